This is an optimization exercise on Yosys and OpenROAD, whose aim is small area, not a production implementation. RTL that was checked went through simulation tests only; none was proved equivalent to the original. The runs stand in the order in which they began. Some may have run side by side, so a run need not build on the results above it, and the first need not be the original design. The series may have gaps, and a smaller design here may also do less where the tests do not look. Only the layout flow was run in runs 3 to 5, 11 and 14; the RTL was not checked for function there.

**constraint.sdc**
```tcl
create_clock -name core_clock -period 110.0 [get_ports {clk}]
set_input_delay 22.0000 -clock core_clock [delete_from_list [all_inputs] [get_ports {clk}]]
set_output_delay 22.0000 -clock core_clock [all_outputs]
set_load 0.01 [all_outputs]
```
**config.mk**
```make
export PLATFORM = sky130hd
export DESIGN_NAME = Calculator2_0
export DESIGN_NICKNAME = Calculator2_0
export VERILOG_FILES = /design/flow/design.v
export SDC_FILE = /design/flow/constraint.sdc
export NUM_CORES = 4
export LEC_CHECK = 0
export CAP_MARGIN = 20
export CORE_MARGIN = 2
export CORE_UTILIZATION = 40
export SLEW_MARGIN = 20
```
**run.sh**
```bash
#!/bin/bash
# synth_recipe.tcl (not shown) runs the flow's synth.tcl, then flattens the netlist and writes it again
# the make line also repeats each setting of config.mk as NAME=value (left out here)
make -C /OpenROAD-flow-scripts/flow DESIGN_CONFIG=/design/flow/config.mk WORK_HOME=/design/flow/orfs CLKGATE_MAP_FILE= SYNTH_SCRIPT=/design/flow/synth_recipe.tcl finish
```
**design.v**
```verilog
module divfreq(clk, rst, clk1kHz);
input clk;
input rst;
output clk1kHz;
reg [20:0]count;
reg clk1kHz_q;
assign clk1kHz = (count >= 21'd24) && !clk1kHz_q;
always @(posedge clk)begin
	if (rst) begin
		count <= 0;
		clk1kHz_q <= 0;
	end else if(count < 24)begin
		count <= count + 1'd1;
	end else begin
		clk1kHz_q <= !clk1kHz_q;
		count <= 0;
	end
end
endmodule
module divfreq20(clk, rst, clk20Hz);
input clk;
input rst;
output clk20Hz;
reg [20:0]count20;
reg clk20Hz_q;
assign clk20Hz = (count20 >= 21'd249) && !clk20Hz_q;
always @(posedge clk)begin
	if (rst) begin
		count20 <= 0;
		clk20Hz_q <= 0;
	end else if(count20 < 249)begin
		count20 <= count20 + 1'd1;
	end else begin
		clk20Hz_q <= !clk20Hz_q;
		count20 <= 0;
	end
end
endmodule
module Barrido_filas(clk, rst, clk20Hz, fil);
	input clk;
	input rst;
	input clk20Hz;
	output reg [3:0] fil;
	reg [1:0] contador;
	always @(posedge clk) begin
		if (rst) begin
			contador <= 'b0;
			fil <= 'b0000;
		end else if (clk20Hz) begin
			case(contador)
				'b00: fil <= 'b1000;
				'b01: fil <= 'b0100;
				'b10: fil <= 'b0010;
				'b11: fil <= 'b0001;
			endcase
			contador <= contador + 'b1;
		end
	end
endmodule
module Comparador_col(clk, rst, fil, col, tecla);
	input clk;
	input rst;
	input [3:0]fil;
	input [3:0]col;
	output reg [3:0] tecla;
	reg [3:0] tecla_q;
	always @(*) begin
		tecla = tecla_q;
		if(col == 'b1000)begin  
			case(fil)
				'b1000: tecla = 'd15;
				'b0100: tecla = 'd1;
				'b0010: tecla = 'd4;
				'b0001: tecla = 'd7;
			default: tecla = 'd15;
			endcase
		end if (col == 'b0100)begin  
			case(fil)
				'b1000: tecla = 'd0;
				'b0100: tecla = 'd2;
				'b0010: tecla = 'd5;
				'b0001: tecla = 'd8;
			default: tecla = 'd15;
			endcase
		end if (col == 'b0010)begin  
			case(fil)
				'b1000: tecla = 'd14;
				'b0100: tecla = 'd3;
				'b0010: tecla = 'd6;
				'b0001: tecla = 'd9;
			default: tecla = 'd15;
			endcase
		end if (col == 'b0001)begin  
			case(fil)
				'b1000: tecla = 'd13;
				'b0100: tecla = 'd10;
				'b0010: tecla = 'd11;
				'b0001: tecla = 'd12;
			default: tecla = 'd15;
			endcase
		end
	end
	always @(posedge clk) begin
		if (rst) tecla_q <= 'd15;
		else tecla_q <= tecla;
	end
endmodule
module Conversor(tecla, CSseg);
	input [3:0] tecla;
	output reg [6:0] CSseg;
	parameter segmin = 7'b1111110;  
	parameter segplus = 7'b1101100;  
	parameter segdiv = 7'b1011011;  
	parameter segmult = 7'b1001000;  
	parameter seg0 = 7'b0000001;  
	parameter seg1 = 7'b1001111;  
	parameter seg2 = 7'b0010010;  
	parameter seg3 = 7'b0000110;  
	parameter seg4 = 7'b1001100;  
	parameter seg5 = 7'b0100100;  
	parameter seg6 = 7'b0100000;  
	parameter seg7 = 7'b0001111;  
	parameter seg8 = 7'b0000000;  
	parameter seg9 = 7'b0000100;  
	parameter segA = 7'b0001000;  
	parameter segb = 7'b1100000;  
	parameter segC = 7'b0110001;  
	parameter segd = 7'b1000010;  
	parameter segE = 7'b0110000;  
	parameter segF = 7'b0111000;  
	parameter sego = 7'b1100010;  
	parameter segh = 7'b1101000;  
	parameter segeq = 7'b1110110;  
	parameter nul = 7'b1111111; 
	always @(*)begin
			case(tecla)
				4'b0000: CSseg = seg0;
				4'b0001: CSseg = seg1;
				4'b0010: CSseg = seg2;
				4'b0011: CSseg = seg3;
				4'b0100: CSseg = seg4;
				4'b0101: CSseg = seg5;
				4'b0110: CSseg = seg6;
				4'b0111: CSseg = seg7;
				4'b1000: CSseg = seg8;
				4'b1001: CSseg = seg9;
				4'b1010: CSseg = segplus;
				4'b1011: CSseg = segmin;
				4'b1100: CSseg = segmult;
				4'b1101: CSseg = segdiv;
				4'b1110: CSseg = segeq;
				4'b1111: CSseg = nul;
			endcase
	end
endmodule
module Barrido_displays(clk, rst, btn, btnres, CSseg, clk1kHz, dres, signo_resultado, Sseg, anodos, Ssegnum1, Ssegnum2, operador, signo1);
	input clk;
	input rst;
	input btn;
	input btnres;
	input [6:0] CSseg;
	input clk1kHz;
	input [23:0] dres;
	input [1:0] signo_resultado;
	output reg [6:0] Sseg;
	output reg [7:0] anodos;
	output reg [20:0] Ssegnum1;
	output reg [20:0] Ssegnum2;
	output reg [6:0] operador;
	output reg [6:0] signo1;	
	reg [6:0] Sseg0;
	reg [6:0] Sseg1;
	reg [6:0] Sseg2;
	reg [6:0] Sseg3;
	reg [6:0] Sseg4;
	reg [6:0] Sseg5;
	reg [6:0] Sseg6;
	reg [6:0] Sseg7;
	parameter segmin = 7'b1111110;  
	parameter segplus = 7'b1101100;  
	parameter segdiv = 7'b1011011;  
	parameter segmult = 7'b1001000;  
	parameter seg0 = 7'b0000001;  
	parameter seg1 = 7'b1001111;  
	parameter seg2 = 7'b0010010;  
	parameter seg3 = 7'b0000110;  
	parameter seg4 = 7'b1001100;  
	parameter seg5 = 7'b0100100;  
	parameter seg6 = 7'b0100000;  
	parameter seg7 = 7'b0001111;  
	parameter seg8 = 7'b0000000;  
	parameter seg9 = 7'b0000100;  
	parameter segeq = 7'b1110110;  
	parameter nul = 7'b1111111; 
	reg [2:0]contadorbar;
	reg btnON;
	reg btnresON;
	reg estado;
	reg [2:0]posdisplay;
	always @(posedge clk) begin
	if (rst) begin
		contadorbar = 3'b0;
		Sseg0 = nul;
		Sseg1 = nul;
		Sseg2 = nul;
		Sseg3 = nul;
		Sseg4 = nul;
		Sseg5 = nul;
		Sseg6 = nul;
		Sseg7 = nul;
		btnON = 1'b0;
		btnresON = 'b0;
		estado = 'b0;
		posdisplay = 'b0;
		anodos <= 8'b11111111;
		Sseg <= nul;
		Ssegnum1 <= {nul, nul, nul};
		Ssegnum2 <= {nul, nul, nul};
		signo1 <= nul;
		operador <= nul;
	end else if (clk1kHz) begin
		if (btnres == 'b0 && btnresON == 'b0)begin
			estado = ~estado;
			btnresON = 'b1;
		end
		if (btnres == 'b1) begin
			btnresON = 'b0;
		end
		contadorbar = contadorbar + 1'b1;
		case(contadorbar)
			3'b000: begin anodos <= 8'b11111110; Sseg <= Sseg0; end
			3'b001: begin anodos <= 8'b11111101; Sseg <= Sseg1; end
			3'b010: begin anodos <= 8'b11111011; Sseg <= Sseg2; end
			3'b011: begin anodos <= 8'b11110111; Sseg <= Sseg3; end
			3'b100: begin anodos <= 8'b11101111; Sseg <= Sseg4; end
			3'b101: begin anodos <= 8'b11011111; Sseg <= Sseg5; end
			3'b110: begin anodos <= 8'b10111111; Sseg <= Sseg6; end
			3'b111: begin anodos <= 8'b01111111; Sseg <= Sseg7; end
		endcase
		if (estado == 0)begin
		if (btn == 'b0 && btnON == 'b0)begin
			posdisplay = posdisplay + 'b1;
			btnON = 'b1;
		end
		if (btn == 'b1) begin
			btnON = 'b0;
		end
		case(posdisplay)
			3'b000: Sseg7 = CSseg;
			3'b001: Sseg6 = CSseg;
			3'b010: Sseg5 = CSseg;
			3'b011: Sseg4 = CSseg;
			3'b100: Sseg3 = CSseg;
			3'b101: Sseg2 = CSseg;
			3'b110: Sseg1 = CSseg;
			3'b111: Sseg0 = CSseg;
		endcase 
		Ssegnum1 <= {Sseg6, Sseg5, Sseg4};
		Ssegnum2 <= {Sseg2, Sseg1, Sseg0};
		signo1 <= Sseg7;
		operador <= Sseg3;
		end
		if (estado == 1) begin
			if(signo_resultado == 2)begin
			Sseg0 = 7'b0110001;  
			Sseg1 = seg0;	 
			Sseg2 = 7'b0110001;	 
			Sseg3 = 7'b0110001;	 
			Sseg4 = 7'b0110000;	 
			Sseg5 = nul;
			Sseg6 = nul;
			Sseg7 = nul;
			end else begin
			case(dres[3:0])
				4'b0000: Sseg0 = seg0;
				4'b0001: Sseg0 = seg1;
				4'b0010: Sseg0 = seg2;
				4'b0011: Sseg0 = seg3;
				4'b0100: Sseg0 = seg4;
				4'b0101: Sseg0 = seg5;
				4'b0110: Sseg0 = seg6;
				4'b0111: Sseg0 = seg7;
				4'b1000: Sseg0 = seg8;
				4'b1001: Sseg0 = seg9;
				default: Sseg0 = nul;
			endcase
			case(dres[7:4])
				4'b0000: Sseg1 = seg0;
				4'b0001: Sseg1 = seg1;
				4'b0010: Sseg1 = seg2;
				4'b0011: Sseg1 = seg3;
				4'b0100: Sseg1 = seg4;
				4'b0101: Sseg1 = seg5;
				4'b0110: Sseg1 = seg6;
				4'b0111: Sseg1 = seg7;
				4'b1000: Sseg1 = seg8;
				4'b1001: Sseg1 = seg9;
				default: Sseg1 = nul;
			endcase
			case(dres[11:8])
				4'b0000: Sseg2 = seg0;
				4'b0001: Sseg2 = seg1;
				4'b0010: Sseg2 = seg2;
				4'b0011: Sseg2 = seg3;
				4'b0100: Sseg2 = seg4;
				4'b0101: Sseg2 = seg5;
				4'b0110: Sseg2 = seg6;
				4'b0111: Sseg2 = seg7;
				4'b1000: Sseg2 = seg8;
				4'b1001: Sseg2 = seg9;
				default: Sseg2 = nul;
			endcase
			case(dres[15:12])
				4'b0000: Sseg3 = seg0;
				4'b0001: Sseg3 = seg1;
				4'b0010: Sseg3 = seg2;
				4'b0011: Sseg3 = seg3;
				4'b0100: Sseg3 = seg4;
				4'b0101: Sseg3 = seg5;
				4'b0110: Sseg3 = seg6;
				4'b0111: Sseg3 = seg7;
				4'b1000: Sseg3 = seg8;
				4'b1001: Sseg3 = seg9;
				default: Sseg3 = nul;
			endcase
			case(dres[19:16])
				4'b0000: Sseg4 = seg0;
				4'b0001: Sseg4 = seg1;
				4'b0010: Sseg4 = seg2;
				4'b0011: Sseg4 = seg3;
				4'b0100: Sseg4 = seg4;
				4'b0101: Sseg4 = seg5;
				4'b0110: Sseg4 = seg6;
				4'b0111: Sseg4 = seg7;
				4'b1000: Sseg4 = seg8;
				4'b1001: Sseg4 = seg9;
				default: Sseg4 = nul;
			endcase
			case(dres[23:20])
				4'b0000: Sseg5 = seg0;
				4'b0001: Sseg5 = seg1;
				4'b0010: Sseg5 = seg2;
				4'b0011: Sseg5 = seg3;
				4'b0100: Sseg5 = seg4;
				4'b0101: Sseg5 = seg5;
				4'b0110: Sseg5 = seg6;
				4'b0111: Sseg5 = seg7;
				4'b1000: Sseg5 = seg8;
				4'b1001: Sseg5 = seg9;
				default: Sseg5 = nul;
			endcase
			if(signo_resultado == 0) begin
				Sseg6 = nul;
				Sseg7 = nul;
			end else begin 
				Sseg6 = segmin;
				Sseg7 = nul;
			end
			end		
		end
	end
	end
endmodule
module Ssegtobin (clk, rst, Ssegnum1, Ssegnum2, signo1, operador, num1, num2, sig1, oper);
	input clk;
	input rst;
	input [20:0] Ssegnum1;
	input [20:0] Ssegnum2;
	input [6:0] signo1;
	input [6:0] operador;
	output reg [9:0] num1;
	output reg [9:0] num2;
	output reg sig1;
	output reg [1:0] oper;
	reg [3:0] digit11;
	reg [3:0] digit12;
	reg [3:0] digit13;
	reg [3:0] digit21;
	reg [3:0] digit22;
	reg [3:0] digit23;
	parameter [6:0] segmin = 7'b1111110;  
	parameter [6:0] segplus = 7'b1101100;  
	parameter [6:0] segdiv = 7'b1011011;  
	parameter [6:0] segmult = 7'b1001000;  
	parameter [6:0] seg0 = 7'b0000001;  
	parameter [6:0] seg1 = 7'b1001111;  
	parameter [6:0] seg2 = 7'b0010010;  
	parameter [6:0] seg3 = 7'b0000110;  
	parameter [6:0] seg4 = 7'b1001100;  
	parameter [6:0] seg5 = 7'b0100100;  
	parameter [6:0] seg6 = 7'b0100000;  
	parameter [6:0] seg7 = 7'b0001111;  
	parameter [6:0] seg8 = 7'b0000000;  
	parameter [6:0] seg9 = 7'b0000100;  
	parameter [6:0] nul = 7'b1111111; 
	reg [3:0] digit11_q;
	reg [3:0] digit12_q;
	reg [3:0] digit13_q;
	reg [3:0] digit21_q;
	reg [3:0] digit22_q;
	reg [3:0] digit23_q;
	reg [1:0] oper_q;
	always @(posedge clk) begin
		if (rst) begin
			digit11_q <= 'b0;
			digit12_q <= 'b0;
			digit13_q <= 'b0;
			digit21_q <= 'b0;
			digit22_q <= 'b0;
			digit23_q <= 'b0;
			oper_q <= 'b0;
		end else begin
			digit11_q <= digit11;
			digit12_q <= digit12;
			digit13_q <= digit13;
			digit21_q <= digit21;
			digit22_q <= digit22;
			digit23_q <= digit23;
			oper_q <= oper;
		end
	end
	always @(*)begin
		digit11 = digit11_q;
		digit12 = digit12_q;
		digit13 = digit13_q;
		digit21 = digit21_q;
		digit22 = digit22_q;
		digit23 = digit23_q;
		oper = oper_q;
		case(Ssegnum1[6:0])
			seg0: digit13 = 'd0;
			seg1: digit13 = 'd1;
			seg2: digit13 = 'd2;
			seg3: digit13 = 'd3;
			seg4: digit13 = 'd4;
			seg5: digit13 = 'd5;
			seg6: digit13 = 'd6;
			seg7: digit13 = 'd7;
			seg8: digit13 = 'd8;
			seg9: digit13 = 'd9;
			default: ;
		endcase
		case(Ssegnum1[13:7])
			seg0: digit12 = 'd0;
			seg1: digit12 = 'd1;
			seg2: digit12 = 'd2;
			seg3: digit12 = 'd3;
			seg4: digit12 = 'd4;
			seg5: digit12 = 'd5;
			seg6: digit12 = 'd6;
			seg7: digit12 = 'd7;
			seg8: digit12 = 'd8;
			seg9: digit12 = 'd9;
			default: ;
		endcase
		case(Ssegnum1[20:14])
			seg0: digit11 = 'd0;
			seg1: digit11 = 'd1;
			seg2: digit11 = 'd2;
			seg3: digit11 = 'd3;
			seg4: digit11 = 'd4;
			seg5: digit11 = 'd5;
			seg6: digit11 = 'd6;
			seg7: digit11 = 'd7;
			seg8: digit11 = 'd8;
			seg9: digit11 = 'd9;
			default: ;
		endcase
		case(Ssegnum2[6:0])
			seg0: digit23 = 'd0;
			seg1: digit23 = 'd1;
			seg2: digit23 = 'd2;
			seg3: digit23 = 'd3;
			seg4: digit23 = 'd4;
			seg5: digit23 = 'd5;
			seg6: digit23 = 'd6;
			seg7: digit23 = 'd7;
			seg8: digit23 = 'd8;
			seg9: digit23 = 'd9;
			default: ;
		endcase
		case(Ssegnum2[13:7])
			seg0: digit22 = 'd0;
			seg1: digit22 = 'd1;
			seg2: digit22 = 'd2;
			seg3: digit22 = 'd3;
			seg4: digit22 = 'd4;
			seg5: digit22 = 'd5;
			seg6: digit22 = 'd6;
			seg7: digit22 = 'd7;
			seg8: digit22 = 'd8;
			seg9: digit22 = 'd9;
			default: ;
		endcase
		case(Ssegnum2[20:14])
			seg0: digit21 = 'd0;
			seg1: digit21 = 'd1;
			seg2: digit21 = 'd2;
			seg3: digit21 = 'd3;
			seg4: digit21 = 'd4;
			seg5: digit21 = 'd5;
			seg6: digit21 = 'd6;
			seg7: digit21 = 'd7;
			seg8: digit21 = 'd8;
			seg9: digit21 = 'd9;
			default: ;
		endcase
		case(operador)
			segplus: oper = 'd0;
			segmin:  oper = 'd1;
			segmult: oper = 'd2;
			segdiv:  oper = 'd3;
			default: ;
		endcase
		sig1 = (signo1 == nul) ? 'd0:'d1;
		num1 = (digit11 * 'd100) + (digit12 * 'd10) + digit13;
		num2 = (digit21 * 'd100) + (digit22 * 'd10) + digit23;
	end
endmodule
module Operacion (num1, num2, sig1, oper, resultado, signo_resultado);
	input [9:0]num1;
	input [9:0]num2;
	input sig1;
	input [1:0]oper;
	output reg [19:0] resultado;
	output reg [1:0] signo_resultado;
	always @(*)begin
		resultado = 'd0;
		signo_resultado = 'd0;
		case(oper)
			'd0: begin	if (sig1 == 0) begin  
						resultado = num1 + num2;
						signo_resultado = 'd0;
					end else begin
						if (num1 > num2)begin
							resultado = num1 - num2;
							signo_resultado = 'd1;
						end else begin
							resultado = num2 - num1;
							signo_resultado = 'd0;
						end
					end
				end
			'd1: begin	if (sig1 == 1) begin  
						resultado = num1 + num2;
						signo_resultado = 'd1;
					end else begin
						if (num2 > num1)begin
							resultado = num2 - num1;
							signo_resultado = 'd1;
						end else begin
							resultado = num1 - num2;
							signo_resultado = 'd0;
						end
					end
				end
			'd2: begin resultado = num1*num2;
							if (sig1 == 0) begin  
								signo_resultado = 'd0;
							end else signo_resultado = 'd1;
			end
			'd3: begin if(num2 != 0 && num1 % num2 == 0) begin  
								resultado = num1/num2;
								if (sig1 == 0) begin  
									signo_resultado = 'd0;
								end else signo_resultado = 'd1;	
							end else signo_resultado = 'd2;
			end
		endcase
	end
endmodule
module Digitos_result (resultado, dres);
	input [19:0] resultado;
	output reg [23:0] dres;
	integer i;
	reg [43:0] sh;
	always @(*)begin
		sh = {24'd0, resultado};
		for (i = 0; i < 20; i = i + 1) begin
			if (sh[23:20] >= 5) sh[23:20] = sh[23:20] + 4'd3;
			if (sh[27:24] >= 5) sh[27:24] = sh[27:24] + 4'd3;
			if (sh[31:28] >= 5) sh[31:28] = sh[31:28] + 4'd3;
			if (sh[35:32] >= 5) sh[35:32] = sh[35:32] + 4'd3;
			if (sh[39:36] >= 5) sh[39:36] = sh[39:36] + 4'd3;
			if (sh[43:40] >= 5) sh[43:40] = sh[43:40] + 4'd3;
			sh = sh << 1;
		end
		dres = sh[43:20];
	end
endmodule
module Calculator2_0(clk, rst, col, btn, btnres, fil, Sseg, anodos);
	input clk;
	input rst;
	input [3:0] col;
	input btn;
	input btnres;
	output [3:0] fil;
	output [6:0] Sseg;
	output [7:0] anodos;
	wire clk1kHz;
	wire clk20Hz;
	wire [3:0]tecla;
	wire [20:0] Ssegnum1;
	wire [20:0] Ssegnum2;
	wire [6:0] signo1;
	wire [6:0] operador;
	wire [9:0] num1;
	wire [9:0] num2;
	wire sig1;
	wire [1:0] oper;
	wire [19:0] resultado;
	wire [1:0] signo_resultado;
	wire [23:0] dres;
	wire [6:0] CSseg;
	divfreq div(clk, rst, clk1kHz);
	divfreq20 div20(clk, rst, clk20Hz);
	Barrido_filas barfil(clk, rst, clk20Hz, fil);
	Comparador_col comp(clk, rst, fil, col, tecla);
	Conversor print(tecla, CSseg);
	Barrido_displays bardisp(clk, rst, btn, btnres, CSseg, clk1kHz, dres, signo_resultado, Sseg, anodos, Ssegnum1, Ssegnum2, operador, signo1);
	Ssegtobin convsegtobin(clk, rst, Ssegnum1, Ssegnum2, signo1, operador, num1, num2, sig1, oper);
	Operacion op(num1, num2, sig1, oper, resultado, signo_resultado);
	Digitos_result digres(resultado, dres);
endmodule
```
==> results.toml, run 1 <==
[run_status]
status = "finished clean"

[timing]
tightestPinTransition_ns = 1.11
drv_slew = 0
timing.final.ws_setup_ns = 6.81
period_needed_ns = 103.19
hold_viol = 0
finalCritPeriodShare_pct = 93.8
tns_ns = 0
max_freq_mhz = 9.69
max_slew_margin_pct = 25.7
finClkSkew_ns = 0.0369
setup-violations-final = 0

[yosys]
synth-compound-area-share_pct = 31.2
synth_edf_count = 0
ys_ff_latch = 216
synthXorXnorAreaFrac_pct = 6.17
async_reset_ff_share_pct = 0
synth_cell_types = 185
syn_inst = 7405
yosys_warnings = 9
yosys.area_share.simple_pct = 26.4
ys.flop_type = "dfxtp_1"
synthAdderAreaFrac_pct = 18.5
yosysSeqAreaShare_pct = 7.98
synth.avg_cell_area_um2 = 7.32
synth_mux_area_share_pct = 4.91
synth.cell_area_mm2 = 0.0542
synth_top_family_by_area = "compound AO/OA/AOI/OAI gates"

[place]
post-dp-hpwl_mm = 131
gp_congestion = 0.940
io_buffer_count = 26
dp_slack_ns = -2.13
dp.cells = 9133

[clock_tree]
clock_latency_ns = 0.55
cts_root_buf = "clkbuf_16"
cts.sinks = 216
clock_path_buffers = 3
clkSlewWorstSetupHoldPaths_ns = 0.06
cts_tree = "built"
hold_buffers = 0
cts_max_level = 1
cts_made_buffers = 24

[worst_setup_path]
startpoint_type = "register"
path_common_cell = "o21a_1"
setup.worst_path.start = "bardisp.Ssegnum2[10]"
critical_path_required_ns = 110.42
slowest_delay_ns = 0.75
critical_path_class = "reg -> reg"
endpoint_kind = "register"
cp_max_fo = 29
reg2reg_from = "bardisp.Ssegnum2[10]"
critical-path-slowest-cell = "or4_2"
crit_arrival_ns = 103.62

[die]
fp.dieArea_mm2 = 0.138
dieWidth_um = 372
die_h_um = 372
start_util_pct = 40.2
boundaryPins = 27
rows = 135
coreArea_mm2 = 0.135

[drt]
viasPerCell = 6.07
drtIter0Drc = 4271
antenna_left = 0
remaining_drc_errors = 0
wl_per_cell_um = 18.3
dr.pass1.iters = 7
vias = 56100
totalWireLength_mm = 169

[grt]
grt_pass1_wl_mm = 269
grt_pass1_vias = 52000
overflow = 0
antenna_found_initial = 0
grtUsageTotal_pct = 23.1
grt_max_degree = 107

[min_path]
hp-start = "bardisp.signo1[2]"
min_path_type = "reg -> reg"

[finish]
mostFrequentLayoutCell = "nor2_1"
syn2layout_area_growth_pct = 8.03
drive_gt1_share_pct = 10.7
final_cell_mix = "nor2_1, ha_1, nand2_1, a21oi_1, nor3_1"
final_net_count = 8207
fin_cells = 9241
antenna-diode-count = 0
post-route-util_pct = 43.4

[run]
maxCapViolCount = 0
layer usage:
metal | wire length (µm) | share of wire, % | track usage, %
met1 | 77900 | 46 | 31.2
met2 | 80000 | 47 | 40.4
met3 | 7690 | 4.6 | 1.29
met4 | 3420 | 2.0 | 4.41
met5 | 0 | 0 | 0
registers in the layout, summed over array words and instances (netlist names), 8 cells and up:
name / flops
bardisp.Ssegnum2: 21
bardisp.Ssegnum1: 21
div.count: 21
div20.count20: 21
bardisp.anodos: 8
cells in the mapped netlist, types with 66 or more instances:
| library cell | n | area [µm²] |
|---|---|---|
| a211oi_1 | 95 | 713 |
| a21o_1 | 106 | 796 |
| a21oi_1 | 521 | 2610 |
| and2_1 | 97 | 607 |
| and3_1 | 66 | 413 |
| clkbuf_1 | 160 | 601 |
| dfxtp_1 | 216 | 4320 |
| fa_1 | 76 | 1520 |
| ha_1 | 680 | 8510 |
| inv_1 | 362 | 1360 |
| mux2_2 | 100 | 1130 |
| mux2i_1 | 128 | 1280 |
| nand2_1 | 681 | 2560 |
| nand2b_1 | 79 | 494 |
| nand3_1 | 154 | 771 |
| nand4_1 | 86 | 538 |
| nor2_1 | 772 | 2900 |
| nor2b_1 | 67 | 419 |
| nor3_1 | 378 | 1890 |
| o211ai_1 | 100 | 751 |
| o21a_1 | 298 | 2240 |
| o21ai_0 | 249 | 1250 |
| o21ai_1 | 91 | 455 |
| o21bai_1 | 66 | 495 |
| o31ai_1 | 144 | 1080 |
| or2_2 | 68 | 425 |
| or3_1 | 66 | 413 |
| xnor2_1 | 222 | 1940 |
| xor2_1 | 126 | 1100 |
cells by family (layout without fill, tap and decap cells):
kind of cell    after synthesis  after routing
xor+xnor                    364            364
fa+ha+maj                   758            758
simple gates               2833           2837
other cells                   1             61
buf+inv                     619            610
compound gates             2367           2367
flops                       216            216
mux                         247            247
metrics by stage:
| step | hold slack (ns) | cell area (µm²) |
|---|---|---|
| finish | 0.465 | 58600 |
| global placement | 0.447 | 56500 |
| global route | 0.489 | 58600 |
| detailed placement | 0.452 | 56500 |
| CTS | 0.467 | 57500 |
| floorplan | 0.430 | 54400 |
critical path, delay by kind of cell (launching register included):
| family | cells | cell delay [ns] |
|---|---|---|
| AOI/OAI and AO/OA | 246 | 49.67 |
| and+or+nand+nor | 141 | 28.88 |
| adders and majority gates | 51 | 13.86 |
| buffers and inverters | 38 | 4.44 |
| muxes | 13 | 3.45 |
| xor gates and xnor gates | 8 | 2.13 |
| DFF | 1 | 0.48 |
worst paths after layout:
kind	to	slack [ns]	cells past startpoint
max reg2reg	bardisp.Sseg5[3]	6.81	497
max	bardisp.Sseg5[3]	6.81	497
min	bardisp.signo1[2]	0.47	2
min reg2reg	bardisp.signo1[2]	0.47	2
layout make-up:
type,instances,area (µm²)
fillers,13700,76400
multi-input cells,6634,48300
well taps,1781,2230
clock inverters,10,98.8
clock buffers,33,694
inverters,383,1450
flip-flops and latches,216,4330
repair buffers,184,1470
repair_timing:
action | in CTS | in global routing
pin swaps | 4 | 24
gates resized for setup | 17 | 139
buffers inserted | 6 | 55
setup endpoints to repair | 42 | 42
gates cloned | 1 | 3
Power of run 1 is not shown: default switching activity piles up to over one toggle a cycle in this logic, so the estimate is an artifact.
==> run 2: changes to the inputs <==
==> design.v (replaced) <==
module Calculator2_0(clk, rst, col, btn, btnres, fil, Sseg, anodos);
	input clk;
	input rst;
	input [3:0] col;
	input btn;
	input btnres;
	output [3:0] fil;
	output reg [6:0] Sseg;
	output [7:0] anodos;
	reg [5:0] c50;       
	reg [2:0] m5;        
	reg [2:0] p;         
	reg [1:0] r;         
	reg       fs;        
	wire tick = (c50 == 6'd49);
	wire rtick = (c50 == 6'd24) && (m5 == 3'd0) && !p[0];
	always @(posedge clk) begin
		if (rst) begin
			c50 <= 6'd25;
			m5 <= 3'd7;
			p <= 3'd1;
			r <= 2'd3;
			fs <= 1'b0;
		end else begin
			c50 <= tick ? 6'd0 : c50 + 6'd1;
			if (tick) begin
				m5 <= (m5 == 3'd4) ? 3'd0 : (m5 == 3'd7) ? 3'd1 : m5 + 3'd1;
				p <= p + 3'd1;
			end
			if (rtick) begin
				r <= r + 2'd1;
				fs <= 1'b1;
			end
		end
	end
	assign fil = fs ? (4'b1000 >> r) : 4'b0000;
	wire [2:0] cb = p - 3'd1;
	assign anodos = (m5 == 3'd7) ? 8'hFF : ~(8'd1 << cb);
	reg [3:0] tecla_q;
	reg [3:0] tecla;
	always @(*) begin
		tecla = tecla_q;
		if (col == 4'b1000 || col == 4'b0100 || col == 4'b0010 || col == 4'b0001) begin
			if (!fs) tecla = 4'd15;
			else case ({r, col})
				6'b00_1000: tecla = 4'd15;
				6'b00_0100: tecla = 4'd0;
				6'b00_0010: tecla = 4'd14;
				6'b00_0001: tecla = 4'd13;
				6'b01_1000: tecla = 4'd1;
				6'b01_0100: tecla = 4'd2;
				6'b01_0010: tecla = 4'd3;
				6'b01_0001: tecla = 4'd10;
				6'b10_1000: tecla = 4'd4;
				6'b10_0100: tecla = 4'd5;
				6'b10_0010: tecla = 4'd6;
				6'b10_0001: tecla = 4'd11;
				6'b11_1000: tecla = 4'd7;
				6'b11_0100: tecla = 4'd8;
				6'b11_0010: tecla = 4'd9;
				default:    tecla = 4'd12;
			endcase
		end
	end
	always @(posedge clk) begin
		if (rst) tecla_q <= 4'd15;
		else tecla_q <= tecla;
	end
	reg [3:0] D0, D1, D2, D3, D4, D5, D6, D7;
	reg F0, F2, F3, F4;       
	reg estado, btnON, btnresON;
	reg [2:0] q;              
	reg [4:0] oc;             
	wire tog = tick && !btnres && !btnresON;
	wire est_n = estado ^ tog;
	wire adv = !btn && !btnON;
	wire [2:0] q_n = q - {2'b0, adv};
	wire ewr = tick && !est_n;    
	reg [3:0] a2, a1, a0, b2, b1, b0;
	reg [1:0] oper;
	reg sig1;
	wire run = estado && !tick;
	wire [1:0] g = c50[5:4];
	wire [3:0] k = c50[3:0];
	wire s_clr = run && (c50 == 6'd0);
	wire s_sh = run && (k == 4'd0) && (g == 2'd1 || g == 2'd2);
	wire s_slot = run && (k != 4'd0) && (k <= 4'd9) && (g != 2'd3);
	wire s_fin = run && (c50 == 6'd48);
	wire mul = (oper == 2'd2);
	wire dv = (oper == 2'd3);
	wire sub = !oper[1] && (oper[0] ^ sig1);
	wire add = !oper[1] && !(oper[0] ^ sig1);
	wire s_rot = run && dv && (g == 2'd2) && (k >= 4'd10) && (k <= 4'd13);
	wire s33 = run && (c50 == 6'd33);
	wire s34 = run && (c50 == 6'd34);
	reg [3:0] Y;
	always @(*) begin
		case (g)
			2'd0: Y = a2;
			2'd1: Y = a1;
			default: Y = a0;
		endcase
	end
	wire [3:0] ins = mul ? 4'd0 : Y;
	wire fail = !D6[2];           
	wire rev = sub && (s33 ? sig1 : !sig1);
	wire subt = dv || sub;        
	wire cmpb = subt && !rev;     
	wire en = (mul && s_slot && (k <= Y)) || (dv && s_slot) || (add && s33) ||
	          (sub && (s33 || (s34 && fail)));
	function [4:0] bcdadd;        
		input [3:0] x;
		input [3:0] y;
		input c;
		reg [4:0] t;
		begin
			t = x + y + c;
			bcdadd = (t >= 5'd10) ? {1'b1, t[3:0] + 4'd6} : {1'b0, t[3:0]};
		end
	endfunction
	function [3:0] c9;
		input [3:0] x;
		begin
			c9 = 4'd9 - x;
		end
	endfunction
	wire [3:0] U0 = rev ? c9(D0) : D0;
	wire [3:0] U1 = rev ? c9(D1) : D1;
	wire [3:0] U2 = rev ? c9(D2) : D2;
	wire [3:0] V0 = cmpb ? c9(b0) : b0;
	wire [3:0] V1 = cmpb ? c9(b1) : b1;
	wire [3:0] V2 = cmpb ? c9(b2) : b2;
	wire [4:0] S0 = bcdadd(U0, V0, subt);
	wire [4:0] S1 = bcdadd(U1, V1, S0[4]);
	wire [4:0] S2 = bcdadd(U2, V2, S1[4]);
	wire [4:0] S3 = bcdadd(D3, subt ? 4'd9 : 4'd0, S2[4]);
	wire c4 = S3[4] && !sub;
	wire [4:0] S4 = bcdadd(D4, 4'd0, c4);
	wire [4:0] S5 = bcdadd(D5, 4'd0, S4[4]);
	wire wr = en && (!subt || S3[4]);
	wire err = dv && ((D4 != 4'd0) || (D5 != 4'd0) || (D6 != 4'd0) || ({b2, b1, b0} == 12'd0));
	wire neg_fin = sig1 && !err;
	always @(posedge clk) begin
		if (rst) begin
			D0 <= 4'd15; D1 <= 4'd15; D2 <= 4'd15; D3 <= 4'd15;
			D4 <= 4'd15; D5 <= 4'd15; D6 <= 4'd15; D7 <= 4'd15;
			F0 <= 1'b0; F2 <= 1'b0; F3 <= 1'b0; F4 <= 1'b0;
			estado <= 1'b0; btnON <= 1'b0; btnresON <= 1'b0;
			q <= 3'd7;
			oc <= 5'd15;
		end else begin
			if (tick) begin
				btnresON <= !btnres;
				estado <= est_n;
				case (p)
					3'd0: oc <= {F0, D0};
					3'd1: oc <= {1'b0, D1};
					3'd2: oc <= {F2, D2};
					3'd3: oc <= {F3, D3};
					3'd4: oc <= {F4, D4};
					3'd5: oc <= {1'b0, D5};
					3'd6: oc <= {1'b0, D6};
					default: oc <= {1'b0, D7};
				endcase
			end
			if (ewr) begin
				btnON <= !btn;
				q <= q_n;
				case (q_n)
					3'd0: begin D0 <= tecla; F0 <= 1'b0; end
					3'd1: D1 <= tecla;
					3'd2: begin D2 <= tecla; F2 <= 1'b0; end
					3'd3: begin D3 <= tecla; F3 <= 1'b0; end
					3'd4: begin D4 <= tecla; F4 <= 1'b0; end
					3'd5: D5 <= tecla;
					3'd6: D6 <= tecla;
					default: D7 <= tecla;
				endcase
			end
			if (s_clr) begin
				D0 <= ins; D1 <= 4'd0; D2 <= 4'd0; D3 <= 4'd0;
				D4 <= 4'd0; D5 <= 4'd0; D6 <= 4'd0; D7 <= 4'd0;
			end
			if (s_sh || s_rot) begin
				D0 <= s_rot ? D7 : ins;
				D1 <= D0; D2 <= D1; D3 <= D2; D4 <= D3; D5 <= D4; D6 <= D5; D7 <= D6;
			end
			if (wr) begin
				D0 <= S0[3:0]; D1 <= S1[3:0]; D2 <= S2[3:0]; D3 <= S3[3:0];
				D4 <= S4[3:0]; D5 <= S5[3:0];
			end
			if (sub && s33)
				D6 <= {1'b1, S3[4], 2'b11};
			if (s_fin) begin
				F0 <= err; F2 <= err; F3 <= err; F4 <= err;
				if (err) begin
					D0 <= 4'd15; D1 <= 4'd0; D2 <= 4'd15; D3 <= 4'd15;
					D4 <= 4'd14; D5 <= 4'd15;
				end
				if (!sub) D6 <= {1'b1, !neg_fin, 2'b11};
				D7 <= 4'd15;
			end
		end
	end
	always @(posedge clk) begin
		if (rst) begin
			a2 <= 4'd0; a1 <= 4'd0; a0 <= 4'd0;
			b2 <= 4'd0; b1 <= 4'd0; b0 <= 4'd0;
			oper <= 2'd0; sig1 <= 1'b0;
		end else if (!estado) begin
			if (D6 <= 4'd9) a2 <= D6;
			if (D5 <= 4'd9) a1 <= D5;
			if (D4 <= 4'd9) a0 <= D4;
			if (D2 <= 4'd9) b2 <= D2;
			if (D1 <= 4'd9) b1 <= D1;
			if (D0 <= 4'd9) b0 <= D0;
			if (D3 >= 4'd10 && D3 <= 4'd13) oper <= D3[1:0] + 2'd2;
			sig1 <= (D7 != 4'd15);
		end
	end
	always @(*) begin
		case (oc)
			5'd0:  Sseg = 7'b0000001;
			5'd1:  Sseg = 7'b1001111;
			5'd2:  Sseg = 7'b0010010;
			5'd3:  Sseg = 7'b0000110;
			5'd4:  Sseg = 7'b1001100;
			5'd5:  Sseg = 7'b0100100;
			5'd6:  Sseg = 7'b0100000;
			5'd7:  Sseg = 7'b0001111;
			5'd8:  Sseg = 7'b0000000;
			5'd9:  Sseg = 7'b0000100;
			5'd10: Sseg = 7'b1101100;
			5'd11: Sseg = 7'b1111110;
			5'd12: Sseg = 7'b1001000;
			5'd13: Sseg = 7'b1011011;
			5'd14: Sseg = 7'b1110110;
			5'd30: Sseg = 7'b0110000;
			5'd31: Sseg = 7'b0110001;
			default: Sseg = 7'b1111111;
		endcase
	end
endmodule
==> run 2 against run 1 <==
Still clean. Worst setup slack improved by 79 ns. Sequential share of layout area rose by 17 points. Area after synthesis fell by 86%. Non-clock buffer count fell by 153. Global-route usage fell by 2.6 points. Critical path depth fell by 489. Via count fell by 88%. Flip-flop and latch count fell by 116. Routed wire length fell by 88%. Synthesized cell count fell by 88%. Die area fell by 86%. Critical path type is now in -> reg. Largest cell class unchanged. Highest routed layer unchanged.
==> results.toml, run 2 <==
[run_status]
status = "finished clean"

[drt]
antenna_left = 0
remaining_drc_errors = 0
viasPerCell = 5.81
wl_per_cell_um = 17.7
totalWireLength_mm = 20.4
vias = 6690
dr.pass1.iters = 6
drtIter0Drc = 499

[grt]
antenna_found_initial = 0
grt_pass1_vias = 6233
grtUsageTotal_pct = 20.5
overflow = 0
grt_pass1_wl_mm = 33.2
grt_max_degree = 51

[timing]
setup-violations-final = 0
drv_slew = 0
tightestPinTransition_ns = 1.19
max_freq_mhz = 40.5
rsz0062_at_grt = "false"
tns_ns = 0
period_needed_ns = 24.68
max_slew_margin_pct = 20.5
finalCritPeriodShare_pct = 22.4
finClkSkew_ns = 0.0116
hold_viol = 0
holdWs_ns = 0.467

[die]
boundaryPins = 27
dieWidth_um = 141
die_h_um = 141
fp.dieArea_mm2 = 0.0199
coreArea_mm2 = 0.0186
start_util_pct = 40.5
rows = 50

[finish]
antenna-diode-count = 0
mostFrequentLayoutCell = "dfxtp_1"
drive_gt1_share_pct = 7.84
final_net_count = 994
syn2layout_area_growth_pct = 8.76
largest_reg_flops = 7
final_cell_mix = "dfxtp_1, nand2_1, nor2_1, ha_1, a21oi_1"

[yosys]
ys_ff_latch = 100
synth.cell_area_mm2 = 0.00752
async_reset_ff_share_pct = 0
yosys.area.top_type_share_pct = 26.6
synth_area_leaders = "dfxtp_1, ha_1, nand2_1, nor2_1, a21oi_1"
ys_top_cells_by_count = "dfxtp_1, nand2_1, nor2_1"
synth.avg_cell_area_um2 = 8.19
synth_most_common_cell = "dfxtp_1"
yosys_warnings = 1
yosysSeqAreaShare_pct = 26.6
syn_inst = 919
synth_edf_count = 0
synth_cell_types = 85
synth.largest_area_cell = "dfxtp_1"
ys.flop_type = "dfxtp_1"

[clock_tree]
cts_max_level = 3
cts_made_buffers = 9
hold_buffers = 0
cts_root_buf = "clkbuf_16"
clkSlewWorstSetupHoldPaths_ns = 0.08
clock_latency_ns = 0.36
post_cts_resized = 0
cts_tree = "built"
cts_setup_buffers = 0
clock_path_buffers = 2
cts.sinks = 100

[min_path]
hp-start = "a2[2]"
min_path_type = "reg -> reg"

[place]
gp_congestion = 0.853
post-dp-hpwl_mm = 14.8
io_buffer_count = 26

[worst_setup_path]
endpoint_kind = "register"
cp_max_fo = 15
reg2reg_from = "c50[1]"
startpoint_type = "input pin"
crit_arrival_ns = 24.90
setup.worst_path.start = "col[3]"
critical_path_class = "in -> reg"
critical_path_required_ns = 110.22

[run]
maxCapViolCount = 0
-- run 2: worst max-delay path, stage by stage --
cell,delay [ns]
clkdlybuf4s50_1,0.77
xor2_1,0.25
a22o_1,0.32
o311ai_0,0.18
o22ai_1,0.77
mux2i_1,0.22
a221oi_2,0.29
o31ai_1,0.10
-- run 2: cell families (layout without fill, tap and decap cells) --
group	count (synthesis)	count (layout)	synth area share [%]
muxes	36	36	5.02
DFF	100	100	26.6
and+or+nand+nor	284	284	19.1
xor gates and xnor gates	45	45	5.24
buffers and inverters	105	104	5.97
adders and majority gates	73	73	12.8
AOI/OAI and AO/OA	276	276	25.2
-- run 2: layer usage --
metal | vias to the layer above | track usage, % | part of all wire, %
li1 | 3325 | - | -
met1 | 3150 | 28.3 | 47
met2 | 181 | 33.6 | 46
met3 | 34 | 3.06 | 5.1
met4 | 0 | 5.53 | 1.5
met5 | - | 0 | 0
-- run 2: stage by stage --
stage / setup WS (ns) / std cells / area (µm²) / utilization (%)
2_1_floorplan: 86.12 / 919 / 7520 / -
4_1_cts: 85.37 / 1152 / 8180 / 44.0
5_1_grt: 85.06 / 1152 / 8180 / 44.0
6_report: 85.32 / 1152 / 8180 / 44.0
3_3_place_gp: 85.16 / 1136 / 7880 / 42.4
3_5_place_dp: 85.00 / 1136 / 7880 / 42.4
-- run 2: cell type report --
| type | instances | area [µm²] |
|---|---|---|
| Sequential cell | 100 | 2000 |
| Clock buffer | 9 | 225 |
| Clock inverter | 7 | 80.1 |
| Inverter | 57 | 214 |
| Tap cell | 234 | 293 |
| Fill cell | 1869 | 10400 |
| Timing Repair Buffer | 31 | 293 |
| Multi-Input combinational cell | 714 | 5080 |
-- run 2: path summary, 6_finish.rpt --
kind	cells after the start	endpoint	slack, ns
worst max-delay path	8	D1[1]	85.32
worst min-delay path	2	a2[2]	0.47
worst max register to register	56	D5[2]	96.21
worst min register to register	2	a2[2]	0.47
Power of run 2 is not shown: the default activity estimate is doubtful for this run.
==> run 3: changes to the inputs <==
--- a/design.v
+++ b/design.v
@@ -109,12 +109,29 @@
 	wire en = (mul && s_slot && (k <= Y)) || (dv && s_slot) || (add && s33) ||
 	          (sub && (s33 || (s34 && fail)));
-	function [4:0] bcdadd;        
+	function [4:0] bcdadd;
 		input [3:0] x;
 		input [3:0] y;
 		input c;
-		reg [4:0] t;
+		reg [4:0] k;
+		reg [3:0] t;
+		reg co;
+		integer j;
 		begin
-			t = x + y + c;
-			bcdadd = (t >= 5'd10) ? {1'b1, t[3:0] + 4'd6} : {1'b0, t[3:0]};
+			k[0] = c;
+			for (j = 0; j < 4; j = j + 1) begin
+				t[j] = x[j] ^ y[j] ^ k[j];
+				k[j+1] = (x[j] & y[j]) | (x[j] & k[j]) | (y[j] & k[j]);
+			end
+			co = k[4] | (t[3] & (t[2] | t[1]));
+			bcdadd = {co, t[3] ^ (co & (t[2] | t[1])), t[2] ^ (co & ~t[1]), t[1] ^ co, t[0]};
+		end
+	endfunction
+	function [4:0] bcdinc;
+		input [3:0] x;
+		input c;
+		begin
+			if (!c) bcdinc = {1'b0, x};
+			else if (x == 4'd9) bcdinc = 5'b10000;
+			else bcdinc = {1'b0, x + 4'd1};
 		end
 	endfunction
@@ -122,5 +139,5 @@
 		input [3:0] x;
 		begin
-			c9 = 4'd9 - x;
+			c9 = {~(x[3] | x[2] | x[1]), x[2] ^ x[1], x[1], ~x[0]};
 		end
 	endfunction
@@ -134,15 +151,44 @@
 	wire [4:0] S1 = bcdadd(U1, V1, S0[4]);
 	wire [4:0] S2 = bcdadd(U2, V2, S1[4]);
-	wire [4:0] S3 = bcdadd(D3, subt ? 4'd9 : 4'd0, S2[4]);
+	wire c3 = S2[4];
+	wire [3:0] D3m = (D3 == 4'd0) ? 4'd9 : D3 - 4'd1;
+	wire [4:0] S3 = subt ? {c3 | (D3 != 4'd0), c3 ? D3 : D3m} : bcdinc(D3, c3);
 	wire c4 = S3[4] && !sub;
-	wire [4:0] S4 = bcdadd(D4, 4'd0, c4);
-	wire [4:0] S5 = bcdadd(D5, 4'd0, S4[4]);
+	wire [4:0] S4 = bcdinc(D4, c4);
+	wire [4:0] S5 = bcdinc(D5, S4[4]);
 	wire wr = en && (!subt || S3[4]);
 	wire err = dv && ((D4 != 4'd0) || (D5 != 4'd0) || (D6 != 4'd0) || ({b2, b1, b0} == 12'd0));
 	wire neg_fin = sig1 && !err;
-	always @(posedge clk) begin
+	wire ld = !rst && (s_clr || s_sh || s_rot);      
+	wire sh = !rst && (s_sh || s_rot);
+	wire w = !rst && wr;
+	wire fin = !rst && s_fin;
+	wire s6 = !rst && sub && s33;
+	wire [7:0] e = {8{ewr && !rst}} & (8'd1 << q_n);
+	wire [3:0] din0 = s_rot ? D7 : ins;
+	wire [7:0] hold;
+	assign hold[0] = !(rst || e[0] || ld || w || (fin && err));
+	assign hold[1] = !(rst || e[1] || ld || w || (fin && err));
+	assign hold[2] = !(rst || e[2] || ld || w || (fin && err));
+	assign hold[3] = !(rst || e[3] || ld || w || (fin && err));
+	assign hold[4] = !(rst || e[4] || ld || w || (fin && err));
+	assign hold[5] = !(rst || e[5] || ld || w || (fin && err));
+	assign hold[6] = !(rst || e[6] || ld || s6 || (fin && !sub));
+	assign hold[7] = !(rst || e[7] || ld || fin);
+	wire ferr = fin && err;
+	wire [3:0] D0n = ({4{hold[0]}} & D0) | ({4{e[0]}} & tecla) | ({4{ld && !rst}} & din0) | ({4{w}} & S0[3:0]) | {4{rst || ferr}};
+	wire [3:0] D1n = ({4{hold[1]}} & D1) | ({4{e[1]}} & tecla) | ({4{sh}} & D0) | ({4{w}} & S1[3:0]) | {4{rst}};
+	wire [3:0] D2n = ({4{hold[2]}} & D2) | ({4{e[2]}} & tecla) | ({4{sh}} & D1) | ({4{w}} & S2[3:0]) | {4{rst || ferr}};
+	wire [3:0] D3n = ({4{hold[3]}} & D3) | ({4{e[3]}} & tecla) | ({4{sh}} & D2) | ({4{w}} & S3[3:0]) | {4{rst || ferr}};
+	wire [3:0] D4n = ({4{hold[4]}} & D4) | ({4{e[4]}} & tecla) | ({4{sh}} & D3) | ({4{w}} & S4[3:0]) | {{3{rst || ferr}}, rst};
+	wire [3:0] D5n = ({4{hold[5]}} & D5) | ({4{e[5]}} & tecla) | ({4{sh}} & D4) | ({4{w}} & S5[3:0]) | {4{rst || ferr}};
+	wire [3:0] D6n = ({4{hold[6]}} & D6) | ({4{e[6]}} & tecla) | ({4{sh}} & D5) |
+	                 {3'b000, rst || s6 || (fin && !sub)} | {rst || s6 || (fin && !sub), (rst || (s6 && S3[4]) || (fin && !sub && !neg_fin)), 2'b00} |
+	                 {2'b00, rst || s6 || (fin && !sub), 1'b0};
+	wire [3:0] D7n = ({4{hold[7]}} & D7) | ({4{e[7]}} & tecla) | ({4{sh}} & D6) | {4{rst || fin}};
+	always @(posedge clk) begin
+		D0 <= D0n; D1 <= D1n; D2 <= D2n; D3 <= D3n;
+		D4 <= D4n; D5 <= D5n; D6 <= D6n; D7 <= D7n;
 		if (rst) begin
-			D0 <= 4'd15; D1 <= 4'd15; D2 <= 4'd15; D3 <= 4'd15;
-			D4 <= 4'd15; D5 <= 4'd15; D6 <= 4'd15; D7 <= 4'd15;
 			F0 <= 1'b0; F2 <= 1'b0; F3 <= 1'b0; F4 <= 1'b0;
 			estado <= 1'b0; btnON <= 1'b0; btnresON <= 1'b0;
@@ -167,37 +213,11 @@
 				btnON <= !btn;
 				q <= q_n;
-				case (q_n)
-					3'd0: begin D0 <= tecla; F0 <= 1'b0; end
-					3'd1: D1 <= tecla;
-					3'd2: begin D2 <= tecla; F2 <= 1'b0; end
-					3'd3: begin D3 <= tecla; F3 <= 1'b0; end
-					3'd4: begin D4 <= tecla; F4 <= 1'b0; end
-					3'd5: D5 <= tecla;
-					3'd6: D6 <= tecla;
-					default: D7 <= tecla;
-				endcase
-			end
-			if (s_clr) begin
-				D0 <= ins; D1 <= 4'd0; D2 <= 4'd0; D3 <= 4'd0;
-				D4 <= 4'd0; D5 <= 4'd0; D6 <= 4'd0; D7 <= 4'd0;
-			end
-			if (s_sh || s_rot) begin
-				D0 <= s_rot ? D7 : ins;
-				D1 <= D0; D2 <= D1; D3 <= D2; D4 <= D3; D5 <= D4; D6 <= D5; D7 <= D6;
-			end
-			if (wr) begin
-				D0 <= S0[3:0]; D1 <= S1[3:0]; D2 <= S2[3:0]; D3 <= S3[3:0];
-				D4 <= S4[3:0]; D5 <= S5[3:0];
-			end
-			if (sub && s33)
-				D6 <= {1'b1, S3[4], 2'b11};
+			end
+			if (e[0]) F0 <= 1'b0;
+			if (e[2]) F2 <= 1'b0;
+			if (e[3]) F3 <= 1'b0;
+			if (e[4]) F4 <= 1'b0;
 			if (s_fin) begin
 				F0 <= err; F2 <= err; F3 <= err; F4 <= err;
-				if (err) begin
-					D0 <= 4'd15; D1 <= 4'd0; D2 <= 4'd15; D3 <= 4'd15;
-					D4 <= 4'd14; D5 <= 4'd15;
-				end
-				if (!sub) D6 <= {1'b1, !neg_fin, 2'b11};
-				D7 <= 4'd15;
 			end
 		end
@@ -219,25 +239,5 @@
 		end
 	end
-	always @(*) begin
-		case (oc)
-			5'd0:  Sseg = 7'b0000001;
-			5'd1:  Sseg = 7'b1001111;
-			5'd2:  Sseg = 7'b0010010;
-			5'd3:  Sseg = 7'b0000110;
-			5'd4:  Sseg = 7'b1001100;
-			5'd5:  Sseg = 7'b0100100;
-			5'd6:  Sseg = 7'b0100000;
-			5'd7:  Sseg = 7'b0001111;
-			5'd8:  Sseg = 7'b0000000;
-			5'd9:  Sseg = 7'b0000100;
-			5'd10: Sseg = 7'b1101100;
-			5'd11: Sseg = 7'b1111110;
-			5'd12: Sseg = 7'b1001000;
-			5'd13: Sseg = 7'b1011011;
-			5'd14: Sseg = 7'b1110110;
-			5'd30: Sseg = 7'b0110000;
-			5'd31: Sseg = 7'b0110001;
-			default: Sseg = 7'b1111111;
-		endcase
-	end
+	wire [223:0] SEGTAB = 224'b01100010110000111111111111111111111111111111111111111111111111111111111111111111111111111111111111111111111111111111111111011010110111001000111111011011000000100000000000011110100000010010010011000000110001001010011110000001;
+	always @(*) Sseg = SEGTAB[oc*7 +: 7];
 endmodule
==> run 3 against run 2 <==
Flip-flop and latch count decreased by 7. Register-to-register slack gained 4.2 ns. Via count decreased by 5.6%. Worst setup slack gained 0.11 ns. Clock-buffer cell count is the same.
==> results.toml, run 3 <==
[run_status]
status = "finished clean"

[finish]
largest_reg_flops = 6
fill_cells = 1638
final_net_count = 900
antenna-diode-count = 0
syn2layout_area_growth_pct = 9.52
final_cell_mix = "dfxtp_1, nor2_1, nand2_1, a21oi_1"
drive_gt1_share_pct = 6.52
mostFrequentLayoutCell = "dfxtp_1"

[drt]
antenna_left = 0
vias = 6317
wl_per_cell_um = 18.1
totalWireLength_mm = 19.3
dr.pass1.iters = 8
remaining_drc_errors = 0
drtIter0Drc = 663
viasPerCell = 5.94

[yosys]
synth.cell_area_mm2 = 0.00682
ys.flop_type = "dfxtp_1"
synth.avg_cell_area_um2 = 7.98
async_reset_ff_share_pct = 0
yosys.area.top_type_share_pct = 27.3
ys_top_cells_by_count = "dfxtp_1, nor2_1, nand2_1"
synth_cell_types = 74
synth_edf_count = 0
synth.largest_area_cell = "dfxtp_1"
synth_most_common_cell = "dfxtp_1"
synth_area_leaders = "dfxtp_1, ha_1, nor2_1, a21oi_1, nand2_1"
yosys_warnings = 1
ys_ff_latch = 93
syn_inst = 855
yosysSeqAreaShare_pct = 27.3

[grt]
overflow = 0
grt_max_degree = 57
grt_pass1_vias = 5608
grt_pass1_wl_mm = 30.3
grtUsageTotal_pct = 21.2
antenna_found_initial = 0

[worst_setup_path]
reg2reg_depth = 35
startpoint_type = "input pin"
timing.rr.end = "D3[0]"
critical_path_class = "in -> reg"
reg2reg_from = "c50[4]"
endpoint_kind = "register"
cp_max_fo = 9
critical_path_required_ns = 110.25
crit_arrival_ns = 24.82
timing.reg2reg.setup_slack_ns = 100.38

[timing]
timing.final.ws_setup_ns = 85.43
drv_slew = 0
tns_ns = 0
max_slew_margin_pct = 29.7
setup-violations-final = 0
period_needed_ns = 24.57
rsz0062_at_grt = "false"
max_freq_mhz = 40.7
finClkSkew_ns = 0.0101
tightestPinTransition_ns = 1.05
finalCritPeriodShare_pct = 22.3
hold_viol = 0

[min_path]
hp-start = "a1[1]"
min_path_type = "reg -> reg"
holdPathEnd = "a1[1]"
holdPathStages = 2

[clock_tree]
cts_made_buffers = 9
clkSlewWorstSetupHoldPaths_ns = 0.07
hold_buffers = 0
clock_latency_ns = 0.36
cts_setup_buffers = 0
post_cts_resized = 0
cts_tree = "built"
cts_max_level = 3
cts.sinks = 93
clock_path_buffers = 2
cts_root_buf = "clkbuf_16"

[place]
post-dp-hpwl_mm = 13.4
dp_slack_ns = 85.06
gp_congestion = 0.887
io_buffer_count = 26

[die]
rows = 47
boundaryPins = 27
dieWidth_um = 135
fp.dieArea_mm2 = 0.0181
coreArea_mm2 = 0.0166
die_h_um = 135
start_util_pct = 41.0

[run]
maxCapViolCount = 0
run 3: cell types whose count changed after synthesis, moves of 13 or more:
cell,previous run,this run
ha_1,66,42
inv_1,55,42
xnor2_1,34,19
clkbuf_1,18,46
run 3: worst max-delay path by stage:
| stage | cells after the start | end | from |
|---|---|---|---|
| after floorplan | 8 | D5[2] | col[0] |
| after global placement | 7 | D5[3] | col[2] |
| after detailed placement | 9 | D5[3] | col[0] |
| after CTS | 6 | Sseg[3] | oc[1] |
| after global routing | 6 | Sseg[3] | oc[1] |
| final | 9 | D5[3] | col[0] |
run 3: critical path: stages:
cell             delay [ns]
clkdlybuf4s50_1        0.43
inv_1                  0.14
ha_1                   0.33
nor2b_1                0.12
o31ai_4                0.30
o311ai_1               0.19
o22ai_1                0.81
o221ai_1               0.20
a311o_1                0.30
run 3: area by class of cell:
cell class                 count  area (µm²)  area share (%)
multi-input combinational    660        4560            61.1
sequential                    93        1860            24.9
timing repair buffer          33         308            4.12
tap                          220         275            3.69
clock buffer                   9         225            3.02
inverter                      42         158            2.11
clock inverter                 7        81.3            1.09
run 3: metal layers:
metal,track usage [%],routed length [µm],vias to the layer above
met3,2.74,1110,34
met2,32.3,8530,201
li1,-,-,3075
met1,30.6,9150,3007
met4,8.01,490,0
met5,0,0,-
run 3: kinds of logic after synthesis:
family          count (synthesis)  share of synthesized area [%]
simple gates                  294                           21.3
xor+xnor                       34                           4.48
buf+inv                       102                           6.05
compound gates                251                           25.7
mux                            28                           4.27
fa+ha+maj                      53                           10.9
flops                          93                           27.3
run 3: through the flow:
stage | hold WS (ns) | cells | util [%] | instance area (µm²)
after floorplan | 0.441 | 855 | - | 6820
after global placement | 0.457 | 1048 | 43.0 | 7160
after detailed placement | 0.465 | 1048 | 43.0 | 7160
after CTS | 0.475 | 1064 | 44.9 | 7470
after global routing | 0.500 | 1064 | 44.9 | 7470
final | 0.473 | 1064 | 44.9 | 7470
Power of run 3 is not shown: the default activity estimate is doubtful for this run.
==> run 4: changes to the inputs <==
--- a/design.v
+++ b/design.v
@@ -6,5 +6,5 @@
 	input btnres;
 	output [3:0] fil;
-	output reg [6:0] Sseg;
+	output [6:0] Sseg;
 	output [7:0] anodos;
 	reg [5:0] c50;       
@@ -239,5 +239,10 @@
 		end
 	end
-	wire [223:0] SEGTAB = 224'b01100010110000111111111111111111111111111111111111111111111111111111111111111111111111111111111111111111111111111111111111011010110111001000111111011011000000100000000000011110100000010010010011000000110001001010011110000001;
-	always @(*) Sseg = SEGTAB[oc*7 +: 7];
+	assign Sseg[6] = !(oc == 5'd0 || oc == 5'd2 || oc == 5'd3 || oc == 5'd5 || oc == 5'd6 || oc == 5'd7 || oc == 5'd8 || oc == 5'd9 || oc == 5'd30 || oc == 5'd31);
+	assign Sseg[5] = !(oc == 5'd0 || oc == 5'd1 || oc == 5'd2 || oc == 5'd3 || oc == 5'd4 || oc == 5'd7 || oc == 5'd8 || oc == 5'd9 || oc == 5'd12 || oc == 5'd13);
+	assign Sseg[4] = !(oc == 5'd0 || oc == 5'd1 || oc == 5'd3 || oc == 5'd4 || oc == 5'd5 || oc == 5'd6 || oc == 5'd7 || oc == 5'd8 || oc == 5'd9 || oc == 5'd10 || oc == 5'd12);
+	assign Sseg[3] = !(oc == 5'd0 || oc == 5'd2 || oc == 5'd3 || oc == 5'd5 || oc == 5'd6 || oc == 5'd8 || oc == 5'd9 || oc == 5'd14 || oc == 5'd30 || oc == 5'd31);
+	assign Sseg[2] = !(oc == 5'd0 || oc == 5'd2 || oc == 5'd6 || oc == 5'd8 || oc == 5'd12 || oc == 5'd13 || oc == 5'd30 || oc == 5'd31);
+	assign Sseg[1] = !(oc == 5'd0 || oc == 5'd4 || oc == 5'd5 || oc == 5'd6 || oc == 5'd8 || oc == 5'd9 || oc == 5'd10 || oc == 5'd12 || oc == 5'd30 || oc == 5'd31);
+	assign Sseg[0] = !(oc == 5'd2 || oc == 5'd3 || oc == 5'd4 || oc == 5'd5 || oc == 5'd6 || oc == 5'd8 || oc == 5'd9 || oc == 5'd10 || oc == 5'd11 || oc == 5'd12 || oc == 5'd14 || oc == 5'd30);
 endmodule
--- a/config.mk
+++ b/config.mk
@@ -9,3 +9,4 @@
 export CORE_MARGIN = 2
 export CORE_UTILIZATION = 40
+export CTS_BUF_LIST = sky130_fd_sc_hd__clkbuf_8
 export SLEW_MARGIN = 20
==> run 4 against run 3 <==
First-iteration DRC count is 27% lower. Non-clock buffer count shrank 2. Fmax decreased by 0.44%. Clock skew is 0.0074 ns higher. Routed wire length grew 0.30%. Design area shrank 1.3%. Register-to-register slack gained 0.84 ns. Critical path type unchanged. Largest cell class unchanged.
==> results.toml, run 4 <==
[run_status]
status = "finished clean"

[clock_tree]
cts_made_buffers = 9
cts_root_buf = "clkbuf_8"
cts_setup_buffers = 0
clock_path_buffers = 2
hold_buffers = 0
cts_max_level = 3
cts.sinks = 93
clock_latency_ns = 0.39
clkSlewWorstSetupHoldPaths_ns = 0.10
post_cts_resized = 0
cts_tree = "built"

[timing]
setup-violations-final = 0
timing.final.ws_setup_ns = 85.32
max_freq_mhz = 40.5
period_needed_ns = 24.68
max_slew_margin_pct = 37.9
finClkSkew_ns = 0.0174
drv_slew = 0
holdWs_ns = 0.476
rsz0062_at_grt = "false"
finalCritPeriodShare_pct = 22.4
tns_ns = 0
hold_viol = 0
tightestPinTransition_ns = 0.931

[finish]
syn2layout_area_growth_pct = 8.01
fill_cells = 1717
final_net_count = 903
antenna-diode-count = 0
final_cell_mix = "dfxtp_1, nand2_1, nor2_1, a21oi_1, inv_1"
drive_gt1_share_pct = 7.28
design_area_mm2 = 0.00737
largest_reg_flops = 6
mostFrequentLayoutCell = "dfxtp_1"

[drt]
remaining_drc_errors = 0
drtIter0Drc = 486
antenna_left = 0
dr.pass1.iters = 7
vias = 6334
wl_per_cell_um = 18.0
totalWireLength_mm = 19.3
viasPerCell = 5.91

[yosys]
synth.cell_area_mm2 = 0.00683
synth_cell_types = 78
synth.largest_area_cell = "dfxtp_1"
ys.flop_type = "dfxtp_1"
yosys.area.top_type_share_pct = 27.3
yosysSeqAreaShare_pct = 27.3
ys_top_cells_by_count = "dfxtp_1, nand2_1, nor2_1"
synth_edf_count = 0
syn_inst = 860
synth_most_common_cell = "dfxtp_1"
async_reset_ff_share_pct = 0
ys_ff_latch = 93
synth_area_leaders = "dfxtp_1, ha_1, nand2_1, a21oi_1, nor2_1"
synth.avg_cell_area_um2 = 7.94
yosys_warnings = 1

[min_path]
min_path_type = "reg -> reg"
hp-start = "a2[1]"

[grt]
grt_use_met3_pct = 3.49
grt_pass1_wl_mm = 31.2
antenna_found_initial = 0
grt_max_degree = 64
busiest_layer = "met2"
grt_use_met1_pct = 31.7
grtUsageTotal_pct = 21.8
overflow = 0
grt_use_met2_pct = 32.7
grt_pass1_vias = 5707

[place]
post-dp-hpwl_mm = 13.9
gp_congestion = 0.879
dp_slack_ns = 84.91
dpl_cell_area_mm2 = 0.00717
io_buffer_count = 26

[worst_setup_path]
reg2reg_from = "c50[1]"
critical-path-slowest-cell = "o22ai_1"
slowest_delay_ns = 0.76
endpoint_kind = "register"
startpoint_type = "input pin"
critPathTopFamily = "compound AO/OA/AOI/OAI gates"
crit_arrival_ns = 24.98
crit_buf_inv = 2
critical_path_class = "in -> reg"
critical_path_depth = 10
critical_path_required_ns = 110.29
cp_max_fo = 9
reg2reg_depth = 35
worstPathCellList = "clkdlybuf4s50_1 -> inv_1 -> ha_1 -> nand2_1 -> o21a_1 -> o21ai_1 -> nand3_1 -> o22ai_1 -> o21ai_0 -> a311o_1"
setup.worst_path.end = "D5[3]"
setup.worst_path.start = "col[1]"
timing.reg2reg.setup_slack_ns = 101.22
timing.rr.end = "D5[1]"

[die]
dieWidth_um = 135
coreArea_mm2 = 0.0166
die_h_um = 135
rows = 47
boundaryPins = 27
start_util_pct = 41.0
fp.dieArea_mm2 = 0.0181

[run]
maxCapViolCount = 0
## run 4: cell count changes after synthesis, moves of 6 or more
cell,previous run,this run
a221oi_1,7,25
clkbuf_1,46,29
nand2_1,77,87
buf_1,2,10
a31oi_1,12,5
o21a_1,0,6
## run 4: cell families after synthesis
kind of cell | count (synthesis) | share of synthesized area (%)
flops | 93 | 27.3
xor+xnor | 28 | 3.59
mux | 31 | 4.73
buf+inv | 101 | 5.97
fa+ha+maj | 48 | 10.0
simple gates | 306 | 22.4
compound gates | 253 | 26.0
## run 4: routing by layer
| layer | routed length [µm] | up-vias |
|---|---|---|
| met4 | 434 | 0 |
| met1 | 9400 | 2993 |
| met5 | 0 | - |
| met2 | 8410 | 199 |
| li1 | - | 3108 |
| met3 | 1090 | 34 |
## run 4: final cells by class
type	instances	area, µm²	area share, %
multi-input cells	666	4570	62.0
flip-flops and latches	93	1860	25.2
well taps	220	275	3.73
repair buffers	31	293	3.97
clock buffers	11	151	2.05
clock inverters	5	51.3	0.696
inverters	46	173	2.34
## run 4: tightest hold or removal path, stage by stage, from the launching register on
cell	delay, ns
dfxtp_1	0.33
nand2_1	0.06
a21oi_1	0.05
## run 4: stage by stage
stage                     std cells  util, %
after floorplan                 860        -
after global placement         1056     43.1
after detailed placement       1056     43.1
after CTS                      1072     44.3
after global routing           1072     44.3
final                          1072     44.3
## run 4: worst min path at each step
stage,cells after the start,to,slack [ns]
floorplan,2,a1[1],0.44
global placement,2,a2[2],0.46
detailed placement,2,a2[2],0.46
CTS,2,a2[2],0.48
global route,2,a1[2],0.50
finish,2,a2[1],0.48
Power of run 4 is not shown: the default activity estimate is doubtful for this run.
==> run 5: changes to the inputs <==
==> flow/run.sh (new file) <==
#!/bin/bash
# Standard ORFS layout (standard.sh) with three changes:
#  - no adder extraction in synthesis (ADDER_MAP_FILE empty): abc maps the adders as plain gates;
#  - abc's area script;
#  - the port buffers are sky130_fd_sc_hd__buf_1.
# Registers, their names and cell types are those of the standard synthesis.
set -euo pipefail
export ADDER_MAP_FILE=
export ABC_AREA=1
export BUFFER_PORTS_ARGS="-buffer_cell sky130_fd_sc_hd__buf_1"
bash standard.sh ADDER_MAP_FILE= ABC_AREA=1 "BUFFER_PORTS_ARGS=-buffer_cell sky130_fd_sc_hd__buf_1" finish > standard_flow.log 2>&1
==> standard.sh (new file) <==
#!/bin/bash
# synth_recipe.tcl (not shown) runs the flow's synth.tcl, then flattens the netlist and writes it again
# the make line also repeats each setting of config.mk as NAME=value (left out here)
make -C /OpenROAD-flow-scripts/flow DESIGN_CONFIG=/design/flow/config.mk WORK_HOME=/design/flow/orfs CLKGATE_MAP_FILE= SYNTH_SCRIPT=/design/flow/synth_recipe.tcl "${@:-finish}"
--- a/config.mk
+++ b/config.mk
@@ -6,7 +6,7 @@
 export NUM_CORES = 4
 export LEC_CHECK = 0
+export ABC_AREA = 1
 export CAP_MARGIN = 20
 export CORE_MARGIN = 2
 export CORE_UTILIZATION = 40
-export CTS_BUF_LIST = sky130_fd_sc_hd__clkbuf_8
 export SLEW_MARGIN = 20
removed: run.sh
==> run 5 against run 4 <==
Synthesized cell count grew 22%. Worst setup slack got worse by 0.15 ns. Die area shrank 3.4%. First-iteration DRC count is 54% higher. Core utilization is 0.33 points higher. Routed wire length grew 6.5%. Non-clock buffer count shrank 3. Area after synthesis shrank 3.5%.
==> results.toml, run 5 <==
[drt]
dr.pass1.iters = 5
vias = 7082
totalWireLength_mm = 20.6
viasPerCell = 5.49
drtIter0Drc = 747
antenna_left = 0
wl_per_cell_um = 16.0
remaining_drc_errors = 0

[yosys]
ys_top_cells_by_count = "nand2_1, inv_1, nor2_1"
yosys.area.top_type_share_pct = 28.3
yosys_warnings = 1
synth_area_leaders = "dfxtp_1, nand2_1, inv_1, nor2_1, nand3_1"
synth.cell_area_mm2 = 0.00659
synth_edf_count = 0
synth_cell_types = 51
ys.flop_type = "dfxtp_1"
async_reset_ff_share_pct = 0
yosysSeqAreaShare_pct = 28.3
syn_inst = 1052
synth.largest_area_cell = "dfxtp_1"
synth.avg_cell_area_um2 = 6.26
synth_most_common_cell = "nand2_1"
ys_ff_latch = 93

[clock_tree]
cts_setup_buffers = 0
clock_latency_ns = 0.36
cts.sinks = 93
hold_buffers = 0
cts_root_buf = "clkbuf_16"
cts_max_level = 3
clock_path_buffers = 2
cts_made_buffers = 9
cts_tree = "built"
clkSlewWorstSetupHoldPaths_ns = 0.07
post_cts_resized = 0

[timing]
tns_ns = 0
drv_slew = 0
tightestPinTransition_ns = 0.977
finalCritPeriodShare_pct = 22.6
rsz0062_at_grt = "false"
period_needed_ns = 24.83
setup-violations-final = 0
max_slew_margin_pct = 34.7
finClkSkew_ns = 0.00710
max_freq_mhz = 40.3
holdWs_ns = 0.454
hold_viol = 0

[finish]
final_net_count = 1076
fin_cells = 1289
antenna-diode-count = 0
final_cell_mix = "nand2_1, inv_1, nor2_1, dfxtp_1, nand3_1"
syn2layout_area_growth_pct = 8.41
largest_reg_flops = 6
mostFrequentLayoutCell = "nand2_1"
drive_gt1_share_pct = 7.08

[worst_setup_path]
cp_max_fo = 30
critical-path-slowest-cell = "nor2_1"
critical_path_depth = 11
reg2reg_depth = 34
crit_arrival_ns = 25.12
timing.rr.end = "D0[1]"
critPathTopFamily = "simple AND/OR/NAND/NOR gates"
worstPathCellList = "buf_1 -> buf_4 -> clkinv_1 -> buf_4 -> nand3b_1 -> nand2_1 -> nor2_1 -> nand2_4 -> nor2_4 -> nand2_1 -> nand3_1"
startpoint_type = "input pin"
setup.worst_path.start = "rst"
endpoint_kind = "register"
critical_path_class = "in -> reg"
reg2reg_from = "estado"
crit_buf_inv = 4
slowest_delay_ns = 0.85
critical_path_required_ns = 110.30
timing.reg2reg.setup_slack_ns = 105.10
setup.worst_path.end = "D1[1]"

[place]
io_buffer_count = 26
post-dp-hpwl_mm = 15.7
gp_congestion = 0.919
dp.cells = 1273

[die]
boundaryPins = 27
coreArea_mm2 = 0.0160
rows = 46
fp.dieArea_mm2 = 0.0175
dieWidth_um = 132
die_h_um = 132
start_util_pct = 41.2

[grt]
grt_max_degree = 31
grtUsageTotal_pct = 23.8
overflow = 0
antenna_found_initial = 0
grt_use_met2_pct = 38.0
grt_pass1_vias = 6436
grt_pass1_wl_mm = 33.7
grt_use_met3_pct = 4.69
grt_use_met1_pct = 32.2
busiest_layer = "met2"

[run_status]
status = "finished clean"

[min_path]
min_path_type = "reg -> reg"

[run]
maxCapViolCount = 0
-- run 5: cell type report --
type | count | area [µm²]
fillers | 1732 | 8860
clock inverters | 5 | 60.1
inverters | 186 | 701
multi-input cells | 750 | 3910
clock buffers | 11 | 233
flip-flops and latches | 93 | 1860
repair buffers | 28 | 113
well taps | 216 | 270
-- run 5: worst register-to-register path: cells and delay by family, from the launching register on --
family                 cells  cell delay (ns)
AO/OA/AOI/OAI              2             0.35
buffers and inverters      3             0.61
flip-flops                 1             0.73
AND/OR/NAND/NOR           29             3.11
-- run 5: worst min-delay path by stage --
stage,endpoint,cells past startpoint,start,slack (ns)
2_1_floorplan,c50[0],1,c50[0],0.41
3_3_place_gp,c50[0],1,c50[0],0.44
3_5_place_dp,c50[0],1,c50[0],0.44
4_1_cts,c50[0],1,c50[0],0.46
5_1_grt,c50[0],1,c50[0],0.48
6_report,c50[0],1,c50[0],0.45
-- run 5: cell families (layout without fill, tap and decap cells) --
group | after synthesis | in the layout | share of synthesized area, %
buffers and inverters | 209 | 230 | 12.5
XOR/XNOR | 11 | 11 | 1.58
AO/OA/AOI/OAI | 222 | 222 | 21.2
AND/OR/NAND/NOR | 517 | 517 | 36.5
flip-flops | 93 | 93 | 28.3
-- run 5: stage by stage --
stage	worst slack (ns)	utilization, %	instance area (µm²)
3_3_place_gp	84.89	42.8	6850
5_1_grt	84.90	44.6	7140
4_1_cts	85.18	44.6	7140
6_report	85.17	44.6	7140
3_5_place_dp	84.79	42.8	6850
2_1_floorplan	86.11	-	6590
-- run 5: routing by layer --
layer	part of all wire, %	vias up
met5	0	-
met4	2.4	0
li1	-	3566
met1	45	3220
met3	6.7	42
met2	46	254
Power of run 5 is not shown: the default activity estimate is doubtful for this run.
==> run 6: changes to the inputs <==
--- a/design.v
+++ b/design.v
@@ -10,15 +10,15 @@
 	reg [5:0] c50;       
 	reg [2:0] m5;        
-	reg [2:0] p;         
+	reg [2:0] cb;        
 	reg [1:0] r;         
 	reg       fs;        
 	wire tick = (c50 == 6'd49);
-	wire rtick = (c50 == 6'd24) && (m5 == 3'd0) && !p[0];
+	wire rtick = (c50 == 6'd24) && (m5 == 3'd0) && cb[0];
 	always @(posedge clk) begin
 		if (rst) begin
 			c50 <= 6'd25;
 			m5 <= 3'd7;
-			p <= 3'd1;
-			r <= 2'd3;
+			cb <= 3'd0;
+			r <= 2'b10;
 			fs <= 1'b0;
 		end else begin
@@ -26,14 +26,13 @@
 			if (tick) begin
 				m5 <= (m5 == 3'd4) ? 3'd0 : (m5 == 3'd7) ? 3'd1 : m5 + 3'd1;
-				p <= p + 3'd1;
+				cb <= cb + 3'd1;
 			end
 			if (rtick) begin
-				r <= r + 2'd1;
+				r <= {r[0], !r[1]};
 				fs <= 1'b1;
 			end
 		end
 	end
-	assign fil = fs ? (4'b1000 >> r) : 4'b0000;
-	wire [2:0] cb = p - 3'd1;
+	assign fil = {fs && r == 2'b00, fs && r == 2'b01, fs && r == 2'b11, fs && r == 2'b10};
 	assign anodos = (m5 == 3'd7) ? 8'hFF : ~(8'd1 << cb);
 	reg [3:0] tecla_q;
@@ -52,11 +51,11 @@
 				6'b01_0010: tecla = 4'd3;
 				6'b01_0001: tecla = 4'd10;
-				6'b10_1000: tecla = 4'd4;
-				6'b10_0100: tecla = 4'd5;
-				6'b10_0010: tecla = 4'd6;
-				6'b10_0001: tecla = 4'd11;
-				6'b11_1000: tecla = 4'd7;
-				6'b11_0100: tecla = 4'd8;
-				6'b11_0010: tecla = 4'd9;
+				6'b11_1000: tecla = 4'd4;
+				6'b11_0100: tecla = 4'd5;
+				6'b11_0010: tecla = 4'd6;
+				6'b11_0001: tecla = 4'd11;
+				6'b10_1000: tecla = 4'd7;
+				6'b10_0100: tecla = 4'd8;
+				6'b10_0010: tecla = 4'd9;
 				default:    tecla = 4'd12;
 			endcase
@@ -91,5 +90,5 @@
 	wire sub = !oper[1] && (oper[0] ^ sig1);
 	wire add = !oper[1] && !(oper[0] ^ sig1);
-	wire s_rot = run && dv && (g == 2'd2) && (k >= 4'd10) && (k <= 4'd13);
+	wire s_rot = run && dv && (g == 2'd2) && (k >= 4'd10) && (k <= 4'd12);
 	wire s33 = run && (c50 == 6'd33);
 	wire s34 = run && (c50 == 6'd34);
@@ -158,5 +157,5 @@
 	wire [4:0] S5 = bcdinc(D5, S4[4]);
 	wire wr = en && (!subt || S3[4]);
-	wire err = dv && ((D4 != 4'd0) || (D5 != 4'd0) || (D6 != 4'd0) || ({b2, b1, b0} == 12'd0));
+	wire err = dv && ((D3 != 4'd0) || (D4 != 4'd0) || (D5 != 4'd0) || ({b2, b1, b0} == 12'd0));
 	wire neg_fin = sig1 && !err;
 	wire ld = !rst && (s_clr || s_sh || s_rot);      
@@ -166,5 +165,5 @@
 	wire s6 = !rst && sub && s33;
 	wire [7:0] e = {8{ewr && !rst}} & (8'd1 << q_n);
-	wire [3:0] din0 = s_rot ? D7 : ins;
+	wire [3:0] din0 = s_rot ? D6 : ins;
 	wire [7:0] hold;
 	assign hold[0] = !(rst || e[0] || ld || w || (fin && err));
@@ -175,5 +174,5 @@
 	assign hold[5] = !(rst || e[5] || ld || w || (fin && err));
 	assign hold[6] = !(rst || e[6] || ld || s6 || (fin && !sub));
-	assign hold[7] = !(rst || e[7] || ld || fin);
+	assign hold[7] = !(rst || e[7] || fin);
 	wire ferr = fin && err;
 	wire [3:0] D0n = ({4{hold[0]}} & D0) | ({4{e[0]}} & tecla) | ({4{ld && !rst}} & din0) | ({4{w}} & S0[3:0]) | {4{rst || ferr}};
@@ -186,5 +185,5 @@
 	                 {3'b000, rst || s6 || (fin && !sub)} | {rst || s6 || (fin && !sub), (rst || (s6 && S3[4]) || (fin && !sub && !neg_fin)), 2'b00} |
 	                 {2'b00, rst || s6 || (fin && !sub), 1'b0};
-	wire [3:0] D7n = ({4{hold[7]}} & D7) | ({4{e[7]}} & tecla) | ({4{sh}} & D6) | {4{rst || fin}};
+	wire [3:0] D7n = ({4{hold[7]}} & D7) | ({4{e[7]}} & tecla) | {4{rst || fin}};
 	always @(posedge clk) begin
 		D0 <= D0n; D1 <= D1n; D2 <= D2n; D3 <= D3n;
@@ -199,12 +198,12 @@
 				btnresON <= !btnres;
 				estado <= est_n;
-				case (p)
-					3'd0: oc <= {F0, D0};
-					3'd1: oc <= {1'b0, D1};
-					3'd2: oc <= {F2, D2};
-					3'd3: oc <= {F3, D3};
-					3'd4: oc <= {F4, D4};
-					3'd5: oc <= {1'b0, D5};
-					3'd6: oc <= {1'b0, D6};
+				case (cb)
+					3'd7: oc <= {F0, D0};
+					3'd0: oc <= {1'b0, D1};
+					3'd1: oc <= {F2, D2};
+					3'd2: oc <= {F3, D3};
+					3'd3: oc <= {F4, D4};
+					3'd4: oc <= {1'b0, D5};
+					3'd5: oc <= {1'b0, D6};
 					default: oc <= {1'b0, D7};
 				endcase
==> flow/run.sh (replaced) <==
#!/bin/bash
# Standard ORFS layout (standard.sh) with these changes:
#  - no adder extraction in synthesis (ADDER_MAP_FILE empty): abc maps the adders as plain gates;
#  - abc's area script;
#  - the port buffers are sky130_fd_sc_hd__buf_1;
#  - clock tree from sky130_fd_sc_hd__clkbuf_8 only, without dummy loads.
# Registers, their names and cell types are those of the standard synthesis.
set -euo pipefail
CTS="-sink_clustering_enable -repair_clock_nets -dont_use_dummy_load -buf_list sky130_fd_sc_hd__clkbuf_8"
export ADDER_MAP_FILE=
export ABC_AREA=1
export BUFFER_PORTS_ARGS="-buffer_cell sky130_fd_sc_hd__buf_1"
export CTS_ARGS="$CTS"
bash standard.sh ADDER_MAP_FILE= ABC_AREA=1 "BUFFER_PORTS_ARGS=$BUFFER_PORTS_ARGS" "CTS_ARGS=$CTS" finish > standard_flow.log 2>&1
==> run 6 against run 5 <==
Worst setup slack improved by 0.56 ns. First-iteration DRC count fell by 28%. Flip-flop and latch count unchanged. Critical path depth unchanged. Non-clock buffer count grew 1. Routed wire length shrank 4.3%. Still clean. Via count shrank 2.7%. Core utilization down 1.2 points. Clock skew up 0.011 ns. Clock-buffer cell count is 2 lower. Design area shrank 3.0%.
==> results.toml, run 6 <==
[run_status]
status = "finished clean"

[yosys]
async_reset_ff_share_pct = 0
syn_inst = 1038
ys_ff_latch = 93
ys.flop_type = "dfxtp_1"
synth-compound-area-share_pct = 20.6
synth.avg_cell_area_um2 = 6.31
synth_top_family_by_area = "simple AND/OR/NAND/NOR gates"
synth.cell_area_mm2 = 0.00655
synth.largest_area_cell = "dfxtp_1"
synth_mux_area_share_pct = 0
synthAdderAreaFrac_pct = 0
yosys_warnings = 1
yosysSeqAreaShare_pct = 28.4
yosys.area_share.simple_pct = 37.1
synthXorXnorAreaFrac_pct = 2.12
synth_edf_count = 0
synth_most_common_cell = "nand2_1"
synth_area_leaders = "dfxtp_1, nand2_1, inv_1, nor2_1, nand3_1"
yosys.area.top_type_share_pct = 28.4
ys_top_cells_by_count = "nand2_1, inv_1, nor2_1"
synth_cell_types = 50

[die]
coreArea_mm2 = 0.0159
fp.dieArea_mm2 = 0.0174
die_h_um = 132
dieWidth_um = 132
boundaryPins = 27
rows = 46
start_util_pct = 41.1

[drt]
remaining_drc_errors = 0
viasPerCell = 5.45
drtIter0Drc = 535
dr.pass1.iters = 5
totalWireLength_mm = 19.7
antenna_left = 0
wl_per_cell_um = 15.6
vias = 6888

[worst_setup_path]
cp_max_fo = 30
critical_path_class = "in -> reg"
startpoint_type = "input pin"
critical_path_required_ns = 110.27
crit_arrival_ns = 24.54
reg2reg_from = "estado"
endpoint_kind = "register"
path_common_cell = "buf_4"
critPathTopFamily = "buffers and inverters"
critical-path-slowest-cell = "clkinv_1"
crit_buf_inv = 5
worstPathCellList = "buf_1 -> buf_4 -> clkinv_1 -> buf_4 -> nand2_1 -> nor2_1 -> buf_4 -> nand2_4 -> nor2_4 -> nand2_1 -> nand3_1"
setup.worst_path.start = "rst"
slowest_delay_ns = 0.48

[min_path]
min_path_type = "reg -> reg"
hp-start = "a2[0]"

[timing]
rsz0062_at_grt = "false"
finalCritPeriodShare_pct = 22.1
tns_ns = 0
period_needed_ns = 24.27
hold_viol = 0
tightestPinTransition_ns = 0.909
max_freq_mhz = 41.2
finClkSkew_ns = 0.0186
drv_slew = 0
max_slew_margin_pct = 37.8
setup-violations-final = 0

[clock_tree]
cts_max_level = 3
clock_path_buffers = 2
cts_root_buf = "clkbuf_8"
cts.sinks = 93
post_cts_resized = 0
clock_latency_ns = 0.39
cts_made_buffers = 9
clkSlewWorstSetupHoldPaths_ns = 0.08
hold_buffers = 0
cts_tree = "built"
cts_setup_buffers = 0

[place]
dpl_cell_area_mm2 = 0.00680
gp_congestion = 1.01
io_buffer_count = 26
post-dp-hpwl_mm = 15.1

[grt]
grtUsageTotal_pct = 23.0
grt_max_degree = 31
antenna_found_initial = 0
grt_pass1_wl_mm = 32.3
overflow = 0
grt_pass1_vias = 6166

[run]
maxCapViolCount = 0

[finish]
mostFrequentLayoutCell = "nand2_1"
final_net_count = 1059
drive_gt1_share_pct = 7.24
design_area_mm2 = 0.00693
final_cell_mix = "nand2_1, inv_1, nor2_1, dfxtp_1, nand3_1"
antenna-diode-count = 0
syn2layout_area_growth_pct = 5.75
post-route-util_pct = 43.5
largest_reg_flops = 6
[run 6: cell types whose count changed after synthesis, sizes merged, moves of 7 or more]
cell / previous run / this run
a31oi: 1 / 11
inv: 185 / 165
o21ai: 83 / 71
o221ai: 11 / 4
nor2: 127 / 141
nand2: 240 / 223
[run 6: metal layers]
metal	wire (µm)	vias to the layer above	part of all wire, %	track usage (%)
li1	-	3506	-	-
met1	9320	3103	47	32.8
met2	8510	238	43	34.4
met3	1160	41	5.9	2.81
met4	716	0	3.6	10.7
met5	0	-	0	0
[run 6: cells by family after synthesis]
logic type | count (synthesis)
XOR/XNOR | 15
buffers and inverters | 194
flip-flops | 93
AO/OA/AOI/OAI | 214
AND/OR/NAND/NOR | 522
[run 6: per-stage QoR]
stage	setup WS, ns	instances	hold slack, ns
6_report	85.73	1265	0.460
5_1_grt	85.48	1265	0.474
4_1_cts	85.77	1265	0.461
3_5_place_dp	85.35	1256	0.450
3_3_place_gp	85.45	1256	0.447
2_1_floorplan	86.04	1038	0.417
[run 6: layout make-up]
| cell class | instances | area (µm²) |
|---|---|---|
| Timing Repair Buffer | 29 | 120 |
| Inverter | 167 | 629 |
| Tap cell | 216 | 270 |
| Sequential cell | 93 | 1860 |
| Clock buffer | 9 | 124 |
| Fill cell | 1728 | 9010 |
| Multi-Input combinational cell | 751 | 3920 |
[run 6: path summary, 6_finish.rpt]
path / end / slack, ns / cells past startpoint
max: D0[2] / 85.73 / 11
min: a2[0] / 0.46 / 2
max reg2reg: D0[3] / 105.33 / 36
min reg2reg: a2[0] / 0.46 / 2
[run 6: worst reg2reg max path, delay by kind of cell, from the launching register on]
family / cells / cell delay, ns
buffers and inverters: 2 / 0.57
DFF: 1 / 0.61
and+or+nand+nor: 34 / 3.44
Power of run 6 is not shown: the default activity estimate is doubtful for this run.
==> run 7: changes to the inputs <==
--- a/design.v
+++ b/design.v
@@ -83,5 +83,4 @@
 	wire [3:0] k = c50[3:0];
 	wire s_clr = run && (c50 == 6'd0);
-	wire s_sh = run && (k == 4'd0) && (g == 2'd1 || g == 2'd2);
 	wire s_slot = run && (k != 4'd0) && (k <= 4'd9) && (g != 2'd3);
 	wire s_fin = run && (c50 == 6'd48);
@@ -90,10 +89,13 @@
 	wire sub = !oper[1] && (oper[0] ^ sig1);
 	wire add = !oper[1] && !(oper[0] ^ sig1);
+	wire fail = !D7[2];           
+	wire ph2 = run && sub && fail && (g == 2'd2) && (k >= 4'd4) && (k <= 4'd6);   
+	wire s_sh = run && (((k == 4'd0) && (g == 2'd1 || g == 2'd2)) || ph2);
 	wire s_rot = run && dv && (g == 2'd2) && (k >= 4'd10) && (k <= 4'd12);
 	wire s33 = run && (c50 == 6'd33);
-	wire s34 = run && (c50 == 6'd34);
+	wire s39 = run && (c50 == 6'd39);
 	reg [3:0] Y;
 	always @(*) begin
-		case (g)
+		case (ph2 ? c50[1:0] : g)
 			2'd0: Y = a2;
 			2'd1: Y = a1;
@@ -101,11 +103,9 @@
 		endcase
 	end
-	wire [3:0] ins = mul ? 4'd0 : Y;
-	wire fail = !D6[2];           
-	wire rev = sub && (s33 ? sig1 : !sig1);
+	wire [3:0] ins = mul ? 4'd0 : (sub && (sig1 ^ ph2)) ? c9(Y) : Y;
 	wire subt = dv || sub;        
-	wire cmpb = subt && !rev;     
+	wire cmpb = dv || (sub && (s33 ^ sig1));     
 	wire en = (mul && s_slot && (k <= Y)) || (dv && s_slot) || (add && s33) ||
-	          (sub && (s33 || (s34 && fail)));
+	          (sub && (s33 || (s39 && fail)));
 	function [4:0] bcdadd;
 		input [3:0] x;
@@ -141,7 +141,7 @@
 		end
 	endfunction
-	wire [3:0] U0 = rev ? c9(D0) : D0;
-	wire [3:0] U1 = rev ? c9(D1) : D1;
-	wire [3:0] U2 = rev ? c9(D2) : D2;
+	wire [3:0] U0 = D0;
+	wire [3:0] U1 = D1;
+	wire [3:0] U2 = D2;
 	wire [3:0] V0 = cmpb ? c9(b0) : b0;
 	wire [3:0] V1 = cmpb ? c9(b1) : b1;
@@ -156,12 +156,12 @@
 	wire [4:0] S4 = bcdinc(D4, c4);
 	wire [4:0] S5 = bcdinc(D5, S4[4]);
-	wire wr = en && (!subt || S3[4]);
+	wire wr = en && (!subt || S3[4] || (sub && s39));
 	wire err = dv && ((D3 != 4'd0) || (D4 != 4'd0) || (D5 != 4'd0) || ({b2, b1, b0} == 12'd0));
-	wire neg_fin = sig1 && !err;
+	wire neg_fin = sub ? fail : (sig1 && !err);
 	wire ld = !rst && (s_clr || s_sh || s_rot);      
 	wire sh = !rst && (s_sh || s_rot);
 	wire w = !rst && wr;
 	wire fin = !rst && s_fin;
-	wire s6 = !rst && sub && s33;
+	wire s7 = !rst && sub && s33;
 	wire [7:0] e = {8{ewr && !rst}} & (8'd1 << q_n);
 	wire [3:0] din0 = s_rot ? D6 : ins;
@@ -170,9 +170,9 @@
 	assign hold[1] = !(rst || e[1] || ld || w || (fin && err));
 	assign hold[2] = !(rst || e[2] || ld || w || (fin && err));
-	assign hold[3] = !(rst || e[3] || ld || w || (fin && err));
-	assign hold[4] = !(rst || e[4] || ld || w || (fin && err));
-	assign hold[5] = !(rst || e[5] || ld || w || (fin && err));
-	assign hold[6] = !(rst || e[6] || ld || s6 || (fin && !sub));
-	assign hold[7] = !(rst || e[7] || fin);
+	assign hold[3] = !(rst || e[3] || ld || w || (fin && (err || sub)));
+	assign hold[4] = !(rst || e[4] || ld || w || (fin && (err || sub)));
+	assign hold[5] = !(rst || e[5] || ld || w || (fin && (err || sub)));
+	assign hold[6] = !(rst || e[6] || ld || fin);
+	assign hold[7] = !(rst || e[7] || s7 || fin);
 	wire ferr = fin && err;
 	wire [3:0] D0n = ({4{hold[0]}} & D0) | ({4{e[0]}} & tecla) | ({4{ld && !rst}} & din0) | ({4{w}} & S0[3:0]) | {4{rst || ferr}};
@@ -183,7 +183,7 @@
 	wire [3:0] D5n = ({4{hold[5]}} & D5) | ({4{e[5]}} & tecla) | ({4{sh}} & D4) | ({4{w}} & S5[3:0]) | {4{rst || ferr}};
 	wire [3:0] D6n = ({4{hold[6]}} & D6) | ({4{e[6]}} & tecla) | ({4{sh}} & D5) |
-	                 {3'b000, rst || s6 || (fin && !sub)} | {rst || s6 || (fin && !sub), (rst || (s6 && S3[4]) || (fin && !sub && !neg_fin)), 2'b00} |
-	                 {2'b00, rst || s6 || (fin && !sub), 1'b0};
-	wire [3:0] D7n = ({4{hold[7]}} & D7) | ({4{e[7]}} & tecla) | {4{rst || fin}};
+	                 {rst || fin, rst || (fin && !neg_fin), rst || fin, rst || fin};
+	wire [3:0] D7n = ({4{hold[7]}} & D7) | ({4{e[7]}} & tecla) |
+	                 {rst || fin || s7, rst || fin || (s7 && S3[4]), rst || fin || s7, rst || fin || s7};
 	always @(posedge clk) begin
 		D0 <= D0n; D1 <= D1n; D2 <= D2n; D3 <= D3n;
==> flow/run.sh (replaced) <==
#!/bin/bash
# Standard ORFS layout (standard.sh) with these changes:
#  - synthesis: no adder extraction (ADDER_MAP_FILE empty), no Kogge-Stone carry map
#    (SYNTH_OPERATIONS_ARGS), and abc's area script replaced by flow/abc_area.script
#    (deepsyn, then area-only standard-cell mapping); the registers, their names and
#    cell types are those of the standard synthesis;
#  - the port buffers are sky130_fd_sc_hd__buf_1;
#  - clock tree from sky130_fd_sc_hd__clkbuf_8 only, without dummy loads.
# SCRIPTS_DIR points to a folder of links to ORFS's scripts, with abc_area.script replaced.
set -euo pipefail
HERE=$(pwd)
S=$HERE/scripts
rm -rf "$S"; mkdir -p "$S"
for f in "$FLOW_HOME"/scripts/*; do ln -s "$f" "$S/"; done
rm "$S/abc_area.script"; cp "$HERE/flow/abc_area.script" "$S/abc_area.script"
CTS="-sink_clustering_enable -repair_clock_nets -dont_use_dummy_load -buf_list sky130_fd_sc_hd__clkbuf_8"
BP="-buffer_cell sky130_fd_sc_hd__buf_1"
export SCRIPTS_DIR="$S" ADDER_MAP_FILE= ABC_AREA=1 SYNTH_OPERATIONS_ARGS=-noshare BUFFER_PORTS_ARGS="$BP" CTS_ARGS="$CTS"
bash standard.sh "SCRIPTS_DIR=$S" ADDER_MAP_FILE= ABC_AREA=1 SYNTH_OPERATIONS_ARGS=-noshare \
  "BUFFER_PORTS_ARGS=$BP" "CTS_ARGS=$CTS" finish > standard_flow.log 2>&1
==> flow/abc_area.script (new file) <==
strash
&get -n
&deepsyn -T 120
&put
dch
amap
topo
==> run 7 against run 6 <==
Sequential share of layout area increased by 5.1 points. Critical endpoint is now anodos[3]. Final cell count decreased by 23%. Via count decreased by 13%. Flip-flop and latch count unchanged. Hold slack about the same. Routed wire length decreased by 6.0%. Synthesized cell count decreased by 27%. Clock-buffer cell count unchanged. Area after synthesis decreased by 18%. Worst setup slack got worse by 0.14 ns. Fmax decreased by 0.57%.
==> results.toml, run 7 <==
[timing]
max_freq_mhz = 41.0
hold_viol = 0
setup-violations-final = 0
finalCritPeriodShare_pct = 22.2
rsz0062_at_grt = "false"
tightestPinTransition_ns = 1.11
max_slew_margin_pct = 25.7
period_needed_ns = 24.41
drv_slew = 0
finClkSkew_ns = 0.0166
tns_ns = 0

[place]
gp_congestion = 1.00
dpl_cell_area_mm2 = 0.00570
io_buffer_count = 26
post-dp-hpwl_mm = 14.1

[drt]
viasPerCell = 6.18
remaining_drc_errors = 0
vias = 6021
drtIter0Drc = 692
dr.pass1.iters = 5
totalWireLength_mm = 18.5
antenna_left = 0
wl_per_cell_um = 19.0

[worst_setup_path]
critical_path_depth = 5
critical_path_class = "reg -> out"
endpoint_kind = "output pin"
critical-path-slowest-cell = "nor2_1"
slowest_delay_ns = 0.61
setup.worst_path.end = "anodos[3]"
startpoint_type = "register"
path_common_cell = "clkinv_1"
crit_buf_inv = 3
critical_path_required_ns = 88.00
timing.reg2reg.setup_slack_ns = 99.62
cp_max_fo = 9
reg2reg_depth = 45
setup.worst_path.start = "cb[0]"
crit_arrival_ns = 2.41
reg2reg_from = "sig1"
timing.rr.end = "D4[3]"
worstPathCellList = "clkinv_1 -> nor2_1 -> clkinv_1 -> or3_1 -> buf_1"
critPathTopFamily = "simple AND/OR/NAND/NOR gates"

[die]
boundaryPins = 27
fp.dieArea_mm2 = 0.0143
coreArea_mm2 = 0.0131
dieWidth_um = 120
rows = 42
die_h_um = 120
start_util_pct = 40.7

[min_path]
holdPathStages = 2
min_path_type = "reg -> reg"

[clock_tree]
hold_buffers = 0
clock_latency_ns = 0.39
cts_made_buffers = 9
cts_setup_buffers = 0
cts_root_buf = "clkbuf_8"
cts_max_level = 3
clock_path_buffers = 2
post_cts_resized = 0
clkSlewWorstSetupHoldPaths_ns = 0.08
cts_tree = "built"
cts.sinks = 93

[finish]
final_net_count = 809
drive_gt1_share_pct = 1.63
mostFrequentLayoutCell = "clkinv_1"
antenna-diode-count = 0
syn2layout_area_growth_pct = 8.82
largest_reg_flops = 6
final_cell_mix = "clkinv_1, nor2_1, dfxtp_1, o21ai_0, o22ai_1"
design_area_mm2 = 0.00582

[yosys]
synth.avg_cell_area_um2 = 7.04
ys.flop_type = "dfxtp_1"
yosys_warnings = 1
ys_top_cells_by_count = "clkinv_1, nor2_1, dfxtp_1"
async_reset_ff_share_pct = 0
yosysSeqAreaShare_pct = 34.8
synth_area_leaders = "dfxtp_1, clkinv_1, nor2_1, o22ai_1, o21ai_0"
synth_most_common_cell = "clkinv_1"
synth_edf_count = 0
ys_ff_latch = 93
synth.largest_area_cell = "dfxtp_1"
synth_cell_types = 44
syn_inst = 760
synth.cell_area_mm2 = 0.00535
yosys.area.top_type_share_pct = 34.8

[grt]
grt_pass1_wl_mm = 29.2
overflow = 0
grt_max_degree = 26
antenna_found_initial = 0
grtUsageTotal_pct = 26.1
grt_pass1_vias = 5440

[run]
maxCapViolCount = 0

[run_status]
status = "finished clean"
-- run 7: logic make-up after synthesis --
logic type | Yosys count | synth area share, %
buffers and inverters | 132 | 9.27
DFF | 93 | 34.8
and+or+nand+nor | 257 | 21.1
AOI/OAI and AO/OA | 278 | 34.8
-- run 7: tightest hold or removal path, cell delays in order, from the launching register on --
cell	delay (ns)
dfxtp_1	0.33
nand2_1	0.04
o21ai_0	0.06
-- run 7: metal layers --
metal	global-route usage, %	wire length (µm)	vias to the layer above
met4	12.8	627	0
met1	36.0	8350	2812
met2	39.5	8080	293
met5	0	0	-
li1	-	-	2872
met3	4.52	1470	44
-- run 7: layout make-up --
type / instances / area, µm²
fillers: 1374 / 7320
clock buffers: 9 / 124
multi-input cells: 535 / 2990
well taps: 176 / 220
flip-flops and latches: 93 / 1860
repair buffers: 30 / 128
inverters: 132 / 495
-- run 7: worst min-delay path by stage --
stage,startpoint,to,slack (ns)
floorplan,c50[0],c50[0],0.40
global placement,c50[0],c50[0],0.44
detailed placement,btnresON,btnresON,0.44
CTS,btnresON,btnresON,0.46
global route,a0[2],a0[2],0.48
finish,btnresON,btnresON,0.46
-- run 7: stage by stage --
stage / instances / setup WS [ns] / utilization (%) / hold WS, ns
after CTS: 975 / 85.64 / 44.3 / 0.464
after floorplan: 760 / 85.85 / - / 0.399
after global routing: 975 / 85.31 / 44.3 / 0.484
after global placement: 966 / 85.50 / 43.4 / 0.441
final: 975 / 85.59 / 44.3 / 0.461
after detailed placement: 966 / 85.37 / 43.4 / 0.443
Power of run 7 is not shown: the default activity estimate is doubtful for this run.
==> run 8: changes to the inputs <==
--- a/flow/run.sh
+++ b/flow/run.sh
@@ -14,5 +14,5 @@
 for f in "$FLOW_HOME"/scripts/*; do ln -s "$f" "$S/"; done
 rm "$S/abc_area.script"; cp "$HERE/flow/abc_area.script" "$S/abc_area.script"
-CTS="-sink_clustering_enable -repair_clock_nets -dont_use_dummy_load -buf_list sky130_fd_sc_hd__clkbuf_8"
+CTS="-sink_clustering_enable -repair_clock_nets -dont_use_dummy_load -buf_list sky130_fd_sc_hd__clkbuf_8 -sink_clustering_size 25 -sink_clustering_max_diameter 100"
 BP="-buffer_cell sky130_fd_sc_hd__buf_1"
 export SCRIPTS_DIR="$S" ADDER_MAP_FILE= ABC_AREA=1 SYNTH_OPERATIONS_ARGS=-noshare BUFFER_PORTS_ARGS="$BP" CTS_ARGS="$CTS"
==> flow/abc_area.script (replaced) <==
strash
&get -n
&deepsyn -T 400
&put
dch
amap
topo
==> run 8 against run 7 <==
Design area increased by 0.30%. First-iteration DRC count decreased by 8.2%. Clock skew increased by 0.010 ns. Fmax increased by 0.31%. Clock-buffer cell count unchanged. Critical path depth increased by 7. Via count increased by 0.25%. Global-route usage increased by 0.77 points. Non-clock buffer count increased by 3. Flip-flop and latch count unchanged. Die area about the same. Synthesized cell count increased by 2.6%. Critical endpoint is now D4[3]. Largest cell class unchanged.
==> results.toml, run 8 <==
[drt]
met2WireLength_mm = 8.46
remaining_drc_errors = 0
drtIter0Drc = 635
antenna_left = 0
top_layer = "met4"
dr.pass1.iters = 6
vias = 6036
wl_met1_mm = 8.64
viasPerCell = 6.05
totalWireLength_mm = 19.1
wl_met3_mm = 1.37
wl_per_cell_um = 19.2

[timing]
finalCritPeriodShare_pct = 22.1
finClkSkew_ns = 0.0270
rsz0062_at_grt = "false"
setup-violations-final = 0
hold_viol = 0
period_needed_ns = 24.33
tns_ns = 0
drv_slew = 0
max_freq_mhz = 41.1
max_slew_margin_pct = 17.7
tightestPinTransition_ns = 1.23

[clock_tree]
cts.sinks = 93
cts_made_buffers = 9
cts_max_level = 3
clock_path_buffers = 2
clock_latency_ns = 0.40
cts_root_buf = "clkbuf_8"
cts_tree = "built"
post_cts_resized = 0
hold_buffers = 0
clkSlewWorstSetupHoldPaths_ns = 0.10
cts_setup_buffers = 0

[yosys]
ys.flop_type = "dfxtp_1"
synth_most_common_cell = "nor2_1"
synth_area_leaders = "dfxtp_1, nor2_1, clkinv_1, o21ai_0, nand2_1"
ys_ff_latch = 93
ys_top_cells_by_count = "nor2_1, clkinv_1, dfxtp_1"
synth.cell_area_mm2 = 0.00534
async_reset_ff_share_pct = 0
synth.avg_cell_area_um2 = 6.85
synth.largest_area_cell = "dfxtp_1"
yosysSeqAreaShare_pct = 34.8
yosys_warnings = 1
syn_inst = 780
synth_edf_count = 0
yosys.area.top_type_share_pct = 34.8
synth_cell_types = 44

[finish]
design_area_mm2 = 0.00584
largest_reg_flops = 6
fill_cells = 1411
mostFrequentLayoutCell = "nor2_1"
fin_cells = 998
post-route-util_pct = 44.4
final_cell_mix = "nor2_1, clkinv_1, dfxtp_1, o21ai_0, nand2_1"
antenna-diode-count = 0
final_net_count = 832
syn2layout_area_growth_pct = 9.25
drive_gt1_share_pct = 1.95

[run_status]
status = "finished clean"

[grt]
overflow = 0
grt_pass1_vias = 5485
grt_pass1_wl_mm = 29.8
grt_max_degree = 29
antenna_found_initial = 0
grtUsageTotal_pct = 26.9

[run]
maxCapViolCount = 0

[worst_setup_path]
endpoint_kind = "register"
critical_path_class = "in -> reg"
startpoint_type = "input pin"
critical_path_required_ns = 110.25
cp_max_fo = 6
crit_arrival_ns = 24.58

[die]
boundaryPins = 27
fp.dieArea_mm2 = 0.0143
dieWidth_um = 120
rows = 42
start_util_pct = 40.7
die_h_um = 120
coreArea_mm2 = 0.0131

[place]
dp.cells = 989
gp_congestion = 0.974
io_buffer_count = 26
post-dp-hpwl_mm = 14.6
dpl_cell_area_mm2 = 0.00571

[min_path]
min_path_type = "reg -> reg"
run 8: kinds of logic after synthesis:
family	share of synthesized area, %
compound gates	30.6
buf+inv	7.73
flops	34.8
simple gates	26.8
run 8: layout make-up:
class / count / area, µm² / share of cell area [%]
flip-flops and latches: 93 / 1860 / 31.9
inverters: 110 / 413 / 7.07
clock buffers: 9 / 124 / 2.12
well taps: 176 / 220 / 3.77
multi-input cells: 577 / 3070 / 52.6
repair buffers: 33 / 150 / 2.57
run 8: routing by layer:
metal  vias to the layer above  track usage, %
met3                        47            5.09
met4                         0            10.7
met1                      2791            36.3
met2                       302            42.5
met5                         -               0
li1                       2896               -
run 8: per-stage QoR:
step / hold slack, ns / setup slack [ns]
2_1_floorplan: 0.411 / 85.93
6_report: 0.473 / 85.67
3_3_place_gp: 0.439 / 85.55
5_1_grt: 0.495 / 85.37
3_5_place_dp: 0.447 / 85.37
4_1_cts: 0.471 / 85.76
run 8: worst paths after layout:
kind | start | end | slack, ns | cells after the start
max | btnres | D4[3] | 85.67 | 12
min | a2[0] | a2[0] | 0.47 | 2
max reg2reg | sig1 | D4[3] | 99.32 | 44
min reg2reg | a2[0] | a2[0] | 0.47 | 2
run 8: critical path: stages:
cell	delay, ns
buf_1	0.08
nor2_1	0.20
o211ai_1	0.19
or3_1	0.45
o21ai_0	0.32
nor2_1	0.12
nand3_1	0.22
clkinv_1	0.09
o21ai_0	0.38
nor2_1	0.12
a311oi_1	0.29
o21ai_0	0.12
Power of run 8 is not shown: the default activity estimate is doubtful for this run.
==> run 9: changes to the inputs <==
--- a/flow/run.sh
+++ b/flow/run.sh
@@ -14,5 +14,5 @@
 for f in "$FLOW_HOME"/scripts/*; do ln -s "$f" "$S/"; done
 rm "$S/abc_area.script"; cp "$HERE/flow/abc_area.script" "$S/abc_area.script"
-CTS="-sink_clustering_enable -repair_clock_nets -dont_use_dummy_load -buf_list sky130_fd_sc_hd__clkbuf_8 -sink_clustering_size 25 -sink_clustering_max_diameter 100"
+CTS="-sink_clustering_enable -repair_clock_nets -dont_use_dummy_load -buf_list sky130_fd_sc_hd__clkbuf_8"
 BP="-buffer_cell sky130_fd_sc_hd__buf_1"
 export SCRIPTS_DIR="$S" ADDER_MAP_FILE= ABC_AREA=1 SYNTH_OPERATIONS_ARGS=-noshare BUFFER_PORTS_ARGS="$BP" CTS_ARGS="$CTS"
==> flow/abc_area.script (replaced) <==
strash
&get -n
&deepsyn -T 120
&put
dch
amap
topo
--- a/config.mk
+++ b/config.mk
@@ -9,4 +9,4 @@
 export CAP_MARGIN = 20
 export CORE_MARGIN = 2
-export CORE_UTILIZATION = 40
+export CORE_UTILIZATION = 65
 export SLEW_MARGIN = 20
==> run 9 against run 8 <==
Routed wire length down 7.6%. Design area down 1.8%. Final cell count down 9.4%. First-iteration DRC count up 37%. Critical path depth up 5. Hold slack worse by 0.042 ns. Core utilization up 26 points. Critical path type unchanged.
==> results.toml, run 9 <==
[worst_setup_path]
endpoint_kind = "register"
worstPathCellList = "buf_1 -> nor2_1 -> nand2_1 -> o211ai_1 -> or2_0 -> nor2_1 -> nand2_1 -> o21ai_0 -> nand2_1 -> nor3_1 -> o22ai_1 -> clkinv_1 -> nor2_1 -> a21oi_1 -> o21a_1 -> a222oi_1 -> a2111o_1"
critical-path-slowest-cell = "or2_0"
crit_arrival_ns = 24.66
critical_path_class = "in -> reg"
critical_path_required_ns = 110.24
slowest_delay_ns = 0.30
startpoint_type = "input pin"
cp_max_fo = 5
reg2reg_depth = 45

[yosys]
synth_edf_count = 0
synth_most_common_cell = "clkinv_1"
ys_ff_latch = 93
synth.avg_cell_area_um2 = 7.04
syn_inst = 760
yosysSeqAreaShare_pct = 34.8
synth_cell_types = 44
ys.flop_type = "dfxtp_1"
yosys.area.top_type_share_pct = 34.8
synth.cell_area_mm2 = 0.00535
async_reset_ff_share_pct = 0
synth.largest_area_cell = "dfxtp_1"
yosys_warnings = 1
ys_top_cells_by_count = "clkinv_1, nor2_1, dfxtp_1"
synth_area_leaders = "dfxtp_1, clkinv_1, nor2_1, o22ai_1, o21ai_0"

[timing]
tns_ns = 0
holdWs_ns = 0.432
hold_viol = 0
max_slew_margin_pct = 35.3
tightestPinTransition_ns = 0.946
max_freq_mhz = 40.9
setup-violations-final = 0
rsz0062_at_grt = "false"
drv_slew = 0
finalCritPeriodShare_pct = 22.2
period_needed_ns = 24.42
finClkSkew_ns = 0.0252

[grt]
grt_max_degree = 26
grtUsageTotal_pct = 39.9
overflow = 0
antenna_found_initial = 0
grt_pass1_vias = 5539
grt_pass1_wl_mm = 27.4

[die]
die_h_um = 94.7
boundaryPins = 27
fp.dieArea_mm2 = 0.00897
rows = 33
dieWidth_um = 94.7
start_util_pct = 66.1
coreArea_mm2 = 0.00809

[place]
io_buffer_count = 26
post-dp-hpwl_mm = 13.3
gp_congestion = 1.04

[finish]
final_net_count = 809
syn2layout_area_growth_pct = 7.16
ff_latch_area_mm2 = 0.00186
final_cell_mix = "clkinv_1, nor2_1, dfxtp_1, o21ai_0, o22ai_1"
drive_gt1_share_pct = 1.63
mostFrequentLayoutCell = "clkinv_1"
post-route-util_pct = 70.8
fill_cells = 697
largest_reg_flops = 6
antenna-diode-count = 0
multiInputGateArea_mm2 = 0.00299

[min_path]
holdPathStages = 1
min_path_type = "reg -> reg"

[clock_tree]
cts.sinks = 93
clock_latency_ns = 0.37
cts_tree = "built"
cts_max_level = 3
post_cts_resized = 0
hold_buffers = 0
clkSlewWorstSetupHoldPaths_ns = 0.07
cts_made_buffers = 9
clock_path_buffers = 2
cts_setup_buffers = 0
cts_root_buf = "clkbuf_8"

[drt]
vias = 6200
dr.pass1.iters = 7
totalWireLength_mm = 17.7
wl_per_cell_um = 19.6
viasPerCell = 6.86
remaining_drc_errors = 0
drtIter0Drc = 870
antenna_left = 0

[run]
maxCapViolCount = 0

[run_status]
status = "finished clean"
-- run 9: metrics by stage --
| stage | instances | instance area [µm²] | setup WS, ns |
|---|---|---|---|
| after floorplan | 760 | 5350 | 85.85 |
| final | 904 | 5730 | 85.58 |
| after CTS | 904 | 5730 | 85.65 |
| after global routing | 904 | 5730 | 85.35 |
| after global placement | 895 | 5610 | 85.58 |
| after detailed placement | 895 | 5610 | 85.31 |
-- run 9: layout make-up --
type / count / area share, %
multi-input cells: 535 / 52.2
flip-flops and latches: 93 / 32.5
inverters: 132 / 8.65
well taps: 105 / 2.29
repair buffers: 30 / 2.23
clock buffers: 9 / 2.16
-- run 9: cell families (layout without fill, tap and decap cells) --
| kind of cell | Yosys count | after routing | share of synthesized area [%] |
|---|---|---|---|
| AOI/OAI and AO/OA | 278 | 278 | 34.8 |
| buffers and inverters | 132 | 171 | 9.27 |
| DFF | 93 | 93 | 34.8 |
| and+or+nand+nor | 257 | 257 | 21.1 |
-- run 9: final timing paths --
kind | startpoint | slack, ns | endpoint
max | btnres | 85.58 | D3[2]
min | c50[0] | 0.43 | c50[0]
max reg2reg | sig1 | 99.68 | D4[3]
min reg2reg | c50[0] | 0.43 | c50[0]
-- run 9: routing by layer --
metal / wire (µm) / global-route usage (%) / up-vias
li1: - / - / 2887
met1: 7160 / 52.8 / 2808
met2: 7620 / 61.6 / 432
met3: 2180 / 9.66 / 73
met4: 713 / 17.6 / 0
met5: 0 / 0 / -
-- run 9: critical path, delay by kind of cell --
family / cells / cell delay [ns]
AND/OR/NAND/NOR: 8 / 1.07
AO/OA/AOI/OAI: 7 / 1.38
buffers and inverters: 2 / 0.20
Power of run 9 is not shown: the default activity estimate is doubtful for this run.
==> run 10: changes to the inputs <==
--- a/flow/run.sh
+++ b/flow/run.sh
@@ -14,5 +14,5 @@
 for f in "$FLOW_HOME"/scripts/*; do ln -s "$f" "$S/"; done
 rm "$S/abc_area.script"; cp "$HERE/flow/abc_area.script" "$S/abc_area.script"
-CTS="-sink_clustering_enable -repair_clock_nets -dont_use_dummy_load -buf_list sky130_fd_sc_hd__clkbuf_8"
+CTS="-sink_clustering_enable -repair_clock_nets -dont_use_dummy_load -buf_list \"sky130_fd_sc_hd__clkbuf_4 sky130_fd_sc_hd__clkbuf_8 sky130_fd_sc_hd__clkbuf_16\""
 BP="-buffer_cell sky130_fd_sc_hd__buf_1"
 export SCRIPTS_DIR="$S" ADDER_MAP_FILE= ABC_AREA=1 SYNTH_OPERATIONS_ARGS=-noshare BUFFER_PORTS_ARGS="$BP" CTS_ARGS="$CTS"
--- a/config.mk
+++ b/config.mk
@@ -9,4 +9,4 @@
 export CAP_MARGIN = 20
 export CORE_MARGIN = 2
-export CORE_UTILIZATION = 65
+export CORE_UTILIZATION = 40
 export SLEW_MARGIN = 20
==> run 10 against run 9 <==
The flow now stops in clock tree synthesis. Synthesized cell count is the same. Area after synthesis is the same.
==> results.toml, run 10 <==
[yosys]
synth_edf_count = 0
synth.cell_area_mm2 = 0.00535
yosys.area.top_type_share_pct = 34.8
yosysSeqAreaShare_pct = 34.8
async_reset_ff_share_pct = 0
ys_top_cells_by_count = "clkinv_1, nor2_1, dfxtp_1"
synth.largest_area_cell = "dfxtp_1"
ys.flop_type = "dfxtp_1"
yosys_warnings = 1
synth.avg_cell_area_um2 = 7.04
syn_inst = 760
synth_cell_types = 44
synth_most_common_cell = "clkinv_1"
ys_ff_latch = 93
synth_area_leaders = "dfxtp_1, clkinv_1, nor2_1, o22ai_1, o21ai_0"

[die]
boundaryPins = 27
die_h_um = 120
dieWidth_um = 120
start_util_pct = 40.7
rows = 42

[run_status]
failing_step = "clock tree synthesis"
status = "did not finish"
error = "[ERROR STA-0564] clock_tree_synthesis positional arguments not supported."

[place]
gp_congestion = 1.00
dp.cells = 966
dpl_cell_area_mm2 = 0.00570
post-dp-hpwl_mm = 14.1
io_buffer_count = 26
==> run 10: cell counts after synthesis <==
Identical to the previous run, type by type.
==> run 10: kinds of logic after synthesis <==
| kind of cell | after synthesis | synth area share [%] |
|---|---|---|
| AND/OR/NAND/NOR | 257 | 21.1 |
| flip-flops | 93 | 34.8 |
| buffers and inverters | 132 | 9.27 |
| AO/OA/AOI/OAI | 278 | 34.8 |
==> run 10: through the flow <==
| step | setup WS (ns) | hold slack [ns] | util (%) |
|---|---|---|---|
| detailed placement | 85.37 | 0.443 | 43.4 |
| global placement | 85.50 | 0.441 | 43.4 |
| floorplan | 85.85 | 0.399 | - |
==> run 10: worst max path at each step <==
stage	slack, ns	to
after floorplan	85.85	D3[2]
after global placement	85.50	D0[3]
after detailed placement	85.37	D3[2]
==> run 11: changes to the inputs <==
--- a/design.v
+++ b/design.v
@@ -238,10 +238,12 @@
 		end
 	end
-	assign Sseg[6] = !(oc == 5'd0 || oc == 5'd2 || oc == 5'd3 || oc == 5'd5 || oc == 5'd6 || oc == 5'd7 || oc == 5'd8 || oc == 5'd9 || oc == 5'd30 || oc == 5'd31);
-	assign Sseg[5] = !(oc == 5'd0 || oc == 5'd1 || oc == 5'd2 || oc == 5'd3 || oc == 5'd4 || oc == 5'd7 || oc == 5'd8 || oc == 5'd9 || oc == 5'd12 || oc == 5'd13);
-	assign Sseg[4] = !(oc == 5'd0 || oc == 5'd1 || oc == 5'd3 || oc == 5'd4 || oc == 5'd5 || oc == 5'd6 || oc == 5'd7 || oc == 5'd8 || oc == 5'd9 || oc == 5'd10 || oc == 5'd12);
-	assign Sseg[3] = !(oc == 5'd0 || oc == 5'd2 || oc == 5'd3 || oc == 5'd5 || oc == 5'd6 || oc == 5'd8 || oc == 5'd9 || oc == 5'd14 || oc == 5'd30 || oc == 5'd31);
-	assign Sseg[2] = !(oc == 5'd0 || oc == 5'd2 || oc == 5'd6 || oc == 5'd8 || oc == 5'd12 || oc == 5'd13 || oc == 5'd30 || oc == 5'd31);
-	assign Sseg[1] = !(oc == 5'd0 || oc == 5'd4 || oc == 5'd5 || oc == 5'd6 || oc == 5'd8 || oc == 5'd9 || oc == 5'd10 || oc == 5'd12 || oc == 5'd30 || oc == 5'd31);
-	assign Sseg[0] = !(oc == 5'd2 || oc == 5'd3 || oc == 5'd4 || oc == 5'd5 || oc == 5'd6 || oc == 5'd8 || oc == 5'd9 || oc == 5'd10 || oc == 5'd11 || oc == 5'd12 || oc == 5'd14 || oc == 5'd30);
+	wire [111:0] SEGTAB = 112'b1111111111011010110111001000111111011011000000100000000000011110100000010010010011000000110001001010011110000001;
+	reg [6:0] seg16;
+	integer si;
+	always @(*) begin
+		seg16 = 7'b1111111;
+		for (si = 0; si < 16; si = si + 1)
+			if (oc[3:0] == si) seg16 = SEGTAB[si*7 +: 7];
+	end
+	assign Sseg = oc[4] ? (oc[0] ? 7'b0110001 : 7'b0110000) : seg16;
 endmodule
--- a/flow/run.sh
+++ b/flow/run.sh
@@ -14,5 +14,5 @@
 for f in "$FLOW_HOME"/scripts/*; do ln -s "$f" "$S/"; done
 rm "$S/abc_area.script"; cp "$HERE/flow/abc_area.script" "$S/abc_area.script"
-CTS="-sink_clustering_enable -repair_clock_nets -dont_use_dummy_load -buf_list \"sky130_fd_sc_hd__clkbuf_4 sky130_fd_sc_hd__clkbuf_8 sky130_fd_sc_hd__clkbuf_16\""
+CTS="-sink_clustering_enable -repair_clock_nets -dont_use_dummy_load -buf_list sky130_fd_sc_hd__clkbuf_8"
 BP="-buffer_cell sky130_fd_sc_hd__buf_1"
 export SCRIPTS_DIR="$S" ADDER_MAP_FILE= ABC_AREA=1 SYNTH_OPERATIONS_ARGS=-noshare BUFFER_PORTS_ARGS="$BP" CTS_ARGS="$CTS"
==> run 11 against run 10 <==
Now clean on timing, DRC and antenna. Synthesized cell count increased by 2.0%. Area after synthesis increased by 0.23%.
==> results.toml, run 11 <==
[run_status]
status = "finished clean"

[worst_setup_path]
endpoint_kind = "register"
crit_arrival_ns = 25.23
path_common_cell = "nor2_1"
critical_path_required_ns = 110.27
timing.rr.end = "D4[3]"
startpoint_type = "input pin"
reg2reg_depth = 40
critical_path_class = "in -> reg"
setup.worst_path.start = "btnres"
reg2reg_from = "estado"
worstPathCellList = "buf_1 -> nor2_1 -> nor2_1 -> a211oi_1 -> clkinv_1 -> or3_1 -> nand2_1 -> o21ai_0 -> nor3_1 -> o22ai_1 -> a31oi_1 -> a21oi_1 -> or4_1"
critical-path-slowest-cell = "a211oi_1"
timing.reg2reg.setup_slack_ns = 99.76
slowest_delay_ns = 0.53
cp_max_fo = 6

[finish]
largest_reg_flops = 6
antenna-diode-count = 0
final_cell_mix = "clkinv_1, nor2_1, dfxtp_1, o21ai_0, nand2_1"
drive_gt1_share_pct = 1.96
mostFrequentLayoutCell = "clkinv_1"
final_net_count = 827
syn2layout_area_growth_pct = 9.22

[die]
start_util_pct = 40.6
fp.dieArea_mm2 = 0.0143
boundaryPins = 27
dieWidth_um = 120
die_h_um = 120
rows = 42
coreArea_mm2 = 0.0132

[clock_tree]
cts_root_buf = "clkbuf_8"
cts_tree = "built"
post_cts_resized = 0
clkSlewWorstSetupHoldPaths_ns = 0.09
hold_buffers = 0
cts_made_buffers = 9
cts.sinks = 93
cts_setup_buffers = 0
cts_max_level = 3
clock_path_buffers = 2
clock_latency_ns = 0.40

[grt]
grtUsageTotal_pct = 26.6
grt_max_degree = 28
grt_pass1_vias = 5481
antenna_found_initial = 0
grt_pass1_wl_mm = 29.5
overflow = 0

[drt]
totalWireLength_mm = 18.9
dr.pass1.iters = 5
drtIter0Drc = 475
antenna_left = 0
remaining_drc_errors = 0
viasPerCell = 6.11
wl_per_cell_um = 19.0
vias = 6069

[yosys]
synth_area_leaders = "dfxtp_1, clkinv_1, nor2_1, o21ai_0, o22ai_1"
yosysSeqAreaShare_pct = 34.7
ys.flop_type = "dfxtp_1"
synth.cell_area_mm2 = 0.00536
synthXorXnorAreaFrac_pct = 0.327
synth_mux_area_share_pct = 0
synth_edf_count = 0
synth-compound-area-share_pct = 32.7
synth_cell_types = 41
yosys.area_share.simple_pct = 22.7
yosys_warnings = 1
ys_top_cells_by_count = "clkinv_1, nor2_1, dfxtp_1"
synth.largest_area_cell = "dfxtp_1"
yosys.area.top_type_share_pct = 34.7
synth_top_family_by_area = "compound AO/OA/AOI/OAI gates"
async_reset_ff_share_pct = 0
synth.avg_cell_area_um2 = 6.92
synthAdderAreaFrac_pct = 0
syn_inst = 775
ys_ff_latch = 93
synth_most_common_cell = "clkinv_1"

[min_path]
holdPathStages = 1
holdPathEnd = "c50[0]"
min_path_type = "reg -> reg"
hp-start = "c50[0]"

[timing]
rsz0062_at_grt = "false"
hold_viol = 0
max_slew_margin_pct = 27.6
drv_slew = 0
setup-violations-final = 0
max_freq_mhz = 40.1
finClkSkew_ns = 0.0306
period_needed_ns = 24.97
tns_ns = 0
finalCritPeriodShare_pct = 22.7
tightestPinTransition_ns = 1.09

[run]
maxCapViolCount = 0

[place]
gp_congestion = 1.00
post-dp-hpwl_mm = 14.4
io_buffer_count = 26
## run 11: cell types whose count changed after synthesis, sizes merged, moves of 5 or more
cell     change
nor3         +9
o22ai        -7
o21ai       +15
o221a        +5
nor2         +7
nand2        +8
o221ai      +12
a21oi        -5
a2111oi      -7
o2111ai      -5
## run 11: how the worst max path moves through the flow
stage,to,slack [ns],depth (start not counted)
after floorplan,D4[2],85.30,12
after global placement,D4[2],84.83,13
after detailed placement,D4[2],84.70,13
after CTS,D4[2],85.12,13
after global routing,D4[2],84.68,13
final,D4[2],85.03,13
## run 11: cell type report
| cell class | count | area [µm²] |
|---|---|---|
| fillers | 1393 | 7340 |
| flip-flops and latches | 93 | 1860 |
| clock buffers | 9 | 124 |
| repair buffers | 33 | 150 |
| well taps | 176 | 220 |
| inverters | 135 | 507 |
| multi-input cells | 547 | 2990 |
## run 11: kinds of logic (layout without fill, tap and decap cells)
kind of cell	count (synthesis)	count (layout)
simple gates	279	279
compound gates	266	266
buf+inv	135	177
flops	93	93
xor+xnor	2	2
## run 11: worst max-delay path, delay by kind of cell
family          cells  cell delay [ns]
simple gates        6             1.59
buf+inv             2             0.35
compound gates      5             1.28
## run 11: layer usage
layer / vias up / track usage, % / share of wire, %
li1: 2913 / - / -
met1: 2865 / 36.7 / 45
met2: 255 / 41.1 / 44
met3: 36 / 4.90 / 7.4
met4: 0 / 10.3 / 2.7
met5: - / 0 / 0
## run 11: through the flow
step | setup WS, ns | cell area [µm²] | hold slack [ns] | instances | util (%)
final | 85.03 | 5850 | 0.453 | 993 | 44.4
after global routing | 84.68 | 5850 | 0.491 | 993 | 44.4
after CTS | 85.12 | 5850 | 0.455 | 993 | 44.4
after detailed placement | 84.70 | 5730 | 0.432 | 984 | 43.4
after global placement | 84.83 | 5730 | 0.428 | 984 | 43.4
after floorplan | 85.30 | 5360 | 0.404 | 775 | -
Power of run 11 is not shown: the default activity estimate is doubtful for this run.
==> run 12: changes to the inputs <==
--- a/design.v
+++ b/design.v
@@ -238,12 +238,10 @@
 		end
 	end
-	wire [111:0] SEGTAB = 112'b1111111111011010110111001000111111011011000000100000000000011110100000010010010011000000110001001010011110000001;
-	reg [6:0] seg16;
-	integer si;
-	always @(*) begin
-		seg16 = 7'b1111111;
-		for (si = 0; si < 16; si = si + 1)
-			if (oc[3:0] == si) seg16 = SEGTAB[si*7 +: 7];
-	end
-	assign Sseg = oc[4] ? (oc[0] ? 7'b0110001 : 7'b0110000) : seg16;
+	assign Sseg[6] = !(oc == 5'd0 || oc == 5'd2 || oc == 5'd3 || oc == 5'd5 || oc == 5'd6 || oc == 5'd7 || oc == 5'd8 || oc == 5'd9 || oc == 5'd30 || oc == 5'd31);
+	assign Sseg[5] = !(oc == 5'd0 || oc == 5'd1 || oc == 5'd2 || oc == 5'd3 || oc == 5'd4 || oc == 5'd7 || oc == 5'd8 || oc == 5'd9 || oc == 5'd12 || oc == 5'd13);
+	assign Sseg[4] = !(oc == 5'd0 || oc == 5'd1 || oc == 5'd3 || oc == 5'd4 || oc == 5'd5 || oc == 5'd6 || oc == 5'd7 || oc == 5'd8 || oc == 5'd9 || oc == 5'd10 || oc == 5'd12);
+	assign Sseg[3] = !(oc == 5'd0 || oc == 5'd2 || oc == 5'd3 || oc == 5'd5 || oc == 5'd6 || oc == 5'd8 || oc == 5'd9 || oc == 5'd14 || oc == 5'd30 || oc == 5'd31);
+	assign Sseg[2] = !(oc == 5'd0 || oc == 5'd2 || oc == 5'd6 || oc == 5'd8 || oc == 5'd12 || oc == 5'd13 || oc == 5'd30 || oc == 5'd31);
+	assign Sseg[1] = !(oc == 5'd0 || oc == 5'd4 || oc == 5'd5 || oc == 5'd6 || oc == 5'd8 || oc == 5'd9 || oc == 5'd10 || oc == 5'd12 || oc == 5'd30 || oc == 5'd31);
+	assign Sseg[0] = !(oc == 5'd2 || oc == 5'd3 || oc == 5'd4 || oc == 5'd5 || oc == 5'd6 || oc == 5'd8 || oc == 5'd9 || oc == 5'd10 || oc == 5'd11 || oc == 5'd12 || oc == 5'd14 || oc == 5'd30);
 endmodule
--- a/flow/run.sh
+++ b/flow/run.sh
@@ -14,5 +14,5 @@
 for f in "$FLOW_HOME"/scripts/*; do ln -s "$f" "$S/"; done
 rm "$S/abc_area.script"; cp "$HERE/flow/abc_area.script" "$S/abc_area.script"
-CTS="-sink_clustering_enable -repair_clock_nets -dont_use_dummy_load -buf_list sky130_fd_sc_hd__clkbuf_8"
+CTS="-sink_clustering_enable -repair_clock_nets -dont_use_dummy_load -buf_list {sky130_fd_sc_hd__clkbuf_4 sky130_fd_sc_hd__clkbuf_8 sky130_fd_sc_hd__clkbuf_16}"
 BP="-buffer_cell sky130_fd_sc_hd__buf_1"
 export SCRIPTS_DIR="$S" ADDER_MAP_FILE= ABC_AREA=1 SYNTH_OPERATIONS_ARGS=-noshare BUFFER_PORTS_ARGS="$BP" CTS_ARGS="$CTS"
==> run 12 against run 11 <==
Non-clock buffer count shrank 3. Die area is 0.23% lower. Area after synthesis fell by 0.23%. Global-route usage down 0.45 points. Clock-buffer cell count unchanged. First-iteration DRC count up 29%. Hold slack better by 0.0071 ns. Fmax grew 2.5%. Routed wire length fell by 1.8%. Flip-flop and latch count did not move. Final cell count is 1.8% lower. Largest cell class unchanged.
==> results.toml, run 12 <==
[worst_setup_path]
critical_path_class = "reg -> out"
critical_path_required_ns = 88.00
crit_arrival_ns = 2.36
cp_max_fo = 4
endpoint_kind = "output pin"
startpoint_type = "register"

[finish]
antenna-diode-count = 0
largest_reg_flops = 6
ff_latch_area_mm2 = 0.00186
mostFrequentLayoutCell = "clkinv_1"
fill_cells = 1362
final_cell_mix = "clkinv_1, nor2_1, dfxtp_1, o21ai_0, o22ai_1"
final_net_count = 809
syn2layout_area_growth_pct = 10.7
multiInputGateArea_mm2 = 0.00299
drive_gt1_share_pct = 1.63

[yosys]
synth_edf_count = 0
yosysSeqAreaShare_pct = 34.8
ys_ff_latch = 93
synth_cell_types = 44
synth_most_common_cell = "clkinv_1"
ys.flop_type = "dfxtp_1"
synth.cell_area_mm2 = 0.00535
async_reset_ff_share_pct = 0
yosys_warnings = 1
synth_area_leaders = "dfxtp_1, clkinv_1, nor2_1, o22ai_1, o21ai_0"
yosys.area.top_type_share_pct = 34.8
ys_top_cells_by_count = "clkinv_1, nor2_1, dfxtp_1"
synth.avg_cell_area_um2 = 7.04
synth.largest_area_cell = "dfxtp_1"
syn_inst = 760

[timing]
finClkSkew_ns = 0.0121
drv_slew = 0
tightestPinTransition_ns = 1.10
max_slew_margin_pct = 26.8
tns_ns = 0
period_needed_ns = 24.36
rsz0062_at_grt = "false"
hold_viol = 0
setup-violations-final = 0
max_freq_mhz = 41.1
finalCritPeriodShare_pct = 22.1

[die]
die_h_um = 120
coreArea_mm2 = 0.0131
start_util_pct = 40.7
fp.dieArea_mm2 = 0.0143
dieWidth_um = 120
rows = 42
boundaryPins = 27

[clock_tree]
clock_path_buffers = 2
post_cts_resized = 0
cts_root_buf = "clkbuf_16"
hold_buffers = 0
cts.sinks = 93
cts_made_buffers = 9
cts_tree = "built"
cts_max_level = 3
clkSlewWorstSetupHoldPaths_ns = 0.06
clock_latency_ns = 0.35
cts_setup_buffers = 0

[place]
gp_congestion = 1.00
post-dp-hpwl_mm = 14.1
io_buffer_count = 26

[grt]
antenna_found_initial = 0
grtUsageTotal_pct = 26.1
overflow = 0
grt_pass1_wl_mm = 29.2
grt_max_degree = 26
grt_pass1_vias = 5469

[drt]
viasPerCell = 6.17
drtIter0Drc = 613
antenna_left = 0
vias = 6015
remaining_drc_errors = 0
dr.pass1.iters = 5
totalWireLength_mm = 18.5
wl_per_cell_um = 19.0

[run_status]
status = "finished clean"

[run]
maxCapViolCount = 0

[min_path]
min_path_type = "reg -> reg"
[run 12: cell count changes after synthesis, moves of 5 or more]
cell	delta
o21ai_0	-15
nand2_1	-8
o221a_1	-5
a21oi_1	+5
nor2_1	-7
o221ai_1	-12
a2111oi_0	+7
o22ai_1	+7
nor3_1	-9
o2111ai_1	+5
[run 12: cell type report]
type,instances,area share [%]
Clock buffer,9,3.80
Inverter,132,8.37
Multi-Input combinational cell,535,50.5
Sequential cell,93,31.4
Tap cell,176,3.72
Timing Repair Buffer,30,2.16
[run 12: metal layers]
| metal | global-route usage [%] | up-vias | wire, µm |
|---|---|---|---|
| met3 | 4.28 | 44 | 1340 |
| met4 | 13.4 | 0 | 646 |
| li1 | - | 2881 | - |
| met5 | 0 | - | 0 |
| met2 | 39.4 | 257 | 8090 |
| met1 | 35.9 | 2833 | 8440 |
[run 12: metrics by stage]
stage	hold WS, ns	instance area (µm²)	std cells	worst slack [ns]	util (%)
finish	0.460	5920	975	85.64	45.1
global route	0.481	5920	975	85.28	45.1
CTS	0.458	5920	975	85.69	45.1
detailed placement	0.443	5700	966	85.37	43.4
global placement	0.441	5700	966	85.50	43.4
floorplan	0.399	5350	760	85.85	-
[run 12: final timing paths]
path	startpoint	end	slack, ns	depth (start not counted)
worst max-delay path	oc[3]	Sseg[3]	85.64	9
worst min-delay path	btnresON	btnresON	0.46	2
worst max register to register	c50[0]	D4[3]	99.62	43
worst min register to register	btnresON	btnresON	0.46	2
[run 12: worst max-delay path, stage by stage, from the launching register on]
cell and delay (ns):
dfxtp_1 0.35, clkinv_1 0.14, nor3_1 0.26, a21oi_1 0.09, o21ai_0 0.30, clkinv_1 0.13
o21a_1 0.20, or2_0 0.23, o21a_1 0.18, buf_1 0.12
[run 12: logic make-up after synthesis]
| logic type | share of synthesized area, % |
|---|---|
| flip-flops | 34.8 |
| AO/OA/AOI/OAI | 34.8 |
| buffers and inverters | 9.27 |
| AND/OR/NAND/NOR | 21.1 |
Power of run 12 is not shown: the default activity estimate is doubtful for this run.
==> run 13: changes to the inputs <==
--- a/flow/run.sh
+++ b/flow/run.sh
@@ -14,5 +14,5 @@
 for f in "$FLOW_HOME"/scripts/*; do ln -s "$f" "$S/"; done
 rm "$S/abc_area.script"; cp "$HERE/flow/abc_area.script" "$S/abc_area.script"
-CTS="-sink_clustering_enable -repair_clock_nets -dont_use_dummy_load -buf_list {sky130_fd_sc_hd__clkbuf_4 sky130_fd_sc_hd__clkbuf_8 sky130_fd_sc_hd__clkbuf_16}"
+CTS="-sink_clustering_enable -repair_clock_nets -dont_use_dummy_load -buf_list sky130_fd_sc_hd__clkbuf_16"
 BP="-buffer_cell sky130_fd_sc_hd__buf_1"
 export SCRIPTS_DIR="$S" ADDER_MAP_FILE= ABC_AREA=1 SYNTH_OPERATIONS_ARGS=-noshare BUFFER_PORTS_ARGS="$BP" CTS_ARGS="$CTS"
==> run 13 against run 12 <==
Still clean. Clock-buffer cell count stayed put. Final cell count stayed put. Global-route usage stayed put. Design area stayed put. Via count stayed put. Routed wire length stayed put. Clock skew stayed put. Largest cell class unchanged.
==> results.toml, run 13 <==
[run_status]
status = "finished clean"

[yosys]
yosys_warnings = 1
synth_most_common_cell = "clkinv_1"
ys_ff_latch = 93
synth_cell_types = 44
synth.avg_cell_area_um2 = 7.04
async_reset_ff_share_pct = 0
synth.cell_area_mm2 = 0.00535
ys_top_cells_by_count = "clkinv_1, nor2_1, dfxtp_1"
synth.largest_area_cell = "dfxtp_1"
syn_inst = 760
ys.flop_type = "dfxtp_1"
yosys.area.top_type_share_pct = 34.8
synth_area_leaders = "dfxtp_1, clkinv_1, nor2_1, o22ai_1, o21ai_0"
synth_edf_count = 0
yosysSeqAreaShare_pct = 34.8

[clock_tree]
clkSlewWorstSetupHoldPaths_ns = 0.06
post_cts_resized = 0
clock_path_buffers = 2
cts.sinks = 93
cts_made_buffers = 9
cts_tree = "built"
hold_buffers = 0
clock_latency_ns = 0.35
cts_max_level = 3
cts_setup_buffers = 0
cts_root_buf = "clkbuf_16"

[run]
maxCapViolCount = 0

[finish]
antenna-diode-count = 0
final_net_count = 809
largest_reg_flops = 6
drive_gt1_share_pct = 1.63
multiInputGateArea_mm2 = 0.00299
mostFrequentLayoutCell = "clkinv_1"
syn2layout_area_growth_pct = 10.7
fill_cells = 1362
ff_latch_area_mm2 = 0.00186
final_cell_mix = "clkinv_1, nor2_1, dfxtp_1, o21ai_0, o22ai_1"

[place]
io_buffer_count = 26
post-dp-hpwl_mm = 14.1
gp_congestion = 1.00
dp_slack_ns = 85.37

[drt]
remaining_drc_errors = 0
totalWireLength_mm = 18.5
wl_met1_mm = 8.44
dr.pass1.iters = 5
vias = 6015
wl_met3_mm = 1.34
wl_per_cell_um = 19.0
met2WireLength_mm = 8.09
top_layer = "met4"
drtIter0Drc = 613
viasPerCell = 6.17
antenna_left = 0

[timing]
rsz0062_at_grt = "false"
finClkSkew_ns = 0.0121
period_needed_ns = 24.36
drv_slew = 0
finalCritPeriodShare_pct = 22.1
timing.final.ws_setup_ns = 85.64
tightestPinTransition_ns = 1.10
tns_ns = 0
hold_viol = 0
setup-violations-final = 0
max_slew_margin_pct = 26.8
max_freq_mhz = 41.1

[grt]
grt_pass1_vias = 5469
overflow = 0
grtUsageTotal_pct = 26.1
antenna_found_initial = 0
grt_pass1_wl_mm = 29.2
grt_max_degree = 26

[worst_setup_path]
reg2reg_depth = 43
crit_arrival_ns = 2.36
startpoint_type = "register"
critical_path_class = "reg -> out"
critical_path_required_ns = 88.00
endpoint_kind = "output pin"
cp_max_fo = 4

[die]
boundaryPins = 27
die_h_um = 120
rows = 42
fp.dieArea_mm2 = 0.0143
dieWidth_um = 120
coreArea_mm2 = 0.0131
start_util_pct = 40.7

[min_path]
holdPathStages = 2
min_path_type = "reg -> reg"
[run 13: cell counts in the layout (fill, tap and decap cells not counted)]
Identical to the previous run, type by type.
[run 13: area by class of cell]
| type | count | area share (%) |
|---|---|---|
| sequential | 93 | 31.4 |
| clock buffer | 9 | 3.80 |
| timing repair buffer | 30 | 2.16 |
| tap | 176 | 3.72 |
| multi-input combinational | 535 | 50.5 |
| inverter | 132 | 8.37 |
[run 13: cells by family after synthesis]
group / Yosys count / synth area share (%)
flops: 93 / 34.8
compound gates: 278 / 34.8
simple gates: 257 / 21.1
buf+inv: 132 / 9.27
[run 13: per-layer routing]
layer | GRT usage [%] | vias up
met5 | 0 | -
met4 | 13.4 | 0
met3 | 4.28 | 44
met2 | 39.4 | 257
met1 | 35.9 | 2833
li1 | - | 2881
[run 13: worst paths after layout]
check | end | slack (ns) | from
worst max register to register | D4[3] | 99.62 | c50[0]
worst min register to register | btnresON | 0.46 | btnresON
worst min-delay path | btnresON | 0.46 | btnresON
worst max-delay path | Sseg[3] | 85.64 | oc[3]
[run 13: worst max-delay path: stages (launching register included)]
cell      delay [ns]
dfxtp_1         0.35
clkinv_1        0.14
nor3_1          0.26
a21oi_1         0.09
o21ai_0         0.30
clkinv_1        0.13
o21a_1          0.20
or2_0           0.23
o21a_1          0.18
buf_1           0.12
[run 13: metrics by stage]
stage	util [%]	hold slack (ns)	cells	area, µm²
final	45.1	0.460	975	5920
after global routing	45.1	0.481	975	5920
after CTS	45.1	0.458	975	5920
after detailed placement	43.4	0.443	966	5700
after global placement	43.4	0.441	966	5700
after floorplan	-	0.399	760	5350
Power of run 13 is not shown: the default activity estimate is doubtful for this run.
==> run 14: changes to the inputs <==
--- a/design.v
+++ b/design.v
@@ -14,9 +14,9 @@
 	reg       fs;        
 	wire tick = (c50 == 6'd49);
-	wire rtick = (c50 == 6'd24) && (m5 == 3'd0) && cb[0];
+	wire rtick = (c50 == 6'd24) && (m5 == 3'b000) && cb[0];
 	always @(posedge clk) begin
 		if (rst) begin
 			c50 <= 6'd25;
-			m5 <= 3'd7;
+			m5 <= 3'b010;
 			cb <= 3'd0;
 			r <= 2'b10;
@@ -25,5 +25,5 @@
 			c50 <= tick ? 6'd0 : c50 + 6'd1;
 			if (tick) begin
-				m5 <= (m5 == 3'd4) ? 3'd0 : (m5 == 3'd7) ? 3'd1 : m5 + 3'd1;
+				m5 <= {m5[1] & m5[0], m5[0], !m5[2]};
 				cb <= cb + 3'd1;
 			end
@@ -35,5 +35,5 @@
 	end
 	assign fil = {fs && r == 2'b00, fs && r == 2'b01, fs && r == 2'b11, fs && r == 2'b10};
-	assign anodos = (m5 == 3'd7) ? 8'hFF : ~(8'd1 << cb);
+	assign anodos = (m5 == 3'b010) ? 8'hFF : ~(8'd1 << cb);
 	reg [3:0] tecla_q;
 	reg [3:0] tecla;
--- a/flow/run.sh
+++ b/flow/run.sh
@@ -14,5 +14,5 @@
 for f in "$FLOW_HOME"/scripts/*; do ln -s "$f" "$S/"; done
 rm "$S/abc_area.script"; cp "$HERE/flow/abc_area.script" "$S/abc_area.script"
-CTS="-sink_clustering_enable -repair_clock_nets -dont_use_dummy_load -buf_list sky130_fd_sc_hd__clkbuf_16"
+CTS="-sink_clustering_enable -repair_clock_nets -dont_use_dummy_load -buf_list sky130_fd_sc_hd__clkbuf_8"
 BP="-buffer_cell sky130_fd_sc_hd__buf_1"
 export SCRIPTS_DIR="$S" ADDER_MAP_FILE= ABC_AREA=1 SYNTH_OPERATIONS_ARGS=-noshare BUFFER_PORTS_ARGS="$BP" CTS_ARGS="$CTS"
==> run 14 against run 13 <==
Area after synthesis rose by 0.12%. Critical path depth increased by 3. Flip-flop and latch count is the same. First-iteration DRC count is 17% lower. Via count hardly changed. Non-clock buffer count increased by 4. Critical path type is now in -> reg. Critical endpoint is now D5[2].
==> results.toml, run 14 <==
[run_status]
status = "finished clean"

[drt]
viasPerCell = 6.13
vias = 6014
dr.pass1.iters = 5
wl_per_cell_um = 19.7
remaining_drc_errors = 0
totalWireLength_mm = 19.3
drtIter0Drc = 507
antenna_left = 0

[timing]
setup-violations-final = 0
hold_viol = 0
period_needed_ns = 24.42
max_freq_mhz = 40.9
drv_slew = 0
finalCritPeriodShare_pct = 22.2
timing.final.ws_setup_ns = 85.58
rsz0062_at_grt = "false"
tns_ns = 0
finClkSkew_ns = 0.0280
max_slew_margin_pct = 28.2
tightestPinTransition_ns = 1.07

[clock_tree]
post_cts_resized = 0
hold_buffers = 0
cts_tree = "built"
clkSlewWorstSetupHoldPaths_ns = 0.09
cts.sinks = 93
clock_latency_ns = 0.39
cts_setup_buffers = 0
clock_path_buffers = 2
cts_max_level = 3
cts_made_buffers = 9
cts_root_buf = "clkbuf_8"

[grt]
overflow = 0
grt_pass1_vias = 5655
grt_pass1_wl_mm = 30.2
grt_max_degree = 30
grtUsageTotal_pct = 27.4
antenna_found_initial = 0

[yosys]
yosys.area.top_type_share_pct = 34.8
ys_top_cells_by_count = "nor2_1, clkinv_1, dfxtp_1"
synth.avg_cell_area_um2 = 7.03
synth_area_leaders = "dfxtp_1, nor2_1, clkinv_1, o21ai_0, nand2_1"
synth_most_common_cell = "nor2_1"
async_reset_ff_share_pct = 0
syn_inst = 762
ys_ff_latch = 93
yosysSeqAreaShare_pct = 34.8
synth.cell_area_mm2 = 0.00535
synth_cell_types = 44
synth.largest_area_cell = "dfxtp_1"
synth_edf_count = 0
ys.flop_type = "dfxtp_1"
yosys_warnings = 1

[die]
die_h_um = 120
fp.dieArea_mm2 = 0.0143
coreArea_mm2 = 0.0131
start_util_pct = 40.8
dieWidth_um = 120
boundaryPins = 27
rows = 42

[worst_setup_path]
crit_buf_inv = 2
worstPathCellList = "buf_1 -> or2_0 -> a211oi_1 -> a31oi_1 -> nor2_1 -> nand3_1 -> o32a_1 -> o21ai_0 -> clkinv_1 -> nand2_1 -> o21ai_0 -> a2111o_1"
critical_path_class = "in -> reg"
path_common_cell = "o21ai_0"
critical-path-slowest-cell = "clkinv_1"
crit_arrival_ns = 24.69
critPathTopFamily = "compound AO/OA/AOI/OAI gates"
slowest_delay_ns = 0.36
critical_path_depth = 12
endpoint_kind = "register"
cp_max_fo = 6
reg2reg_depth = 47
critical_path_required_ns = 110.26
startpoint_type = "input pin"

[place]
dp_slack_ns = 85.25
gp_congestion = 0.982
post-dp-hpwl_mm = 15.0
io_buffer_count = 26

[finish]
drive_gt1_share_pct = 2.11
antenna-diode-count = 0
final_cell_mix = "nor2_1, clkinv_1, dfxtp_1, o21ai_0, nand2_1"
final_net_count = 815
largest_reg_flops = 6
syn2layout_area_growth_pct = 9.32
mostFrequentLayoutCell = "nor2_1"

[min_path]
min_path_type = "reg -> reg"
holdPathStages = 1

[run]
maxCapViolCount = 0
==> run 14: metal layers <==
| metal | up-vias | part of all wire (%) | track usage (%) |
|---|---|---|---|
| li1 | 2882 | - | - |
| met5 | - | 0 | 0 |
| met4 | 0 | 5.1 | 16.2 |
| met1 | 2809 | 42 | 33.8 |
| met3 | 57 | 7.1 | 5.61 |
| met2 | 266 | 45 | 44.0 |
==> run 14: path summary, 6_finish.rpt <==
check,from,endpoint,slack [ns]
min,c50[0],c50[0],0.45
max reg2reg,c50[2],D0[1],99.29
max,col[0],D5[2],85.58
min reg2reg,c50[0],c50[0],0.45
==> run 14: final cells by class <==
cell class	instances	area (µm²)
fillers	1352	7280
well taps	176	220
clock buffers	9	124
inverters	122	458
multi-input cells	547	3030
repair buffers	34	155
flip-flops and latches	93	1860
==> run 14: kinds of logic after synthesis <==
family	share of synthesized area, %
and+or+nand+nor	23.5
AOI/OAI and AO/OA	33.2
buffers and inverters	8.55
DFF	34.8
==> run 14: per-stage QoR <==
step / cell area [µm²] / hold slack (ns) / std cells / util [%]
after CTS: 5850 / 0.450 / 980 / 44.5
final: 5850 / 0.450 / 981 / 44.6
after global placement: 5720 / 0.411 / 971 / 43.6
after global routing: 5850 / 0.474 / 981 / 44.6
after detailed placement: 5720 / 0.428 / 971 / 43.6
after floorplan: 5350 / 0.388 / 762 / -
Power of run 14 is not shown: the default activity estimate is doubtful for this run.
==> run 15: changes to the inputs <==
--- a/design.v
+++ b/design.v
@@ -14,9 +14,9 @@
 	reg       fs;        
 	wire tick = (c50 == 6'd49);
-	wire rtick = (c50 == 6'd24) && (m5 == 3'b000) && cb[0];
+	wire rtick = (c50 == 6'd24) && (m5 == 3'd0) && cb[0];
 	always @(posedge clk) begin
 		if (rst) begin
 			c50 <= 6'd25;
-			m5 <= 3'b010;
+			m5 <= 3'd7;
 			cb <= 3'd0;
 			r <= 2'b10;
@@ -25,5 +25,5 @@
 			c50 <= tick ? 6'd0 : c50 + 6'd1;
 			if (tick) begin
-				m5 <= {m5[1] & m5[0], m5[0], !m5[2]};
+				m5 <= (m5 == 3'd4) ? 3'd0 : (m5 == 3'd7) ? 3'd1 : m5 + 3'd1;
 				cb <= cb + 3'd1;
 			end
@@ -35,5 +35,5 @@
 	end
 	assign fil = {fs && r == 2'b00, fs && r == 2'b01, fs && r == 2'b11, fs && r == 2'b10};
-	assign anodos = (m5 == 3'b010) ? 8'hFF : ~(8'd1 << cb);
+	assign anodos = (m5 == 3'd7) ? 8'hFF : ~(8'd1 << cb);
 	reg [3:0] tecla_q;
 	reg [3:0] tecla;
--- a/config.mk
+++ b/config.mk
@@ -7,6 +7,7 @@
 export LEC_CHECK = 0
 export ABC_AREA = 1
-export CAP_MARGIN = 20
+export CAP_MARGIN = 0
 export CORE_MARGIN = 2
 export CORE_UTILIZATION = 40
-export SLEW_MARGIN = 20
+export GPL_TIMING_DRIVEN = 0
+export SLEW_MARGIN = 0
==> run 15 against run 14 <==
Design area down 1.1%. Hold slack improved by 0.0081 ns. Global-route usage down 2.6 points. Critical endpoint is now D0[3]. Largest cell class unchanged. Highest routed layer unchanged.
==> results.toml, run 15 <==
[timing]
finalCritPeriodShare_pct = 22.9
rsz0062_at_grt = "false"
tightestPinTransition_ns = 1.42
setup-violations-final = 0
finClkSkew_ns = 0.0145
max_freq_mhz = 39.7
drv_slew = 0
max_slew_margin_pct = 5.01
hold_viol = 0
tns_ns = 0
period_needed_ns = 25.21

[clock_tree]
post_cts_resized = 0
cts_max_level = 3
cts_root_buf = "clkbuf_8"
cts.sinks = 93
clkSlewWorstSetupHoldPaths_ns = 0.08
cts_made_buffers = 9
clock_latency_ns = 0.38
cts_tree = "built"
hold_buffers = 0
clock_path_buffers = 2
cts_setup_buffers = 0

[worst_setup_path]
startpoint_type = "input pin"
critical_path_required_ns = 110.21
endpoint_kind = "register"
crit_arrival_ns = 25.43
critical-path-slowest-cell = "nor2_1"
cp_max_fo = 25
worstPathCellList = "buf_1 -> nor2_1 -> clkinv_1 -> a2111oi_0 -> o221ai_1"
slowest_delay_ns = 1.17
critical_path_class = "in -> reg"

[drt]
antenna_left = 0
vias = 5938
remaining_drc_errors = 0
top_layer = "met4"
totalWireLength_mm = 17.5
drtIter0Drc = 474
viasPerCell = 6.12
dr.pass1.iters = 5
wl_met1_mm = 7.73
met2WireLength_mm = 7.61
wl_met3_mm = 1.49
wl_per_cell_um = 18.0

[finish]
post-route-util_pct = 44.1
syn2layout_area_growth_pct = 8.26
drive_gt1_share_pct = 1.13
fin_cells = 971
final_cell_mix = "clkinv_1, nor2_1, dfxtp_1, o21ai_0, o22ai_1"
mostFrequentLayoutCell = "clkinv_1"
antenna-diode-count = 0
fill_cells = 1398
largest_reg_flops = 6
final_net_count = 805

[die]
coreArea_mm2 = 0.0131
rows = 42
die_h_um = 120
boundaryPins = 27
start_util_pct = 40.7
dieWidth_um = 120
fp.dieArea_mm2 = 0.0143

[place]
dp.cells = 962
post-dp-hpwl_mm = 13.3
gp_congestion = 0.993
io_buffer_count = 26

[yosys]
synth_edf_count = 0
synth_most_common_cell = "clkinv_1"
synth_area_leaders = "dfxtp_1, clkinv_1, nor2_1, o22ai_1, o21ai_0"
yosysSeqAreaShare_pct = 34.8
synth_cell_types = 44
synth.largest_area_cell = "dfxtp_1"
ys_top_cells_by_count = "clkinv_1, nor2_1, dfxtp_1"
ys.flop_type = "dfxtp_1"
syn_inst = 760
synth.cell_area_mm2 = 0.00535
ys_ff_latch = 93
yosys_warnings = 1
yosys.area.top_type_share_pct = 34.8
async_reset_ff_share_pct = 0
synth.avg_cell_area_um2 = 7.04

[grt]
grt_max_degree = 26
grt_pass1_wl_mm = 27.9
grtUsageTotal_pct = 24.8
grt_pass1_vias = 5442
overflow = 0
antenna_found_initial = 0

[min_path]
min_path_type = "reg -> reg"

[run]
maxCapViolCount = 0

[run_status]
status = "finished clean"
-- run 15: metrics by stage --
stage	area, µm²	hold WS, ns	setup WS, ns
4_1_cts	5790	0.457	84.97
5_1_grt	5790	0.482	84.80
2_1_floorplan	5350	0.399	85.85
3_3_place_gp	5670	0.426	84.67
6_report	5790	0.458	84.79
3_5_place_dp	5670	0.437	84.59
-- run 15: layer usage --
metal	vias up	global-route usage, %
li1	2868	-
met1	2758	32.7
met2	267	38.5
met3	45	6.27
met4	0	10.2
met5	-	0
-- run 15: cell families (layout without fill, tap and decap cells) --
family	Yosys count	after routing	synth area share, %
AO/OA/AOI/OAI	278	278	34.8
flip-flops	93	93	34.8
buffers and inverters	132	167	9.27
AND/OR/NAND/NOR	257	257	21.1
-- run 15: path summary, 6_finish.rpt --
check | start | endpoint | slack [ns] | depth (start not counted)
max | rst | D0[3] | 84.79 | 5
min | btnON | btnON | 0.46 | 2
max reg2reg | c50[0] | D5[3] | 99.57 | 47
min reg2reg | btnON | btnON | 0.46 | 2
-- run 15: area by class of cell --
cell class / instances / area, µm² / share of cell area [%]
multi-input combinational: 535 / 2990 / 51.7
sequential: 93 / 1860 / 32.2
inverter: 132 / 495 / 8.56
tap: 176 / 220 / 3.80
clock buffer: 9 / 124 / 2.14
timing repair buffer: 26 / 97.6 / 1.69
-- run 15: worst max-delay path, delay by kind of cell --
family,cells,cell delay [ns]
compound gates,2,1.08
buf+inv,2,1.16
simple gates,1,1.17
Power of run 15 is not shown: the default activity estimate is doubtful for this run.
==> run 16: changes to the inputs <==
--- a/design.v
+++ b/design.v
@@ -14,9 +14,9 @@
 	reg       fs;        
 	wire tick = (c50 == 6'd49);
-	wire rtick = (c50 == 6'd24) && (m5 == 3'd0) && cb[0];
+	wire rtick = (c50 == 6'd24) && (m5 == 3'b000) && cb[0];
 	always @(posedge clk) begin
 		if (rst) begin
 			c50 <= 6'd25;
-			m5 <= 3'd7;
+			m5 <= 3'b010;
 			cb <= 3'd0;
 			r <= 2'b10;
@@ -25,5 +25,5 @@
 			c50 <= tick ? 6'd0 : c50 + 6'd1;
 			if (tick) begin
-				m5 <= (m5 == 3'd4) ? 3'd0 : (m5 == 3'd7) ? 3'd1 : m5 + 3'd1;
+				m5 <= {m5[1] & m5[0], m5[0], !m5[2]};
 				cb <= cb + 3'd1;
 			end
@@ -35,5 +35,5 @@
 	end
 	assign fil = {fs && r == 2'b00, fs && r == 2'b01, fs && r == 2'b11, fs && r == 2'b10};
-	assign anodos = (m5 == 3'd7) ? 8'hFF : ~(8'd1 << cb);
+	assign anodos = (m5 == 3'b010) ? 8'hFF : ~(8'd1 << cb);
 	reg [3:0] tecla_q;
 	reg [3:0] tecla;
@@ -153,5 +153,5 @@
 	wire [3:0] D3m = (D3 == 4'd0) ? 4'd9 : D3 - 4'd1;
 	wire [4:0] S3 = subt ? {c3 | (D3 != 4'd0), c3 ? D3 : D3m} : bcdinc(D3, c3);
-	wire c4 = S3[4] && !sub;
+	wire c4 = S3[4];              
 	wire [4:0] S4 = bcdinc(D4, c4);
 	wire [4:0] S5 = bcdinc(D5, S4[4]);
==> run 16 against run 15 <==
Critical endpoint unchanged. Core utilization grew 0.39 points. Non-clock buffer count up 2. Global-route usage up 0.70 points. Design area increased by 1.3%.
==> results.toml, run 16 <==
[finish]
mostFrequentLayoutCell = "nor2_1"
largest_reg_flops = 6
drive_gt1_share_pct = 1.60
fin_cells = 991
design_area_mm2 = 0.00586
multiInputGateArea_mm2 = 0.00305
ff_latch_area_mm2 = 0.00186
fill_cells = 1364
antenna-diode-count = 0
final_cell_mix = "nor2_1, clkinv_1, dfxtp_1, nand2_1, o21ai_0"
final_net_count = 825
syn2layout_area_growth_pct = 8.77

[yosys]
ys.flop_type = "dfxtp_1"
synth.cell_area_mm2 = 0.00539
yosysSeqAreaShare_pct = 34.5
syn_inst = 778
ys_ff_latch = 93
synth.avg_cell_area_um2 = 6.93
synth_most_common_cell = "nor2_1"
synth_edf_count = 0
synth.largest_area_cell = "dfxtp_1"
ys_top_cells_by_count = "nor2_1, clkinv_1, dfxtp_1"
yosys.area.top_type_share_pct = 34.5
synth_cell_types = 37
yosys_warnings = 1
async_reset_ff_share_pct = 0
synth_area_leaders = "dfxtp_1, nor2_1, clkinv_1, o21ai_0, o22ai_1"

[drt]
drtIter0Drc = 567
remaining_drc_errors = 0
wl_met3_mm = 1.48
dr.pass1.iters = 7
wl_per_cell_um = 18.0
met2WireLength_mm = 8.00
viasPerCell = 6.00
vias = 5942
totalWireLength_mm = 17.9
antenna_left = 0
wl_met1_mm = 7.62
top_layer = "met4"

[die]
die_h_um = 120
coreArea_mm2 = 0.0132
fp.dieArea_mm2 = 0.0144
boundaryPins = 27
rows = 42
dieWidth_um = 120
start_util_pct = 40.9

[clock_tree]
cts_made_buffers = 9
cts.sinks = 93
cts_tree = "built"
post_cts_resized = 0
cts_root_buf = "clkbuf_8"
clkSlewWorstSetupHoldPaths_ns = 0.08
cts_max_level = 3
cts_setup_buffers = 0
hold_buffers = 0
clock_path_buffers = 2
clock_latency_ns = 0.39

[timing]
tightestPinTransition_ns = 1.30
hold_viol = 0
drv_slew = 0
holdWs_ns = 0.411
rsz0062_at_grt = "false"
finClkSkew_ns = 0.0278
setup-violations-final = 0
tns_ns = 0
max_freq_mhz = 39.1
finalCritPeriodShare_pct = 23.3
max_slew_margin_pct = 12.9
period_needed_ns = 25.59

[grt]
antenna_found_initial = 0
overflow = 0
grt_pass1_vias = 5548
grtUsageTotal_pct = 25.5
grt_pass1_wl_mm = 28.6
grt_max_degree = 34

[place]
dp.cells = 982
dpl_cell_area_mm2 = 0.00574
post-dp-hpwl_mm = 13.8
gp_congestion = 1.01
io_buffer_count = 26

[worst_setup_path]
crit_arrival_ns = 25.89
timing.reg2reg.setup_slack_ns = 99.25
critical_path_class = "in -> reg"
startpoint_type = "input pin"
cp_max_fo = 6
endpoint_kind = "register"
critical_path_required_ns = 110.30

[run_status]
status = "finished clean"

[run]
maxCapViolCount = 0

[min_path]
min_path_type = "reg -> reg"
==> run 16: cell count changes in the layout (fill, tap and decap cells not counted), moves of 6 or more <==
cell      before  now
a31oi_1        8   17
nor2_1       124  132
nand2_1       52   66
o221ai_1      19   25
nor3_1        23   29
o22ai_1       53   40
==> run 16: per-layer routing <==
layer	up-vias	track usage (%)
li1	2905	-
met1	2719	31.8
met2	264	40.4
met3	54	6.08
met4	0	13.9
met5	-	0
==> run 16: critical path, stage by stage <==
cell	delay, ns
buf_1	0.08
nor2_1	0.14
nor2_1	0.06
a211oi_1	1.05
clkinv_1	0.29
or3_1	0.45
nand2_1	0.11
o21ai_0	0.24
nor3_1	0.64
clkinv_1	0.36
o22ai_1	0.27
a211oi_1	0.12
o221ai_1	0.10
==> run 16: metrics by stage <==
| step | setup WS [ns] | utilization (%) |
|---|---|---|
| final | 84.41 | 44.5 |
| after global routing | 84.20 | 44.5 |
| after CTS | 84.59 | 44.5 |
| after detailed placement | 84.19 | 43.5 |
| after global placement | 83.36 | 43.3 |
| after floorplan | 85.25 | - |
==> run 16: layout make-up <==
| class | count | area share (%) |
|---|---|---|
| Multi-Input combinational cell | 556 | 52.0 |
| Sequential cell | 93 | 31.7 |
| Inverter | 129 | 8.26 |
| Tap cell | 176 | 3.76 |
| Timing Repair Buffer | 28 | 2.13 |
| Clock buffer | 9 | 2.11 |
==> run 16: cells by family after synthesis <==
logic type / after synthesis / synth area share (%)
buffers and inverters: 129 / 8.98
DFF: 93 / 34.5
AOI/OAI and AO/OA: 269 / 33.2
and+or+nand+nor: 287 / 23.3
==> run 16: path summary, 6_finish.rpt <==
| check | startpoint | depth (start not counted) | end |
|---|---|---|---|
| max | btnres | 13 | D0[3] |
| min | c50[0] | 1 | c50[0] |
| min reg2reg | c50[0] | 1 | c50[0] |
| max reg2reg | sig1 | 48 | D4[3] |
Power of run 16 is not shown: the default activity estimate is doubtful for this run.
==> run 17: changes to the inputs <==
--- a/design.v
+++ b/design.v
@@ -14,9 +14,9 @@
 	reg       fs;        
 	wire tick = (c50 == 6'd49);
-	wire rtick = (c50 == 6'd24) && (m5 == 3'b000) && cb[0];
+	wire rtick = (c50 == 6'd24) && (m5 == 3'd0) && cb[0];
 	always @(posedge clk) begin
 		if (rst) begin
 			c50 <= 6'd25;
-			m5 <= 3'b010;
+			m5 <= 3'd7;
 			cb <= 3'd0;
 			r <= 2'b10;
@@ -25,5 +25,5 @@
 			c50 <= tick ? 6'd0 : c50 + 6'd1;
 			if (tick) begin
-				m5 <= {m5[1] & m5[0], m5[0], !m5[2]};
+				m5 <= (m5 == 3'd4) ? 3'd0 : (m5 == 3'd7) ? 3'd1 : m5 + 3'd1;
 				cb <= cb + 3'd1;
 			end
@@ -35,5 +35,5 @@
 	end
 	assign fil = {fs && r == 2'b00, fs && r == 2'b01, fs && r == 2'b11, fs && r == 2'b10};
-	assign anodos = (m5 == 3'b010) ? 8'hFF : ~(8'd1 << cb);
+	assign anodos = (m5 == 3'd7) ? 8'hFF : ~(8'd1 << cb);
 	reg [3:0] tecla_q;
 	reg [3:0] tecla;
@@ -153,5 +153,5 @@
 	wire [3:0] D3m = (D3 == 4'd0) ? 4'd9 : D3 - 4'd1;
 	wire [4:0] S3 = subt ? {c3 | (D3 != 4'd0), c3 ? D3 : D3m} : bcdinc(D3, c3);
-	wire c4 = S3[4];              
+	wire c4 = S3[4] && !sub;
 	wire [4:0] S4 = bcdinc(D4, c4);
 	wire [4:0] S5 = bcdinc(D5, S4[4]);
--- a/flow/run.sh
+++ b/flow/run.sh
@@ -3,5 +3,5 @@
 #  - synthesis: no adder extraction (ADDER_MAP_FILE empty), no Kogge-Stone carry map
 #    (SYNTH_OPERATIONS_ARGS), and abc's area script replaced by flow/abc_area.script
-#    (deepsyn, then area-only standard-cell mapping); the registers, their names and
+#    (twice: deepsyn, then area-only standard-cell mapping); the registers, their names and
 #    cell types are those of the standard synthesis;
 #  - the port buffers are sky130_fd_sc_hd__buf_1;
==> flow/abc_area.script (replaced) <==
strash
&get -n
&deepsyn -T 120
&put
dch
amap
strash
&get -n
&deepsyn -T 120
&put
dch
amap
topo
==> run 17 against run 16 <==
Still clean on timing, DRC and antenna. Clock-buffer cell count is the same. Design area down 0.92%. Sequential share of layout area rose by 0.29 points. Via count down 0.69%. Final cell count shrank 1.3%. Critical path depth down 4. First-iteration DRC count rose by 4.8%. Area after synthesis fell by 0.88%. Die area is 0.85% lower. Flip-flop and latch count unchanged. Hold slack better by 0.041 ns. Clock skew increased by 0.00080 ns. Critical path type unchanged. Highest routed layer unchanged.
==> results.toml, run 17 <==
[grt]
grtUsageTotal_pct = 25.5
antenna_found_initial = 0
grt_pass1_vias = 5480
grt_pass1_wl_mm = 28.5
grt_max_degree = 28
overflow = 0

[place]
post-dp-hpwl_mm = 13.6
io_buffer_count = 26
dp.cells = 968
gp_congestion = 0.964

[yosys]
synth_most_common_cell = "clkinv_1"
ys_top_cells_by_count = "clkinv_1, nor2_1, dfxtp_1"
synth.largest_area_cell = "dfxtp_1"
synth_cell_types = 41
async_reset_ff_share_pct = 0
syn_inst = 766
ys_ff_latch = 93
synth.avg_cell_area_um2 = 6.98
synth_area_leaders = "dfxtp_1, clkinv_1, nor2_1, o21ai_0, o22ai_1"
yosysSeqAreaShare_pct = 34.8
synth.cell_area_mm2 = 0.00534
yosys.area.top_type_share_pct = 34.8
synth_edf_count = 0
yosys_warnings = 1
ys.flop_type = "dfxtp_1"

[drt]
vias = 5901
viasPerCell = 6.03
remaining_drc_errors = 0
antenna_left = 0
totalWireLength_mm = 17.7
wl_per_cell_um = 18.1
dr.pass1.iters = 6
drtIter0Drc = 594

[finish]
drive_gt1_share_pct = 1.50
ff_latch_area_mm2 = 0.00186
mostFrequentLayoutCell = "clkinv_1"
post-route-util_pct = 44.2
final_cell_mix = "clkinv_1, nor2_1, dfxtp_1, o21ai_0, nand2_1"
fin_cells = 978
final_net_count = 812
multiInputGateArea_mm2 = 0.00301
fill_cells = 1389
antenna-diode-count = 0
syn2layout_area_growth_pct = 8.73
largest_reg_flops = 6

[timing]
tns_ns = 0
finalCritPeriodShare_pct = 22.5
finClkSkew_ns = 0.0286
period_needed_ns = 24.78
hold_viol = 0
max_slew_margin_pct = 25.8
setup-violations-final = 0
rsz0062_at_grt = "false"
drv_slew = 0
tightestPinTransition_ns = 1.10
max_freq_mhz = 40.4
holdWs_ns = 0.452

[worst_setup_path]
crit_buf_inv = 4
critical_path_class = "in -> reg"
slowest_delay_ns = 0.74
cp_max_fo = 25
worstPathCellList = "buf_1 -> buf_8 -> clkinv_1 -> nand2_1 -> clkinv_1 -> nand3_1 -> nor2_1 -> nor2_1 -> o21ai_0"
crit_arrival_ns = 25.02
critPathTopFamily = "buffers and inverters"
critical_path_required_ns = 110.24
critical-path-slowest-cell = "clkinv_1"
endpoint_kind = "register"
startpoint_type = "input pin"

[min_path]
min_path_type = "reg -> reg"

[die]
boundaryPins = 27
start_util_pct = 40.7
coreArea_mm2 = 0.0131
die_h_um = 120
dieWidth_um = 120
rows = 42
fp.dieArea_mm2 = 0.0143

[clock_tree]
cts_max_level = 3
cts_tree = "built"
cts.sinks = 93
hold_buffers = 0
cts_made_buffers = 9
clock_latency_ns = 0.39
post_cts_resized = 0
clock_path_buffers = 2
clkSlewWorstSetupHoldPaths_ns = 0.09
cts_setup_buffers = 0
cts_root_buf = "clkbuf_8"

[run_status]
status = "finished clean"

[run]
maxCapViolCount = 0
## run 17: cell types whose count changed after synthesis, sizes merged, moves of 8 or more
cell,change
o22ai,+10
nor3,-13
a211oi,-8
o21ai,+10
o221ai,-11
a31oi,-9
o211ai,+9
## run 17: worst paths after layout
kind | slack (ns) | startpoint | cells past startpoint | to
setup / recovery | 85.22 | rst | 9 | D1[1]
hold / removal | 0.45 | c50[0] | 1 | c50[0]
setup reg to reg | 98.71 | c50[0] | 43 | D4[3]
hold reg to reg | 0.45 | c50[0] | 1 | c50[0]
## run 17: metrics by stage
| stage | area [µm²] | setup WS, ns |
|---|---|---|
| 2_1_floorplan | 5340 | 85.74 |
| 3_3_place_gp | 5660 | 83.86 |
| 3_5_place_dp | 5670 | 83.79 |
| 4_1_cts | 5790 | 84.23 |
| 5_1_grt | 5810 | 84.96 |
| 6_report | 5810 | 85.22 |
## run 17: worst reg2reg max path, delay by kind of cell, from the launching register on
kind,cells,cell delay (ns)
buffers and inverters,9,2.12
DFF,1,0.42
and+or+nand+nor,12,2.82
AOI/OAI and AO/OA,22,5.81
## run 17: cell type report
class / count / share of cell area [%]
Clock buffer: 9 / 2.13
Inverter: 129 / 8.33
Multi-Input combinational cell: 544 / 51.8
Sequential cell: 93 / 32.0
Tap cell: 176 / 3.79
Timing Repair Buffer: 27 / 1.94
## run 17: kinds of logic (layout without fill, tap and decap cells)
| group | count (synthesis) | after routing | share of synthesized area (%) |
|---|---|---|---|
| compound gates | 276 | 276 | 34.2 |
| simple gates | 268 | 268 | 21.9 |
| buf+inv | 129 | 165 | 9.06 |
| flops | 93 | 93 | 34.8 |
## run 17: metal layers
layer / vias up / part of all wire, % / track usage (%)
met5: - / 0 / 0
li1: 2875 / - / -
met4: 0 / 4.9 / 16.0
met3: 57 / 6.9 / 3.80
met2: 224 / 44 / 38.7
met1: 2745 / 45 / 34.0
Power of run 17 is not shown: the default activity estimate is doubtful for this run.
==> run 18: changes to the inputs <==
--- a/flow/run.sh
+++ b/flow/run.sh
@@ -3,5 +3,5 @@
 #  - synthesis: no adder extraction (ADDER_MAP_FILE empty), no Kogge-Stone carry map
 #    (SYNTH_OPERATIONS_ARGS), and abc's area script replaced by flow/abc_area.script
-#    (twice: deepsyn, then area-only standard-cell mapping); the registers, their names and
+#    (four rounds of deepsyn and area-only standard-cell mapping); the registers, their names and
 #    cell types are those of the standard synthesis;
 #  - the port buffers are sky130_fd_sc_hd__buf_1;
==> flow/abc_area.script (replaced) <==
strash
&get -n
&deepsyn -T 60 
&put
dch
amap
strash
&get -n
&deepsyn -T 60 
&put
dch
amap
strash
&get -n
&deepsyn -T 60 
&put
dch
amap
strash
&get -n
&deepsyn -T 60 
&put
dch
amap
topo
==> run 18 against run 17 <==
Worst setup slack got worse by 0.90 ns. Area after synthesis up 0.28%. Synthesized cell count grew 0.52%. Via count is 2.1% higher. Largest cell class unchanged. Sequential share of layout area is 0.089 points lower. Design area up 0.28%. Still clean. Critical path depth shrank 2. Flip-flop and latch count did not move.
==> results.toml, run 18 <==
[run_status]
status = "finished clean"

[drt]
dr.pass1.iters = 5
viasPerCell = 6.13
antenna_left = 0
remaining_drc_errors = 0
drtIter0Drc = 533
vias = 6023
wl_per_cell_um = 18.0
totalWireLength_mm = 17.7

[timing]
setup-violations-final = 0
tightestPinTransition_ns = 1.39
max_freq_mhz = 38.9
period_needed_ns = 25.68
tns_ns = 0
rsz0062_at_grt = "false"
max_slew_margin_pct = 7.48
finClkSkew_ns = 0.0289
hold_viol = 0
drv_slew = 0
finalCritPeriodShare_pct = 23.3

[worst_setup_path]
crit_arrival_ns = 25.98
critical_path_class = "in -> reg"
timing.rr.end = "D4[3]"
reg2reg_depth = 43
timing.reg2reg.setup_slack_ns = 99.28
critical_path_required_ns = 110.30
cp_max_fo = 25
endpoint_kind = "register"
reg2reg_from = "estado"
startpoint_type = "input pin"

[finish]
antenna-diode-count = 0
ff_latch_area_mm2 = 0.00186
multiInputGateArea_mm2 = 0.00303
fill_cells = 1407
drive_gt1_share_pct = 1.49
final_net_count = 817
mostFrequentLayoutCell = "nor2_1"
final_cell_mix = "nor2_1, clkinv_1, dfxtp_1, o21ai_0, nand2_1"
syn2layout_area_growth_pct = 8.73
largest_reg_flops = 6

[grt]
antenna_found_initial = 0
grt_max_degree = 26
grt_pass1_wl_mm = 28.2
grtUsageTotal_pct = 25.0
grt_pass1_vias = 5499
overflow = 0

[yosys]
synth.largest_area_cell = "dfxtp_1"
yosys.area.top_type_share_pct = 34.7
synth_cell_types = 41
yosysSeqAreaShare_pct = 34.7
ys_ff_latch = 93
ys_top_cells_by_count = "nor2_1, clkinv_1, dfxtp_1"
async_reset_ff_share_pct = 0
synth.avg_cell_area_um2 = 6.96
ys.flop_type = "dfxtp_1"
synth_edf_count = 0
synth_most_common_cell = "nor2_1"
yosys_warnings = 1
synth.cell_area_mm2 = 0.00536
syn_inst = 770
synth_area_leaders = "dfxtp_1, nor2_1, clkinv_1, o21ai_0, o22ai_1"

[place]
io_buffer_count = 26
gp_congestion = 0.973
post-dp-hpwl_mm = 13.5

[clock_tree]
clock_latency_ns = 0.39
cts.sinks = 93
cts_tree = "built"
cts_setup_buffers = 0
cts_max_level = 3
clock_path_buffers = 2
clkSlewWorstSetupHoldPaths_ns = 0.08
post_cts_resized = 0
hold_buffers = 0
cts_root_buf = "clkbuf_8"
cts_made_buffers = 9

[min_path]
holdPathEnd = "c50[0]"
min_path_type = "reg -> reg"
holdPathStages = 1
hp-start = "c50[0]"

[die]
die_h_um = 120
boundaryPins = 27
dieWidth_um = 120
coreArea_mm2 = 0.0131
start_util_pct = 40.8
rows = 42
fp.dieArea_mm2 = 0.0143

[run]
maxCapViolCount = 0
run 18: cell count changes in the layout (fill, tap and decap cells not counted), moves of 6 or more:
cell	before	now
a22oi_1	1	7
o21ai_0	72	66
a21oi_1	44	50
nor3_1	16	33
o22ai_1	50	43
o221ai_1	14	20
run 18: cells by family after synthesis:
family	Yosys count	share of synthesized area, %
flip-flops	93	34.7
buffers and inverters	125	8.76
AND/OR/NAND/NOR	281	22.9
AO/OA/AOI/OAI	271	33.6
run 18: critical path, stage by stage:
cell and delay [ns]:
buf_1 0.99, clkinv_1 1.22, nand2_1 0.63, clkinv_1 0.55, o211ai_1 0.38, a221oi_1 0.09
o21ai_0 0.11
run 18: stage by stage:
step           worst slack, ns  cells  util [%]  cell area [µm²]  hold slack, ns
2_1_floorplan            85.64    770         -             5360           0.388
3_3_place_gp             84.01    972      43.2             5680           0.410
3_5_place_dp             84.03    974      43.4             5700           0.411
4_1_cts                  84.43    983      44.4             5830           0.429
5_1_grt                  84.18    983      44.4             5830           0.463
6_report                 84.32    983      44.4             5830           0.424
run 18: per-layer routing:
metal / vias up / track usage [%] / part of all wire, %
li1: 2890 / - / -
met1: 2825 / 34.3 / 44
met2: 261 / 39.5 / 44
met3: 47 / 2.85 / 7.8
met4: 0 / 11.8 / 3.7
met5: - / 0 / 0
run 18: worst max path at each step:
stage / slack [ns] / end / from / cells past startpoint
2_1_floorplan: 85.64 / D3[2] / btnres / 14
3_3_place_gp: 84.01 / D0[2] / rst / 7
3_5_place_dp: 84.03 / D0[2] / rst / 7
4_1_cts: 84.43 / D0[2] / rst / 7
5_1_grt: 84.18 / D0[2] / rst / 7
6_report: 84.32 / D0[2] / rst / 7
run 18: final cells by class:
cell class	instances	share of cell area, %
Tap cell	176	3.78
Sequential cell	93	32.0
Timing Repair Buffer	28	2.06
Multi-Input combinational cell	552	52.0
Inverter	125	8.05
Clock buffer	9	2.13
Power of run 18 is not shown: the default activity estimate is doubtful for this run.
==> run 19: changes to the inputs <==
--- a/design.v
+++ b/design.v
@@ -14,9 +14,9 @@
 	reg       fs;        
 	wire tick = (c50 == 6'd49);
-	wire rtick = (c50 == 6'd24) && (m5 == 3'd0) && cb[0];
+	wire rtick = (c50 == 6'd24) && (m5 == 3'b000) && cb[0];
 	always @(posedge clk) begin
 		if (rst) begin
 			c50 <= 6'd25;
-			m5 <= 3'd7;
+			m5 <= 3'b010;
 			cb <= 3'd0;
 			r <= 2'b10;
@@ -25,5 +25,5 @@
 			c50 <= tick ? 6'd0 : c50 + 6'd1;
 			if (tick) begin
-				m5 <= (m5 == 3'd4) ? 3'd0 : (m5 == 3'd7) ? 3'd1 : m5 + 3'd1;
+				m5 <= {m5[1] & m5[0], m5[0], !m5[2]};
 				cb <= cb + 3'd1;
 			end
@@ -35,5 +35,5 @@
 	end
 	assign fil = {fs && r == 2'b00, fs && r == 2'b01, fs && r == 2'b11, fs && r == 2'b10};
-	assign anodos = (m5 == 3'd7) ? 8'hFF : ~(8'd1 << cb);
+	assign anodos = (m5 == 3'b010) ? 8'hFF : ~(8'd1 << cb);
 	reg [3:0] tecla_q;
 	reg [3:0] tecla;
@@ -153,5 +153,5 @@
 	wire [3:0] D3m = (D3 == 4'd0) ? 4'd9 : D3 - 4'd1;
 	wire [4:0] S3 = subt ? {c3 | (D3 != 4'd0), c3 ? D3 : D3m} : bcdinc(D3, c3);
-	wire c4 = S3[4] && !sub;
+	wire c4 = S3[4];              
 	wire [4:0] S4 = bcdinc(D4, c4);
 	wire [4:0] S5 = bcdinc(D5, S4[4]);
==> run 19 against run 18 <==
Routed wire length up 3.0%. Die area shrank 0.81%. Still clean. Worst setup slack got worse by 0.68 ns. Synthesized cell count stayed put. Sequential share of layout area increased by 0.35 points. Critical path depth rose by 4.
==> results.toml, run 19 <==
[run_status]
status = "finished clean"

[die]
die_h_um = 119
coreArea_mm2 = 0.0131
rows = 42
fp.dieArea_mm2 = 0.0142
dieWidth_um = 119
start_util_pct = 40.6
boundaryPins = 27

[drt]
wl_per_cell_um = 18.5
totalWireLength_mm = 18.2
vias = 5841
antenna_left = 0
viasPerCell = 5.95
drtIter0Drc = 423
remaining_drc_errors = 0
dr.pass1.iters = 5

[yosys]
synth.cell_area_mm2 = 0.00531
yosysSeqAreaShare_pct = 35.0
synth_edf_count = 0
synth_cell_types = 40
async_reset_ff_share_pct = 0
synth.largest_area_cell = "dfxtp_1"
ys_ff_latch = 93
yosys_warnings = 1
syn_inst = 770
synth.avg_cell_area_um2 = 6.90
yosys.area.top_type_share_pct = 35.0
synth_most_common_cell = "nor2_1"
synth_area_leaders = "dfxtp_1, nor2_1, clkinv_1, o21ai_0, o22ai_1"
ys_top_cells_by_count = "nor2_1, clkinv_1, dfxtp_1"
ys.flop_type = "dfxtp_1"

[worst_setup_path]
reg2reg_depth = 46
critical_path_class = "in -> reg"
cp_max_fo = 24
endpoint_kind = "register"
setup.worst_path.start = "rst"
timing.reg2reg.setup_slack_ns = 100.34
critical_path_required_ns = 110.26
crit_arrival_ns = 26.62
reg2reg_from = "c50[2]"
timing.rr.end = "D4[3]"
startpoint_type = "input pin"

[clock_tree]
cts_made_buffers = 9
cts.sinks = 93
cts_max_level = 3
clock_latency_ns = 0.39
post_cts_resized = 0
clock_path_buffers = 2
cts_tree = "built"
clkSlewWorstSetupHoldPaths_ns = 0.08
cts_root_buf = "clkbuf_8"
hold_buffers = 0
cts_setup_buffers = 0

[place]
post-dp-hpwl_mm = 14.1
gp_congestion = 0.950
io_buffer_count = 26

[min_path]
min_path_type = "reg -> reg"
holdPathStages = 1
hp-start = "c50[0]"
holdPathEnd = "c50[0]"

[finish]
largest_reg_flops = 6
antenna-diode-count = 0
post-route-util_pct = 44.0
mostFrequentLayoutCell = "nor2_1"
drive_gt1_share_pct = 1.24
final_cell_mix = "nor2_1, clkinv_1, dfxtp_1, o21ai_0, nand2_1"
final_net_count = 816
fill_cells = 1374
syn2layout_area_growth_pct = 8.45

[timing]
drv_slew = 0
setup-violations-final = 0
tns_ns = 0
finClkSkew_ns = 0.0162
finalCritPeriodShare_pct = 24.0
hold_viol = 0
period_needed_ns = 26.36
max_slew_margin_pct = 8.04
tightestPinTransition_ns = 1.38
rsz0062_at_grt = "false"
max_freq_mhz = 37.9

[grt]
grt_pass1_wl_mm = 28.6
grt_max_degree = 25
antenna_found_initial = 0
overflow = 0
grtUsageTotal_pct = 25.8
grt_pass1_vias = 5516

[run]
maxCapViolCount = 0
run 19: layout make-up:
type | instances | area [µm²] | share of cell area, %
Inverter | 126 | 473 | 8.21
Sequential cell | 93 | 1860 | 32.3
Tap cell | 176 | 220 | 3.82
Timing Repair Buffer | 27 | 105 | 1.82
Clock buffer | 9 | 124 | 2.15
Multi-Input combinational cell | 551 | 2980 | 51.7
run 19: worst max-delay path by stage:
stage | endpoint | slack (ns) | cells past startpoint
final | D3[2] | 83.64 | 11
after global routing | D3[2] | 83.42 | 11
after CTS | D3[2] | 83.77 | 11
after detailed placement | D3[2] | 83.36 | 11
after global placement | D3[2] | 83.36 | 11
after floorplan | D3[2] | 85.97 | 10
run 19: cells by family after synthesis:
kind of cell	Yosys count	synth area share [%]
AND/OR/NAND/NOR	278	22.3
AO/OA/AOI/OAI	273	33.8
buffers and inverters	126	8.90
flip-flops	93	35.0
run 19: per-stage QoR:
stage               worst slack [ns]  cells  instance area [µm²]  hold WS [ns]
detailed placement             83.36    973                 5640         0.441
global placement               83.36    972                 5630         0.430
finish                         83.64    982                 5760         0.456
global route                   83.42    982                 5760         0.472
CTS                            83.77    982                 5760         0.457
floorplan                      85.97    770                 5310         0.399
run 19: metal layers:
metal	global-route usage, %	wire length [µm]	up-vias
li1	-	-	2878
met1	32.5	7930	2730
met2	43.1	8630	206
met3	6.75	1210	27
met4	7.89	418	0
met5	0	0	-
run 19: worst max-delay path, cell delays in order:
cell and delay (ns):
buf_1 0.98, clkinv_1 1.14, nand2_1 0.71, nor3_1 0.24, o21ai_0 0.32, nor2_1 0.11
a31oi_1 0.27, nor2b_1 0.21, o221ai_1 0.16, a311oi_1 0.34, o31ai_1 0.12
Power of run 19 is not shown: the default activity estimate is doubtful for this run.
==> run 20: changes to the inputs <==
--- a/flow/run.sh
+++ b/flow/run.sh
@@ -14,5 +14,5 @@
 for f in "$FLOW_HOME"/scripts/*; do ln -s "$f" "$S/"; done
 rm "$S/abc_area.script"; cp "$HERE/flow/abc_area.script" "$S/abc_area.script"
-CTS="-sink_clustering_enable -repair_clock_nets -dont_use_dummy_load -buf_list sky130_fd_sc_hd__clkbuf_8"
+CTS="-sink_clustering_enable -repair_clock_nets -dont_use_dummy_load -buf_list sky130_fd_sc_hd__clkbuf_8 -sink_clustering_size 30 -sink_clustering_max_diameter 400 -sink_clustering_levels 1"
 BP="-buffer_cell sky130_fd_sc_hd__buf_1"
 export SCRIPTS_DIR="$S" ADDER_MAP_FILE= ABC_AREA=1 SYNTH_OPERATIONS_ARGS=-noshare BUFFER_PORTS_ARGS="$BP" CTS_ARGS="$CTS"
==> run 20 against run 19 <==
Still clean. Final cell count is the same. Non-clock buffer count is the same. Global-route usage is the same. First-iteration DRC count is the same. Sequential share of layout area is the same. Worst setup slack is the same. Synthesized cell count is the same. Clock skew is the same. Area after synthesis is the same. Die area is the same. Largest cell class unchanged.
==> results.toml, run 20 <==
[yosys]
yosys.area.top_type_share_pct = 35.0
ys_ff_latch = 93
synth.largest_area_cell = "dfxtp_1"
async_reset_ff_share_pct = 0
yosysSeqAreaShare_pct = 35.0
ys.flop_type = "dfxtp_1"
synth_most_common_cell = "nor2_1"
synth_edf_count = 0
synth_cell_types = 40
synth.cell_area_mm2 = 0.00531
synth_area_leaders = "dfxtp_1, nor2_1, clkinv_1, o21ai_0, o22ai_1"
ys_top_cells_by_count = "nor2_1, clkinv_1, dfxtp_1"
yosys_warnings = 1
syn_inst = 770
synth.avg_cell_area_um2 = 6.90

[drt]
drtIter0Drc = 423
remaining_drc_errors = 0
antenna_left = 0
vias = 5841
dr.pass1.iters = 5
viasPerCell = 5.95
wl_per_cell_um = 18.5
totalWireLength_mm = 18.2

[timing]
rsz0062_at_grt = "false"
setup-violations-final = 0
hold_viol = 0
tightestPinTransition_ns = 1.38
period_needed_ns = 26.36
finClkSkew_ns = 0.0162
max_freq_mhz = 37.9
drv_slew = 0
tns_ns = 0
finalCritPeriodShare_pct = 24.0
max_slew_margin_pct = 8.04

[finish]
mostFrequentLayoutCell = "nor2_1"
syn2layout_area_growth_pct = 8.45
final_net_count = 816
largest_reg_flops = 6
final_cell_mix = "nor2_1, clkinv_1, dfxtp_1, o21ai_0, nand2_1"
fill_cells = 1374
drive_gt1_share_pct = 1.24
antenna-diode-count = 0
post-route-util_pct = 44.0

[die]
dieWidth_um = 119
die_h_um = 119
rows = 42
boundaryPins = 27
start_util_pct = 40.6
coreArea_mm2 = 0.0131
fp.dieArea_mm2 = 0.0142

[run_status]
status = "finished clean"

[worst_setup_path]
crit_arrival_ns = 26.62
cp_max_fo = 24
critical_path_class = "in -> reg"
critical-path-slowest-cell = "clkinv_1"
critical_path_required_ns = 110.26
startpoint_type = "input pin"
worstPathCellList = "buf_1 -> clkinv_1 -> nand2_1 -> nor3_1 -> o21ai_0 -> nor2_1 -> a31oi_1 -> nor2b_1 -> o221ai_1 -> a311oi_1 -> o31ai_1"
slowest_delay_ns = 1.14
endpoint_kind = "register"

[clock_tree]
clock_path_buffers = 2
post_cts_resized = 0
hold_buffers = 0
cts_max_level = 3
cts_root_buf = "clkbuf_8"
cts_setup_buffers = 0
clkSlewWorstSetupHoldPaths_ns = 0.08
cts_tree = "built"
cts_made_buffers = 9
clock_latency_ns = 0.39
cts.sinks = 93

[place]
post-dp-hpwl_mm = 14.1
io_buffer_count = 26
gp_congestion = 0.950

[grt]
grt_pass1_vias = 5516
grt_max_degree = 25
antenna_found_initial = 0
grtUsageTotal_pct = 25.8
grt_pass1_wl_mm = 28.6
overflow = 0

[min_path]
min_path_type = "reg -> reg"

[run]
maxCapViolCount = 0
[run 20: cell counts in the layout (fill, tap and decap cells not counted)]
Identical to the previous run, type by type.
[run 20: worst paths after layout]
check	startpoint	to	slack, ns	cells past startpoint
setup / recovery	rst	D3[2]	83.64	11
hold / removal	c50[0]	c50[0]	0.46	1
setup reg to reg	c50[2]	D4[3]	100.34	46
hold reg to reg	c50[0]	c50[0]	0.46	1
[run 20: metrics by stage]
step	cell area (µm²)	setup WS, ns	hold slack (ns)	cells
6_report	5760	83.64	0.456	982
5_1_grt	5760	83.42	0.472	982
4_1_cts	5760	83.77	0.457	982
3_5_place_dp	5640	83.36	0.441	973
3_3_place_gp	5630	83.36	0.430	972
2_1_floorplan	5310	85.97	0.399	770
[run 20: worst max-delay path: cells and delay by family]
kind | cells | cell delay (ns)
compound gates | 5 | 1.21
simple gates | 4 | 1.27
buf+inv | 2 | 2.12
[run 20: area by class of cell]
cell class	instances	area (µm²)	share of cell area (%)
multi-input cells	551	2980	51.7
well taps	176	220	3.82
repair buffers	27	105	1.82
clock buffers	9	124	2.15
flip-flops and latches	93	1860	32.3
inverters	126	473	8.21
[run 20: metal layers]
| layer | share of wire (%) | wire length (µm) | track usage, % | up-vias |
|---|---|---|---|---|
| li1 | - | - | - | 2878 |
| met3 | 6.7 | 1210 | 6.75 | 27 |
| met1 | 44 | 7930 | 32.5 | 2730 |
| met2 | 47 | 8630 | 43.1 | 206 |
| met4 | 2.3 | 418 | 7.89 | 0 |
| met5 | 0 | 0 | 0 | - |
[run 20: cells by family (layout without fill, tap and decap cells)]
logic type	Yosys count	count (layout)	share of synthesized area (%)
buffers and inverters	126	162	8.90
and+or+nand+nor	278	278	22.3
AOI/OAI and AO/OA	273	273	33.8
DFF	93	93	35.0
Power of run 20 is not shown: the default activity estimate is doubtful for this run.
==> run 21: changes to the inputs <==
--- a/flow/run.sh
+++ b/flow/run.sh
@@ -14,5 +14,5 @@
 for f in "$FLOW_HOME"/scripts/*; do ln -s "$f" "$S/"; done
 rm "$S/abc_area.script"; cp "$HERE/flow/abc_area.script" "$S/abc_area.script"
-CTS="-sink_clustering_enable -repair_clock_nets -dont_use_dummy_load -buf_list sky130_fd_sc_hd__clkbuf_8 -sink_clustering_size 30 -sink_clustering_max_diameter 400 -sink_clustering_levels 1"
+CTS="-repair_clock_nets -dont_use_dummy_load -buf_list sky130_fd_sc_hd__clkbuf_8"
 BP="-buffer_cell sky130_fd_sc_hd__buf_1"
 export SCRIPTS_DIR="$S" ADDER_MAP_FILE= ABC_AREA=1 SYNTH_OPERATIONS_ARGS=-noshare BUFFER_PORTS_ARGS="$BP" CTS_ARGS="$CTS"
==> run 21 against run 20 <==
First-iteration DRC count unchanged. Die area unchanged. Routed wire length unchanged. Design area unchanged. Final cell count unchanged. Flip-flop and latch count unchanged. Area after synthesis unchanged. Largest cell class unchanged. Critical path depth unchanged. Critical path type unchanged. Worst setup slack unchanged. Global-route usage unchanged. Non-clock buffer count unchanged. Register-to-register slack about the same.
==> results.toml, run 21 <==
[clock_tree]
cts_setup_buffers = 0
cts_tree = "built"
cts_max_level = 3
cts_made_buffers = 9
cts.sinks = 93
clock_latency_ns = 0.39
clock_path_buffers = 2
clkSlewWorstSetupHoldPaths_ns = 0.08
cts_root_buf = "clkbuf_8"
post_cts_resized = 0
hold_buffers = 0

[drt]
totalWireLength_mm = 18.2
vias = 5841
dr.pass1.iters = 5
drtIter0Drc = 423
wl_per_cell_um = 18.5
viasPerCell = 5.95
remaining_drc_errors = 0
antenna_left = 0

[yosys]
yosysSeqAreaShare_pct = 35.0
synth.avg_cell_area_um2 = 6.90
yosys.area.top_type_share_pct = 35.0
yosys_warnings = 1
synth_cell_types = 40
async_reset_ff_share_pct = 0
syn_inst = 770
ys_top_cells_by_count = "nor2_1, clkinv_1, dfxtp_1"
synth.cell_area_mm2 = 0.00531
ys.flop_type = "dfxtp_1"
ys_ff_latch = 93
synth_edf_count = 0
synth_area_leaders = "dfxtp_1, nor2_1, clkinv_1, o21ai_0, o22ai_1"
synth_most_common_cell = "nor2_1"
synth.largest_area_cell = "dfxtp_1"

[finish]
design_area_mm2 = 0.00576
syn2layout_area_growth_pct = 8.45
drive_gt1_share_pct = 1.24
mostFrequentLayoutCell = "nor2_1"
final_net_count = 816
final_cell_mix = "nor2_1, clkinv_1, dfxtp_1, o21ai_0, nand2_1"
largest_reg_flops = 6
post-route-util_pct = 44.0
antenna-diode-count = 0
fill_cells = 1374

[worst_setup_path]
startpoint_type = "input pin"
critical_path_class = "in -> reg"
worstPathCellList = "buf_1 -> clkinv_1 -> nand2_1 -> nor3_1 -> o21ai_0 -> nor2_1 -> a31oi_1 -> nor2b_1 -> o221ai_1 -> a311oi_1 -> o31ai_1"
endpoint_kind = "register"
cp_max_fo = 24
slowest_delay_ns = 1.14
critical-path-slowest-cell = "clkinv_1"
critical_path_required_ns = 110.26
crit_arrival_ns = 26.62

[grt]
antenna_found_initial = 0
grt_max_degree = 25
grtUsageTotal_pct = 25.8
overflow = 0
grt_pass1_vias = 5516
grt_pass1_wl_mm = 28.6

[die]
die_h_um = 119
coreArea_mm2 = 0.0131
boundaryPins = 27
rows = 42
dieWidth_um = 119
start_util_pct = 40.6
fp.dieArea_mm2 = 0.0142

[timing]
tns_ns = 0
max_slew_margin_pct = 8.04
period_needed_ns = 26.36
setup-violations-final = 0
finalCritPeriodShare_pct = 24.0
holdWs_ns = 0.456
finClkSkew_ns = 0.0162
tightestPinTransition_ns = 1.38
rsz0062_at_grt = "false"
hold_viol = 0
max_freq_mhz = 37.9
drv_slew = 0

[place]
io_buffer_count = 26
post-dp-hpwl_mm = 14.1
gp_congestion = 0.950
dpl_cell_area_mm2 = 0.00564

[run]
maxCapViolCount = 0

[min_path]
min_path_type = "reg -> reg"

[run_status]
status = "finished clean"
## run 21: final cells by class
type | count | area (µm²) | share of cell area, %
Clock buffer | 9 | 124 | 2.15
Multi-Input combinational cell | 551 | 2980 | 51.7
Timing Repair Buffer | 27 | 105 | 1.82
Sequential cell | 93 | 1860 | 32.3
Inverter | 126 | 473 | 8.21
Tap cell | 176 | 220 | 3.82
## run 21: cells by family after synthesis
family,count (synthesis),share of synthesized area [%]
compound gates,273,33.8
buf+inv,126,8.90
flops,93,35.0
simple gates,278,22.3
## run 21: metrics by stage
stage	std cells	setup slack, ns
6_report	982	83.64
5_1_grt	982	83.42
4_1_cts	982	83.77
3_5_place_dp	973	83.36
3_3_place_gp	972	83.36
2_1_floorplan	770	85.97
## run 21: final timing paths
kind / startpoint / endpoint / slack, ns / cells past startpoint
max: rst / D3[2] / 83.64 / 11
min: c50[0] / c50[0] / 0.46 / 1
max reg2reg: c50[2] / D4[3] / 100.34 / 46
min reg2reg: c50[0] / c50[0] / 0.46 / 1
## run 21: worst max-delay path: cells and delay by family
kind	cells	cell delay (ns)
AO/OA/AOI/OAI	5	1.21
buffers and inverters	2	2.12
AND/OR/NAND/NOR	4	1.27
## run 21: metal layers
metal	track usage (%)	routed length, µm	part of all wire, %
met1	32.5	7930	44
met2	43.1	8630	47
met3	6.75	1210	6.7
met4	7.89	418	2.3
met5	0	0	0
Power of run 21 is not shown: the default activity estimate is doubtful for this run.
==> run 22: changes to the inputs <==
--- a/flow/run.sh
+++ b/flow/run.sh
@@ -3,5 +3,5 @@
 #  - synthesis: no adder extraction (ADDER_MAP_FILE empty), no Kogge-Stone carry map
 #    (SYNTH_OPERATIONS_ARGS), and abc's area script replaced by flow/abc_area.script
-#    (four rounds of deepsyn and area-only standard-cell mapping); the registers, their names and
+#    (three rounds of deepsyn and area-only standard-cell mapping); the registers, their names and
 #    cell types are those of the standard synthesis;
 #  - the port buffers are sky130_fd_sc_hd__buf_1;
@@ -14,5 +14,5 @@
 for f in "$FLOW_HOME"/scripts/*; do ln -s "$f" "$S/"; done
 rm "$S/abc_area.script"; cp "$HERE/flow/abc_area.script" "$S/abc_area.script"
-CTS="-repair_clock_nets -dont_use_dummy_load -buf_list sky130_fd_sc_hd__clkbuf_8"
+CTS="-sink_clustering_enable -repair_clock_nets -dont_use_dummy_load -buf_list sky130_fd_sc_hd__clkbuf_8"
 BP="-buffer_cell sky130_fd_sc_hd__buf_1"
 export SCRIPTS_DIR="$S" ADDER_MAP_FILE= ABC_AREA=1 SYNTH_OPERATIONS_ARGS=-noshare BUFFER_PORTS_ARGS="$BP" CTS_ARGS="$CTS"
==> flow/abc_area.script (replaced) <==
strash
&get -n
&deepsyn -J 300
&put
dch
amap
strash
&get -n
&deepsyn -J 300
&put
dch
amap
strash
&get -n
&deepsyn -J 300
&put
dch
amap
topo
==> run 22 against run 21 <==
Non-clock buffer count is 1 lower. Core utilization is 0.071 points lower. Clock skew is 0.0051 ns higher. Hold slack better by 0.025 ns. Global-route usage is 0.78 points lower. Synthesized cell count is 1.7% lower. Flip-flop and latch count stayed put. Worst setup slack better by 0.84 ns. Final cell count is 1.4% lower. Area after synthesis is 0.12% higher. Register-to-register slack worse by 0.78 ns. Critical endpoint is now D5[2].
==> results.toml, run 22 <==
[finish]
fill_cells = 1386
ff_latch_area_mm2 = 0.00186
multiInputGateArea_mm2 = 0.00303
syn2layout_area_growth_pct = 8.58
antenna-diode-count = 0
mostFrequentLayoutCell = "nor2_1"
final_cell_mix = "nor2_1, clkinv_1, dfxtp_1, o21ai_0, nand2_1"
drive_gt1_share_pct = 1.52
largest_reg_flops = 6
final_net_count = 802

[run]
maxCapViolCount = 0

[clock_tree]
clkSlewWorstSetupHoldPaths_ns = 0.09
cts.sinks = 93
hold_buffers = 0
cts_root_buf = "clkbuf_8"
cts_setup_buffers = 0
cts_made_buffers = 9
clock_path_buffers = 2
post_cts_resized = 0
cts_max_level = 3
clock_latency_ns = 0.38
cts_tree = "built"

[timing]
hold_viol = 0
timing.final.ws_setup_ns = 84.48
drv_slew = 0
tns_ns = 0
max_slew_margin_pct = 16.3
finClkSkew_ns = 0.0213
period_needed_ns = 25.52
finalCritPeriodShare_pct = 23.2
rsz0062_at_grt = "false"
tightestPinTransition_ns = 1.24
max_freq_mhz = 39.2
setup-violations-final = 0

[drt]
dr.pass1.iters = 6
remaining_drc_errors = 0
drtIter0Drc = 646
antenna_left = 0
vias = 5949
wl_per_cell_um = 18.5
viasPerCell = 6.15
totalWireLength_mm = 17.9

[die]
boundaryPins = 27
rows = 42
fp.dieArea_mm2 = 0.0142
start_util_pct = 40.5
coreArea_mm2 = 0.0131
die_h_um = 119
dieWidth_um = 119

[run_status]
status = "finished clean"

[worst_setup_path]
path_common_cell = "o21ai_0"
critical_path_class = "in -> reg"
worstPathCellList = "buf_2 -> clkinv_1 -> nand2_1 -> nor3_1 -> o21ai_0 -> o21ai_0 -> a31oi_1 -> a21oi_1 -> a2111o_1"
crit_arrival_ns = 25.78
critical_path_required_ns = 110.26
critical-path-slowest-cell = "clkinv_1"
startpoint_type = "input pin"
endpoint_kind = "register"
slowest_delay_ns = 0.94
cp_max_fo = 26

[yosys]
ys_ff_latch = 93
synth_most_common_cell = "nor2_1"
synth.largest_area_cell = "dfxtp_1"
ys.flop_type = "dfxtp_1"
synth_area_leaders = "dfxtp_1, nor2_1, clkinv_1, o21ai_0, o22ai_1"
yosysSeqAreaShare_pct = 35.0
synth.cell_area_mm2 = 0.00532
yosys.area.top_type_share_pct = 35.0
yosys_warnings = 1
synth_cell_types = 44
async_reset_ff_share_pct = 0
synth.avg_cell_area_um2 = 7.03
synth_edf_count = 0
syn_inst = 757
ys_top_cells_by_count = "nor2_1, clkinv_1, dfxtp_1"

[place]
io_buffer_count = 26
post-dp-hpwl_mm = 13.7
dp_slack_ns = 84.22
gp_congestion = 1.03

[grt]
grt_pass1_vias = 5278
overflow = 0
antenna_found_initial = 0
grtUsageTotal_pct = 25.0
grt_max_degree = 27
grt_pass1_wl_mm = 27.8

[min_path]
min_path_type = "reg -> reg"
[run 22: cell count changes in the layout (fill, tap and decap cells not counted), sizes merged, moves of 8 or more]
cell	change
nor2	-20
nor3	+12
clkinv	-9
o21ai	+9
o221ai	-8
o22ai	-12
[run 22: worst paths after layout]
check,start,cells past startpoint,slack (ns),end
max,rst,9,84.48,D5[2]
min,c50[0],1,0.48,c50[0]
max reg2reg,oper[0],39,99.56,D3[3]
min reg2reg,c50[0],1,0.48,c50[0]
[run 22: area by class of cell]
cell class	instances	share of cell area (%)
clock buffer	9	2.14
inverter	117	7.60
multi-input combinational	547	52.5
sequential	93	32.2
tap	176	3.81
timing repair buffer	26	1.71
[run 22: critical path: cells and delay by family]
kind,cells,cell delay (ns)
AND/OR/NAND/NOR,2,1.07
buffers and inverters,2,1.48
AO/OA/AOI/OAI,5,1.19
[run 22: cell families after synthesis]
| logic type | synth area share, % |
|---|---|
| flops | 35.0 |
| buf+inv | 8.25 |
| simple gates | 22.1 |
| compound gates | 34.6 |
[run 22: through the flow]
stage	cells	hold WS (ns)	area [µm²]	utilization (%)
global route	968	0.486	5780	44.0
global placement	959	0.443	5640	42.9
floorplan	757	0.411	5320	-
CTS	968	0.474	5770	43.9
detailed placement	959	0.452	5650	43.0
finish	968	0.480	5780	44.0
[run 22: per-layer routing]
metal	wire length (µm)	track usage, %	vias to the layer above
met2	8340	41.2	295
met5	0	0	-
met4	320	9.19	0
met3	1460	4.50	28
met1	7770	32.7	2762
li1	-	-	2864
Power of run 22 is not shown: the default activity estimate is doubtful for this run.
==> run 23: changes to the inputs <==
--- a/flow/run.sh
+++ b/flow/run.sh
@@ -3,5 +3,5 @@
 #  - synthesis: no adder extraction (ADDER_MAP_FILE empty), no Kogge-Stone carry map
 #    (SYNTH_OPERATIONS_ARGS), and abc's area script replaced by flow/abc_area.script
-#    (three rounds of deepsyn and area-only standard-cell mapping); the registers, their names and
+#    (six rounds of deepsyn and area-only standard-cell mapping); the registers, their names and
 #    cell types are those of the standard synthesis;
 #  - the port buffers are sky130_fd_sc_hd__buf_1;
==> flow/abc_area.script (replaced) <==
strash
&get -n
&deepsyn -T 60
&put
dch
amap
strash
&get -n
&deepsyn -T 60
&put
dch
amap
strash
&get -n
&deepsyn -T 60
&put
dch
amap
strash
&get -n
&deepsyn -T 60
&put
dch
amap
strash
&get -n
&deepsyn -T 60
&put
dch
amap
strash
&get -n
&deepsyn -T 60
&put
dch
amap
topo
==> run 23 against run 22 <==
Synthesized cell count is 0.92% higher. Clock-buffer cell count stayed put. Final cell count is 0.93% higher. Highest routed layer unchanged. Routed wire length is 2.0% higher. Clock skew is 0.020 ns higher. First-iteration DRC count is 30% lower.
==> results.toml, run 23 <==
[yosys]
synth_most_common_cell = "nor2_1"
ys_ff_latch = 93
ys.flop_type = "dfxtp_1"
synth.largest_area_cell = "dfxtp_1"
synth_cell_types = 42
yosys.area.top_type_share_pct = 35.1
synth_area_leaders = "dfxtp_1, nor2_1, clkinv_1, o22ai_1, o21ai_0"
async_reset_ff_share_pct = 0
yosys_warnings = 1
ys_top_cells_by_count = "nor2_1, clkinv_1, dfxtp_1"
synth_edf_count = 0
syn_inst = 764
synth.cell_area_mm2 = 0.00530
synth.avg_cell_area_um2 = 6.94
yosysSeqAreaShare_pct = 35.1

[grt]
overflow = 0
antenna_found_initial = 0
grt_max_degree = 25
grt_pass1_wl_mm = 28.9
grtUsageTotal_pct = 26.1
grt_pass1_vias = 5509

[finish]
largest_reg_flops = 6
drive_gt1_share_pct = 1.75
final_cell_mix = "nor2_1, clkinv_1, dfxtp_1, nand2_1, o21ai_0"
mostFrequentLayoutCell = "nor2_1"
syn2layout_area_growth_pct = 8.99
antenna-diode-count = 0
final_net_count = 811

[clock_tree]
clkSlewWorstSetupHoldPaths_ns = 0.07
post_cts_resized = 0
cts_tree = "built"
cts_setup_buffers = 0
cts_root_buf = "clkbuf_8"
clock_path_buffers = 2
hold_buffers = 0
cts.sinks = 93
cts_max_level = 3
clock_latency_ns = 0.40
cts_made_buffers = 9

[worst_setup_path]
crit_arrival_ns = 26.07
critical_path_required_ns = 110.24
critical_path_class = "in -> reg"
endpoint_kind = "register"
timing.reg2reg.setup_slack_ns = 100.23
reg2reg_from = "c50[2]"
reg2reg_depth = 46
timing.rr.end = "D3[2]"
cp_max_fo = 24
startpoint_type = "input pin"

[drt]
dr.pass1.iters = 5
antenna_left = 0
remaining_drc_errors = 0
viasPerCell = 6.02
drtIter0Drc = 455
totalWireLength_mm = 18.3
wl_per_cell_um = 18.7
vias = 5885

[timing]
hold_viol = 0
drv_slew = 0
finClkSkew_ns = 0.0416
tightestPinTransition_ns = 1.08
setup-violations-final = 0
finalCritPeriodShare_pct = 23.5
rsz0062_at_grt = "false"
period_needed_ns = 25.84
tns_ns = 0
max_freq_mhz = 38.7
max_slew_margin_pct = 27.9

[die]
start_util_pct = 40.5
fp.dieArea_mm2 = 0.0142
rows = 42
dieWidth_um = 119
boundaryPins = 27
die_h_um = 119
coreArea_mm2 = 0.0131

[place]
gp_congestion = 0.952
io_buffer_count = 26
post-dp-hpwl_mm = 14.0

[run]
maxCapViolCount = 0

[min_path]
holdPathEnd = "F2"
hp-start = "F2"
min_path_type = "reg -> reg"
holdPathStages = 2

[run_status]
status = "finished clean"
==> run 23: changes by cell type after synthesis, moves of 4 or more <==
cell	change
nor2_1	+24
o21ai_0	-19
o221ai_1	+12
o22ai_1	+9
a22oi_1	-6
a31oi_1	-6
a32o_1	-6
nor3_1	-6
clkinv_1	+5
o221a_1	+5
or3_1	-5
a2111oi_0	-4
a211oi_1	-4
==> run 23: cell families (layout without fill, tap and decap cells) <==
logic type	Yosys count	in the layout	synth area share, %
simple gates	287	287	23.1
compound gates	262	262	33.1
buf+inv	122	159	8.63
flops	93	93	35.1
==> run 23: critical path, stage by stage <==
cell and delay (ns):
clkbuf_2 0.51, clkinv_1 0.89, nand2_1 0.77, nor3_1 0.28
o21ai_0 0.40, nor2_1 0.11, a31oi_1 0.32, nor2b_1 0.22
o221ai_1 0.15, a311oi_1 0.28, o31ai_1 0.10
==> run 23: per-stage QoR <==
stage / cells / cell area [µm²] / setup slack (ns) / hold WS (ns) / utilization, %
4_1_cts: 977 / 5780 / 83.37 / 0.474 / 44.2
3_3_place_gp: 966 / 5620 / 83.06 / 0.443 / 43.0
3_5_place_dp: 968 / 5660 / 83.03 / 0.454 / 43.2
5_1_grt: 977 / 5780 / 83.87 / 0.498 / 44.2
6_report: 977 / 5780 / 84.16 / 0.471 / 44.2
2_1_floorplan: 764 / 5300 / 85.93 / 0.411 / -
==> run 23: worst max path at each step <==
stage                     from  endpoint  cells after the start  slack, ns
after CTS                  rst     D3[2]                     11      83.37
after global placement     rst     D3[2]                     11      83.06
after global routing       rst     D3[2]                     11      83.87
after floorplan            rst     D3[2]                     10      85.93
after detailed placement   rst     D3[2]                     11      83.03
final                      rst     D3[2]                     11      84.16
==> run 23: metal layers <==
layer,share of wire (%),track usage (%),wire length [µm],vias up
li1,-,-,-,2864
met1,45,35.4,8260,2769
met2,46,42.5,8430,224
met3,6.8,4.69,1250,28
met4,1.8,7.22,325,0
met5,0,0,0,-
==> run 23: final cells by class <==
cell class / count / area [µm²]
fill: 1377 / 7300
multi-input combinational: 549 / 3000
sequential: 93 / 1860
inverter: 122 / 458
tap: 176 / 220
clock buffer: 9 / 124
timing repair buffer: 28 / 121
Power of run 23 is not shown: the default activity estimate is doubtful for this run.

port drivers added, routing unchanged:
In the flow no input, the clock included, has a driving cell. The finished layouts below were timed again as built, in two steps.
Step 1 sets driving cells, clkbuf_16 on the clock port and buf_2 on the other inputs (assumed; they add their load-dependent delay and slew).
Step 2 adds t to the input delays and takes it off the output delays; t is the mean of the earliest and latest rising clock arrival at the registers after step 1. Input paths then give back, and output paths get back, about the clock's delay inside the block.
a / b / c = ideal ports / drivers / drivers and shift; a / b = the first two.
run | shift t [ns] | setup slack, ns | worst hold slack (ns) | worst data-port slew with drivers (ns) | pins driven straight from the clock port
run 1 | 0.579 | 6.805 / 6.805 / 6.805 | 0.465 / 0.465 / 0.465 | 0.03 | 1
run 2 | 0.392 | 85.317 / 85.333 / 84.941 | 0.467 / 0.467 / 0.467 | 0.03 | 1
run 3 | 0.394 | 85.427 / 85.424 / 85.052 | 0.473 / 0.473 / 0.473 | 0.03 | 1
run 4 | 0.424 | 85.317 / 85.333 / 84.909 | 0.476 / 0.476 / 0.476 | 0.03 | 1
run 5 | 0.396 | 85.172 / 85.195 / 84.799 | 0.454 / 0.454 / 0.454 | 0.03 | 1
run 6 | 0.416 | 85.732 / 85.747 / 85.330 | 0.460 / 0.460 / 0.460 | 0.03 | 1
run 7 | 0.415 | 85.593 / 85.557 / 85.297 | 0.461 / 0.461 / 0.461 | 0.03 | 1
run 8 | 0.422 | 85.669 / 85.684 / 85.262 | 0.473 / 0.473 / 0.473 | 0.03 | 1
run 9 | 0.389 | 85.576 / 85.574 / 85.196 | 0.432 / 0.432 / 0.432 | 0.03 | 1
run 11 | 0.423 | 85.032 / 85.051 / 84.627 | 0.453 / 0.453 / 0.453 | 0.03 | 1
run 12 | 0.386 | 85.641 / 85.602 / 85.284 | 0.460 / 0.460 / 0.460 | 0.03 | 1
run 13 | 0.386 | 85.641 / 85.602 / 85.284 | 0.460 / 0.460 / 0.460 | 0.03 | 1
run 14 | 0.410 | 85.578 / 85.591 / 85.181 | 0.450 / 0.450 / 0.450 | 0.04 | 1
run 15 | 0.412 | 84.789 / 84.809 / 84.397 | 0.458 / 0.458 / 0.458 | 0.03 | 1
run 16 | 0.419 | 84.414 / 84.428 / 84.009 | 0.411 / 0.411 / 0.411 | 0.03 | 1
run 17 | 0.406 | 85.220 / 85.233 / 84.827 | 0.452 / 0.452 / 0.452 | 0.03 | 1
run 18 | 0.409 | 84.320 / 84.319 / 83.910 | 0.424 / 0.424 / 0.424 | 0.03 | 1
run 19 | 0.423 | 83.638 / 83.645 / 83.222 | 0.456 / 0.456 / 0.456 | 0.03 | 1
run 20 | 0.423 | 83.638 / 83.645 / 83.222 | 0.456 / 0.456 / 0.456 | 0.03 | 1
run 21 | 0.423 | 83.638 / 83.645 / 83.222 | 0.456 / 0.456 / 0.456 | 0.03 | 1
run 22 | 0.412 | 84.480 / 84.495 / 84.082 | 0.480 / 0.480 / 0.480 | 0.03 | 1
run 23 | 0.409 | 84.161 / 84.173 / 83.764 | 0.471 / 0.471 / 0.471 | 0.03 | 1
After both steps every run listed still meets setup and hold.
